Context: an optimization exercise on an open-source flow, tuned for a short achievable clock period and few clock cycles. The choices shown serve that exercise and are no tape-out recipe.
RTL that was checked went through simulation tests only; none was proved equivalent to the original.
Order is by start time. A run may have started before the one above it ended, and the first run may already hold edits.
Not every run is shown, and edits may drop behaviour that the tests do not exercise.
No functional check of the RTL was part of runs 2 to 4 and 6 to 8.
Power figures rest on the tool's default switching activity, not on a simulated workload.

===== config.mk =====
export PLATFORM = sky130hd
export DESIGN_NAME = cpu
export DESIGN_NICKNAME = cpu
export VERILOG_FILES = /design/flow/design.v
export SDC_FILE = /design/flow/constraint.sdc
export NUM_CORES = 4
export LEC_CHECK = 0
export CAP_MARGIN = 20
export CORE_MARGIN = 2
export CORE_UTILIZATION = 40
export SLEW_MARGIN = 20

===== constraint.sdc =====
create_clock -name core_clock -period 5.0 [get_ports {clk}]
set_input_delay 1.0000 -clock core_clock [delete_from_list [all_inputs] [get_ports {clk}]]
set_output_delay 1.0000 -clock core_clock [all_outputs]
set_load 0.01 [all_outputs]

===== design.v =====
module cpu(clk,reset,read_data,write_data,N,V,Z,mem_addr,mem_cmd);
input clk, reset;
input [15:0] read_data;
output reg [15:0] write_data;
output reg N, V, Z;
wire load_pc, loadir, load_addr;  
output reg [8:0] mem_addr;
output reg [1:0] mem_cmd;
reg [15:0]in_ID;  
reg write,loada,loadb,asel,bsel,loadc,loads,addr_sel,reset_pc;  
reg [2:0] nsel;
reg [2:0] opcode, readnum, writenum;  
reg [1:0] op,shift,ALUop,vsel;
reg [15:0] sximm5, sximm8;
reg [8:0] PC;
reg [8:0] next_pc,in_AD;
wire [8:0] zero=9'b0;
instruction_register IR(  
	.clk(clk),
	.load(loadir),
	.in(read_data),
	.out(in_ID)
);
instruction_decoder ID(  
		.in(in_ID),
		.opcode(opcode),
		.readnum(readnum),
		.writenum(writenum),
		.nsel(nsel),
		.op(op),
		.shift(shift),
		.ALUop(ALUop),
		.sximm5(sximm5),
		.sximm8(sximm8)
	);
state_machine ST(  
		.OP(op),
		.clk(clk),
		.reset(reset),
		.opcode(opcode),
		.load_pc(load_pc),
		.vsel(vsel),
		.write(write),
		.loada(loada),
		.loadb(loadb),
		.asel(asel),
		.bsel(bsel),
		.loadc(loadc),
		.loads(loads),
		.nsel(nsel),
		.mem_cmd(mem_cmd),
		.addr_sel(addr_sel),
		.reset_pc(reset_pc),
      .loadir(loadir),
		.load_addr(load_addr)		
	);
datapath DP(   
		.clk(clk),
		.mdata(read_data),
		.PC(PC),
		.sximm8(sximm8),
		.sximm5(sximm5),
		.write(write),
		.vsel(vsel),
		.loada(loada),
		.loadb(loadb),
		.asel(asel),
		.bsel(bsel),
		.loadc(loadc),
		.loads(loads),
		.readnum(readnum),
		.writenum(writenum),
		.shift(shift),
		.ALUop(ALUop),
		.datapath_out(write_data),
		.Z_out(Z),
		.N_out(N),
		.V_out(V)
	);
multiplex PC1(  
	.load(reset_pc),
	.A(zero),
	.B(PC+1'b1),
	.out(next_pc)
	);
multiplex AD(  
	.load(addr_sel),
	.A(PC),
	.B(in_AD),
	.out(mem_addr)
   );		
Program_Counter PC2(  
	.clk(clk),
	.load(load_pc),
	.in(next_pc),
	.out(PC)
);
Data_Adress DA(  
	.clk(clk),
	.load(load_addr),
	.in(write_data[8:0]),
	.out(in_AD)
);
endmodule
module state_machine(OP,clk,reset,opcode,nsel,loada,loadb,loadc,loads,asel,bsel,vsel,write,load_pc,mem_cmd,addr_sel,reset_pc,loadir,load_addr);
input clk,reset;
input [1:0] OP;
input [2:0] opcode;
output reg write,loada,loadb,asel,bsel,loadc,loads,addr_sel,loadir,load_addr,load_pc,reset_pc;
output reg [1:0]vsel, mem_cmd;
output reg [2:0] nsel;
reg [4-1:0] state;
always_ff@(posedge clk)begin
if(reset==1'b1)begin
state<=4'b0000;  
end else begin
	case(state)
		4'b0000:state<=4'b0111; 
		4'b0111:state<=4'b1111;
		4'b1111:state<=4'b1001;
		4'b1001:state<=4'b0001;
		4'b0011:state<=4'b0100;  
		4'b0100:state<=4'b0101;
		4'b1010:state<=4'b0111; 
		4'b0010:state<=4'b0111;  
		4'b1110:state<=4'b0111;
		4'b1101:state<=4'b0111;
		4'b0110:state<=4'b1110;
		4'b0001:if(opcode==3'b110&&OP==2'b10)begin  
			state<=4'b0010;
		end else if (opcode==3'b101||opcode==3'b110||opcode==3'b011||opcode==3'b100) begin
			state<=4'b0011;  
		end else if(opcode==3'b111)begin
			state<=4'b1011;
			end 
		4'b0101:if(opcode==3'b011||opcode==3'b100)begin  
			state<=4'b1100; 
		end else begin
			state<=4'b1010;
		end
		4'b1100:if(opcode==3'b100)begin  
			state<=4'b1101;
		end else begin
			state<=4'b0110;
		end
		4'b1011:state<=4'b1011;  
	default:state<=4'b0000;
endcase
end
end
always@(*)begin
	case(state)
	4'b0000:begin  
    nsel = 3'b000;
    vsel = 2'b00;
    write = 1'b0;
	 loada=1'b0;
	 loadb=1'b0;
	 loadc=1'b0;
	 asel=1'b0;
	 bsel=1'b0;
	 load_pc=1'b1;
	 loads=1'b0;
	 mem_cmd=2'b00;
	 reset_pc=1'b1;
	 load_addr=1'b0;
	 loadir=1'b0;
	 addr_sel=1'b0;
   end
	4'b0111:begin  
	  nsel = 3'b000;
    vsel = 2'b00;
    write = 1'b0;
	 loada=1'b0;
	 loadb=1'b0;
	 loadc=1'b0;
	 asel=1'b0;
	 bsel=1'b0;
	 load_pc=1'b0;
	 loads=1'b0;
	 mem_cmd=2'b11;
	 reset_pc=1'b0;
	 load_addr=1'b0;
	 loadir=1'b0;
	 addr_sel=1'b1;
	 end
	4'b1111:begin  
	nsel = 3'b000;
    vsel = 2'b00;
    write = 1'b0;
	 loada=1'b0;
	 loadb=1'b0;
	 loadc=1'b0;
	 asel=1'b0;
	 bsel=1'b0;
	 load_pc=1'b0;
	 loads=1'b0;
	 mem_cmd=2'b11;
	 reset_pc=1'b0;
	 load_addr=1'b0;
	 loadir=1'b1;
	 addr_sel=1'b1;
	end
	4'b1001:begin  
	nsel = 3'b000;
    vsel = 2'b00;
    write = 1'b0;
	 loada=1'b0;
	 loadb=1'b0;
	 loadc=1'b0;
	 asel=1'b0;
	 bsel=1'b0;
	 load_pc=1'b1;
	 loads=1'b0;
	 mem_cmd=2'b00;
	 reset_pc=1'b0;
	 load_addr=1'b0;
	 loadir=1'b0;
	 addr_sel=1'b0;
	end
	4'b0001:begin  
	nsel = 3'b000;
    vsel = 2'b00;
    write = 1'b0;
	 loada=1'b0;
	 loadb=1'b0;
	 loadc=1'b0;
	 asel=1'b0;
	 bsel=1'b0;
	 load_pc=1'b0;
	 loads=1'b0;
	 mem_cmd=2'b00;
	 reset_pc=1'b0;
	 load_addr=1'b0;
	 loadir=1'b0;
	 addr_sel=1'b0;
	end
	4'b0011:begin  
	nsel = 3'b100;
    vsel = 2'b00;
    write = 1'b0;
	 loada=1'b1;
	 loadb=1'b0;
	 loadc=1'b0;
	 asel=1'b0;
	 bsel=1'b0;
	 load_pc=1'b0;
	 loads=1'b0;
	 mem_cmd=2'b00;
	 reset_pc=1'b0;
	 load_addr=1'b0;
	 loadir=1'b0;
	 addr_sel=1'b0;
	end
	4'b0100:begin  
	if(opcode==3'b100)begin
	nsel=3'b010;
	end else begin
	nsel = 3'b001;
	end;
    vsel = 2'b00;
    write = 1'b0;
	 loada=1'b0;
	 loadb=1'b1;
	 loadc=1'b0;
	 asel=1'b0;
	 bsel=1'b0;
	 load_pc=1'b0;
	 loads=1'b0;
	 mem_cmd=2'b00;
	 reset_pc=1'b0;
	 load_addr=1'b0;
	 loadir=1'b0;
	 addr_sel=1'b0;
	end
	4'b0101:begin  
	if(opcode==3'b110)begin
	asel=1'b1;
	end else begin
	asel=1'b0;
	end
	nsel = 3'b001;
    vsel = 2'b00;
    write = 1'b0;
	 loada=1'b0;
	 loadb=1'b0;
	 loadc=1'b1;
	 load_pc=1'b0; 
	 if(OP==2'b01)begin
	loads=1'b1;
	end else begin
	loads=1'b0;
	end
	if(opcode==3'b011||opcode==3'b100)begin
	bsel=1'b1;
	end else begin
	bsel=1'b0;
	end
	 mem_cmd=2'b00;
	 reset_pc=1'b0;
	 load_addr=1'b0;
	 loadir=1'b0;
	 addr_sel=1'b0;
	end
	4'b1010:begin  
	nsel = 3'b010;
    vsel = 2'b00;
	 if(OP==2'b01)begin
	 write=1'b0;
	 end else begin
	 write=1'b1;
	 end
    loadc = 1'b0;
	 loada=1'b0;
	 loadb=1'b0;
	 asel=1'b0;
	 bsel=1'b0;
	 load_pc=1'b0;
	 loads=1'b0;
	 mem_cmd=2'b00;
	 reset_pc=1'b0;
	 load_addr=1'b0;
	 loadir=1'b0;
	 addr_sel=1'b0;
	end
	4'b0010:begin    
	nsel = 3'b100;
    vsel = 2'b10;
    write = 1'b1;
	 loada=1'b0;
	 loadb=1'b0;
	 loadc=1'b0;
	 asel=1'b0;
	 bsel=1'b0;
	 load_pc=1'b0;
	 loads=1'b0;
	 mem_cmd=2'b00;
	 reset_pc=1'b0;
	 load_addr=1'b0;
	 loadir=1'b0;
	 addr_sel=1'b0;
	end
	4'b1011:begin  
	nsel = 3'b000;
    vsel = 2'b00;
    write = 1'b0;
	 loada=1'b0;
	 loadb=1'b0;
	 loadc=1'b0;
	 asel=1'b0;
	 bsel=1'b0;
	 load_pc=1'b0;
	 loads=1'b0;
	 mem_cmd=2'b00;
	 reset_pc=1'b0;
	 load_addr=1'b0;
	 loadir=1'b0;
	 addr_sel=1'b0;
	end
	4'b1100:begin   
	nsel = 3'b000;
    vsel = 2'b00;
    write = 1'b0;
	 loada=1'b0;
	 loadb=1'b0;
	 load_pc=1'b0;
	 loads=1'b0;
	 mem_cmd=2'b00;
	 reset_pc=1'b0;
	 load_addr=1'b1;
	 loadir=1'b0;
	 addr_sel=1'b0;
	 if(opcode==3'b100)begin
	 bsel=1'b0;
	 asel=1'b1;
	 loadc=1'b1;
	 end else begin
	  bsel=1'b0;
	 asel=1'b0;
	 loadc=1'b0;
	 end
	end
	4'b1101:begin  
	nsel = 3'b000;
    vsel = 2'b00;
    write = 1'b0;
	 loada=1'b0;
	 loadb=1'b0;
	 loadc=1'b0;
	 asel=1'b0;
	 bsel=1'b0;
	 load_pc=1'b0;
	 loads=1'b0;
	 mem_cmd=2'b01;
	 reset_pc=1'b0;
	 load_addr=1'b0;
	 loadir=1'b0;
	 addr_sel=1'b0;
	end
	4'b0110:begin  
	nsel = 3'b100;
    vsel = 2'b00;
    write = 1'b0;
	 loada=1'b0;
	 loadb=1'b0;
	 loadc=1'b0;
	 asel=1'b0;
	 bsel=1'b0;
	 load_pc=1'b0;
	 loads=1'b0;
	 mem_cmd=2'b11;
	 reset_pc=1'b0;
	 load_addr=1'b0;
	 loadir=1'b0;
	 addr_sel=1'b0;
	end
	4'b1110:begin  
	nsel = 3'b010;
    vsel = 2'b11;
    write = 1'b1;
	 loada=1'b0;
	 loadb=1'b0;
	 loadc=1'b0;
	 asel=1'b0;
	 bsel=1'b0;
	 load_pc=1'b0;
	 loads=1'b0;
	 mem_cmd=2'b11;
	 reset_pc=1'b0;
	 load_addr=1'b0;
	 loadir=1'b0;
	 addr_sel=1'b0;
	end
	default:begin  
	nsel = 3'b000;
    vsel = 2'b00;
    write = 1'b0;
	 loada=1'b0;
	 loadb=1'b0;
	 loadc=1'b0;
	 asel=1'b0;
	 bsel=1'b0;
	 load_pc=1'b0;
	 loads=1'b0;
	 mem_cmd=2'b00;
	 reset_pc=1'b0;
	 load_addr=1'b0;
	 loadir=1'b0;
	 addr_sel=1'b0;
	end
	endcase
end
endmodule	
module datapath(clk,mdata,PC,sximm8,sximm5,write,vsel,loada,loadb,asel,bsel,loadc,loads,readnum,writenum,shift,ALUop,datapath_out,Z_out,V_out,N_out);
  input clk;
  input [15:0] mdata,sximm8,sximm5;
  input write, loada, loadb, asel, bsel, loadc, loads;
  input [2:0] readnum, writenum;
  input [1:0] shift, vsel, ALUop;
	input [8:0] PC;
  output reg [15:0] datapath_out;
  output reg Z_out,V_out,N_out;
reg [15:0] data_in; 
reg [15:0] data_out;
reg [15:0] LOADA;
reg [15:0] in;
reg [15:0] out;
reg [15:0] sout;
reg [15:0] Ain;
reg [15:0] Bin;
reg Z,V,N;
  regfile REGFILE (  
    .data_in(data_in),
    .writenum(writenum),
    .readnum(readnum),
    .write(write),
    .clk(clk),
    .data_out(data_out)
  );
  shifter SHIFTER (  
	  .in(in),
	  .shift(shift),
	  .sout(sout)
  );
  ALU alu(   
	  .Ain(Ain),
	  .Bin(Bin),
	  .ALUop(ALUop),
	  .out(out),
	  .Z(Z),
	  .V(V),
	  .N(N)
  );
 always@(*)begin   
	case(vsel)
	2'b11:data_in=mdata;
	2'b10:data_in=sximm8;
	2'b01:data_in={7'b0,PC};
	2'b00:data_in=datapath_out;
	default:data_in=16'bx;
endcase
	case(asel)
	1'b1:Ain=16'b0;
	1'b0:Ain=LOADA;
	default:Ain=16'bx;
endcase
	case(bsel)
		1'b1:Bin=sximm5;
		1'b0:Bin=sout;
		default:Bin=16'bx;
	endcase
end
wire [15:0] LOADA_nxt = loada ? data_out:LOADA;  
VDFF #(16) loadA(clk,LOADA_nxt,LOADA);
wire [15:0] LOADB_nxt = loadb ? data_out:in;  
VDFF #(16) loadB(clk,LOADB_nxt,in);
wire [15:0] LOADC_nxt = loadc ? out:datapath_out;  
VDFF #(16) loadC(clk,LOADC_nxt,datapath_out);
wire LOADS_nxtZ = loads ? Z:Z_out;  
VDFF #(1) loadZ(clk,LOADS_nxtZ,Z_out);
wire LOADS_nxtN = loads ? N:N_out;  
VDFF #(1) loadN(clk,LOADS_nxtN,N_out);
wire LOADS_nxtV = loads ? V:V_out;  
VDFF #(1) loadV(clk,LOADS_nxtV,V_out);
endmodule
module VDFF(clk,D,Q);  
  parameter n=1;
  input clk;
  input [n-1:0] D;
  output [n-1:0] Q;
  reg [n-1:0] Q;
  always @(posedge clk)
    Q <= D;
endmodule
module ALU(Ain,Bin,ALUop,out,Z,V,N);
input [15:0] Ain, Bin;
input [1:0] ALUop;
output reg [15:0] out;
output reg Z,V,N;
always@(*)begin
case(ALUop)  
	2'b00:out=Ain+Bin;
	2'b01:out=Ain-Bin;
	2'b10:out=Ain&Bin;
	2'b11:out=~Bin;
	default:out=1'bx;
endcase
if(out==16'b0000000000000000)begin  
Z=1'b1;
end else begin
Z=1'b0;
end
if(out[15]==1'b1)begin
N=1'b1;
end else begin
N=1'b0;
end
if ((Ain[15]==1'b1)&&(Ain[15]==Bin[15])&&(Ain[15]!=out[15])) begin  
    V = 1'b1; 
end else if ((Ain[15]!=Bin[15])&&(Ain[15]==out[15])) begin
    V = 1'b1; 
end else begin
    V = 1'b0; 
end
end
endmodule
module shifter(in,shift,sout);
input [15:0] in;
input [1:0] shift;
output reg [15:0] sout;
always@(*)begin  
case(shift)
	2'b01:sout={in[14],in[13],in[12],in[11],in[10],in[9],in[8],in[7],in[6],in[5],in[4],in[3],in[2],in[1],in[0],1'b0};
	2'b10:sout={1'b0, in[15],in[14],in[13],in[12],in[11],in[10],in[9],in[8],in[7],in[6],in[5],in[4],in[3],in[2],in[1]};
	2'b11:sout={in[15], in[15],in[14],in[13],in[12],in[11],in[10],in[9],in[8],in[7],in[6],in[5],in[4],in[3],in[2],in[1]};
	default:sout=in;
endcase
end
	endmodule
module regfile(data_in,writenum,write,readnum,clk,data_out);
input [15:0] data_in;
input [2:0] writenum, readnum;
input write, clk;
output reg [15:0] data_out;
reg [7:0] writenum_dec,readnum_dec;
reg B0,B1,B2,B3,B4,B5,B6,B7;
reg [15:0] R0,R1,R2,R3,R4,R5,R6,R7;
always@(*)begin
writenum_dec=1'b0;		 
	case(writenum)
	3'b000:writenum_dec[0]=1'b1;
	3'b001:writenum_dec[1]=1'b1;
	3'b010:writenum_dec[2]=1'b1;
	3'b011:writenum_dec[3]=1'b1;
	3'b100:writenum_dec[4]=1'b1;
	3'b101:writenum_dec[5]=1'b1;
	3'b110:writenum_dec[6]=1'b1;
	3'b111:writenum_dec[7]=1'b1;
	default:writenum_dec=1'b0;
	endcase
end
always@(*)begin   
readnum_dec=1'b0;
	case(readnum)
	3'b000:readnum_dec[0]=1'b1;
	3'b001:readnum_dec[1]=1'b1;
	3'b010:readnum_dec[2]=1'b1;
	3'b011:readnum_dec[3]=1'b1;
	3'b100:readnum_dec[4]=1'b1;
	3'b101:readnum_dec[5]=1'b1;
	3'b110:readnum_dec[6]=1'b1;
	3'b111:readnum_dec[7]=1'b1;
	default:readnum_dec=1'b0;
	endcase
end
always@(*)begin  
	case(write)
		1'b1:{B7,B6,B5,B4,B3,B2,B1,B0}=writenum_dec;
		default :{B0,B1,B2,B3,B4,B5,B6,B7}=1'b0;
	endcase
end
always@(*)begin	 
data_out=1'sb0;
	if(readnum_dec[0]==1'b1)begin
		data_out=R0;
		end
	if(readnum_dec[1]==1'b1)begin
	data_out=R1;
	end
	if(readnum_dec[2]==1'b1)begin
	data_out=R2;
	end
	if(readnum_dec[3]==1'b1)begin
	data_out=R3;
	end
	if(readnum_dec[4]==1'b1)begin
	data_out=R4;
	end
	if(readnum_dec[5]==1'b1)begin
	data_out=R5;
	end
	if(readnum_dec[6]==1'b1)begin
	data_out=R6;
	end
	if(readnum_dec[7]==1'b1)begin
	data_out=R7;
	end
end	
always_ff@(posedge clk)begin
{R0,R1,R2,R3,R4,R5,R6,R7}<={R0,R1,R2,R3,R4,R5,R6,R7};   
	if(B0==1'b1)begin
		R0<=data_in;
	end
	if(B1==1'b1)begin
		R1<=data_in;
	end
	if(B2==1'b1)begin
		R2<=data_in;
	end
	if(B3==1'b1)begin
		R3<=data_in;
	end
	if(B4==1'b1)begin
		R4<=data_in;
	end
	if(B5==1'b1)begin
		R5<=data_in;
	end
	if(B6==1'b1)begin
		R6<=data_in;
	end
	if(B7==1'b1)begin
		R7<=data_in;
	end
end	
endmodule
module multiplex(load,A,B,out);
input load;
input [8:0] A,B;
output reg [8:0] out;
always@(*)begin
case(load)
	1'b0:out=B;
	1'b1:out=A;
	default:out=1'bx;
endcase
end
endmodule
module Program_Counter(clk,load,in,out);
input clk,load;
input [8:0] in;
output reg [8:0] out;
always_ff@(posedge clk)begin  
	if(load==1'b1)begin
	out<=in;
	end else begin
	out<=out;
end end
endmodule
module instruction_register(clk,load,in,out);
input clk,load;
input [15:0] in;
output reg [15:0] out;
always_ff@(posedge clk)begin  
	if(load==1'b1)begin
	out<=in;
	end else begin
	out<=out;
end end
endmodule
module instruction_decoder(in,ALUop,sximm5,sximm8,shift,readnum,writenum,opcode,op,nsel);
input [15:0] in;
input [2:0] nsel;
output reg [2:0] opcode, readnum, writenum;
output reg [1:0] op,shift,ALUop;
output reg [15:0] sximm5, sximm8;
always@(*)begin  
opcode={in[15],in[14],in[13]};
op={in[12],in[11]};
shift={in[4],in[3]};
sximm8={8'b0,in[7],in[6],in[5],in[4],in[3],in[2],in[1],in[0]};
sximm5={13'b0,in[4],in[3],in[2],in[1],in[0]};
ALUop={in[12],in[11]};
case(nsel)  
	3'b001:readnum={in[2:0]};
	3'b010:readnum={in[7],in[6],in[5]};
	3'b100:readnum={in[10],in[9],in[8]};
	default:readnum=3'b000;
endcase
writenum=readnum;
end
endmodule
module Data_Adress(clk,load,in,out);
input clk,load;
input [8:0] in;
output reg [8:0] out;
always_ff@(posedge clk)begin 
	if(load==1'b1)begin
	out<=in;
	end else begin
	out<=out;
end end
endmodule

===== run.sh =====
#!/bin/bash
# synth_recipe.tcl (not shown) runs the flow's synth.tcl, then flattens the netlist and writes it again
# the make line also repeats each setting of config.mk as NAME=value (left out here)
make -C /OpenROAD-flow-scripts/flow DESIGN_CONFIG=/design/flow/config.mk WORK_HOME=/design/flow/orfs CLKGATE_MAP_FILE= SYNTH_SCRIPT=/design/flow/synth_recipe.tcl finish

==> results_dict.tcl, run 1 <==
set metrics [dict create \
    hp-class "register to register" \
    worst_clock_skew_ns 0.0121 \
    ios 48 \
    post-route-drc-count 0 \
    grt_pass1_wl_um 41100 \
    ys_ff_latch 217 \
    htreeDepth 1 \
    cts_tree "done" \
    mostFrequentLayoutCells "edfxtp_1 (213), nand2_1 (96), nor2_1 (69)" \
    fin_setup_tns_ns 0 \
    synth_top_cell_area_share_pct 60.4 \
    nets 969 \
    wl_met1_um 12200 \
    fin_util_pct 47.9 \
    powerDensity_nw_per_um2 458 \
    synth_cell_types 61 \
    grt_use_total_pct 19.0 \
    die_area_um2 27800 \
    worstReg2RegStart "IR.out[13]$_DFFE_PP_" \
    ys_top_cells_by_area "edfxtp_1 (60%), mux2_2 (3.8%), nand2_1 (3.4%), mux2i_1 (2.9%), nor2_1 (2.4%)" \
    clk_path_buf_depth 3 \
    antennaDiodeCount 0 \
    async_reset_ff_share_pct 0 \
    dp_hpwl_um 18700 \
    avgSynthCellArea_um2 12.3 \
    clkLatencyLatePin_ns 0.51 \
    yosysWarningCount 12 \
    wl_um 26700 \
    ir_worst_vdd_mv 0.324 \
    hp-start "DP.REGFILE.R7[5]$_DFFE_PP_" \
    wl_per_cell_um 20.8 \
    drt_iter0_drc 632 \
    clock-sinks 217 \
    reg2reg_to "DP.loadZ.Q$_DFFE_PP_" \
    relSlewSlack_pct 31.2 \
    start_util_pct 40.7 \
    ys.flop_type "edfxtp_1" \
    wl_met3_um 1310 \
    fp-row-count 59 \
    cts_root_buf "clkbuf_16" \
    synth_edf_count 213 \
    netlist_area_um2 10600 \
    antenna_found_initial 0 \
    p_int_mw 3.89 \
    cp.arrival_ns 5.23 \
    coreArea_um2 26000 \
    required_ns 5.38 \
    fin_crit_ns 4.85 \
    grt_max_degree 44 \
    power_mw 5.69 \
    dr_total_vias 7148 \
    swShare_pct 31.7 \
    synth_top_cell_by_area "edfxtp_1" \
    rrSetupSlack_ns 0.15 \
    finalCritPeriodShare_pct 97.1 \
    switchingPower_mw 1.80 \
    wl_met2_um 12600 \
    path_max_fanout 5 \
    outcome "finished clean" \
    clkPwrFrac_pct 28.0 \
    setup_viol 0 \
    holdWs_ns 0.564 \
    synthCells 858 \
    p_comb_share_pct 29.7 \
    cts_buffers 25 \
    clk_pin_slew_ns 0.06 \
    reg2reg_depth 18 \
    gp_congestion 0.847 \
    grt.overflow.total 0 \
    ant_nets 0 \
    drive_gt1_share_pct 14.1 \
    die_y_um 167 \
    maxCapViolations 0 \
    pre_cts_ws_ns -0.0683 \
    ys_seq_area_share_pct 61.2 \
    numPortBuffers 47 \
    final_max_slew_viol_count 0 \
    mappedNetlistNets 896 \
    end_kind "register" \
    worstSetupPathType "register to register" \
    setup_ws_ns 0.146 \
    syn2layout_area_growth_pct 17.6 \
    whs_endpoint "DP.loadA.Q[5]$_DFFE_PP_" \
    power_frac_seq_pct 42.2 \
    fmax_mhz 206 \
    mostFrequentLayoutCell "edfxtp_1" \
    die_w_um 167 \
    grt_pass1_vias 6927 \
    cp-start-kind "register" \
    hold_depth 1 \
    worst_pin_slew_ns 1.02 \
    drtPass1Iterations 6 \
    vias_per_cell 5.58 \
    hold_viol_final 0 \
    dr.max_layer_used "met4" \
    grt_setup_unrepaired "yes" \
    p_leak_nw 4.34 \
]
-- routing by layer --
layer | global-route usage, % | vias up
met5 | 0 | -
met4 | 4.61 | 0
met3 | 2.42 | 37
met2 | 30.7 | 196
met1 | 27.3 | 3515
li1 | - | 3400
-- worst max-delay path by stage --
stage	slack [ns]	endpoint	cells past startpoint	from
final	0.15	DP.loadZ.Q$_DFFE_PP_	18	IR.out[13]$_DFFE_PP_
after global routing	-0.1	DP.loadZ.Q$_DFFE_PP_	18	IR.out[14]$_DFFE_PP_
after CTS	0.02	DP.loadZ.Q$_DFFE_PP_	19	IR.out[13]$_DFFE_PP_
after detailed placement	-0.07	DP.loadZ.Q$_DFFE_PP_	19	IR.out[15]$_DFFE_PP_
after global placement	-0.07	DP.loadZ.Q$_DFFE_PP_	19	IR.out[13]$_DFFE_PP_
after floorplan	0.13	DP.loadZ.Q$_DFFE_PP_	18	IR.out[14]$_DFFE_PP_
-- through the flow --
stage / instances / cell area [um2]
after CTS: 1279 / 12400
final: 1281 / 12400
after global placement: 1236 / 11600
after detailed placement: 1236 / 11600
after global routing: 1281 / 12400
after floorplan: 858 / 10600
-- area by class of cell --
cell class / instances / area, um2
multi-input cells: 581 / 3980
clock buffers: 31 / 648
clock inverters: 11 / 51.3
repair buffers: 94 / 823
flip-flops and latches: 217 / 6480
well taps: 335 / 419
fillers: 2327 / 13500
inverters: 12 / 45.0
-- synthesized netlist by cell type (all sizes together), types with 13 or more instances --
library cell	number
edfxtp	213
nand2	96
nor2	69
o21ai	50
clkbuf	43
a21oi	41
mux2	36
mux2i	33
xnor2	28
and2	21
ha	19
a222oi	17
a21o	16
a221oi	14
nor3	14
nand3	13
-- flip-flops by register name, summed over array words and instances, names as in the netlist --
signal / cells
DP.loadB.Q: 16
DP.REGFILE.R6: 16
DP.loadV.Q: 1
DA.out: 9
DP.loadA.Q: 16
DP.REGFILE.R2: 16
DP.REGFILE.R4: 16
PC2.out: 9
ST.state: 4
DP.REGFILE.R3: 16
DP.REGFILE.R5: 16
DP.REGFILE.R1: 16
DP.REGFILE.R7: 16
DP.loadZ.Q: 1
DP.loadN.Q: 1
IR.out: 16
DP.REGFILE.R0: 16
DP.loadC.Q: 16
-- cell families after synthesis --
group | share of synthesized area (%)
AO/OA/AOI/OAI | 12.0
multiplexers | 7.19
flip-flops | 61.2
buffers and inverters | 2.21
AND/OR/NAND/NOR | 12.0
XOR/XNOR | 2.90
adder cells (fa/ha/maj) | 2.44
-- power by group through the flow --
stage,clock (mW),sequential [mW],combinational [mW]
2_1_floorplan,0,2.41,1.11
3_3_place_gp,0,2.44,1.63
3_5_place_dp,0,2.44,1.64
4_1_cts,1.62,2.41,1.66
5_1_grt,1.69,2.42,1.87
6_report,1.60,2.40,1.69
-- worst max-delay path: stages (launching register included) --
cell and delay [ns]:
edfxtp_1 0.38, or3b_4 0.42, a21o_4 0.26, mux2_4 0.34
nor4bb_4 0.26, buf_4 0.15, and2_1 0.17, nor2_1 0.06
xnor2_1 0.13, ha_1 0.38, a2111oi_4 0.36, buf_4 0.16
nor2_1 0.05, xnor2_1 0.15, mux2i_1 0.11, or4_4 0.56
or4_4 0.44, nor4_4 0.13, o2111a_1 0.20
-- timing repair --
item                       in CTS  in global routing
setup endpoints to repair       1                  2
resized for setup               3                 13
hold buffers                    0                  0
pin swaps                       0                  6
buffers inserted                1                  2
Testbench counts, summed over its fixed seeds: cycles 68,440.
==> run 2, diff against run 1 <==
==> design.v (replaced) <==
module cpu(clk,reset,read_data,write_data,N,V,Z,mem_addr,mem_cmd);
input clk, reset;
input [15:0] read_data;
output reg [15:0] write_data;
output reg N, V, Z;
output reg [8:0] mem_addr;
output reg [1:0] mem_cmd;
reg [15:0] R0, R1, R2, R3, R4, R5, R6, R7;
reg [8:0] pc;                 
reg op_fetch;                 
reg op_load;                  
reg [7:0] m_sel;              
reg arr_fetch;                
reg arr_load;                 
reg [7:0] w_sel;
reg [15:0] fq [0:7];          
reg [3:0] wptr, rptr;
reg d_valid;
reg [15:0] d_ir;
reg d_wr, d_fwdok, d_hzsrc, d_and, d_add, d_cmp, d_inv, d_ldr, d_str, d_halt, d_movi;
reg [7:0] d_rdsel;            
reg [7:0] d_asrc, d_bsrc;     
reg d_hz;                     
reg dA_e, dA_l, dB_e, dB_l;   
reg [7:0] dA_r, dB_r;         
reg [7:0] e_wsel;             
reg [7:0] e_rdsel;
reg e_add, e_and, e_cmp, e_ldr, e_str, e_cin;
reg [15:0] e_A, e_B;
reg [4:0] e_im5;
reg halted;
function [7:0] onehot(input [2:0] x);
  onehot = 8'b1 << x;
endfunction
reg x_movi, x_mov, x_alu, x_add, x_cmp, x_and, x_mvn, x_ldr, x_str, x_halt;
reg x_usesA, x_usesB, x_wr;
reg [7:0] x_asrc, x_bsrc, x_rdsel;
wire q_empty = wptr == rptr;
wire [15:0] x_ir = q_empty ? read_data : fq[rptr[2:0]];
always @(*) begin
  x_movi = x_ir[15:13] == 3'b110 &  x_ir[12];
  x_mov  = x_ir[15:13] == 3'b110 & ~x_ir[12];
  x_alu  = x_ir[15:13] == 3'b101;
  x_add  = x_alu & x_ir[12:11] == 2'b00;
  x_cmp  = x_alu & x_ir[12:11] == 2'b01;
  x_and  = x_alu & x_ir[12:11] == 2'b10;
  x_mvn  = x_alu & x_ir[12:11] == 2'b11;
  x_ldr  = x_ir[15:13] == 3'b011;
  x_str  = x_ir[15:13] == 3'b100;
  x_halt = x_ir[15:13] == 3'b111;
  x_usesA = x_add | x_cmp | x_and | x_ldr | x_str;
  x_usesB = x_mov | x_alu | x_str;
  x_wr = x_movi | x_mov | x_add | x_and | x_mvn;
  x_asrc = x_usesA ? onehot(x_ir[10:8]) : 8'b0;
  x_bsrc = x_usesB ? onehot(x_str ? x_ir[7:5] : x_ir[2:0]) : 8'b0;
  x_rdsel = onehot(x_movi ? x_ir[10:8] : x_ir[7:5]);
end
wire d_adv = d_valid & ~d_hz & ~halted;
wire d_take = ~d_valid | d_adv;
wire kill = |(e_wsel & m_sel);
wire arr_next = op_load & ~kill;
wire e1_fwd = d_valid & d_fwdok;           
wire e1_hz  = d_valid & d_hzsrc;           
wire tA_e = e1_fwd & |(x_asrc & d_rdsel);
wire tB_e = e1_fwd & |(x_bsrc & d_rdsel);
wire tA_l = ~tA_e & arr_next & |(x_asrc & m_sel);
wire tB_l = ~tB_e & arr_next & |(x_bsrc & m_sel);
wire t_hz = (e1_hz & |((x_asrc | x_bsrc) & d_rdsel)) | (e_ldr & |((x_asrc | x_bsrc) & e_rdsel));
wire hA_l = arr_next & |(d_asrc & m_sel);
wire hB_l = arr_next & |(d_bsrc & m_sel);
wire h_hz = e_ldr & |((d_asrc | d_bsrc) & e_rdsel);
wire [15:0] sum = e_A + e_B + {15'b0, e_cin};
wire [15:0] e_fast = e_and ? (e_A & e_B) : e_B;   
wire [15:0] e_res = e_add ? sum : e_fast;
wire [8:0] daddr = e_A[8:0] + {4'b0, e_im5};
wire [15:0] a_val = ({16{dA_e}} & e_fast) | ({16{dA_l}} & read_data) |
  ({16{dA_r[0]}} & R0) | ({16{dA_r[1]}} & R1) | ({16{dA_r[2]}} & R2) | ({16{dA_r[3]}} & R3) |
  ({16{dA_r[4]}} & R4) | ({16{dA_r[5]}} & R5) | ({16{dA_r[6]}} & R6) | ({16{dA_r[7]}} & R7);
wire [15:0] b_val = ({16{dB_e}} & e_fast) | ({16{dB_l}} & read_data) |
  ({16{dB_r[0]}} & R0) | ({16{dB_r[1]}} & R1) | ({16{dB_r[2]}} & R2) | ({16{dB_r[3]}} & R3) |
  ({16{dB_r[4]}} & R4) | ({16{dB_r[5]}} & R5) | ({16{dB_r[6]}} & R6) | ({16{dB_r[7]}} & R7);
reg [15:0] b_sh;
always @(*) begin
  case (d_ir[4:3])
    2'b00: b_sh = b_val;
    2'b01: b_sh = {b_val[14:0], 1'b0};
    2'b10: b_sh = {1'b0, b_val[15:1]};
    default: b_sh = {b_val[15], b_val[15:1]};
  endcase
end
wire [15:0] b_next = (d_inv ? ~b_sh : b_sh) | {8'b0, d_movi ? d_ir[7:0] : 8'b0};
always @(posedge clk) begin
  if (arr_fetch) fq[wptr[2:0]] <= read_data;
  if (d_take) begin
    d_ir <= x_ir;
    d_wr <= x_wr;
    d_fwdok <= x_movi | x_mov | x_and | x_mvn;
    d_hzsrc <= x_add | x_ldr;
    d_and <= x_and;
    d_add <= x_add | x_cmp;
    d_cmp <= x_cmp;
    d_inv <= x_cmp | x_mvn;
    d_ldr <= x_ldr;
    d_str <= x_str;
    d_halt <= x_halt;
    d_movi <= x_movi;
    d_rdsel <= x_rdsel;
    d_asrc <= x_asrc;
    d_bsrc <= x_bsrc;
    dA_e <= tA_e;
    dB_e <= tB_e;
    dA_l <= tA_l;
    dB_l <= tB_l;
    dA_r <= x_asrc & {8{~tA_e & ~tA_l}};
    dB_r <= x_bsrc & {8{~tB_e & ~tB_l}};
  end else begin
    dA_e <= 1'b0;
    dB_e <= 1'b0;
    dA_l <= hA_l;
    dB_l <= hB_l;
    dA_r <= d_asrc & {8{~hA_l}};
    dB_r <= d_bsrc & {8{~hB_l}};
  end
  if (reset) begin
    wptr <= 4'd0;
    rptr <= 4'd0;
    d_valid <= 1'b0;
    d_hz <= 1'b0;
  end else begin
    if (arr_fetch) wptr <= wptr + 4'd1;
    if (d_take) begin
      if (~q_empty | arr_fetch) rptr <= rptr + 4'd1;
      d_valid <= ~q_empty | arr_fetch;
      d_hz <= t_hz;
    end else
      d_hz <= h_hz;
  end
end
always @(posedge clk) begin
  if (reset) begin
    e_wsel <= 8'b0; e_add <= 1'b0; e_and <= 1'b0; e_cmp <= 1'b0; e_ldr <= 1'b0; e_str <= 1'b0;
    halted <= 1'b0;
  end else begin
    e_wsel <= d_rdsel & {8{d_adv & d_wr}};
    e_add <= d_adv & d_add;
    e_and <= d_adv & d_and;
    e_cmp <= d_adv & d_cmp;
    e_ldr <= d_adv & d_ldr;
    e_str <= d_adv & d_str;
    if (d_adv & d_halt) halted <= 1'b1;
  end
  e_cin <= d_cmp;
  e_rdsel <= d_rdsel;
  e_A <= a_val;
  e_B <= b_next;
  e_im5 <= d_ir[4:0];
end
always @(posedge clk) begin
  if (e_wsel[0]) R0 <= e_res; else if (arr_load & w_sel[0]) R0 <= read_data;
  if (e_wsel[1]) R1 <= e_res; else if (arr_load & w_sel[1]) R1 <= read_data;
  if (e_wsel[2]) R2 <= e_res; else if (arr_load & w_sel[2]) R2 <= read_data;
  if (e_wsel[3]) R3 <= e_res; else if (arr_load & w_sel[3]) R3 <= read_data;
  if (e_wsel[4]) R4 <= e_res; else if (arr_load & w_sel[4]) R4 <= read_data;
  if (e_wsel[5]) R5 <= e_res; else if (arr_load & w_sel[5]) R5 <= read_data;
  if (e_wsel[6]) R6 <= e_res; else if (arr_load & w_sel[6]) R6 <= read_data;
  if (e_wsel[7]) R7 <= e_res; else if (arr_load & w_sel[7]) R7 <= read_data;
  if (e_cmp) begin
    Z <= &(e_A ^ e_B);
    N <= sum[15];
    V <= (e_A[15] & ~e_B[15] & ~sum[15]) | ((e_A[15] == e_B[15]) & (e_A[15] == sum[15]));
  end
end
wire [3:0] q_cnt = wptr - rptr;
wire fetch_ok = ~halted & (q_cnt + {3'b0, arr_fetch} + {3'b0, op_fetch} < 4'd8);
always @(posedge clk) begin
  if (reset) begin
    mem_cmd <= 2'b11;
    mem_addr <= 9'd0;
    pc <= 9'd1;
    op_fetch <= 1'b1;
    op_load <= 1'b0;
    arr_fetch <= 1'b0;
    arr_load <= 1'b0;
  end else begin
    arr_fetch <= op_fetch;
    arr_load <= arr_next;
    w_sel <= m_sel;
    if (e_ldr | e_str) begin
      mem_addr <= daddr;
      mem_cmd <= e_str ? 2'b01 : 2'b11;
      op_fetch <= 1'b0;
      op_load <= e_ldr;
      m_sel <= e_rdsel;
      write_data <= e_B;
    end else if (fetch_ok) begin
      mem_addr <= pc;
      pc <= pc + 9'd1;
      mem_cmd <= 2'b11;
      op_fetch <= 1'b1;
      op_load <= 1'b0;
    end else begin
      mem_cmd <= 2'b00;
      op_fetch <= 1'b0;
      op_load <= 1'b0;
    end
  end
end
endmodule
--- a/config.mk
+++ b/config.mk
@@ -7,2 +7,3 @@
 export LEC_CHECK = 0
+export ABC_CLOCK_PERIOD_IN_PS = 1500
 export CAP_MARGIN = 20
@@ -10,2 +11,3 @@
 export CORE_UTILIZATION = 40
+export SETUP_SLACK_MARGIN = 3.0
 export SLEW_MARGIN = 20
==> results_dict.tcl, run 2 <==
set metrics [dict create \
    design_area_um2 27600 \
    wl_per_cell_um 26.7 \
    cts_hold_repair.buffers 0 \
    maxCapViolations 0 \
    ant_nets 0 \
    drtPass1Iterations 9 \
    die_area_um2 54900 \
    vias_per_cell 6.10 \
    holdWs_ns 0.449 \
    synth_top_cell_area_share_pct 47.3 \
    coreArea_um2 52400 \
    cts_root_buf "clkbuf_16" \
    mappedNetlistNets 1784 \
    ys.flop_type "edfxtp_1" \
    fin_setup_tns_ns 0 \
    nets 1957 \
    async_reset_ff_share_pct 0 \
    path_cells "inv_2 > ha_4 > and2_4 > nand3_1 > buf_12 > a31oi_4 > or3b_4 > a211oi_4 > nor2b_4 > a22o_1 > o311ai_2 > buf_4 > a21oi_1 > nor2_1" \
    grt_setup_unrepaired "yes" \
    ys_seq_area_share_pct 58.3 \
    synthCells 1732 \
    fillerInstances 4293 \
    hold_viol_final 0 \
    worst_pin_slew_ns 1.35 \
    wl_um 70400 \
    antenna_found_initial 2 \
    yosysWarningCount 1 \
    worstSetupPathType "register to register" \
    mostFrequentLayoutCells "edfxtp_1 (334), nand2_1 (154), buf_4 (128)" \
    cts_tree "done" \
    die_y_um 234 \
    post-route-drc-count 0 \
    numPortBuffers 47 \
    avgSynthCellArea_um2 12.2 \
    setup_viol 0 \
    clk_pin_slew_ns 0.06 \
    synth_common_cells "edfxtp_1 (334), nand2_1 (168), dfxtp_1 (117), nor2_1 (105), mux2_2 (101)" \
    dr_total_vias 16100 \
    hp-start "d_cmp$_DFFE_PN_" \
    ir_worst_vdd_mv 0.393 \
    grt_use_total_pct 25.1 \
    fmax_mhz 297 \
    mostFrequentLayoutCell "edfxtp_1" \
    rrSetupSlack_ns 1.64 \
    drt_iter0_drc 1795 \
    synth_edf_count 334 \
    gp_congestion 0.959 \
    grt_pass1_wl_um 101000 \
    dp_hpwl_um 43300 \
    synth_most_common_cell "edfxtp_1" \
    cp_top_family "compound AO/OA/AOI/OAI gates" \
    whs_endpoint "e_cin$_DFF_P_" \
    synth_cell_types 72 \
    cts_buffers 49 \
    fin_crit_ns 3.36 \
    ios 48 \
    reg2reg_depth 14 \
    fin_util_pct 52.6 \
    fp-row-count 84 \
    max_stage_delay_ns 0.43 \
    finalCritPeriodShare_pct 67.3 \
    synth_top_cell_by_area "edfxtp_1" \
    clkLatencyLatePin_ns 0.59 \
    start_util_pct 40.4 \
    outcome "finished clean" \
    die_w_um 234 \
    grt.overflow.total 0 \
    reg2reg_to "dB_l$_DFF_P_" \
    netlist_area_um2 21200 \
    clk_path_buf_depth 3 \
    grt_max_degree 41 \
    regArea_um2 12500 \
    largest_reg_flops 128 \
    p_leak_nw 10.1 \
    place_area_um2 22800 \
    htreeDepth 2 \
    cp.arrival_ns 3.82 \
    hp-class "register to register" \
    drive_gt1_share_pct 37.3 \
    antennaDiodeCount 0 \
    syn2layout_area_growth_pct 30.2 \
    end_kind "register" \
    clock-sinks 451 \
    path_max_fanout 8 \
    hold_depth 0 \
    cp_num_buf_inv 3 \
    dp.cells 2391 \
    ys_top_cells_by_area "edfxtp_1 (47%), dfxtp_1 (11%), mux2_2 (5.4%), mux2i_1 (3.9%), nand2_1 (3.0%)" \
    worst_clock_skew_ns 0.0125 \
    slowest_stage "or3b_4" \
    powerDensity_nw_per_um2 618 \
    cp-start-kind "register" \
    grt_pass1_vias 15900 \
    relSlewSlack_pct 9.70 \
    multiInputGateArea_um2 10200 \
    final_max_slew_viol_count 0 \
    worstReg2RegStart "rptr[1]$_SDFFE_PP0P_" \
    ys_ff_latch 451 \
    final_cell_count_no_fill 2633 \
    required_ns 5.46 \
]
-- run 2: cell count changes in the layout (fill, tap and decap cells not counted), sizes merged, moves of 42 or more --
cell,delta
clkdlybuf4s50,-47
nand2,+72
inv,+55
dfxtp,+113
mux2,+65
mux2i,+49
a22oi,+80
buf,+178
clkbuf,+42
edfxtp,+121
-- run 2: per-layer routing --
metal | vias to the layer above | GRT usage, % | part of all wire [%]
li1 | 7006 | - | -
met1 | 7925 | 31.1 | 38
met2 | 887 | 41.5 | 47
met3 | 244 | 6.59 | 10
met4 | 2 | 10.4 | 4.8
met5 | - | 0 | 0.018
-- run 2: stage by stage --
step | worst slack, ns | power, mW
after CTS | 1.71 | 16.1
after floorplan | 1.73 | 9.09
after global placement | 0.990 | 10.6
final | 1.64 | 17.1
after global routing | 1.55 | 17.7
after detailed placement | 0.888 | 10.7
-- run 2: worst max path at each step --
| stage | from | slack [ns] | end | cells after the start |
|---|---|---|---|---|
| after floorplan | rptr[1]$_SDFFE_PP0P_ | 1.73 | dB_r[7]$_DFF_P_ | 15 |
| final | rptr[1]$_SDFFE_PP0P_ | 1.64 | dB_l$_DFF_P_ | 14 |
| after global routing | rptr[2]$_SDFFE_PP0P_ | 1.55 | d_hz$_SDFF_PP0_ | 15 |
| after CTS | rptr[2]$_SDFFE_PP0P_ | 1.71 | dB_r[1]$_DFF_P_ | 13 |
| after global placement | register | 0.99 | dB_r[7]$_DFF_P_ | 10 |
| after detailed placement | register | 0.89 | dB_r[1]$_DFF_P_ | 10 |
-- run 2: what timing repair did --
item                                    4_1_cts  5_1_grt
gates cloned                                  2        1
pin swaps                                    83       93
endpoints found under the setup margin      484      317
gates resized for setup                     397      211
buffers inserted                             85       62
-- run 2: layout make-up --
cell class,count,share of cell area [%]
Clock buffer,72,5.16
Clock inverter,19,0.562
Inverter,60,0.861
Multi-Input combinational cell,1103,36.8
Sequential cell,451,45.1
Tap cell,688,3.12
Timing Repair Buffer,239,8.33
Timing Repair inverter,1,0.0227
-- run 2: worst reg2reg max path: stages, from the launching register on --
cell and delay [ns]:
dfxtp_2 0.34, inv_2 0.04, ha_4 0.26, and2_4 0.17, nand3_1 0.15, buf_12 0.20
a31oi_4 0.28, or3b_4 0.43, a211oi_4 0.34, nor2b_4 0.24, a22o_1 0.20, o311ai_2 0.12
buf_4 0.17, a21oi_1 0.20, nor2_1 0.07
-- run 2: where the power goes --
group | switching (mW) | internal, mW
clock network | 1.50 | 2.08
logic | 4.33 | 3.66
registers | 0.838 | 4.65
total | 6.67 | 10.4
-- run 2: cell families after synthesis --
group,synth area share [%]
and+or+nand+nor,8.88
AOI/OAI and AO/OA,14.7
buffers and inverters,3.53
muxes,10.4
DFF,58.3
xor gates and xnor gates,2.06
adders and majority gates,2.11
==> run 3, diff against run 2 <==
--- a/design.v
+++ b/design.v
@@ -15,4 +15,2 @@
 reg [7:0] w_sel;
-reg [15:0] fq [0:7];          
-reg [3:0] wptr, rptr;
 reg d_valid;
@@ -34,25 +32,41 @@
 endfunction
-reg x_movi, x_mov, x_alu, x_add, x_cmp, x_and, x_mvn, x_ldr, x_str, x_halt;
-reg x_usesA, x_usesB, x_wr;
-reg [7:0] x_asrc, x_bsrc, x_rdsel;
-wire q_empty = wptr == rptr;
-wire [15:0] x_ir = q_empty ? read_data : fq[rptr[2:0]];
+localparam FW = 16 + 13 + 24;    
+function [FW-1:0] predecode(input [15:0] w);
+  reg movi, mov, alu, add, cmp, andi, mvn, ldr, str, halt, usesA, usesB, wr;
+  begin
+    movi = w[15:13] == 3'b110 &  w[12];
+    mov  = w[15:13] == 3'b110 & ~w[12];
+    alu  = w[15:13] == 3'b101;
+    add  = alu & w[12:11] == 2'b00;
+    cmp  = alu & w[12:11] == 2'b01;
+    andi = alu & w[12:11] == 2'b10;
+    mvn  = alu & w[12:11] == 2'b11;
+    ldr  = w[15:13] == 3'b011;
+    str  = w[15:13] == 3'b100;
+    halt = w[15:13] == 3'b111;
+    usesA = add | cmp | andi | ldr | str;
+    usesB = mov | alu | str;
+    wr = movi | mov | add | andi | mvn;
+    predecode = {w,
+      wr, movi | mov | andi | mvn, add | ldr, andi, add | cmp, cmp, cmp | mvn, ldr, str, halt, movi, 2'b00,
+      usesA ? onehot(w[10:8]) : 8'b0,
+      usesB ? onehot(str ? w[7:5] : w[2:0]) : 8'b0,
+      onehot(movi ? w[10:8] : w[7:5])};
+  end
+endfunction
+reg [FW-1:0] fq [0:7];        
+reg [7:0] wsel, rsel;         
+reg [3:0] q_cnt;
+reg q_nonempty;
+wire [FW-1:0] pd_in = predecode(read_data);
+reg [FW-1:0] x;
+integer k;
 always @(*) begin
-  x_movi = x_ir[15:13] == 3'b110 &  x_ir[12];
-  x_mov  = x_ir[15:13] == 3'b110 & ~x_ir[12];
-  x_alu  = x_ir[15:13] == 3'b101;
-  x_add  = x_alu & x_ir[12:11] == 2'b00;
-  x_cmp  = x_alu & x_ir[12:11] == 2'b01;
-  x_and  = x_alu & x_ir[12:11] == 2'b10;
-  x_mvn  = x_alu & x_ir[12:11] == 2'b11;
-  x_ldr  = x_ir[15:13] == 3'b011;
-  x_str  = x_ir[15:13] == 3'b100;
-  x_halt = x_ir[15:13] == 3'b111;
-  x_usesA = x_add | x_cmp | x_and | x_ldr | x_str;
-  x_usesB = x_mov | x_alu | x_str;
-  x_wr = x_movi | x_mov | x_add | x_and | x_mvn;
-  x_asrc = x_usesA ? onehot(x_ir[10:8]) : 8'b0;
-  x_bsrc = x_usesB ? onehot(x_str ? x_ir[7:5] : x_ir[2:0]) : 8'b0;
-  x_rdsel = onehot(x_movi ? x_ir[10:8] : x_ir[7:5]);
-end
+  x = {FW{1'b0}};
+  for (k = 0; k < 8; k = k + 1) x = x | ({FW{rsel[k]}} & fq[k]);
+end
+wire [15:0] x_ir = x[FW-1:FW-16];
+wire x_wr = x[36], x_fwdok = x[35], x_hzsrc = x[34], x_and = x[33], x_add = x[32], x_cmp = x[31],
+     x_inv = x[30], x_ldr = x[29], x_str = x[28], x_halt = x[27], x_movi = x[26];
+wire [7:0] x_asrc = x[23:16], x_bsrc = x[15:8], x_rdsel = x[7:0];
 wire d_adv = d_valid & ~d_hz & ~halted;
@@ -91,4 +105,6 @@
 wire [15:0] b_next = (d_inv ? ~b_sh : b_sh) | {8'b0, d_movi ? d_ir[7:0] : 8'b0};
-always @(posedge clk) begin
-  if (arr_fetch) fq[wptr[2:0]] <= read_data;
+wire d_load = d_take & q_nonempty;
+always @(posedge clk) begin
+  for (k = 0; k < 8; k = k + 1)
+    if (arr_fetch & wsel[k]) fq[k] <= pd_in;
   if (d_take) begin
@@ -96,8 +112,8 @@
     d_wr <= x_wr;
-    d_fwdok <= x_movi | x_mov | x_and | x_mvn;
-    d_hzsrc <= x_add | x_ldr;
+    d_fwdok <= x_fwdok;
+    d_hzsrc <= x_hzsrc;
     d_and <= x_and;
-    d_add <= x_add | x_cmp;
+    d_add <= x_add;
     d_cmp <= x_cmp;
-    d_inv <= x_cmp | x_mvn;
+    d_inv <= x_inv;
     d_ldr <= x_ldr;
@@ -124,4 +140,6 @@
   if (reset) begin
-    wptr <= 4'd0;
-    rptr <= 4'd0;
+    wsel <= 8'b1;
+    rsel <= 8'b1;
+    q_cnt <= 4'd0;
+    q_nonempty <= 1'b0;
     d_valid <= 1'b0;
@@ -129,6 +147,8 @@
   end else begin
-    if (arr_fetch) wptr <= wptr + 4'd1;
+    if (arr_fetch) wsel <= {wsel[6:0], wsel[7]};
+    if (d_load) rsel <= {rsel[6:0], rsel[7]};
+    q_cnt <= q_cnt + {3'b0, arr_fetch} - {3'b0, d_load};
+    q_nonempty <= arr_fetch | (q_cnt > {3'b0, d_load});
     if (d_take) begin
-      if (~q_empty | arr_fetch) rptr <= rptr + 4'd1;
-      d_valid <= ~q_empty | arr_fetch;
+      d_valid <= q_nonempty;
       d_hz <= t_hz;
@@ -172,3 +192,2 @@
 end
-wire [3:0] q_cnt = wptr - rptr;
 wire fetch_ok = ~halted & (q_cnt + {3'b0, arr_fetch} + {3'b0, op_fetch} < 4'd8);
==> results_dict.tcl, run 3 <==
set metrics [dict create \
    outcome "finished clean" \
    finalCritPeriodShare_pct 57.1 \
    fin_setup_tns_ns 0 \
    die_y_um 272 \
    die_w_um 272 \
    mostFrequentLayoutCell "edfxtp_1" \
    grt_max_degree 47 \
    antenna_found_initial 3 \
    worstSetupPathType "register to register" \
    ys.flop_type "edfxtp_1" \
    yosysWarningCount 2 \
    required_ns 5.34 \
    p_int_mw 12.9 \
    maxCapViolations 0 \
    power_frac_seq_pct 40.7 \
    drtPass1Iterations 8 \
    holdWs_ns 0.464 \
    synth_most_common_cell "edfxtp_1" \
    slowest_stage "or4_4" \
    end_kind "register" \
    clkPwrFrac_pct 25.7 \
    worst_clock_skew_ns 0.0377 \
    regArea_um2 19200 \
    grt_pass1_wl_um 134000 \
    cts_root_buf "clkbuf_16" \
    synth_edf_count 550 \
    worst_pin_slew_ns 1.24 \
    numPortBuffers 47 \
    dp_hpwl_um 51300 \
    ys_ff_latch 677 \
    nets 2345 \
    gp_congestion 0.874 \
    place_area_um2 30600 \
    clk_path_buf_depth 3 \
    path_max_fanout 8 \
    async_reset_ff_share_pct 0 \
    fp-row-count 98 \
    swShare_pct 35.4 \
    mappedNetlistNets 2169 \
    vias_per_cell 6.17 \
    cts_tree "done" \
    drive_gt1_share_pct 31.4 \
    coreArea_um2 71200 \
    fmax_mhz 350 \
    clock-sinks 677 \
    path_cells "inv_2 > fa_2 > inv_2 > fa_2 > a211oi_4 > o21ai_2 > a21oi_4 > o21ai_2 > or4_4 > a32oi_4 > buf_12 > a21oi_1" \
    cts_hold_repair.buffers 0 \
    clkLatencyLatePin_ns 0.63 \
    dr_total_vias 20400 \
    rrSetupSlack_ns 2.15 \
    p_leak_nw 12.2 \
    drt_iter0_drc 2585 \
    synthCells 2120 \
    cts_buffers 72 \
    fillerInstances 5981 \
    grt_use_total_pct 24.5 \
    fin_crit_ns 2.85 \
    pre_cts_ws_ns 1.59 \
    synth_top_cell_area_share_pct 57.5 \
    setup_viol 0 \
    hold_viol_final 0 \
    avgSynthCellArea_um2 13.5 \
    grt_pass1_vias 20100 \
    synth_cell_types 75 \
    mostFrequentLayoutCells "edfxtp_1 (550), a22oi_1 (212), buf_4 (136)" \
    relSlewSlack_pct 17.4 \
    start_util_pct 40.3 \
    grt_setup_unrepaired "yes" \
    ant_nets 0 \
    synth_top_cell_by_area "edfxtp_1" \
    hp-class "register to register" \
    ios 48 \
    die_area_um2 73900 \
    cp-start-kind "register" \
    grt.overflow.total 0 \
    design_area_um2 35700 \
    switchingPower_mw 7.07 \
    setup_ws_ns 2.15 \
    fin_util_pct 50.1 \
    reg2reg_depth 12 \
    wl_per_cell_um 28.0 \
    syn2layout_area_growth_pct 24.3 \
    ys_seq_area_share_pct 66.4 \
    htreeDepth 3 \
    hold_depth 0 \
    cp.arrival_ns 3.19 \
    max_stage_delay_ns 0.43 \
    wl_um 92500 \
    ir_worst_vdd_mv 0.369 \
    final_max_slew_viol_count 0 \
    multiInputGateArea_um2 10400 \
    powerDensity_nw_per_um2 560 \
    largest_reg_flops 344 \
    ys_top_cells_by_area "edfxtp_1 (58%), dfxtp_1 (8.9%), a22oi_1 (6.5%), mux2_2 (3.6%), nand2_1 (1.7%)" \
    clk_pin_slew_ns 0.06 \
    netlist_area_um2 28700 \
    p_comb_share_pct 33.6 \
    post-route-drc-count 0 \
    synth_common_cells "edfxtp_1 (550), a22oi_1 (248), nand2_1 (130), dfxtp_1 (127), nor2_1 (121)" \
]
## run 3: worst paths after layout
kind,from,to
setup / recovery,e_A[0]$_DFF_P_,R1[14]$_DFFE_PP_
setup reg to reg,e_A[0]$_DFF_P_,R1[14]$_DFFE_PP_
hold reg to reg,d_rdsel[6]$_DFFE_PN_,e_rdsel[6]$_DFF_P_
hold / removal,d_rdsel[6]$_DFFE_PN_,e_rdsel[6]$_DFF_P_
## run 3: layout make-up
cell class,instances,area share (%)
flip-flops and latches,677,53.7
multi-input cells,1253,29.0
repair buffers,258,7.10
clock buffers,101,5.46
well taps,950,3.33
clock inverters,30,0.838
inverters,33,0.491
repair inverters,1,0.0456
diodes,1,0.00701
## run 3: critical path, delay by kind of cell (launching register included)
| family | cells | cell delay, ns |
|---|---|---|
| fa+ha+maj | 2 | 0.59 |
| compound gates | 6 | 0.95 |
| flops | 1 | 0.34 |
| buf+inv | 3 | 0.25 |
| simple gates | 1 | 0.43 |
## run 3: power groups by stage
stage / registers [mW] / clock network [mW] / logic, mW
6_report: 8.14 / 5.15 / 6.72
3_3_place_gp: 8.19 / 0 / 4.60
4_1_cts: 8.04 / 5.21 / 6.13
2_1_floorplan: 7.28 / 0 / 3.78
3_5_place_dp: 8.19 / 0 / 4.66
5_1_grt: 8.14 / 5.43 / 7.14
## run 3: metal layers
layer  up-vias  GRT usage [%]  wire length [um]
met5         -              0                13
met4         2           8.05              2960
met3       214           5.63              9630
met2      1192           38.5             42200
met1     10300           33.7             37600
li1       8718              -                 -
## run 3: per-stage QoR
stage | power (mW) | std cells
after floorplan | 11.1 | 2120
after global placement | 12.8 | 2995
after detailed placement | 12.9 | 2995
after CTS | 19.4 | 3269
after global routing | 20.7 | 3303
final | 20.0 | 3304
## run 3: logic make-up (layout without fill, tap and decap cells)
family	count (synthesis)	in the layout	share of synthesized area (%)
AO/OA/AOI/OAI	572	575	14.6
flip-flops	677	677	66.4
other	0	1	0
multiplexers	112	112	4.30
buffers and inverters	194	423	3.36
XOR/XNOR	43	43	1.31
adder cells (fa/ha/maj)	31	31	1.43
AND/OR/NAND/NOR	491	492	8.64
## run 3: what timing repair did
action / 4_1_cts / 5_1_grt
setup endpoints to repair: 732 / 454
pin swaps: 103 / 73
gates cloned: 6 / 1
setup buffers: 137 / 33
gates resized for setup: 432 / 105
endpoints found under the hold margin: 0 / 0
==> run 4, diff against run 3 <==
--- a/design.v
+++ b/design.v
@@ -14,3 +14,3 @@
 reg arr_load;                 
-reg [7:0] w_sel;
+reg [7:0] l_sel;
 reg d_valid;
@@ -21,9 +21,13 @@
 reg d_hz;                     
-reg dA_e, dA_l, dB_e, dB_l;   
+reg dA_e, dA_w, dA_l, dB_e, dB_w, dB_l;   
 reg [7:0] dA_r, dB_r;         
 reg [7:0] e_wsel;             
+reg [7:0] e_addsel;           
 reg [7:0] e_rdsel;
-reg e_add, e_and, e_cmp, e_ldr, e_str, e_cin;
+reg e_and, e_cmp, e_ldr, e_str, e_cin;
 reg [15:0] e_A, e_B;
 reg [4:0] e_im5;
+reg [15:0] a_sum;
+reg [7:0] a_sel;
+reg w_cmp, w_z, w_a15, w_b15;
 reg halted;
@@ -73,3 +77,3 @@
 wire d_take = ~d_valid | d_adv;
-wire kill = |(e_wsel & m_sel);
+wire kill = |((e_wsel | e_addsel) & m_sel);
 wire arr_next = op_load & ~kill;
@@ -79,16 +83,20 @@
 wire tB_e = e1_fwd & |(x_bsrc & d_rdsel);
-wire tA_l = ~tA_e & arr_next & |(x_asrc & m_sel);
-wire tB_l = ~tB_e & arr_next & |(x_bsrc & m_sel);
+wire tA_w = ~tA_e & |(x_asrc & e_addsel);
+wire tB_w = ~tB_e & |(x_bsrc & e_addsel);
+wire tA_l = ~tA_e & ~tA_w & arr_next & |(x_asrc & m_sel);
+wire tB_l = ~tB_e & ~tB_w & arr_next & |(x_bsrc & m_sel);
 wire t_hz = (e1_hz & |((x_asrc | x_bsrc) & d_rdsel)) | (e_ldr & |((x_asrc | x_bsrc) & e_rdsel));
-wire hA_l = arr_next & |(d_asrc & m_sel);
-wire hB_l = arr_next & |(d_bsrc & m_sel);
+wire hA_w = |(d_asrc & e_addsel);
+wire hB_w = |(d_bsrc & e_addsel);
+wire hA_l = ~hA_w & arr_next & |(d_asrc & m_sel);
+wire hB_l = ~hB_w & arr_next & |(d_bsrc & m_sel);
 wire h_hz = e_ldr & |((d_asrc | d_bsrc) & e_rdsel);
-wire [15:0] sum = e_A + e_B + {15'b0, e_cin};
+wire [16:0] sum17 = {e_A, 1'b1} + {e_B, e_cin};
+wire [15:0] sum = sum17[16:1];
 wire [15:0] e_fast = e_and ? (e_A & e_B) : e_B;   
-wire [15:0] e_res = e_add ? sum : e_fast;
 wire [8:0] daddr = e_A[8:0] + {4'b0, e_im5};
-wire [15:0] a_val = ({16{dA_e}} & e_fast) | ({16{dA_l}} & read_data) |
+wire [15:0] a_val = ({16{dA_e}} & e_fast) | ({16{dA_w}} & a_sum) | ({16{dA_l}} & read_data) |
   ({16{dA_r[0]}} & R0) | ({16{dA_r[1]}} & R1) | ({16{dA_r[2]}} & R2) | ({16{dA_r[3]}} & R3) |
   ({16{dA_r[4]}} & R4) | ({16{dA_r[5]}} & R5) | ({16{dA_r[6]}} & R6) | ({16{dA_r[7]}} & R7);
-wire [15:0] b_val = ({16{dB_e}} & e_fast) | ({16{dB_l}} & read_data) |
+wire [15:0] b_val = ({16{dB_e}} & e_fast) | ({16{dB_w}} & a_sum) | ({16{dB_l}} & read_data) |
   ({16{dB_r[0]}} & R0) | ({16{dB_r[1]}} & R1) | ({16{dB_r[2]}} & R2) | ({16{dB_r[3]}} & R3) |
@@ -127,6 +135,8 @@
     dB_e <= tB_e;
+    dA_w <= tA_w;
+    dB_w <= tB_w;
     dA_l <= tA_l;
     dB_l <= tB_l;
-    dA_r <= x_asrc & {8{~tA_e & ~tA_l}};
-    dB_r <= x_bsrc & {8{~tB_e & ~tB_l}};
+    dA_r <= x_asrc & {8{~tA_e & ~tA_w & ~tA_l}};
+    dB_r <= x_bsrc & {8{~tB_e & ~tB_w & ~tB_l}};
   end else begin
@@ -134,6 +144,8 @@
     dB_e <= 1'b0;
+    dA_w <= hA_w;
+    dB_w <= hB_w;
     dA_l <= hA_l;
     dB_l <= hB_l;
-    dA_r <= d_asrc & {8{~hA_l}};
-    dB_r <= d_bsrc & {8{~hB_l}};
+    dA_r <= d_asrc & {8{~hA_w & ~hA_l}};
+    dB_r <= d_bsrc & {8{~hB_w & ~hB_l}};
   end
@@ -160,7 +172,9 @@
   if (reset) begin
-    e_wsel <= 8'b0; e_add <= 1'b0; e_and <= 1'b0; e_cmp <= 1'b0; e_ldr <= 1'b0; e_str <= 1'b0;
+    e_wsel <= 8'b0; e_addsel <= 8'b0; a_sel <= 8'b0; w_cmp <= 1'b0; e_and <= 1'b0; e_cmp <= 1'b0; e_ldr <= 1'b0; e_str <= 1'b0;
     halted <= 1'b0;
   end else begin
-    e_wsel <= d_rdsel & {8{d_adv & d_wr}};
-    e_add <= d_adv & d_add;
+    e_wsel <= d_rdsel & {8{d_adv & d_wr & d_fwdok}};
+    e_addsel <= d_rdsel & {8{d_adv & d_wr & ~d_fwdok}};
+    a_sel <= e_addsel;
+    w_cmp <= e_cmp;
     e_and <= d_adv & d_and;
@@ -178,14 +192,18 @@
 always @(posedge clk) begin
-  if (e_wsel[0]) R0 <= e_res; else if (arr_load & w_sel[0]) R0 <= read_data;
-  if (e_wsel[1]) R1 <= e_res; else if (arr_load & w_sel[1]) R1 <= read_data;
-  if (e_wsel[2]) R2 <= e_res; else if (arr_load & w_sel[2]) R2 <= read_data;
-  if (e_wsel[3]) R3 <= e_res; else if (arr_load & w_sel[3]) R3 <= read_data;
-  if (e_wsel[4]) R4 <= e_res; else if (arr_load & w_sel[4]) R4 <= read_data;
-  if (e_wsel[5]) R5 <= e_res; else if (arr_load & w_sel[5]) R5 <= read_data;
-  if (e_wsel[6]) R6 <= e_res; else if (arr_load & w_sel[6]) R6 <= read_data;
-  if (e_wsel[7]) R7 <= e_res; else if (arr_load & w_sel[7]) R7 <= read_data;
-  if (e_cmp) begin
-    Z <= &(e_A ^ e_B);
-    N <= sum[15];
-    V <= (e_A[15] & ~e_B[15] & ~sum[15]) | ((e_A[15] == e_B[15]) & (e_A[15] == sum[15]));
+  if (e_wsel[0]) R0 <= e_fast; else if (a_sel[0]) R0 <= a_sum; else if (arr_load & l_sel[0]) R0 <= read_data;
+  if (e_wsel[1]) R1 <= e_fast; else if (a_sel[1]) R1 <= a_sum; else if (arr_load & l_sel[1]) R1 <= read_data;
+  if (e_wsel[2]) R2 <= e_fast; else if (a_sel[2]) R2 <= a_sum; else if (arr_load & l_sel[2]) R2 <= read_data;
+  if (e_wsel[3]) R3 <= e_fast; else if (a_sel[3]) R3 <= a_sum; else if (arr_load & l_sel[3]) R3 <= read_data;
+  if (e_wsel[4]) R4 <= e_fast; else if (a_sel[4]) R4 <= a_sum; else if (arr_load & l_sel[4]) R4 <= read_data;
+  if (e_wsel[5]) R5 <= e_fast; else if (a_sel[5]) R5 <= a_sum; else if (arr_load & l_sel[5]) R5 <= read_data;
+  if (e_wsel[6]) R6 <= e_fast; else if (a_sel[6]) R6 <= a_sum; else if (arr_load & l_sel[6]) R6 <= read_data;
+  if (e_wsel[7]) R7 <= e_fast; else if (a_sel[7]) R7 <= a_sum; else if (arr_load & l_sel[7]) R7 <= read_data;
+  a_sum <= sum;
+  w_z <= &(e_A ^ e_B);
+  w_a15 <= e_A[15];
+  w_b15 <= ~e_B[15];
+  if (w_cmp) begin
+    Z <= w_z;
+    N <= a_sum[15];
+    V <= (w_a15 & w_b15 & ~a_sum[15]) | ((w_a15 != w_b15) & (w_a15 == a_sum[15]));
   end
@@ -205,3 +223,3 @@
     arr_load <= arr_next;
-    w_sel <= m_sel;
+    l_sel <= m_sel;
     if (e_ldr | e_str) begin
==> results_dict.tcl, run 4 <==
set metrics [dict create \
    p_leak_nw 12.2 \
    dr_total_vias 21900 \
    worstReg2RegStart "rsel[5]$_SDFFE_PP0P_" \
    path_max_fanout 8 \
    dp.cells 3252 \
    setup_viol 0 \
    synth_compound_area_share_pct 15.4 \
    ant_nets 0 \
    drtPass1Iterations 7 \
    grt_use_total_pct 25.1 \
    worst_clock_skew_ns 0.0169 \
    synthCells 2370 \
    netlist_area_um2 30300 \
    post-route-drc-count 0 \
    place_area_um2 31800 \
    die_w_um 279 \
    worst_pin_slew_ns 1.32 \
    clk_path_buf_depth 3 \
    cts_tree "done" \
    muxShareOfSynthArea_pct 5.59 \
    htreeDepth 3 \
    ys.flop_type "edfxtp_1" \
    hold_depth 0 \
    fmax_mhz 410 \
    die_y_um 279 \
    yosys.area_share.simple_pct 8.77 \
    ys_top_cells_by_area "edfxtp_1 (54%), dfxtp_1 (11%), a22oi_1 (7.8%), mux2i_1 (5.0%), nand2_1 (3.2%)" \
    cts_buffers 77 \
    max_stage_delay_ns 0.43 \
    grt_setup_unrepaired "yes" \
    ir_worst_vdd_mv 0.270 \
    synth_top_cell_by_area "edfxtp_1" \
    powerDensity_nw_per_um2 555 \
    relSlewSlack_pct 11.9 \
    synth_most_common_cell "edfxtp_1" \
    start_util_pct 40.5 \
    cts_root_buf "clkbuf_16" \
    antenna_found_initial 3 \
    finalCritPeriodShare_pct 48.8 \
    cts_hold_repair.buffers 0 \
    grt_max_degree 44 \
    maxCapViolations 0 \
    clock-sinks 705 \
    die_area_um2 77900 \
    cp_top_family "compound AO/OA/AOI/OAI gates" \
    vias_per_cell 6.23 \
    end_kind "register" \
    wl_per_cell_um 28.4 \
    nets 2533 \
    clkLatencyLatePin_ns 0.64 \
    fin_util_pct 48.7 \
    mostFrequentLayoutCell "edfxtp_1" \
    reg2reg_to "dB_r[7]$_DFF_P_" \
    ys_seq_area_share_pct 64.5 \
    synth_top_cell_area_share_pct 53.7 \
    setup_ws_ns 2.56 \
    synth_xor_area_share_pct 1.39 \
    power_mw 20.2 \
    reg2reg_depth 8 \
    grt_pass1_wl_um 144000 \
    cp_num_buf_inv 1 \
    wl_um 99900 \
    hold_viol_final 0 \
    drt_iter0_drc 2744 \
    grt_pass1_vias 21500 \
    cp-start-kind "register" \
    worstSetupPathType "register to register" \
    fin_crit_ns 2.44 \
    synth_common_cells "edfxtp_1 (541), a22oi_1 (315), nand2_1 (257), o21ai_0 (175), dfxtp_1 (164)" \
    coreArea_um2 74700 \
    ys_ff_latch 705 \
    fp-row-count 100 \
    largest_reg_flops 336 \
    path_cells "buf_4 > a22oi_2 > nand4_2 > a222oi_1 > a41oi_1 > or3b_4 > a21oi_4 > a22o_1" \
    slowest_stage "or3b_4" \
    ios 48 \
    drive_gt1_share_pct 23.0 \
    synthAdderAreaFrac_pct 1.29 \
    numPortBuffers 47 \
    avgSynthCellArea_um2 12.8 \
    synth_cell_types 69 \
    clk_pin_slew_ns 0.06 \
    dp_hpwl_um 56400 \
    yosysWarningCount 2 \
    gp_congestion 0.886 \
    mostFrequentLayoutCells "edfxtp_1 (541), a22oi_1 (291), nand2_1 (247)" \
    synth_top_family_by_area "compound AO/OA/AOI/OAI gates" \
    final_cell_count_no_fill 3518 \
    required_ns 5.57 \
    grt.overflow.total 0 \
    rrSetupSlack_ns 2.56 \
    outcome "finished clean" \
    mappedNetlistNets 2418 \
    hp-class "register to register" \
    final_max_slew_viol_count 0 \
    holdWs_ns 0.377 \
    whs_endpoint "w_a15$_DFF_P_" \
    cp.arrival_ns 3.01 \
    antennaDiodeCount 0 \
    design_area_um2 36400 \
    async_reset_ff_share_pct 0 \
    synth_edf_count 541 \
    pre_cts_ws_ns 1.42 \
    fin_setup_tns_ns 0 \
    syn2layout_area_growth_pct 20.2 \
    hp-start "e_A[15]$_DFF_P_" \
]
==> run 4: cell types whose count changed in the layout (fill, tap and decap cells not counted), moves of 30 or more <==
cell      change
a21oi_1      -30
a222oi_1     -33
a22oi_1      +79
dfxtp_1      +38
mux2_4       -46
mux2i_1     +131
nand2_1     +123
nor2_1       -47
o21ai_0     +131
==> run 4: final cells by class <==
cell class / count / area, um2
inverters: 29 / 123
multi-input cells: 1455 / 10800
well taps: 969 / 1210
clock buffers: 103 / 2170
fillers: 6357 / 38300
repair buffers: 216 / 1990
clock inverters: 40 / 468
flip-flops and latches: 705 / 19600
repair inverters: 1 / 8.76
==> run 4: per-layer routing <==
metal | routed length (um) | part of all wire, % | track usage, %
met1 | 38900 | 39 | 32.7
met2 | 46400 | 46 | 41.0
met3 | 10500 | 11 | 5.85
met4 | 4070 | 4.1 | 9.42
met5 | 46 | 0.046 | 0
==> run 4: timing repair <==
item,CTS,global route
gates resized for setup,331,111
buffers inserted,98,21
endpoints found under the hold margin,0,0
setup endpoints to repair,482,327
cloned,3,1
pin swaps,69,61
==> run 4: kinds of logic (layout without fill, tap and decap cells) <==
| family | count (synthesis) | count (layout) |
|---|---|---|
| buf+inv | 211 | 389 |
| xor+xnor | 48 | 48 |
| flops | 705 | 705 |
| compound gates | 667 | 667 |
| mux | 167 | 167 |
| simple gates | 542 | 543 |
| fa+ha+maj | 30 | 30 |
==> run 4: worst max path at each step <==
stage / startpoint / endpoint / slack (ns) / cells past startpoint
finish: rsel[5]$_SDFFE_PP0P_ / dB_r[7]$_DFF_P_ / 2.56 / 8
global route: rsel[0]$_SDFFE_PP1P_ / dB_r[6]$_DFF_P_ / 2.44 / 8
CTS: rsel[0]$_SDFFE_PP1P_ / dB_r[7]$_DFF_P_ / 2.57 / 8
detailed placement: read_data[14] / fq[6][20]$_DFFE_PP_ / 1.42 / 5
global placement: read_data[2] / fq[6][14]$_DFFE_PP_ / 1.57 / 5
floorplan: read_data[13] / fq[0][7]$_DFFE_PP_ / 2.64 / 6
==> run 4: power by group <==
part           switching [mW]  internal (mW)  total, mW
clock network            2.43           3.50       5.93
logic                    3.19           2.49       5.68
registers                1.36           7.20       8.56
total                    6.98           13.2       20.2
==> run 5, diff against run 4 <==
--- a/design.v
+++ b/design.v
@@ -61,12 +61,6 @@
 reg [FW-1:0] fq [0:7];        
-reg [7:0] wsel, rsel;         
-reg [3:0] q_cnt;
-reg q_nonempty;
+reg [7:0] qv;                 
 wire [FW-1:0] pd_in = predecode(read_data);
-reg [FW-1:0] x;
+wire [FW-1:0] x = fq[0];
 integer k;
-always @(*) begin
-  x = {FW{1'b0}};
-  for (k = 0; k < 8; k = k + 1) x = x | ({FW{rsel[k]}} & fq[k]);
-end
 wire [15:0] x_ir = x[FW-1:FW-16];
@@ -113,6 +107,11 @@
 wire [15:0] b_next = (d_inv ? ~b_sh : b_sh) | {8'b0, d_movi ? d_ir[7:0] : 8'b0};
-wire d_load = d_take & q_nonempty;
-always @(posedge clk) begin
-  for (k = 0; k < 8; k = k + 1)
-    if (arr_fetch & wsel[k]) fq[k] <= pd_in;
+wire d_load = d_take & qv[0];
+always @(posedge clk) begin
+  for (k = 0; k < 8; k = k + 1) begin
+    if (d_load) begin
+      if (k < 7 && qv[k < 7 ? k + 1 : 7]) fq[k] <= fq[k < 7 ? k + 1 : 7];
+      else if (arr_fetch & qv[k]) fq[k] <= pd_in;
+    end else if (arr_fetch & ~qv[k] & (k == 0 || qv[k > 0 ? k - 1 : 0]))
+      fq[k] <= pd_in;
+  end
   if (d_take) begin
@@ -152,6 +151,3 @@
   if (reset) begin
-    wsel <= 8'b1;
-    rsel <= 8'b1;
-    q_cnt <= 4'd0;
-    q_nonempty <= 1'b0;
+    qv <= 8'b0;
     d_valid <= 1'b0;
@@ -159,8 +155,6 @@
   end else begin
-    if (arr_fetch) wsel <= {wsel[6:0], wsel[7]};
-    if (d_load) rsel <= {rsel[6:0], rsel[7]};
-    q_cnt <= q_cnt + {3'b0, arr_fetch} - {3'b0, d_load};
-    q_nonempty <= arr_fetch | (q_cnt > {3'b0, d_load});
+    if (d_load & ~arr_fetch) qv <= {1'b0, qv[7:1]};
+    else if (arr_fetch & ~d_load) qv <= {qv[6:0], 1'b1};
     if (d_take) begin
-      d_valid <= q_nonempty;
+      d_valid <= qv[0];
       d_hz <= t_hz;
@@ -210,3 +204,3 @@
 end
-wire fetch_ok = ~halted & (q_cnt + {3'b0, arr_fetch} + {3'b0, op_fetch} < 4'd8);
+wire fetch_ok = ~halted & ~(arr_fetch & op_fetch ? qv[5] : (arr_fetch | op_fetch) ? qv[6] : qv[7]);
 always @(posedge clk) begin
==> results_dict.tcl, run 5 <==
set metrics [dict create \
    outcome "finished clean" \
    hp-start "e_A[15]$_DFF_P_" \
    hp-class "register to register" \
    fin_crit_ns 2.16 \
    rrSetupSlack_ns 2.85 \
    muxShareOfSynthArea_pct 7.68 \
    die_area_um2 81500 \
    relSlewSlack_pct 17.9 \
    drive_gt1_share_pct 22.5 \
    antenna_found_initial 4 \
    hold_depth 0 \
    cts_root_buf "clkbuf_16" \
    fmax_mhz 463 \
    drtPass1Iterations 7 \
    mostFrequentLayoutCell "edfxtp_1" \
    synth_top_cell_area_share_pct 51.2 \
    grt_setup_unrepaired "yes" \
    worstSetupPathType "register to output pin" \
    clkLatencyLatePin_ns 0.65 \
    post-route-drc-count 0 \
    dp.cells 3688 \
    final_max_slew_viol_count 0 \
    max_stage_delay_ns 0.38 \
    path_cells "buf_2" \
    final_cell_count_no_fill 3996 \
    synthAdderAreaFrac_pct 1.11 \
    synth_most_common_cell "edfxtp_1" \
    required_ns 4.00 \
    yosysWarningCount 2 \
    design_area_um2 38600 \
    fin_setup_tns_ns 0 \
    ys.flop_type "edfxtp_1" \
    dr_total_vias 24800 \
    synthCells 2791 \
    cts_tree "done" \
    fp-row-count 103 \
    synth_xor_area_share_pct 1.02 \
    ys_seq_area_share_pct 60.8 \
    vias_per_cell 6.21 \
    cp_num_cells 1 \
    mostFrequentLayoutCells "edfxtp_1 (541), nand2_1 (473), o21ai_0 (240)" \
    grt_max_degree 64 \
    grt_use_total_pct 26.6 \
    p_leak_nw 13.2 \
    avgSynthCellArea_um2 11.4 \
    start_util_pct 40.3 \
    grt_pass1_wl_um 160000 \
    cp-start-kind "register" \
    worstReg2RegStart "halted$_SDFFE_PP0P_" \
    die_w_um 286 \
    end_kind "output pin" \
    synth_edf_count 541 \
    netlist_area_um2 31700 \
    place_area_um2 33100 \
    synth_top_cell_by_area "edfxtp_1" \
    cts_buffers 75 \
    dp_hpwl_um 58800 \
    whs_endpoint "w_a15$_DFF_P_" \
    async_reset_ff_share_pct 0 \
    die_y_um 286 \
    worst_pin_slew_ns 1.23 \
    htreeDepth 3 \
    synth_cell_types 70 \
    reg2reg_to "fq[6][19]$_DFFE_PP_" \
    worst_clock_skew_ns 0.0254 \
    wl_um 114000 \
    mappedNetlistNets 2836 \
    gp_congestion 0.920 \
    ys_top_cells_by_area "edfxtp_1 (51%), dfxtp_1 (9.5%), nand2_1 (5.7%), mux2i_1 (5.2%), o21ai_0 (5.1%)" \
    numPortBuffers 47 \
    setup_viol 0 \
    clk_pin_slew_ns 0.06 \
    setup_ws_ns 2.84 \
    path_max_fanout 1 \
    clk_path_buf_depth 3 \
    finalCritPeriodShare_pct 43.2 \
    hold_viol_final 0 \
    powerDensity_nw_per_um2 467 \
    cp_num_buf_inv 1 \
    fin_util_pct 49.0 \
    reg2reg_depth 10 \
    cp.arrival_ns 1.16 \
    ys_ff_latch 692 \
    drt_iter0_drc 3559 \
    syn2layout_area_growth_pct 21.8 \
    synth_top_family_by_area "compound AO/OA/AOI/OAI gates" \
    synth_compound_area_share_pct 15.3 \
    grt.overflow.total 0 \
    synth_common_cells "edfxtp_1 (541), nand2_1 (478), o21ai_0 (325), a22oi_1 (178), clkbuf_1 (172)" \
    yosys.area_share.simple_pct 10.3 \
    largest_reg_flops 336 \
    cp_top_family "flip-flops" \
    wl_per_cell_um 28.6 \
    maxCapViolations 0 \
    grt_pass1_vias 23700 \
    ios 48 \
    nets 2930 \
    pre_cts_ws_ns 1.03 \
    power_mw 18.0 \
    ir_worst_vdd_mv 0.288 \
    slowest_stage "edfxtp_1" \
    holdWs_ns 0.374 \
    clock-sinks 692 \
    ant_nets 0 \
    coreArea_um2 78700 \
]
run 5: changes by cell type in the layout (fill, tap and decap cells not counted), moves of 12 or more:
cell      change
o21ai_0      +82
nand2b_4     +44
nand3_1      +15
nand2_1     +226
a22oi_2      -30
a22oi_1     -122
inv_2        +15
o31ai_1      +19
mux2i_1      +18
mux2_2       +42
nand4_1      -44
o21ai_1     +140
and3_1       -12
run 5: logic make-up after synthesis:
group | count (synthesis)
adder cells (fa/ha/maj) | 27
AND/OR/NAND/NOR | 738
flip-flops | 692
buffers and inverters | 295
AO/OA/AOI/OAI | 770
XOR/XNOR | 37
multiplexers | 232
run 5: power breakdown:
group          switching [mW]  total (mW)  internal, mW
Combinational            2.47        4.21          1.74
Sequential               1.18        8.07          6.89
Clock                    2.43        5.73          3.30
Total                    6.08        18.0          11.9
run 5: worst max-delay path by stage:
stage,startpoint,endpoint,slack (ns)
2_1_floorplan,read_data[14],fq[1][20]$_DFFE_PP_,2.72
3_3_place_gp,read_data[14],fq[0][15]$_DFFE_PP_,1.17
3_5_place_dp,read_data[14],fq[1][6]$_DFFE_PP_,1.03
4_1_cts,e_cin$_DFF_P_,a_sum[13]$_DFF_P_,2.81
5_1_grt,e_B[0]$_DFF_P_,a_sum[13]$_DFF_P_,2.80
6_report,write_data[14]$_DFFE_PP_,write_data[14],2.84
run 5: layer usage:
| layer | part of all wire, % | track usage, % |
|---|---|---|
| met2 | 46 | 42.5 |
| met5 | 0.030 | 0 |
| met4 | 5.5 | 12.0 |
| met3 | 11 | 5.71 |
| met1 | 37 | 34.7 |
run 5: cell type report:
| cell class | count | area [um2] |
|---|---|---|
| Clock buffer | 98 | 2060 |
| Clock inverter | 39 | 448 |
| Timing Repair Buffer | 219 | 2420 |
| Antenna cell | 1 | 2.50 |
| Inverter | 53 | 221 |
| Fill cell | 6804 | 40100 |
| Timing Repair inverter | 2 | 17.5 |
| Tap cell | 1050 | 1310 |
| Multi-Input combinational cell | 1842 | 12800 |
| Sequential cell | 692 | 19300 |
run 5: worst reg2reg max path, delay by kind of cell (launching register included):
kind / cells / cell delay (ns)
AND/OR/NAND/NOR: 3 / 0.54
buffers and inverters: 5 / 0.72
AO/OA/AOI/OAI: 2 / 0.23
flip-flops: 1 / 0.35
run 5: what timing repair did:
action / 4_1_cts / 5_1_grt
pin swaps: 38 / 51
gates resized for setup: 400 / 114
buffers inserted: 68 / 46
hold buffers: 0 / 0
endpoints found under the setup margin: 880 / 571
gates cloned: 42 / 14
Testbench counts for the RTL of run 5, summed over its fixed seeds: cycles 11,707.
==> run 6, diff against run 5 <==
--- a/design.v
+++ b/design.v
@@ -32,2 +32,3 @@
 reg w_cmp, w_z, w_a15, w_b15;
+reg fN, fV, fZ;               
 reg halted;
@@ -60,4 +61,7 @@
 endfunction
-reg [FW-1:0] fq [0:7];        
-reg [7:0] qv;                 
+localparam QN = 6;            
+reg [FW-1:0] fq [0:QN-1];     
+reg [QN-1:0] qv;              
+reg d_take;                   
+reg d_load;                   
 wire [FW-1:0] pd_in = predecode(read_data);
@@ -69,4 +73,3 @@
 wire [7:0] x_asrc = x[23:16], x_bsrc = x[15:8], x_rdsel = x[7:0];
-wire d_adv = d_valid & ~d_hz & ~halted;
-wire d_take = ~d_valid | d_adv;
+wire d_adv = d_valid & d_take;   
 wire kill = |((e_wsel | e_addsel) & m_sel);
@@ -87,4 +90,19 @@
 wire h_hz = e_ldr & |((d_asrc | d_bsrc) & e_rdsel);
-wire [16:0] sum17 = {e_A, 1'b1} + {e_B, e_cin};
-wire [15:0] sum = sum17[16:1];
+function [15:0] ksadd(input [15:0] a, input [15:0] b, input ci);
+  reg [15:0] g, p, pp;
+  integer i, d;
+  begin
+    p = a ^ b;
+    g = a & b;
+    g[0] = g[0] | (p[0] & ci);
+    pp = p;
+    for (d = 1; d < 16; d = d * 2)
+      for (i = 15; i >= d; i = i - 1) begin
+        g[i] = g[i] | (pp[i] & g[i - d]);
+        pp[i] = pp[i] & pp[i - d];
+      end
+    ksadd = p ^ {g[14:0], ci};
+  end
+endfunction
+wire [15:0] sum = ksadd(e_A, e_B, e_cin);
 wire [15:0] e_fast = e_and ? (e_A & e_B) : e_B;   
@@ -107,7 +125,22 @@
 wire [15:0] b_next = (d_inv ? ~b_sh : b_sh) | {8'b0, d_movi ? d_ir[7:0] : 8'b0};
-wire d_load = d_take & qv[0];
-always @(posedge clk) begin
-  for (k = 0; k < 8; k = k + 1) begin
+reg [QN-1:0] qv_n;
+reg d_valid_n, d_hz_n, halted_n;
+always @(*) begin
+  qv_n = qv;
+  if (d_load & ~arr_fetch) qv_n = qv >> 1;
+  else if (arr_fetch & ~d_load) qv_n = {qv[QN-2:0], 1'b1};
+  d_valid_n = d_take ? qv[0] : d_valid;
+  d_hz_n = d_take ? t_hz : h_hz;
+  halted_n = halted | (d_adv & d_halt);
+  if (reset) begin
+    qv_n = {QN{1'b0}};
+    d_valid_n = 1'b0;
+    d_hz_n = 1'b0;
+    halted_n = 1'b0;
+  end
+end
+always @(posedge clk) begin
+  for (k = 0; k < QN; k = k + 1) begin
     if (d_load) begin
-      if (k < 7 && qv[k < 7 ? k + 1 : 7]) fq[k] <= fq[k < 7 ? k + 1 : 7];
+      if (k < QN - 1 && qv[k < QN - 1 ? k + 1 : QN - 1]) fq[k] <= fq[k < QN - 1 ? k + 1 : QN - 1];
       else if (arr_fetch & qv[k]) fq[k] <= pd_in;
@@ -116,2 +149,8 @@
   end
+  qv <= qv_n;
+  d_valid <= d_valid_n;
+  d_hz <= d_hz_n;
+  halted <= halted_n;
+  d_take <= ~d_valid_n | (~d_hz_n & ~halted_n);
+  d_load <= (~d_valid_n | (~d_hz_n & ~halted_n)) & qv_n[0];
   if (d_take) begin
@@ -150,15 +189,2 @@
   end
-  if (reset) begin
-    qv <= 8'b0;
-    d_valid <= 1'b0;
-    d_hz <= 1'b0;
-  end else begin
-    if (d_load & ~arr_fetch) qv <= {1'b0, qv[7:1]};
-    else if (arr_fetch & ~d_load) qv <= {qv[6:0], 1'b1};
-    if (d_take) begin
-      d_valid <= qv[0];
-      d_hz <= t_hz;
-    end else
-      d_hz <= h_hz;
-  end
 end
@@ -167,3 +193,2 @@
     e_wsel <= 8'b0; e_addsel <= 8'b0; a_sel <= 8'b0; w_cmp <= 1'b0; e_and <= 1'b0; e_cmp <= 1'b0; e_ldr <= 1'b0; e_str <= 1'b0;
-    halted <= 1'b0;
   end else begin
@@ -177,3 +202,2 @@
     e_str <= d_adv & d_str;
-    if (d_adv & d_halt) halted <= 1'b1;
   end
@@ -185,2 +209,3 @@
 end
+wire w_v = (w_a15 & w_b15 & ~a_sum[15]) | ((w_a15 != w_b15) & (w_a15 == a_sum[15]));
 always @(posedge clk) begin
@@ -199,8 +224,11 @@
   if (w_cmp) begin
-    Z <= w_z;
-    N <= a_sum[15];
-    V <= (w_a15 & w_b15 & ~a_sum[15]) | ((w_a15 != w_b15) & (w_a15 == a_sum[15]));
-  end
-end
-wire fetch_ok = ~halted & ~(arr_fetch & op_fetch ? qv[5] : (arr_fetch | op_fetch) ? qv[6] : qv[7]);
+    fZ <= w_z;
+    fN <= a_sum[15];
+    fV <= w_v;
+  end
+  Z <= w_cmp ? w_z : fZ;
+  N <= w_cmp ? a_sum[15] : fN;
+  V <= w_cmp ? w_v : fV;
+end
+wire fetch_ok = ~halted & ~(arr_fetch & op_fetch ? qv[QN-3] : (arr_fetch | op_fetch) ? qv[QN-2] : qv[QN-1]);
 always @(posedge clk) begin
@@ -218,2 +246,3 @@
     l_sel <= m_sel;
+    m_sel <= e_rdsel;
     if (e_ldr | e_str) begin
@@ -223,4 +252,2 @@
       op_load <= e_ldr;
-      m_sel <= e_rdsel;
-      write_data <= e_B;
     end else if (fetch_ok) begin
@@ -232,2 +259,3 @@
     end else begin
+      mem_addr <= pc;
       mem_cmd <= 2'b00;
@@ -238,2 +266,3 @@
 end
+always @(posedge clk) write_data <= e_B;   
 endmodule
==> results_dict.tcl, run 6 <==
set metrics [dict create \
    swShare_pct 36.7 \
    worstSetupEndpoint "a_sum[12]$_DFF_P_" \
    clk_path_buf_depth 3 \
    cp_num_buf_inv 2 \
    start_util_pct 40.4 \
    wl_per_cell_um 25.9 \
    numPortBuffers 47 \
    cts_hold_repair.buffers 0 \
    cts_tree "done" \
    die_area_um2 71200 \
    fp-row-count 96 \
    end_kind "register" \
    reg2reg_depth 9 \
    drive_gt1_share_pct 19.7 \
    drt_iter0_drc 2919 \
    hold_viol_final 0 \
    finalCritPeriodShare_pct 45.5 \
    post-route-drc-count 0 \
    p_leak_nw 11.3 \
    drtPass1Iterations 9 \
    p_int_mw 11.9 \
    die_w_um 267 \
    worstReg2RegStart "e_cin$_DFF_P_" \
    max_stage_delay_ns 0.37 \
    path_cells "inv_2 > fa_2 > inv_2 > fa_2 > a211oi_2 > o21ai_2 > nor3_4 > o211ai_1 > xor2_2" \
    ios 48 \
    fin_crit_ns 2.27 \
    ys_seq_area_share_pct 59.9 \
    synth_common_cells "edfxtp_1 (441), nand2_1 (419), o21ai_0 (341), a22oi_1 (177), dfxtp_1 (166)" \
    rrSetupSlack_ns 2.73 \
    synth_edf_count 441 \
    synth_top_cell_area_share_pct 47.9 \
    nets 2555 \
    cts_buffers 68 \
    fmax_mhz 440 \
    grt_pass1_wl_um 130000 \
    coreArea_um2 68500 \
    synth_most_common_cell "edfxtp_1" \
    yosysWarningCount 2 \
    outcome "finished clean" \
    cp-start-kind "register" \
    cp_num_cells 9 \
    grt_pass1_vias 19900 \
    mappedNetlistNets 2502 \
    clkPwrFrac_pct 26.8 \
    ir_worst_vdd_mv 0.283 \
    grt.overflow.total 0 \
    setup_viol 0 \
    cts_root_buf "clkbuf_16" \
    htreeDepth 3 \
    fillerInstances 6040 \
    synth_cell_types 71 \
    avgSynthCellArea_um2 11.3 \
    antenna_found_initial 1 \
    maxCapViolations 0 \
    syn2layout_area_growth_pct 18.5 \
    ant_nets 0 \
    clkLatencyLatePin_ns 0.62 \
    clock-sinks 607 \
    required_ns 5.50 \
    mostFrequentLayoutCells "edfxtp_1 (441), nand2_1 (405), o21ai_0 (263)" \
    grt_setup_unrepaired "yes" \
    dp_hpwl_um 53400 \
    async_reset_ff_share_pct 0 \
    powerDensity_nw_per_um2 572 \
    mostFrequentLayoutCell "edfxtp_1" \
    synthCells 2456 \
    ys_top_cells_by_area "edfxtp_1 (48%), dfxtp_1 (12%), o21ai_0 (6.2%), nand2_1 (5.7%), mux2i_1 (5.5%)" \
    power_mw 18.7 \
    path_max_fanout 3 \
    fin_setup_tns_ns 0 \
    switchingPower_mw 6.87 \
    clk_pin_slew_ns 0.06 \
    slowest_stage "fa_2" \
    cp-startpoint "e_cin$_DFF_P_" \
    synth_top_cell_by_area "edfxtp_1" \
    ys.flop_type "edfxtp_1" \
    grt_use_total_pct 24.6 \
    grt_max_degree 79 \
    cp.arrival_ns 2.78 \
    final_max_slew_viol_count 0 \
    relSlewSlack_pct 16.3 \
    ys_ff_latch 607 \
    reg2reg_to "a_sum[12]$_DFF_P_" \
    worst_clock_skew_ns 0.0253 \
    holdWs_ns 0.363 \
    die_y_um 267 \
    largest_reg_flops 252 \
    worst_pin_slew_ns 1.25 \
    hp-class "register to register" \
    worstSetupPathType "register to register" \
    cp_top_family "adder cells" \
    vias_per_cell 6.05 \
    wl_um 89300 \
    netlist_area_um2 27600 \
    dr_total_vias 20800 \
    p_comb_share_pct 29.1 \
    gp_congestion 0.916 \
    power_frac_seq_pct 44.1 \
]
-- run 6: timing repair --
item | CTS | global route
gates resized for setup | 295 | 126
setup endpoints to repair | 613 | 317
buffers inserted | 32 | 33
cloned | 8 | 4
pin swaps | 43 | 45
-- run 6: final cells by class --
class | instances | area (um2) | share of cell area, %
flip-flops and latches | 607 | 16600 | 50.8
multi-input cells | 1603 | 10900 | 33.3
clock buffers | 102 | 2040 | 6.22
repair buffers | 168 | 1620 | 4.94
well taps | 882 | 1100 | 3.37
inverters | 61 | 244 | 0.745
clock inverters | 20 | 211 | 0.646
diodes | 1 | 2.50 | 0.00764
-- run 6: kinds of logic after synthesis --
group | count (synthesis) | synth area share (%)
mux | 200 | 7.58
xor+xnor | 35 | 1.11
compound gates | 698 | 16.2
buf+inv | 252 | 3.67
simple gates | 636 | 10.1
flops | 607 | 59.9
fa+ha+maj | 28 | 1.35
-- run 6: worst register-to-register path, delay by kind of cell (launching register included) --
kind	cells	cell delay, ns
adders and majority gates	2	0.59
AOI/OAI and AO/OA	3	0.54
DFF	1	0.36
xor gates and xnor gates	1	0.32
and+or+nand+nor	1	0.22
buffers and inverters	2	0.11
-- run 6: layer usage --
layer / vias up / global-route usage, % / wire length, um
met1: 10100 / 32.4 / 36000
met3: 309 / 5.72 / 8960
met2: 1223 / 39.0 / 40100
met4: 0 / 10.3 / 4290
met5: - / 0 / 0
li1: 9205 / - / -
-- run 6: worst min path at each step --
stage	from	endpoint	slack [ns]	cells after the start
after floorplan	e_A[15]$_DFF_P_	w_a15$_DFF_P_	0.34	0
after global placement	e_A[15]$_DFF_P_	w_a15$_DFF_P_	0.35	0
after detailed placement	e_A[15]$_DFF_P_	w_a15$_DFF_P_	0.36	0
after CTS	e_A[15]$_DFF_P_	w_a15$_DFF_P_	0.37	0
after global routing	e_A[15]$_DFF_P_	w_a15$_DFF_P_	0.38	0
final	e_A[15]$_DFF_P_	w_a15$_DFF_P_	0.36	0
-- run 6: power groups by stage --
stage	sequential (mW)	combinational, mW	clock [mW]
floorplan	7.20	3.46	0
global placement	8.24	4.43	0
detailed placement	8.26	4.47	0
CTS	8.18	4.85	5.10
global route	8.31	5.83	5.29
finish	8.26	5.45	5.02
-- run 6: through the flow --
| stage | std cells | area [um2] | util, % | setup WS, ns |
|---|---|---|---|---|
| floorplan | 2456 | 28000 | - | 2.77 |
| global placement | 3244 | 29100 | 42.6 | 1.36 |
| detailed placement | 3244 | 29100 | 42.6 | 1.27 |
| CTS | 3406 | 32000 | 46.7 | 2.69 |
| global route | 3443 | 32800 | 47.8 | 2.65 |
| finish | 3444 | 32800 | 47.8 | 2.73 |
==> run 7, diff against run 6 <==
--- a/design.v
+++ b/design.v
@@ -26,4 +26,5 @@
 reg [7:0] e_rdsel;
-reg e_and, e_cmp, e_ldr, e_str, e_cin;
+reg e_and, e_cmp, e_ldr, e_str;
 reg [15:0] e_A, e_B;
+reg [15:0] e_g, e_p;           
 reg [4:0] e_im5;
@@ -55,3 +56,3 @@
     predecode = {w,
-      wr, movi | mov | andi | mvn, add | ldr, andi, add | cmp, cmp, cmp | mvn, ldr, str, halt, movi, 2'b00,
+      wr, movi | mov | andi | mvn, add | ldr, andi, add | cmp, cmp, mvn, ldr, str, halt, movi, 2'b00,
       usesA ? onehot(w[10:8]) : 8'b0,
@@ -90,20 +91,18 @@
 wire h_hz = e_ldr & |((d_asrc | d_bsrc) & e_rdsel);
-function [15:0] ksadd(input [15:0] a, input [15:0] b, input ci);
-  reg [15:0] g, p, pp;
+function [15:0] ksadd(input [15:0] g0, input [15:0] p0);
+  reg [15:0] g, p;
   integer i, d;
   begin
-    p = a ^ b;
-    g = a & b;
-    g[0] = g[0] | (p[0] & ci);
-    pp = p;
+    g = g0;
+    p = p0;
     for (d = 1; d < 16; d = d * 2)
       for (i = 15; i >= d; i = i - 1) begin
-        g[i] = g[i] | (pp[i] & g[i - d]);
-        pp[i] = pp[i] & pp[i - d];
+        g[i] = g[i] | (p[i] & g[i - d]);
+        p[i] = p[i] & p[i - d];
       end
-    ksadd = p ^ {g[14:0], ci};
+    ksadd = p0 ^ {g[14:0], 1'b0};
   end
 endfunction
-wire [15:0] sum = ksadd(e_A, e_B, e_cin);
-wire [15:0] e_fast = e_and ? (e_A & e_B) : e_B;   
+wire [15:0] sum = ksadd(e_g, e_p);
+wire [15:0] e_fast = e_and ? e_g : e_p;   
 wire [8:0] daddr = e_A[8:0] + {4'b0, e_im5};
@@ -125,2 +124,3 @@
 wire [15:0] b_next = (d_inv ? ~b_sh : b_sh) | {8'b0, d_movi ? d_ir[7:0] : 8'b0};
+wire [15:0] a_next = d_cmp ? ~a_val : a_val;
 reg [QN-1:0] qv_n;
@@ -203,9 +203,11 @@
   end
-  e_cin <= d_cmp;
   e_rdsel <= d_rdsel;
-  e_A <= a_val;
+  e_A <= a_next;
   e_B <= b_next;
+  e_g <= a_next & b_next;
+  e_p <= a_next ^ b_next;
   e_im5 <= d_ir[4:0];
 end
-wire w_v = (w_a15 & w_b15 & ~a_sum[15]) | ((w_a15 != w_b15) & (w_a15 == a_sum[15]));
+wire w_r15 = ~a_sum[15];    
+wire w_v = (w_a15 & w_b15 & ~w_r15) | ((w_a15 != w_b15) & (w_a15 == w_r15));
 always @(posedge clk) begin
@@ -220,8 +222,8 @@
   a_sum <= sum;
-  w_z <= &(e_A ^ e_B);
-  w_a15 <= e_A[15];
-  w_b15 <= ~e_B[15];
+  w_z <= &e_p;
+  w_a15 <= ~e_A[15];
+  w_b15 <= e_B[15];
   if (w_cmp) begin
     fZ <= w_z;
-    fN <= a_sum[15];
+    fN <= w_r15;
     fV <= w_v;
@@ -229,3 +231,3 @@
   Z <= w_cmp ? w_z : fZ;
-  N <= w_cmp ? a_sum[15] : fN;
+  N <= w_cmp ? w_r15 : fN;
   V <= w_cmp ? w_v : fV;
==> results_dict.tcl, run 7 <==
set metrics [dict create \
    start_util_pct 40.4 \
    die_y_um 270 \
    relSlewSlack_pct 29.1 \
    cts_root_buf "clkbuf_16" \
    ys.flop_type "edfxtp_1" \
    dp_hpwl_um 54700 \
    antenna_found_initial 2 \
    netlist_area_um2 28200 \
    hold_viol_final 0 \
    die_w_um 270 \
    path_cells "buf_12 > buf_12 > mux2_4 > a211oi_4 > mux2i_1 > mux2i_1 > buf_4 > mux2i_2 > ha_1" \
    clk_pin_slew_ns 0.06 \
    synth_most_common_cell "edfxtp_1" \
    p_int_mw 12.1 \
    worst_pin_slew_ns 1.06 \
    place_area_um2 30100 \
    path_max_fanout 5 \
    htreeDepth 3 \
    design_area_um2 33600 \
    powerDensity_nw_per_um2 563 \
    maxCapViolations 0 \
    fillerInstances 6294 \
    die_area_um2 72700 \
    async_reset_ff_share_pct 0 \
    synthAdderAreaFrac_pct 1.22 \
    grt.overflow.total 0 \
    cp_num_buf_inv 3 \
    yosys.area_share.simple_pct 10.1 \
    dr_total_vias 21700 \
    synth_cell_types 67 \
    clock-sinks 631 \
    cts_hold_repair.buffers 0 \
    rrSetupSlack_ns 2.69 \
    final_max_slew_viol_count 0 \
    cts_buffers 70 \
    worst_clock_skew_ns 0.0282 \
    grt_max_degree 45 \
    grt_pass1_wl_um 133000 \
    grt_setup_unrepaired "yes" \
    synth_top_cell_area_share_pct 46.9 \
    cp_top_family "multiplexers" \
    hp-class "register to register" \
    coreArea_um2 69900 \
    grt_use_total_pct 24.3 \
    swShare_pct 35.8 \
    hold_depth 0 \
    drtPass1Iterations 9 \
    muxShareOfSynthArea_pct 7.55 \
    setup_viol 0 \
    switchingPower_mw 6.77 \
    gp_congestion 0.936 \
    finalCritPeriodShare_pct 46.3 \
    mostFrequentLayoutCell "edfxtp_1" \
    grt_pass1_vias 20800 \
    cp_num_cells 9 \
    synth_xor_area_share_pct 1.52 \
    yosysWarningCount 2 \
    synth_common_cells "edfxtp_1 (441), nand2_1 (414), o21ai_0 (355), dfxtp_1 (190), a22oi_1 (178)" \
    fin_setup_tns_ns 0 \
    worstSetupPathType "register to register" \
    ir_worst_vdd_mv 0.321 \
    ys_top_cells_by_area "edfxtp_1 (47%), dfxtp_1 (13%), o21ai_0 (6.3%), nand2_1 (5.5%), mux2i_1 (5.5%)" \
    drive_gt1_share_pct 21.2 \
    fp-row-count 97 \
    drt_iter0_drc 2958 \
    mappedNetlistNets 2566 \
    syn2layout_area_growth_pct 18.8 \
    wl_per_cell_um 25.9 \
    required_ns 5.50 \
    numPortBuffers 47 \
    ys_seq_area_share_pct 60.4 \
    slowest_stage "dfxtp_4" \
    synth_top_family_by_area "compound AO/OA/AOI/OAI gates" \
    ios 48 \
    nets 2634 \
    avgSynthCellArea_um2 11.2 \
    synth_top_cell_by_area "edfxtp_1" \
    fin_crit_ns 2.31 \
    p_leak_nw 11.6 \
    max_stage_delay_ns 0.43 \
    synth_compound_area_share_pct 15.6 \
    cp-start-kind "register" \
    power_frac_seq_pct 45.5 \
    worstReg2RegStart "e_and$_SDFF_PP0_" \
    ys_ff_latch 631 \
    mostFrequentLayoutCells "edfxtp_1 (441), nand2_1 (397), o21ai_0 (226)" \
    clkLatencyLatePin_ns 0.62 \
    reg2reg_depth 9 \
    synth_edf_count 441 \
    end_kind "register" \
    ant_nets 0 \
    post-route-drc-count 0 \
    fmax_mhz 432 \
    wl_um 92700 \
    outcome "finished clean" \
    cts_tree "done" \
    clk_path_buf_depth 3 \
    vias_per_cell 6.05 \
    largest_reg_flops 252 \
    cp-startpoint "e_and$_SDFF_PP0_" \
    hp-start "e_B[0]$_DFF_P_" \
    cp.arrival_ns 2.81 \
    synthCells 2521 \
    clkPwrFrac_pct 27.4 \
    p_comb_share_pct 27.1 \
]
## run 7: cell count changes in the layout (fill, tap and decap cells not counted), moves of 10 or more
cell and change:
a21oi_1 +21, dfxtp_4 +11, o21ai_1 +38, buf_4 +36, nand3_1 -15, dfxtp_1 +22, and3_1 +10, xor2_1 +12
inv_2 +10, nor2_1 +17, o21ai_0 -37
## run 7: repair_timing
action / CTS / global route
resized for setup: 307 / 60
setup buffers: 59 / 26
pin swaps: 50 / 50
cloned: 3 / 1
endpoints found under the setup margin: 480 / 205
## run 7: final timing paths
| path | to |
|---|---|
| worst min-delay path | write_data[0]$_DFF_P_ |
| worst max-delay path | e_p[7]$_DFF_P_ |
| worst min register to register | write_data[0]$_DFF_P_ |
| worst max register to register | e_p[7]$_DFF_P_ |
## run 7: per-layer routing
metal / track usage, % / wire length, um / vias to the layer above / part of all wire (%)
met3: 5.80 / 10500 / 396 / 11
li1: - / - / 9431 / -
met2: 38.5 / 42100 / 1432 / 45
met1: 31.2 / 35200 / 10400 / 38
met4: 11.7 / 4920 / 2 / 5.3
met5: 0 / 8 / - / 0.0086
## run 7: cell type report
cell class / count / area [um2] / share of cell area (%)
Antenna cell: 1 / 2.50 / 0.00746
Clock buffer: 93 / 1970 / 5.88
Clock inverter: 35 / 325 / 0.969
Inverter: 63 / 253 / 0.753
Multi-Input combinational cell: 1634 / 11100 / 33.2
Sequential cell: 631 / 17100 / 51.1
Tap cell: 940 / 1180 / 3.50
Timing Repair Buffer: 189 / 1560 / 4.63
## run 7: power by group through the flow
stage                     Clock [mW]  Combinational [mW]  Sequential, mW
after detailed placement           0                4.31            8.58
after global routing            5.46                5.49            8.67
after CTS                       5.26                4.78            8.49
after global placement             0                4.20            8.54
final                           5.18                5.11            8.61
after floorplan                    0                3.29            7.59
## run 7: through the flow
stage / worst slack, ns / total power, mW / instances / utilization, % / hold WS (ns)
finish: 2.69 / 18.9 / 3586 / 48.0 / 0.324
global route: 2.64 / 19.6 / 3585 / 48.0 / 0.332
CTS: 2.73 / 18.5 / 3558 / 47.3 / 0.324
detailed placement: 1.33 / 12.9 / 3368 / 43.1 / 0.312
global placement: 1.34 / 12.7 / 3368 / 43.1 / 0.311
floorplan: 2.57 / 10.9 / 2521 / - / 0.310
## run 7: kinds of logic (layout without fill, tap and decap cells)
kind of cell             Yosys count  count (layout)
buffers and inverters            260             380
XOR/XNOR                          48              48
other                              0               1
multiplexers                     204             204
AND/OR/NAND/NOR                  645             649
flip-flops                       631             631
AO/OA/AOI/OAI                    706             706
adder cells (fa/ha/maj)           27              27
==> run 8, diff against run 7 <==
--- a/design.v
+++ b/design.v
@@ -63,3 +63,4 @@
 localparam QN = 6;            
-reg [FW-1:0] fq [0:QN-1];     
+reg [FW-1:0] fq0;             
+reg [15:0] fq [1:QN-1];       
 reg [QN-1:0] qv;              
@@ -68,3 +69,3 @@
 wire [FW-1:0] pd_in = predecode(read_data);
-wire [FW-1:0] x = fq[0];
+wire [FW-1:0] x = fq0;
 integer k;
@@ -142,8 +143,13 @@
 always @(posedge clk) begin
-  for (k = 0; k < QN; k = k + 1) begin
+  if (d_load) begin
+    if (qv[1]) fq0 <= predecode(fq[1]);
+    else if (arr_fetch) fq0 <= pd_in;
+  end else if (arr_fetch & ~qv[0])
+    fq0 <= pd_in;
+  for (k = 1; k < QN; k = k + 1) begin
     if (d_load) begin
       if (k < QN - 1 && qv[k < QN - 1 ? k + 1 : QN - 1]) fq[k] <= fq[k < QN - 1 ? k + 1 : QN - 1];
-      else if (arr_fetch & qv[k]) fq[k] <= pd_in;
-    end else if (arr_fetch & ~qv[k] & (k == 0 || qv[k > 0 ? k - 1 : 0]))
-      fq[k] <= pd_in;
+      else if (arr_fetch & qv[k]) fq[k] <= read_data;
+    end else if (arr_fetch & ~qv[k] & qv[k - 1])
+      fq[k] <= read_data;
   end
==> results_dict.tcl, run 8 <==
set metrics [dict create \
    relSlewSlack_pct 36.0 \
    die_area_um2 60400 \
    synth_top_cell_by_area "edfxtp_1" \
    fp-row-count 88 \
    fin_setup_tns_ns 0 \
    clkLatencyLatePin_ns 0.62 \
    cts_hold_repair.buffers 0 \
    htreeDepth 2 \
    clk_path_buf_depth 3 \
    largest_reg_flops 80 \
    synth_cell_types 67 \
    numPortBuffers 47 \
    avgSynthCellArea_um2 11.2 \
    wl_um 79100 \
    nets 2199 \
    die_w_um 246 \
    post-route-drc-count 0 \
    path_max_fanout 8 \
    hold_viol_final 0 \
    ys_seq_area_share_pct 56.2 \
    top_regs "fq: 80 flops, fq0: 42 flops" \
    async_reset_ff_share_pct 0 \
    synth_edf_count 311 \
    busiest_layer "met2" \
    gp_congestion 0.904 \
    dp_hpwl_um 49600 \
    setup_viol 0 \
    grt_max_degree 43 \
    regArea_um2 13200 \
    clkPwrFrac_pct 25.2 \
    synth_top_cell_area_share_pct 40.0 \
    maxCapViolations 0 \
    ios 48 \
    clock-sinks 501 \
    p_int_mw 10.2 \
    switchingPower_mw 6.00 \
    cts_buffers 55 \
    mostFrequentLayoutCell "edfxtp_1" \
    outcome "finished clean" \
    powerDensity_nw_per_um2 580 \
    cp-start-kind "register" \
    p_comb_share_pct 31.1 \
    hold_depth 0 \
    die_y_um 246 \
    cp.arrival_ns 2.71 \
    ys.flop_type "edfxtp_1" \
    grt.overflow.total 0 \
    yosysWarningCount 2 \
    fillerInstances 5208 \
    syn2layout_area_growth_pct 19.5 \
    reg2reg_depth 7 \
    drive_gt1_share_pct 23.7 \
    ys_ff_latch 501 \
    required_ns 5.50 \
    swShare_pct 37.1 \
    synth_common_cells "edfxtp_1 (311), nand2_1 (266), dfxtp_1 (190), a22oi_1 (179), o21ai_0 (177)" \
    mappedNetlistNets 2125 \
    synth_most_common_cell "edfxtp_1" \
    clk_pin_slew_ns 0.06 \
    mostFrequentLayoutCells "edfxtp_1 (311), nand2_1 (262), o21ai_0 (170)" \
    coreArea_um2 57700 \
    antennaDiodeCount 0 \
    power_mw 16.2 \
    fmax_mhz 453 \
    start_util_pct 40.5 \
    end_kind "register" \
    grt_setup_unrepaired "yes" \
    wl_per_cell_um 26.7 \
    drt_iter0_drc 2389 \
    ir_worst_vdd_mv 0.323 \
    grt_pass1_wl_um 115000 \
    multiInputGateArea_um2 10200 \
    hp-class "register to register" \
    finalCritPeriodShare_pct 44.1 \
    worst_clock_skew_ns 0.0187 \
    ant_nets 0 \
    grt_use_total_pct 25.7 \
    final_max_slew_viol_count 0 \
    gr-usage-met2_pct 40.9 \
    rrSetupSlack_ns 2.79 \
    antenna_found_initial 1 \
    worst_pin_slew_ns 0.960 \
    vias_per_cell 6.16 \
    drtPass1Iterations 6 \
    power_frac_seq_pct 43.8 \
    cts_tree "done" \
    met3_usage_pct 5.43 \
    p_leak_nw 9.63 \
    worstSetupPathType "register to register" \
    fin_crit_ns 2.21 \
    synthCells 2080 \
    grt_util_met1_pct 33.0 \
    ys_top_cells_by_area "edfxtp_1 (40%), dfxtp_1 (16%), mux2i_1 (6.9%), a22oi_1 (5.8%), nand2_1 (4.3%)" \
    netlist_area_um2 23400 \
    dr_total_vias 18300 \
    grt_pass1_vias 17700 \
    cts_root_buf "clkbuf_16" \
]
-- run 8: cell types whose count changed in the layout (fill, tap and decap cells not counted), moves of 12 or more --
cell / change
o21ai_1: -118
edfxtp_1: -130
o21ai_0: -56
inv_2: -15
inv_1: -17
mux2_2: +34
o22ai_1: +24
clkbuf_16: -12
nand2_1: -135
-- run 8: layout make-up --
| class | instances | area share, % |
|---|---|---|
| Multi-Input combinational cell | 1380 | 36.4 |
| Timing Repair Buffer | 186 | 5.76 |
| Clock buffer | 87 | 6.17 |
| Sequential cell | 501 | 47.4 |
| Tap cell | 765 | 3.43 |
| Inverter | 30 | 0.421 |
| Clock inverter | 16 | 0.376 |
-- run 8: power groups by stage --
stage	Sequential (mW)	Clock [mW]	Combinational, mW
floorplan	6.06	0	3.14
global placement	7.06	0	3.89
detailed placement	7.08	0	3.98
CTS	6.99	4.13	4.60
global route	7.14	4.30	5.39
finish	7.08	4.08	5.03
-- run 8: final timing paths --
kind | from | end
worst max-delay path | e_and$_SDFF_PP0_ | e_p[6]$_DFF_P_
worst min register to register | e_B[7]$_DFF_P_ | write_data[7]$_DFF_P_
worst min-delay path | e_B[7]$_DFF_P_ | write_data[7]$_DFF_P_
worst max register to register | e_and$_SDFF_PP0_ | e_p[6]$_DFF_P_
-- run 8: what timing repair did --
item | CTS | global route
buffers inserted | 62 | 29
gates resized for setup | 322 | 76
hold endpoints to repair | 0 | 0
setup endpoints to repair | 260 | 132
pin swaps | 46 | 51
cloned | 1 | 0
-- run 8: routing by layer --
metal  up-vias  routed length [um]
li1       7936                   -
met1      8809               30600
met2      1203               35800
met3       325                8200
met4         2                4530
met5         -                  14
-- run 8: critical path, stage by stage, from the launching register on --
cell and delay, ns:
dfxtp_4 0.39, buf_12 0.15, mux2_4 0.36, a211oi_4 0.38, mux2i_1 0.16, o21ai_2 0.17
mux2i_1 0.23, ha_1 0.25
-- run 8: kinds of logic after synthesis --
logic type,count (synthesis),synth area share (%)
xor gates and xnor gates,50,1.91
muxes,245,11.1
adders and majority gates,27,1.48
buffers and inverters,199,3.43
DFF,501,56.2
and+or+nand+nor,488,9.61
AOI/OAI and AO/OA,570,16.2
-- run 8: per-stage QoR --
step	cell area, um2	cells	worst slack, ns	hold slack, ns	util, %
after floorplan	23700	2080	2.50	0.310	-
after global placement	24700	2770	1.46	0.312	42.8
after detailed placement	24700	2770	1.48	0.312	42.8
after CTS	27400	2936	2.75	0.325	47.4
after global routing	27900	2965	2.70	0.328	48.4
final	27900	2965	2.79	0.323	48.4
==> run 9, diff against run 8 <==
--- a/design.v
+++ b/design.v
@@ -28,3 +28,3 @@
 reg [15:0] e_A, e_B;
-reg [15:0] e_g, e_p;           
+reg [15:0] e_p;                 
 reg [4:0] e_im5;
@@ -106,2 +106,3 @@
 endfunction
+wire [15:0] e_g = e_A & e_B;
 wire [15:0] sum = ksadd(e_g, e_p);
@@ -126,2 +127,3 @@
 wire [15:0] a_next = d_cmp ? ~a_val : a_val;
+wire [15:0] p_next = a_val ^ b_sh ^ ({16{d_cmp ^ d_inv}} | {8'b0, d_movi ? d_ir[7:0] : 8'b0});
 reg [QN-1:0] qv_n;
@@ -212,4 +214,3 @@
   e_B <= b_next;
-  e_g <= a_next & b_next;
-  e_p <= a_next ^ b_next;
+  e_p <= p_next;
   e_im5 <= d_ir[4:0];
@@ -236,5 +237,5 @@
   end
-  Z <= w_cmp ? w_z : fZ;
-  N <= w_cmp ? w_r15 : fN;
-  V <= w_cmp ? w_v : fV;
+  Z <= (w_cmp & w_z) | (~w_cmp & fZ);
+  N <= (w_cmp & w_r15) | (~w_cmp & fN);
+  V <= (w_cmp & w_v) | (~w_cmp & fV);
 end
==> results_dict.tcl, run 9 <==
set metrics [dict create \
    outcome "finished clean" \
    start_util_pct 40.5 \
    cp_top_family "compound AO/OA/AOI/OAI gates" \
    relSlewSlack_pct 25.3 \
    die_y_um 246 \
    cts_buffers 54 \
    p_comb_share_pct 30.7 \
    synthCells 2099 \
    grt_pass1_vias 17500 \
    grt_use_total_pct 25.4 \
    final_max_slew_viol_count 0 \
    fillerInstances 5211 \
    gp_congestion 0.920 \
    finalCritPeriodShare_pct 41.3 \
    synth_cell_types 72 \
    antenna_found_initial 1 \
    largest_reg_flops 80 \
    clkLatencyLatePin_ns 0.62 \
    grt_max_degree 43 \
    syn2layout_area_growth_pct 18.3 \
    synth_most_common_cell "edfxtp_1" \
    grt_pass1_wl_um 114000 \
    ys_top_cells_by_area "edfxtp_1 (40%), dfxtp_1 (16%), mux2i_1 (6.4%), a22oi_1 (5.2%), nand2_1 (4.1%)" \
    wl_um 78500 \
    cts_hold_repair.buffers 0 \
    cp_num_buf_inv 0 \
    regArea_um2 13100 \
    busiest_layer "met2" \
    ios 48 \
    maxCapViolations 0 \
    grt_util_met1_pct 33.2 \
    numPortBuffers 47 \
    dp_hpwl_um 48800 \
    setup_ws_ns 2.94 \
    path_max_fanout 3 \
    yosysWarningCount 2 \
    power_frac_seq_pct 43.1 \
    post-route-drc-count 0 \
    drive_gt1_share_pct 21.8 \
    worstReg2RegStart "e_A[0]$_DFF_P_" \
    fmax_mhz 485 \
    worst_clock_skew_ns 0.0189 \
    mappedNetlistNets 2128 \
    ys_seq_area_share_pct 55.6 \
    mostFrequentLayoutCells "edfxtp_1 (311), nand2_1 (252), o21ai_0 (170)" \
    die_w_um 246 \
    max_stage_delay_ns 0.40 \
    swShare_pct 37.3 \
    ys.flop_type "edfxtp_1" \
    hold_depth 0 \
    ir_worst_vdd_mv 0.349 \
    fin_setup_tns_ns 0 \
    async_reset_ff_share_pct 0 \
    avgSynthCellArea_um2 11.1 \
    met3_usage_pct 4.94 \
    mostFrequentLayoutCell "edfxtp_1" \
    power_mw 16.4 \
    htreeDepth 2 \
    grt.overflow.total 0 \
    gr-usage-met2_pct 40.4 \
    switchingPower_mw 6.11 \
    reg2reg_depth 8 \
    cp.arrival_ns 2.61 \
    wl_per_cell_um 26.6 \
    synth_common_cells "edfxtp_1 (311), nand2_1 (256), dfxtp_1 (183), o21ai_0 (174), a22oi_1 (161)" \
    dr_total_vias 18200 \
    end_kind "register" \
    multiInputGateArea_um2 10200 \
    clk_pin_slew_ns 0.06 \
    cts_root_buf "clkbuf_16" \
    hp-class "register to register" \
    pre_cts_ws_ns 1.43 \
    setup_viol 0 \
    cp-start-kind "register" \
    ant_nets 0 \
    coreArea_um2 57700 \
    vias_per_cell 6.19 \
    fin_crit_ns 2.06 \
    clk_path_buf_depth 3 \
    hold_viol_final 0 \
    cp_num_cells 8 \
    drtPass1Iterations 6 \
    p_int_mw 10.3 \
    clock-sinks 494 \
    cp-startpoint "e_A[0]$_DFF_P_" \
    nets 2168 \
    synth_edf_count 311 \
    hp-start "e_B[0]$_DFF_P_" \
    cts_tree "done" \
    ys_ff_latch 494 \
    drt_iter0_drc 2520 \
    fin_util_pct 47.9 \
    synth_top_cell_area_share_pct 40.0 \
    die_area_um2 60400 \
    worst_pin_slew_ns 1.12 \
    netlist_area_um2 23400 \
    grt_setup_unrepaired "yes" \
    antennaDiodeCount 0 \
    worstSetupPathType "register to register" \
    p_leak_nw 9.43 \
    top_regs "fq: 80 flops, fq0: 42 flops" \
    clkPwrFrac_pct 26.2 \
    powerDensity_nw_per_um2 592 \
    synth_top_cell_by_area "edfxtp_1" \
    fp-row-count 88 \
    path_cells "and2_4 > ha_4 > a21oi_4 > o221ai_4 > a221o_2 > a31oi_4 > mux2i_1 > nand2b_4" \
    required_ns 5.55 \
    slowest_stage "a221o_2" \
]
run 9: cell count changes after synthesis, moves of 11 or more:
| cell | previous run | this run |
|---|---|---|
| a22o_1 | 19 | 43 |
| nand3_1 | 29 | 44 |
| mux2i_1 | 161 | 150 |
| clkbuf_1 | 132 | 120 |
| xnor2_1 | 18 | 62 |
| a22oi_1 | 179 | 161 |
| ha_1 | 26 | 10 |
| and2_1 | 24 | 35 |
run 9: what timing repair did:
action | 4_1_cts | 5_1_grt
setup buffers | 28 | 23
gates cloned | 3 | 1
gates resized for setup | 272 | 98
pin swaps | 31 | 26
setup endpoints to repair | 266 | 167
run 9: logic make-up (layout without fill, tap and decap cells):
group | count (synthesis) | after routing | synth area share [%]
muxes | 223 | 223 | 9.94
adders and majority gates | 11 | 11 | 0.621
DFF | 494 | 494 | 55.6
xor gates and xnor gates | 83 | 83 | 3.11
AOI/OAI and AO/OA | 584 | 584 | 17.1
and+or+nand+nor | 503 | 503 | 10.1
buffers and inverters | 201 | 285 | 3.56
run 9: area by class of cell:
| type | count | share of cell area (%) |
|---|---|---|
| clock buffers | 76 | 5.82 |
| clock inverters | 24 | 1.10 |
| inverters | 35 | 0.489 |
| multi-input cells | 1404 | 36.7 |
| flip-flops and latches | 494 | 47.3 |
| well taps | 765 | 3.46 |
| repair buffers | 150 | 5.08 |
run 9: stage by stage:
stage | std cells | instance area, um2 | hold slack (ns)
final | 2948 | 27600 | 0.370
after global routing | 2948 | 27600 | 0.377
after CTS | 2924 | 27100 | 0.374
after detailed placement | 2793 | 24600 | 0.369
after global placement | 2792 | 24600 | 0.373
after floorplan | 2099 | 23600 | 0.323
run 9: worst paths after layout:
| kind | endpoint | slack, ns |
|---|---|---|
| setup / recovery | a_sum[14]$_DFF_P_ | 2.94 |
| hold reg to reg | write_data[0]$_DFF_P_ | 0.37 |
| setup reg to reg | a_sum[14]$_DFF_P_ | 2.94 |
| hold / removal | write_data[0]$_DFF_P_ | 0.37 |
run 9: power groups by stage:
stage	clock [mW]	combinational, mW	sequential, mW
after floorplan	0	3.44	6.00
after global placement	0	4.24	6.99
after detailed placement	0	4.34	7.00
after CTS	4.34	4.66	6.96
after global routing	4.50	5.40	7.11
final	4.29	5.04	7.05
run 9: per-layer routing:
| layer | vias up | part of all wire, % |
|---|---|---|
| li1 | 7969 | - |
| met2 | 1173 | 45 |
| met4 | 0 | 5.2 |
| met3 | 311 | 9.5 |
| met5 | - | 0 |
| met1 | 8786 | 40 |
run 9: worst register-to-register path: cells and delay by family (launching register included):
kind	cells	cell delay [ns]
fa+ha+maj	1	0.16
compound gates	4	0.92
mux	1	0.26
simple gates	2	0.32
flops	1	0.36
Testbench counts for the RTL of run 9, summed over its fixed seeds: cycles 11,711.
==> run 10, diff against run 9 <==
--- a/design.v
+++ b/design.v
@@ -30,2 +30,3 @@
 reg [4:0] e_im5;
+reg [8:0] e_ap;                
 reg [15:0] a_sum;
@@ -109,3 +110,4 @@
 wire [15:0] e_fast = e_and ? e_g : e_p;   
-wire [8:0] daddr = e_A[8:0] + {4'b0, e_im5};
+wire [15:0] daddr16 = ksadd({7'b0, e_A[8:0] & {4'b0, e_im5}}, {7'b0, e_ap});
+wire [8:0] daddr = daddr16[8:0];
 wire [15:0] a_val = ({16{dA_e}} & e_fast) | ({16{dA_w}} & a_sum) | ({16{dA_l}} & read_data) |
@@ -216,2 +218,3 @@
   e_im5 <= d_ir[4:0];
+  e_ap <= a_next[8:0] ^ {4'b0, d_ir[4:0]};
 end
--- a/config.mk
+++ b/config.mk
@@ -10,3 +10,4 @@
 export CORE_MARGIN = 2
-export CORE_UTILIZATION = 40
+export CORE_UTILIZATION = 60
+export PLACE_DENSITY = 0.75
 export SETUP_SLACK_MARGIN = 3.0
==> results_dict.tcl, run 10 <==
set metrics [dict create \
    clkLatencyLatePin_ns 0.61 \
    required_ns 5.50 \
    post-route-drc-count 0 \
    ios 48 \
    syn2layout_area_growth_pct 15.6 \
    dp_hpwl_um 46300 \
    p_comb_share_pct 24.7 \
    numPortBuffers 47 \
    fin_setup_tns_ns 0 \
    ir_worst_vdd_mv 0.281 \
    cts_root_buf "clkbuf_16" \
    finalCritPeriodShare_pct 41.7 \
    cp-start-kind "register" \
    rrSetupSlack_ns 2.92 \
    mostFrequentLayoutCell "edfxtp_1" \
    coreArea_um2 38600 \
    synth_top_cell_by_area "edfxtp_1" \
    cts_hold_repair.buffers 0 \
    start_util_pct 60.8 \
    yosysWarningCount 2 \
    synth_edf_count 311 \
    synth_cell_types 69 \
    synth_common_cells "edfxtp_1 (311), nand2_1 (259), dfxtp_1 (188), o21ai_0 (176), a22oi_1 (165)" \
    power_mw 13.6 \
    setup_viol 0 \
    cts_buffers 51 \
    clk_path_buf_depth 3 \
    antenna_found_initial 2 \
    maxCapViolations 0 \
    die_w_um 202 \
    setup_ws_ns 2.92 \
    pre_cts_ws_ns 1.60 \
    relSlewSlack_pct 26.8 \
    ant_nets 0 \
    drtPass1Iterations 10 \
    path_max_fanout 4 \
    synth_compound_area_share_pct 17.4 \
    synth_top_family_by_area "compound AO/OA/AOI/OAI gates" \
    yosys.area_share.simple_pct 9.79 \
    vias_per_cell 6.89 \
    final_max_slew_viol_count 0 \
    outcome "finished clean" \
    dr_total_vias 18600 \
    synth_top_cell_area_share_pct 39.8 \
    nets 2165 \
    grt.overflow.total 0 \
    p_leak_nw 9.34 \
    synth_most_common_cell "edfxtp_1" \
    fmax_mhz 480 \
    clkPwrFrac_pct 29.0 \
    hold_depth 0 \
    muxShareOfSynthArea_pct 9.64 \
    reg2reg_depth 8 \
    drive_gt1_share_pct 20.9 \
    drt_iter0_drc 2262 \
    mappedNetlistNets 2122 \
    worstSetupPathType "register to register" \
    largest_reg_flops 80 \
    ys_seq_area_share_pct 55.9 \
    ys.flop_type "edfxtp_1" \
    gp_congestion 0.911 \
    synthAdderAreaFrac_pct 0.320 \
    netlist_area_um2 23400 \
    fillerInstances 2767 \
    die_y_um 202 \
    grt_setup_unrepaired "yes" \
    end_kind "register" \
    top_regs "fq: 80 flops, fq0: 42 flops" \
    clk_pin_slew_ns 0.06 \
    htreeDepth 2 \
    synthCells 2098 \
    swShare_pct 34.6 \
    avgSynthCellArea_um2 11.2 \
    ys_ff_latch 499 \
    grt_pass1_vias 17900 \
    grt_pass1_wl_um 109000 \
    wl_um 73800 \
    holdWs_ns 0.352 \
    wl_per_cell_um 27.3 \
    async_reset_ff_share_pct 0 \
    grt_max_degree 43 \
    fp-row-count 72 \
    cp.arrival_ns 2.58 \
    powerDensity_nw_per_um2 501 \
    fin_crit_ns 2.08 \
    clock-sinks 499 \
    ys_top_cells_by_area "edfxtp_1 (40%), dfxtp_1 (16%), mux2i_1 (6.3%), a22oi_1 (5.3%), nand2_1 (4.1%)" \
    mostFrequentLayoutCells "edfxtp_1 (311), nand2_1 (256), o21ai_0 (169)" \
    hold_viol_final 0 \
    die_area_um2 40700 \
    antennaDiodeCount 0 \
    switchingPower_mw 4.70 \
    p_int_mw 8.88 \
    grt_use_total_pct 35.7 \
    worst_pin_slew_ns 1.10 \
    synth_xor_area_share_pct 3.29 \
    worst_clock_skew_ns 0.0364 \
    power_frac_seq_pct 46.3 \
    hp-class "register to register" \
    cts_tree "done" \
]
-- run 10: cell count changes after synthesis, sizes merged, moves of 5 or more --
cell	change
a31oi	-6
dfxtp	+5
nor2	-14
o21ai	+6
-- run 10: metal layers --
layer	global-route usage (%)	up-vias	wire length, um
met5	0.476	-	12
met4	18.4	2	4500
met3	10.1	370	9400
met2	56.9	1412	33600
met1	44.6	8842	26200
li1	-	7986	-
-- run 10: power groups by stage --
stage	Clock, mW	Sequential, mW	Combinational (mW)
final	3.94	6.28	3.36
after floorplan	0	5.59	2.36
after detailed placement	0	6.26	2.92
after CTS	3.96	6.19	3.08
after global routing	4.12	6.32	3.58
after global placement	0	6.24	2.84
-- run 10: kinds of logic after synthesis --
kind of cell / count (synthesis)
AOI/OAI and AO/OA: 595
xor gates and xnor gates: 88
adders and majority gates: 6
buffers and inverters: 204
DFF: 499
muxes: 217
and+or+nand+nor: 489
-- run 10: area by class of cell --
| class | instances | area [um2] | share of cell area (%) |
|---|---|---|---|
| Sequential cell | 499 | 13200 | 48.6 |
| Multi-Input combinational cell | 1395 | 9990 | 36.9 |
| Clock buffer | 74 | 1570 | 5.80 |
| Timing Repair Buffer | 158 | 1380 | 5.09 |
| Tap cell | 518 | 648 | 2.39 |
| Clock inverter | 22 | 190 | 0.702 |
| Inverter | 36 | 140 | 0.517 |
-- run 10: what timing repair did --
item	in CTS	in global routing
endpoints found under the setup margin	276	125
resized for setup	253	80
gates cloned	1	0
setup buffers	28	32
pin swaps	31	34
-- run 10: path summary, 6_finish.rpt --
path,from,end
setup / recovery,e_A[0]$_DFF_P_,mem_addr[8]$_SDFF_PP0_
hold reg to reg,e_p[0]$_DFF_P_,a_sum[0]$_DFF_P_
hold / removal,e_p[0]$_DFF_P_,a_sum[0]$_DFF_P_
setup reg to reg,e_A[0]$_DFF_P_,mem_addr[8]$_SDFF_PP0_
-- run 10: worst max-delay path, stage by stage (launching register included) --
cell and delay (ns):
dfxtp_4 0.35, and2_1 0.14, ha_1 0.17, a21o_1 0.19
a222oi_1 0.46, nor3b_2 0.13, o2111ai_1 0.23, xor2_1 0.21
o21ai_1 0.09
-- run 10: stage by stage --
| step | cells | util [%] | area (um2) |
|---|---|---|---|
| 2_1_floorplan | 2098 | - | 23700 |
| 3_3_place_gp | 2545 | 63.3 | 24400 |
| 3_5_place_dp | 2545 | 63.3 | 24400 |
| 4_1_cts | 2670 | 69.0 | 26600 |
| 5_1_grt | 2702 | 70.3 | 27100 |
| 6_report | 2702 | 70.3 | 27100 |
Testbench counts for the RTL of run 10, summed over its fixed seeds: cycles 11,711.
==> run 11, diff against run 10 <==
--- a/config.mk
+++ b/config.mk
@@ -10,4 +10,3 @@
 export CORE_MARGIN = 2
-export CORE_UTILIZATION = 60
-export PLACE_DENSITY = 0.75
+export CORE_UTILIZATION = 40
 export SETUP_SLACK_MARGIN = 3.0
==> results_dict.tcl, run 11 <==
set metrics [dict create \
    outcome "finished clean" \
    yosys.area_share.simple_pct 9.79 \
    ant_nets 0 \
    pre_cts_ws_ns 1.49 \
    cts_buffers 54 \
    clk_pin_slew_ns 0.06 \
    reg2reg_depth 6 \
    start_util_pct 40.5 \
    mostFrequentLayoutCells "edfxtp_1 (311), nand2_1 (258), o21ai_0 (172)" \
    drive_gt1_share_pct 21.4 \
    dp_hpwl_um 48300 \
    cts_tree "done" \
    grt_pass1_vias 17700 \
    grt_use_total_pct 25.4 \
    p_int_mw 8.99 \
    rrSetupSlack_ns 3.03 \
    end_kind "output pin" \
    setup_viol 0 \
    yosysWarningCount 2 \
    reg2reg_to "e_p[6]$_DFF_P_" \
    hp-class "register to register" \
    hold_depth 0 \
    design_area_um2 27500 \
    synth_common_cells "edfxtp_1 (311), nand2_1 (259), dfxtp_1 (188), o21ai_0 (176), a22oi_1 (165)" \
    hold_viol_final 0 \
    max_stage_delay_ns 0.32 \
    slowest_stage "dfxtp_2" \
    syn2layout_area_growth_pct 17.4 \
    die_y_um 246 \
    fin_setup_tns_ns 0 \
    fillerInstances 5195 \
    p_leak_nw 9.39 \
    multiInputGateArea_um2 10000 \
    mappedNetlistNets 2122 \
    ys_top_cells_by_area "edfxtp_1 (40%), dfxtp_1 (16%), mux2i_1 (6.3%), a22oi_1 (5.3%), nand2_1 (4.1%)" \
    finalCritPeriodShare_pct 41.1 \
    p_comb_share_pct 23.8 \
    drt_iter0_drc 2524 \
    hp-start "e_p[0]$_DFF_P_" \
    required_ns 4.00 \
    nets 2165 \
    worstReg2RegStart "dA_r[4]$_DFF_P_" \
    vias_per_cell 6.17 \
    setup_ws_ns 2.94 \
    synthAdderAreaFrac_pct 0.320 \
    fin_crit_ns 2.06 \
    cts_root_buf "clkbuf_16" \
    netlist_area_um2 23400 \
    path_max_fanout 2 \
    clkPwrFrac_pct 29.9 \
    ir_worst_vdd_mv 0.304 \
    synth_top_cell_area_share_pct 39.8 \
    synth_top_family_by_area "compound AO/OA/AOI/OAI gates" \
    cp_num_buf_inv 1 \
    clk_path_buf_depth 3 \
    switchingPower_mw 4.75 \
    largest_reg_flops 80 \
    whs_endpoint "a_sum[0]$_DFF_P_" \
    grt_setup_unrepaired "yes" \
    antenna_found_initial 1 \
    avgSynthCellArea_um2 11.2 \
    post-route-drc-count 0 \
    synth_edf_count 311 \
    grt_pass1_wl_um 115000 \
    gp_congestion 0.907 \
    muxShareOfSynthArea_pct 9.64 \
    synth_top_cell_by_area "edfxtp_1" \
    worst_pin_slew_ns 1.05 \
    top_regs "fq: 80 flops, fq0: 42 flops" \
    regArea_um2 13200 \
    grt.overflow.total 0 \
    clkLatencyLatePin_ns 0.63 \
    dr_total_vias 18200 \
    ios 48 \
    synth_most_common_cell "edfxtp_1" \
    powerDensity_nw_per_um2 499 \
    cp.arrival_ns 1.06 \
    die_w_um 246 \
    wl_um 78400 \
    power_mw 13.7 \
    fp-row-count 88 \
    worstSetupPathType "register to output pin" \
    drtPass1Iterations 6 \
    maxCapViolations 0 \
    path_cells "buf_6" \
    ys_ff_latch 499 \
    synth_compound_area_share_pct 17.4 \
    coreArea_um2 57800 \
    synth_cell_types 69 \
    async_reset_ff_share_pct 0 \
    die_area_um2 60500 \
    cp-start-kind "register" \
    numPortBuffers 47 \
    synthCells 2098 \
    cp_top_family "flip-flops" \
    wl_per_cell_um 26.6 \
    swShare_pct 34.6 \
    worst_clock_skew_ns 0.0331 \
    ys_seq_area_share_pct 55.9 \
    grt_max_degree 43 \
    mostFrequentLayoutCell "edfxtp_1" \
    antennaDiodeCount 0 \
    ys.flop_type "edfxtp_1" \
    htreeDepth 2 \
    clock-sinks 499 \
    place_area_um2 24700 \
    fmax_mhz 487 \
    final_max_slew_viol_count 0 \
    synth_xor_area_share_pct 3.29 \
    relSlewSlack_pct 29.8 \
    power_frac_seq_pct 46.3 \
]
[run 11: how the worst max path moves through the flow]
stage	slack (ns)	start	to	cells after the start
final	2.94	write_data[15]$_DFF_P_	write_data[15]	1
after global routing	2.89	qv[1]$_SDFFE_PP0P_	fq0[13]$_DFFE_PP_	7
after CTS	2.89	fq[1][14]$_DFFE_PP_	fq0[11]$_DFFE_PP_	5
after detailed placement	1.49	read_data[13]	fq0[11]$_DFFE_PP_	5
after global placement	1.58	read_data[13]	fq0[11]$_DFFE_PP_	5
after floorplan	2.61	d_load$_DFF_P_	fq[1][0]$_DFFE_PP_	4
[run 11: kinds of logic (layout without fill, tap and decap cells)]
family          count (synthesis)  count (layout)
simple gates                  489             489
compound gates                595             595
fa+ha+maj                       6               6
buf+inv                       204             291
xor+xnor                       88              88
mux                           217             217
flops                         499             499
[run 11: timing repair]
action	CTS	global route
pin swaps	28	32
setup buffers	33	28
hold buffers	0	0
cloned	3	1
gates resized for setup	260	74
endpoints found under the setup margin	247	152
[run 11: layout make-up]
class	instances	area share [%]
repair inverters	1	0.0182
multi-input cells	1395	36.5
well taps	765	3.48
flip-flops and latches	499	47.9
repair buffers	154	4.91
clock buffers	74	5.97
clock inverters	26	0.741
inverters	36	0.509
[run 11: routing by layer]
| layer | vias up | track usage (%) | share of wire, % |
|---|---|---|---|
| met2 | 1105 | 41.0 | 46 |
| met5 | - | 0 | 0 |
| met4 | 0 | 11.9 | 5.1 |
| met3 | 286 | 5.36 | 10 |
| li1 | 7984 | - | - |
| met1 | 8823 | 32.6 | 39 |
[run 11: power by group through the flow]
stage	Sequential (mW)	Clock (mW)	Combinational, mW
2_1_floorplan	5.59	0	2.36
3_3_place_gp	6.34	0	2.82
3_5_place_dp	6.35	0	2.87
4_1_cts	6.28	4.16	3.02
5_1_grt	6.41	4.31	3.54
6_report	6.36	4.11	3.26
[run 11: stage by stage]
stage / hold slack [ns] / cells / utilization [%]
final: 0.364 / 2950 / 47.6
after global placement: 0.341 / 2785 / 42.7
after global routing: 0.376 / 2950 / 47.6
after CTS: 0.366 / 2921 / 46.8
after floorplan: 0.331 / 2098 / -
after detailed placement: 0.360 / 2785 / 42.7
==> run 12, diff against run 11 <==
--- a/config.mk
+++ b/config.mk
@@ -11,2 +11,4 @@
 export CORE_UTILIZATION = 40
+export CTS_CLUSTER_DIAMETER = 60
+export CTS_CLUSTER_SIZE = 30
 export SETUP_SLACK_MARGIN = 3.0
==> results_dict.tcl, run 12 <==
set metrics [dict create \
    cp_top_family "simple AND/OR/NAND/NOR gates" \
    wl_um 78000 \
    required_ns 5.48 \
    dr_total_vias 18200 \
    clk_pin_slew_ns 0.10 \
    ys_top_cells_by_area "edfxtp_1 (40%), dfxtp_1 (16%), mux2i_1 (6.3%), a22oi_1 (5.3%), nand2_1 (4.1%)" \
    nets 2163 \
    cpMostUsedCell "buf_4" \
    setup_ws_ns 2.96 \
    regArea_um2 13200 \
    netlist_area_um2 23400 \
    hp-class "register to register" \
    design_area_um2 27300 \
    fin_crit_ns 2.04 \
    synthCells 2098 \
    largest_reg_flops 80 \
    antennaDiodeCount 0 \
    post-route-drc-count 0 \
    final_cell_count_no_fill 2934 \
    path_max_fanout 34 \
    worst_clock_skew_ns 0.0368 \
    drt_iter0_drc 2383 \
    final_max_slew_viol_count 0 \
    synth_top_cell_area_share_pct 39.8 \
    p_leak_nw 9.25 \
    yosysWarningCount 2 \
    path_cells "buf_4 > o21ai_0 > nand4_1 > nor3_4 > buf_4 > a21boi_4 > a22o_1" \
    cts_buffers 39 \
    vias_per_cell 6.21 \
    die_w_um 246 \
    grt.overflow.total 0 \
    synth_edf_count 311 \
    cp_num_buf_inv 2 \
    htreeDepth 2 \
    drive_gt1_share_pct 21.5 \
    clock-sinks 499 \
    numPortBuffers 47 \
    worstSetupPathType "register to register" \
    fin_setup_tns_ns 0 \
    dp_hpwl_um 48300 \
    relSlewSlack_pct 33.4 \
    grt_pass1_vias 17600 \
    die_y_um 246 \
    cts_root_buf "clkbuf_16" \
    die_area_um2 60500 \
    coreArea_um2 57800 \
    gp_congestion 0.907 \
    mostFrequentLayoutCells "edfxtp_1 (311), nand2_1 (256), o21ai_0 (171)" \
    max_stage_delay_ns 0.43 \
    power_frac_seq_pct 48.3 \
    ys_ff_latch 499 \
    maxCapViolations 0 \
    pre_cts_ws_ns 1.49 \
    end_kind "register" \
    wl_per_cell_um 26.6 \
    mostFrequentLayoutCell "edfxtp_1" \
    ys.flop_type "edfxtp_1" \
    fillerInstances 5224 \
    slowest_stage "nor3_4" \
    start_util_pct 40.5 \
    clkLatencyLatePin_ns 0.61 \
    grt_max_degree 43 \
    cp-start-kind "register" \
    cts_tree "done" \
    fp-row-count 88 \
    dp.cells 2785 \
    setup_viol 0 \
    synth_most_common_cell "edfxtp_1" \
    multiInputGateArea_um2 10100 \
    clkPwrFrac_pct 26.3 \
    fmax_mhz 490 \
    grt_setup_unrepaired "yes" \
    finalCritPeriodShare_pct 40.8 \
    ir_worst_vdd_mv 0.333 \
    avgSynthCellArea_um2 11.2 \
    synth_cell_types 69 \
    switchingPower_mw 4.80 \
    cp.arrival_ns 2.53 \
    drtPass1Iterations 8 \
    place_area_um2 24700 \
    async_reset_ff_share_pct 0 \
    syn2layout_area_growth_pct 16.4 \
    top_regs "fq: 80 flops, fq0: 42 flops" \
    worst_pin_slew_ns 0.997 \
    mappedNetlistNets 2122 \
    grt_pass1_wl_um 115000 \
    p_comb_share_pct 25.4 \
    hold_viol_final 0 \
    grt_use_total_pct 25.4 \
    ant_nets 0 \
    ys_seq_area_share_pct 55.9 \
    antenna_found_initial 4 \
    powerDensity_nw_per_um2 483 \
    synth_common_cells "edfxtp_1 (311), nand2_1 (259), dfxtp_1 (188), o21ai_0 (176), a22oi_1 (165)" \
    clk_path_buf_depth 3 \
    outcome "finished clean" \
    synth_top_cell_by_area "edfxtp_1" \
    swShare_pct 36.5 \
    p_int_mw 8.36 \
    ios 48 \
]
run 12: cell counts after synthesis:
No cell type changed its count.
run 12: power by group through the flow:
stage	registers (mW)	clock network [mW]	logic [mW]
finish	6.36	3.47	3.34
global placement	6.34	0	2.82
detailed placement	6.35	0	2.87
floorplan	5.59	0	2.36
global route	6.41	3.65	3.61
CTS	6.28	3.52	3.04
run 12: area by class of cell:
class / count / area share, %
Inverter: 36 / 0.514
Timing Repair Buffer: 167 / 5.34
Timing Repair inverter: 1 / 0.0275
Clock inverter: 28 / 1.28
Clock buffer: 43 / 3.87
Multi-Input combinational cell: 1395 / 37.1
Sequential cell: 499 / 48.4
Tap cell: 765 / 3.51
run 12: per-layer routing:
metal | routed length (um) | GRT usage (%) | share of wire [%]
met5 | 0 | 0 | 0
met4 | 3840 | 11.4 | 4.9
met3 | 8180 | 5.53 | 10
met2 | 35700 | 40.5 | 46
met1 | 30300 | 32.9 | 39
run 12: metrics by stage:
step	util, %	hold slack [ns]	total power, mW
floorplan	-	0.331	7.96
global placement	42.7	0.341	9.17
detailed placement	42.7	0.360	9.22
CTS	46.1	0.372	12.8
global route	47.2	0.385	13.7
finish	47.2	0.371	13.2
run 12: final timing paths:
kind | endpoint | slack, ns | start | cells past startpoint
min | write_data[15]$_DFF_P_ | 0.37 | e_B[15]$_DFF_P_ | 0
min reg2reg | write_data[15]$_DFF_P_ | 0.37 | e_B[15]$_DFF_P_ | 0
max | dB_r[1]$_DFF_P_ | 2.96 | e_wsel[3]$_SDFF_PP0_ | 7
max reg2reg | dB_r[1]$_DFF_P_ | 2.96 | e_wsel[3]$_SDFF_PP0_ | 7
run 12: what timing repair did:
action                     CTS  global route
cloned                       3             0
hold buffers                 0             0
setup buffers               38            37
setup endpoints to repair  293           145
resized for setup          268            99
pin swaps                   28            39
run 12: worst register-to-register path, stage by stage, from the launching register on:
cell and delay (ns):
dfxtp_1 0.31, buf_4 0.26, o21ai_0 0.22, nand4_1 0.22
nor3_4 0.43, buf_4 0.20, a21boi_4 0.08, a22o_1 0.20
run 12: cells by family (layout without fill, tap and decap cells):
logic type,count (synthesis),count (layout),share of synthesized area [%]
AOI/OAI and AO/OA,595,595,17.4
muxes,217,217,9.64
adders and majority gates,6,6,0.320
DFF,499,499,55.9
buffers and inverters,204,275,3.63
xor gates and xnor gates,88,88,3.29
and+or+nand+nor,489,489,9.79

==> separate check: timing with driven ports <==
Ports are ideal in the flow. The routed layouts listed here were re-timed in OpenROAD.
Step 1 assumes that a clkbuf_16 drives the clock port and a buf_2 every other input.
Step 2 moves the port delays by t, midway between the first and last clock arrival at a register: inputs arrive t later, outputs are due t later. That takes back most of the time a late clock gives input paths.
Three values: no drivers, after step 1, after step 2; two values: the first two.
| run | shift t [ns] | setup slack, ns | worst setup path after step 2 |
|---|---|---|---|
| run 1 | 0.551 | 0.146 / 0.146 / 0.146 | register to register |
| run 2 | 0.643 | 1.637 / 1.637 / 1.437 | input to register |
| run 3 | 0.671 | 2.145 / 2.145 / 2.145 | register to register |
| run 4 | 0.694 | 2.560 / 2.560 / 2.331 | input to register |
| run 5 | 0.697 | 2.841 / 2.780 / 2.306 | input to register |
| run 6 | 0.671 | 2.725 / 2.725 / 2.369 | input to register |
| run 7 | 0.665 | 2.686 / 2.686 / 2.083 | input to register |
| run 8 | 0.665 | 2.793 / 2.793 / 2.187 | input to register |
| run 9 | 0.665 | 2.937 / 2.894 / 2.399 | input to register |
| run 10 | 0.653 | 2.916 / 2.892 / 2.349 | input to register |
| run 11 | 0.673 | 2.945 / 2.885 / 2.358 | input to register |
| run 12 | 0.641 | 2.959 / 2.904 / 2.389 | input to register |
After both steps every run listed still meets setup and hold. The setup slack of run 8, which loses most, moves by 0.000 ns with the drivers and by -0.606 ns with both steps.
